Source: an optimization exercise on an open RTL-to-GDS flow (aim: small area, a short achievable clock period and few clock cycles per item). Production flows keep margins and buffers that such runs may drop.
RTL that was checked went through simulation tests only; none was proved equivalent to the original.
Runs are listed by start time; runs that overlapped did not see each other's results, and the first one shown may already differ from the original design.
The series may have gaps, and a smaller design here may also do less where the tests do not look.
Function not checked in runs 2 to 9, 12 and 13: the RTL went through the layout flow alone.
Power figures rest on the tool's default switching activity, not on a simulated workload.

==> design.v <==
`timescale 1ns / 1ps
module mul_fp16
    (input  logic [15:0] a,
     input  logic [15:0] b,
     output logic [15:0] s
    );
    logic [21:0] m;
    logic [5:0]  esum;
    logic [4:0]  e0;
    logic        zero, ninf, pinf, keep;
    logic [9:0]  mo;
    always_comb begin
        m    = {1'b1, a[9:0]} * {1'b1, b[9:0]};
        esum = {1'b0, a[14:10]} + {1'b0, b[14:10]};
        e0   = esum[4:0] + 5'd17;               
        zero = (a == 16'h0000) || (b == 16'h0000);
        ninf = (a == 16'hFA00) || (b == 16'hFA00);
        pinf = (a == 16'h7A00) || (b == 16'h7A00);
        keep = m[21] || (e0 == 5'd0);
        mo   = keep ? m[20:11] : {m[19:11], 1'b0};
        if (zero)
            s = 16'h0000;
        else if (ninf)
            s = 16'hFA00;
        else if (pinf)
            s = 16'h7A00;
        else if (esum <= 6'd14)
            s = 16'h0000;
        else
            s = {a[15] ^ b[15], e0 + {4'd0, m[21]}, mo};
    end
endmodule
`timescale 1ns / 1ps
module add_s1
    (input  logic [15:0] a,
     input  logic [15:0] b,
     output logic [15:0] l,
     output logic [10:0] ms,
     output logic        sub
    );
    logic        agt;
    logic [15:0] t;
    logic [4:0]  shr;
    always_comb begin
        agt = a[14:0] > b[14:0];
        t   = agt ? b : a;
        shr = (agt ? a[14:10] : b[14:10]) - t[14:10];
        sub = a[15] ^ b[15];
        ms  = {1'b1, t[9:0]} >> shr;
        l   = agt ? a : b;
        if (a == 16'h0000) begin
            l  = b;
            ms = 11'd0;
        end else if (b == 16'h0000) begin
            l  = a;
            ms = 11'd0;
        end else if (a == 16'hFA00 || b == 16'hFA00) begin
            l  = 16'hFA00;
            ms = 11'd0;
        end else if (a == 16'h7A00 || b == 16'h7A00) begin
            l  = 16'h7A00;
            ms = 11'd0;
        end else if (a[14:0] == b[14:0] && sub) begin
            l  = 16'h0000;
            ms = 11'd0;
        end
    end
endmodule
module add_s2
    (input  logic [15:0] l,
     input  logic [10:0] ms,
     input  logic        sub,
     output logic [15:0] s
    );
    logic [11:0] mf;
    logic [4:0]  lz, sh;
    logic [10:0] mn;
    always_comb begin
        mf = sub ? {1'b0, 1'b1, l[9:0]} - {1'b0, ms}
                 : {1'b0, 1'b1, l[9:0]} + {1'b0, ms};
        lz = 5'd11;
        for (int p = 0; p <= 10; p++)
            if (mf[p]) lz = 5'(10 - p);
        sh = (lz < l[14:10]) ? lz : l[14:10];
        mn = mf[10:0] << sh;
        if (mf[11])
            s = {l[15], l[14:10] + 5'd1, mf[10:1]};
        else
            s = {l[15], l[14:10] - sh, mn[9:0]};
    end
endmodule
`timescale 1ns / 1ps
module dnn_relu_fp16
     (input     logic   clk,
      input     logic   rst,
      input     logic   start,
      input     logic   reset,
      output    logic   done,
      output    logic   unsigned    [16:0]    mem_addr,
      input     logic   signed      [15:0]    mem_data,
      output    logic               [159:0]   out);
    localparam logic [16:0] BASE_W1 = 17'd401;
    localparam logic [16:0] BASE_W2 = 17'd10426;
    localparam logic [15:0] ONE     = 16'h3C00;
    localparam logic [2:0] S_IDLE = 3'd0,
                           S_L1   = 3'd1,
                           S_PRE  = 3'd2,
                           S_L2   = 3'd3,
                           S_FIN  = 3'd4,
                           S_DONE = 3'd5;
    logic [2:0]  st;
    logic [16:0] ma;
    logic [4:0]  nj;
    logic [8:0]  n;        
    logic [16:0] fb;       
    logic [16:0] sb;       
    logic [4:0]  wleft;    
    logic        qv;       
    logic [4:0]  clrc;     
    logic [3:0]  cnt;      
    logic [4:0]  li;       
    logic        lk;       
    logic [2:0]  lp;       
    logic r_act, r_w1, r_l2, r_pre, r_l2f, r_last, r_fin, r_first;
    logic m_act, m_v, m_l2, m_pre, m_l2f, m_last, m_fin;
    logic s1_l2, s1_pre, s1_l2f, s1_last, s1_fin;
    logic s2_l2, s2_pre, s2_last, s2_fin;
    logic y_pre, y_last, y_fin;
    logic [15:0] D, A, Q, P, Y, H;
    logic [15:0] R [0:23];
    logic [15:0] O [0:9];
    logic [15:0] X_l;
    logic [10:0] X_ms;
    logic        X_sub;
    logic [4:0]  njn;
    logic        cap, busy, clr, rot;
    logic [15:0] prod, acc, s1_l, s2_s;
    logic [10:0] s1_ms;
    logic        s1_sub;
    assign njn  = (nj >= 5'd12) ? nj - 5'd12 : nj + 5'd13;
    assign cap  = (st == S_L1) && m_act && (D[14:0] != 15'd0);
    assign busy = r_w1 && (wleft != 5'd0);
    assign clr  = (clrc != 5'd0);
    assign rot  = s1_l2f || y_last || y_pre;
    mul_fp16 U_MUL (.a(A), .b(D), .s(prod));
    always_comb begin
        if (s1_l2)
            acc = s1_pre ? 16'h0000 : (s1_l2f ? O[0] : Y);
        else
            acc = clr ? 16'h0000 : R[0];
    end
    add_s1 U_ADD1 (.a(acc), .b(P), .l(s1_l), .ms(s1_ms), .sub(s1_sub));
    add_s2 U_ADD2 (.l(X_l), .ms(X_ms), .sub(X_sub), .s(s2_s));
    logic [2:0]  st_n;
    logic [16:0] ma_n, sb_n;
    logic [8:0]  n_n;
    logic [4:0]  wleft_n, li_n;
    logic [3:0]  cnt_n;
    logic        lk_n;
    logic [2:0]  lp_n;
    logic nr_act, nr_w1, nr_l2, nr_pre, nr_l2f, nr_last, nr_fin, nr_first;
    always_comb begin
        st_n = st; ma_n = ma; sb_n = sb; n_n = n; wleft_n = wleft;
        cnt_n = cnt; li_n = li; lk_n = lk; lp_n = lp;
        nr_act = 1'b0; nr_w1 = 1'b0; nr_l2 = 1'b0; nr_pre = 1'b0;
        nr_l2f = 1'b0; nr_last = 1'b0; nr_fin = 1'b0; nr_first = 1'b0;
        case (st)
            S_IDLE: begin
                ma_n = 17'd0;
                nr_act = 1'b1;
                if (start) begin
                    st_n = S_L1;
                    ma_n = 17'd1;
                    n_n  = 9'd2;
                end
            end
            S_L1: begin
                if (busy) begin
                    nr_w1 = 1'b1;
                    wleft_n = wleft - 5'd1;
                    ma_n = sb + {12'd0, njn};
                end else if (qv || cap) begin
                    nr_w1 = 1'b1;
                    nr_first = 1'b1;
                    wleft_n = 5'd24;
                    sb_n = cap ? fb : sb + 17'd25;
                    ma_n = sb_n + {12'd0, njn};
                end else if (n != 9'd401) begin
                    nr_act = 1'b1;
                    ma_n = {8'd0, n};
                    n_n = n + 9'd1;
                end else if (!r_act) begin
                    st_n = S_PRE;
                    cnt_n = 4'd0;
                    ma_n = BASE_W2;
                    nr_l2 = 1'b1;
                    nr_pre = 1'b1;
                end
            end
            S_PRE: begin
                if (cnt != 4'd11)
                    cnt_n = cnt + 4'd1;
                if (cnt < 4'd9) begin
                    ma_n = ma + 17'd1;
                    nr_l2 = 1'b1;
                    nr_pre = 1'b1;
                end else if (cnt == 4'd11 && njn == 5'd0) begin
                    st_n = S_L2;
                    ma_n = BASE_W2 + 17'd10;
                    li_n = 5'd1; lk_n = 1'b0; lp_n = 3'd0;
                    nr_l2 = 1'b1;
                    nr_l2f = 1'b1;
                end
            end
            S_L2: begin
                if (!lk) begin
                    lk_n = 1'b1;
                    ma_n = ma + 17'd1;
                    nr_l2 = 1'b1;
                    nr_l2f = (li == 5'd1);
                    nr_last = (li == 5'd25);
                    nr_fin = (li == 5'd25) && (lp == 3'd4);
                end else if (li != 5'd25) begin
                    li_n = li + 5'd1;
                    lk_n = 1'b0;
                    ma_n = ma + 17'd9;
                    nr_l2 = 1'b1;
                    nr_last = (li == 5'd24);
                end else if (lp != 3'd4) begin
                    lp_n = lp + 3'd1;
                    li_n = 5'd1;
                    lk_n = 1'b0;
                    ma_n = ma - 17'd239;
                    nr_l2 = 1'b1;
                    nr_l2f = 1'b1;
                end else begin
                    st_n = S_FIN;
                end
            end
            S_FIN: begin
                if (y_fin)
                    st_n = S_DONE;
            end
            S_DONE: begin
                ma_n = 17'd0;
                nr_act = 1'b1;
                if (reset)
                    st_n = S_IDLE;
            end
            default: st_n = S_IDLE;
        endcase
    end
    always_ff @(posedge clk or posedge rst) begin
        if (rst) begin
            st <= S_IDLE; ma <= 17'd0; nj <= 5'd0; n <= 9'd0;
            fb <= 17'd0; sb <= 17'd0; wleft <= 5'd0; qv <= 1'b0;
            clrc <= 5'd0; cnt <= 4'd0; li <= 5'd0; lk <= 1'b0; lp <= 3'd0;
            done <= 1'b0;
            r_act <= 1'b0; r_w1 <= 1'b0; r_l2 <= 1'b0; r_pre <= 1'b0;
            r_l2f <= 1'b0; r_last <= 1'b0; r_fin <= 1'b0; r_first <= 1'b0;
            m_act <= 1'b0; m_v <= 1'b0; m_l2 <= 1'b0; m_pre <= 1'b0;
            m_l2f <= 1'b0; m_last <= 1'b0; m_fin <= 1'b0;
            s1_l2 <= 1'b0; s1_pre <= 1'b0; s1_l2f <= 1'b0; s1_last <= 1'b0; s1_fin <= 1'b0;
            s2_l2 <= 1'b0; s2_pre <= 1'b0; s2_last <= 1'b0; s2_fin <= 1'b0;
            y_pre <= 1'b0; y_last <= 1'b0; y_fin <= 1'b0;
        end else begin
            st <= st_n; ma <= ma_n; nj <= njn; n <= n_n; sb <= sb_n;
            wleft <= wleft_n; cnt <= cnt_n; li <= li_n; lk <= lk_n; lp <= lp_n;
            if (st == S_IDLE && start)
                fb <= BASE_W1;
            else if (m_act)
                fb <= fb + 17'd25;
            if (st == S_IDLE)
                qv <= 1'b0;
            else
                qv <= cap || (qv && !r_first);
            if (st == S_IDLE && start)
                clrc <= 5'd25;
            else if (clrc != 5'd0)
                clrc <= clrc - 5'd1;
            if (y_fin)
                done <= 1'b1;
            else if (reset)
                done <= 1'b0;
            r_act <= nr_act; r_w1 <= nr_w1; r_l2 <= nr_l2; r_pre <= nr_pre;
            r_l2f <= nr_l2f; r_last <= nr_last; r_fin <= nr_fin; r_first <= nr_first;
            m_act <= r_act || (st == S_IDLE && start); m_v <= r_w1 || r_l2; m_l2 <= r_l2; m_pre <= r_pre;
            m_l2f <= r_l2f; m_last <= r_last; m_fin <= r_fin;
            s1_l2 <= m_l2; s1_pre <= m_pre; s1_l2f <= m_l2f; s1_last <= m_last; s1_fin <= m_fin;
            s2_l2 <= s1_l2; s2_pre <= s1_pre; s2_last <= s1_last; s2_fin <= s1_fin;
            y_pre <= s2_pre; y_last <= s2_last; y_fin <= s2_fin;
        end
    end
    always_ff @(posedge clk) begin
        D <= mem_data;
        P <= m_v ? prod : 16'h0000;
        X_l <= s1_l;
        X_ms <= s1_ms;
        X_sub <= s1_sub;
        Y <= s2_s;
        H <= R[0];
        for (int k = 0; k < 23; k++)
            R[k] <= R[k+1];
        R[23] <= s2_l2 ? H : s2_s;
        if (cap)
            Q <= D;
        if (r_first)
            A <= Q;
        else if (r_pre)
            A <= ONE;
        else if (r_l2 && !lk)
            A <= R[2][15] ? 16'h0000 : R[2];
        if (rot) begin
            for (int k = 0; k < 9; k++)
                O[k] <= O[k+1];
            O[9] <= (y_pre || !Y[15]) ? Y : 16'h0000;
        end
    end
    always_comb begin
        for (int k = 0; k < 10; k++)
            out[16*k +: 16] = O[k];
    end
    assign mem_addr = ma;
endmodule
==> run.sh <==
#!/bin/bash
# synth_recipe.tcl (not shown) runs the flow's synth.tcl, then flattens the netlist and writes it again
# the make line also repeats each setting of config.mk as NAME=value (left out here)
make -C /OpenROAD-flow-scripts/flow DESIGN_CONFIG=/design/flow/config.mk WORK_HOME=/design/flow/orfs CLKGATE_MAP_FILE= SYNTH_SCRIPT=/design/flow/synth_recipe.tcl finish
==> config.mk <==
export PLATFORM = sky130hd
export DESIGN_NAME = dnn_relu_fp16
export DESIGN_NICKNAME = dnn_relu_fp16
export VERILOG_FILES = /design/flow/design.v
export SDC_FILE = /design/flow/constraint.sdc
export NUM_CORES = 8
export LEC_CHECK = 0
export CAP_MARGIN = 20
export CORE_MARGIN = 2
export CORE_UTILIZATION = 40
export SLEW_MARGIN = 20
==> constraint.sdc <==
create_clock -name core_clock -period 30.0 [get_ports {clk}]
set_input_delay 6.0000 -clock core_clock [delete_from_list [all_inputs] [get_ports {clk}]]
set_output_delay 6.0000 -clock core_clock [all_outputs]
set_load 0.01 [all_outputs]
==> results of run 1 <==
## flip-flops by register name (all words and copies together), names as in the netlist, 17 cells and up
| name | flops |
|---|---|
| R | 384 |
| ma | 17 |
| sb | 17 |
| O | 160 |
| fb | 17 |
## cell usage after synthesis, types with 20 or more instances
library cell / count
nor3_1: 55
nand2_1: 205
mux2i_1: 56
nor2_1: 168
nand3_1: 47
ha_1: 137
a21oi_1: 123
a21o_1: 30
o21ai_0: 108
inv_1: 186
xor2_1: 54
fa_1: 84
and2_1: 66
edfxtp_1: 192
a22o_1: 27
nand2b_1: 22
nor4_1: 20
nand4_1: 24
dfrtp_1: 120
dfxtp_1: 476
mux2_2: 21
xnor2_1: 79
clkbuf_1: 67
## through the flow
stage          util (%)  cells
6_report           47.8   4013
3_3_place_gp       44.2   3865
3_5_place_dp       44.2   3865
4_1_cts            47.8   4012
5_1_grt            47.8   4013
2_1_floorplan         -   2684
## final timing paths
kind | to | slack, ns | depth (start not counted)
min | R[16][1]$_DFF_P_ | 0.32 | 0
max reg2reg | R[23][14]$_DFF_P_ | 22.75 | 26
max in group asynchronous | sb[2]$_DFFE_PP0P_ | 22.80 | 3
max | mem_addr[12] | 22.22 | 1
min reg2reg | R[16][1]$_DFF_P_ | 0.32 | 0
min in group asynchronous | ma[12]$_DFFE_PP0P_ | 5.86 | 2
## per-layer routing
metal | share of wire [%] | GRT usage, % | vias up | wire length (µm)
li1 | - | - | 9803 | -
met4 | 3.1 | 6.49 | 0 | 2310
met1 | 43 | 23.4 | 10300 | 32300
met5 | 0 | 0 | - | 0
met2 | 50 | 32.0 | 487 | 37200
met3 | 3.8 | 2.85 | 132 | 2860
## cells by family (layout without fill, tap and decap cells)
| family | after synthesis | after routing |
|---|---|---|
| multiplexers | 85 | 85 |
| adder cells (fa/ha/maj) | 221 | 221 |
| AO/OA/AOI/OAI | 476 | 476 |
| AND/OR/NAND/NOR | 710 | 710 |
| buffers and inverters | 270 | 549 |
| XOR/XNOR | 134 | 134 |
| flip-flops | 788 | 788 |
## worst register-to-register path, cell delays in order (launching register included)
cell	delay, ns
dfxtp_1	0.34
nor2_1	0.15
nor4b_1	0.64
a21oi_1	0.17
xnor2_1	0.16
ha_1	0.40
nand2_1	0.11
a2bb2oi_1	0.15
a311oi_1	0.41
o21a_1	0.26
a31oi_2	0.22
or3_1	0.46
a21oi_1	0.34
ha_1	0.22
a21oi_1	0.08
or2_2	0.34
and2_1	0.21
o31ai_1	0.11
o21a_4	0.24
mux2i_1	0.80
xor2_1	0.21
nor2_1	0.06
ha_1	0.34
a21oi_1	0.17
xor2_1	0.18
xnor2_1	0.12
mux2_2	0.27
## layout make-up
type                    count  area share (%)
repair buffers            214            5.65
multi-input cells        1626            32.6
clock inverters            40            1.61
well taps                1050            3.50
clock buffers             107            5.99
inverters                 188            1.89
flip-flops and latches    788            48.7
==> run summary, run 1 <==
FILL cells 6922; MaxCap Viol Count 0; Synth Warn # 6; top post-synthesis cells by area dfxtp_1, edfxtp_1, dfrtp_1; WP data required 24.00 ns; # Post-CTS Setup Buffers 0; fin nets 3139; Setup WS pre-CTS 21.81 ns; Die Span Y 285 µm; critical path peak fanout 8; drt via density 5.15; first-pass GRT wire length 119000 µm; post-cts resize count 0; H-tree levels 3; Hold Path Origin R[17][1]$_DFF_P_; fin crit share 25.9%; CP Launch Type register; HPWL after DPL 54400 µm; prevailing post-synth register cell dfxtp_1; cell taking the most area after synthesis dfxtp_1; Longest Clk Path Bufs 3; multiplexer area fraction after synthesis 3.10%; Slew @ Worst Pin 1.12 ns; GP Congestion 0.898; outcome timing/DRC/antenna clean; Reg area 18300 µm²; kind of critical path reg2out; critical path cell sequence clkdlybuf4s50_1; worst hold slack 0.317 ns; Tot GR Track Use 18.4%; crit path DAT 1.78 ns; input/output buffers 197; final hold vios 0; Core Footprint 78500 µm²; WL/cell 18.6 µm; delay-heaviest family, CP buffers and inverters; Adder-Cell Fraction of Synth Area 10.8%; CTS buffer count 80; crit path buf inv count 1; Ports 198; commonest non-fill, non-tap cell in the layout dfxtp_1; CTS tree done; Max Slew Vio Count 0; post-synthesis compound-gate area fraction 10.0%; worst relative slew slack 24.0%; Post-Synth XOR/XNOR Area 3.76%; clock-pin slew on the worst setup and hold paths 0.06 ns; dpl cell area 34700 µm²; Die Area 81200 µm²; final critical-path required period 7.78 ns; Min-Delay Path Class reg2reg; via count 20700; Post-Syn Instances 2684; reg-to-reg startpoint X_ms[3]$_SDFF_PP0_; mapped cell area 31600 µm²; EDFF count, synth 192; Largest stage delay, worst path 0.61 ns; Synth top area share 30.2%; Worst Skew 0.0332 ns; drt first-iter violations 1223; sequential-to-total area share from yosys stat 58.0%; Post-synth ARST share 15.2%; vias in the first global route 21200; drt first pass iters 5; final number of setup-violating endpoints 0; FF+latch count, synth 788; pin count of the biggest net entering global routing 83; initial core utilization 40.2%; Antenna Violating Nets Remaining 0; Crit-path slowest cell clkdlybuf4s50_1; antenna violations before repair 2; GR Overflow Total 0; Root Driver clkbuf_16; layout cells sized above 1 7.26%; FMAX 128 MHz; syn_area_per_cell 11.8 µm²; ANT cells 0; Crit. End Element output pin; synth-to-layout area growth 19.0%; unrepaired setup endpoints after global routing false; TNS Setup 0 ns; TritonCTS Sinks 788; Chip Width 285 µm; worst-skew pair later-pin latency 0.64 ns; finished layout cell area 37500 µm²; DRT Wirelength 74700 µm; largest family of logic cells by synthesized area simple AND/OR/NAND/NOR gates; hold buffers post-CTS 0; commonest non-fill, non-tap cells in the layout dfxtp_1, nand2_1, clkdlybuf4s50_1; DRC viols 0; Critical Path Start ma[12]$_DFFE_PP0P_; # rows 103; area of the multi-input gates 12300 µm²; worst setup margin 22.22 ns; post-synth cell types 101; simple-gate share of the synthesized area 11.1%
Testbench counts, summed over its fixed seeds: cycles 143,457, items 48.
Power of run 1 is not shown: the default activity estimate is doubtful for this run.
==> run 2: changes to the inputs <==
==> design.v (replaced) <==
`timescale 1ns / 1ps
module mul_fp16
    (input  logic [15:0] a,
     input  logic [12:0] a3,
     input  logic [15:0] b,
     output logic [15:0] s
    );
    logic [10:0] ma;
    logic [12:0] pp [0:4];
    logic [21:0] m, r0, r1, r2, r3, r4, r5, s1, c1, s2, c2, s3, c3, s4, c4;
    logic [5:0]  esum;
    logic [4:0]  e0, e1;
    logic        keep;
    logic [9:0]  mo;
    always_comb begin
        ma = {1'b1, a[9:0]};
        for (int j = 0; j < 5; j++) begin
            case (b[2*j +: 2])
                2'd0: pp[j] = 13'd0;
                2'd1: pp[j] = {2'b00, ma};
                2'd2: pp[j] = {1'b0, ma, 1'b0};
                default: pp[j] = a3;
            endcase
        end
        r0 = {9'd0, pp[0]};
        r1 = {7'd0, pp[1], 2'd0};
        r2 = {5'd0, pp[2], 4'd0};
        r3 = {3'd0, pp[3], 6'd0};
        r4 = {1'b0, pp[4], 8'd0};
        r5 = {1'b0, ma, 10'd0};
        s1 = r0 ^ r1 ^ r2;
        c1 = ((r0 & r1) | (r0 & r2) | (r1 & r2)) << 1;
        s2 = r3 ^ r4 ^ r5;
        c2 = ((r3 & r4) | (r3 & r5) | (r4 & r5)) << 1;
        s3 = s1 ^ c1 ^ s2;
        c3 = ((s1 & c1) | (s1 & s2) | (c1 & s2)) << 1;
        s4 = s3 ^ c3 ^ c2;
        c4 = ((s3 & c3) | (s3 & c2) | (c3 & c2)) << 1;
        m = s4 + c4;
        esum = {1'b0, a[14:10]} + {1'b0, b[14:10]};
        e0   = esum[4:0] + 5'd17;               
        e1   = e0 + 5'd1;
        keep = m[21] || (e0 == 5'd0);
        mo   = keep ? m[20:11] : {m[19:11], 1'b0};
        if ((a == 16'h0000) || (b == 16'h0000))
            s = 16'h0000;
        else if ((a == 16'hFA00) || (b == 16'hFA00))
            s = 16'hFA00;
        else if ((a == 16'h7A00) || (b == 16'h7A00))
            s = 16'h7A00;
        else if (esum <= 6'd14)
            s = 16'h0000;
        else
            s = {a[15] ^ b[15], m[21] ? e1 : e0, mo};
    end
endmodule
`timescale 1ns / 1ps
module add_s1
    (input  logic [15:0] a,
     input  logic [15:0] b,
     output logic [15:0] l,
     output logic [10:0] ms,
     output logic        sub
    );
    logic        agt;
    logic [15:0] t;
    logic [4:0]  shr;
    always_comb begin
        agt = a[14:0] > b[14:0];
        t   = agt ? b : a;
        shr = (agt ? a[14:10] : b[14:10]) - t[14:10];
        sub = a[15] ^ b[15];
        ms  = {1'b1, t[9:0]} >> shr;
        l   = agt ? a : b;
        if (a == 16'h0000) begin
            l  = b;
            ms = 11'd0;
        end else if (b == 16'h0000) begin
            l  = a;
            ms = 11'd0;
        end else if (a == 16'hFA00 || b == 16'hFA00) begin
            l  = 16'hFA00;
            ms = 11'd0;
        end else if (a == 16'h7A00 || b == 16'h7A00) begin
            l  = 16'h7A00;
            ms = 11'd0;
        end else if (a[14:0] == b[14:0] && sub) begin
            l  = 16'h0000;
            ms = 11'd0;
        end
    end
endmodule
module add_s2
    (input  logic [15:0] l,
     input  logic [10:0] ms,
     input  logic        sub,
     output logic [15:0] s
    );
    logic [11:0] mf;
    logic [10:0] mk, z, mn;
    logic [4:0]  sh;
    always_comb begin
        mf = sub ? {1'b0, 1'b1, l[9:0]} - {1'b0, ms}
                 : {1'b0, 1'b1, l[9:0]} + {1'b0, ms};
        mk = 11'd0;
        for (int p = 0; p <= 10; p++)
            if (l[14:10] == 5'(10 - p)) mk[p] = 1'b1;
        z  = mf[10:0] | mk;
        sh = 5'd11;
        for (int p = 0; p <= 10; p++)
            if (z[p]) sh = 5'(10 - p);
        mn = mf[10:0] << sh;
        if (mf[11])
            s = {l[15], l[14:10] + 5'd1, mf[10:1]};
        else
            s = {l[15], l[14:10] - sh, mn[9:0]};
    end
endmodule
`timescale 1ns / 1ps
module dnn_relu_fp16
     (input     logic   clk,
      input     logic   rst,
      input     logic   start,
      input     logic   reset,
      output    logic   done,
      output    logic   unsigned    [16:0]    mem_addr,
      input     logic   signed      [15:0]    mem_data,
      output    logic               [159:0]   out);
    localparam logic [13:0] BASE_W1 = 14'd401;
    localparam logic [13:0] BASE_W2 = 14'd10426;
    localparam logic [15:0] ONE     = 16'h3C00;
    localparam logic [12:0] ONE3    = 13'd3072;     
    localparam logic [2:0] S_IDLE = 3'd0,
                           S_L1   = 3'd1,
                           S_PRE  = 3'd2,
                           S_L2   = 3'd3,
                           S_FIN  = 3'd4,
                           S_DONE = 3'd5;
    logic [2:0]  st;
    logic [4:0]  nj;
    logic        start_q;
    logic [13:0] ma;       
    logic [13:0] la;       
    logic [8:0]  n;        
    logic [13:0] fb;       
    logic [13:0] sb;       
    logic [4:0]  wleft;    
    logic        qv;       
    logic [4:0]  clrc;     
    logic [3:0]  cnt;      
    logic [4:0]  li;       
    logic        lk;       
    logic [2:0]  lp;       
    logic        sel_r, sel_y, sel_o;    
    logic        rot;      
    logic r_act, r_w1, r_l2, r_pre, r_l2f, r_last, r_fin, r_first;
    logic m_act, m_v, m_l2, m_pre, m_l2f, m_last, m_fin;
    logic s1_l2, s1_pre, s1_l2f, s1_last, s1_fin;
    logic s2_l2, s2_pre, s2_last, s2_fin;
    logic y_pre, y_last, y_fin;
    logic [15:0] D, A, Q, P, Y, H;
    logic [12:0] A3;
    logic [15:0] R [0:23];
    logic [15:0] O [0:9];
    logic [15:0] X_l;
    logic [10:0] X_ms;
    logic        X_sub;
    logic [4:0]  njn;
    logic        cap, busy;
    logic [15:0] prod, acc, s1_l, s2_s, h2;
    logic [10:0] s1_ms;
    logic        s1_sub;
    assign njn  = (nj >= 5'd12) ? nj - 5'd12 : nj + 5'd13;
    assign cap  = (st == S_L1) && m_act && (D[14:0] != 15'd0);
    assign busy = r_w1 && (wleft != 5'd0);
    assign h2   = R[2][15] ? 16'h0000 : R[2];
    mul_fp16 U_MUL (.a(A), .a3(A3), .b(D), .s(prod));
    assign acc = ({16{sel_r}} & R[0]) | ({16{sel_y}} & Y) | ({16{sel_o}} & O[0]);
    add_s1 U_ADD1 (.a(acc), .b(P), .l(s1_l), .ms(s1_ms), .sub(s1_sub));
    add_s2 U_ADD2 (.l(X_l), .ms(X_ms), .sub(X_sub), .s(s2_s));
    logic [2:0]  st_n;
    logic [13:0] ma_n, la_n, sb_n;
    logic [8:0]  n_n;
    logic [4:0]  wleft_n, li_n;
    logic [3:0]  cnt_n;
    logic        lk_n;
    logic [2:0]  lp_n;
    logic nr_act, nr_w1, nr_l2, nr_pre, nr_l2f, nr_last, nr_fin, nr_first;
    always_comb begin
        st_n = st; ma_n = 14'd0; la_n = la; sb_n = sb; n_n = n; wleft_n = wleft;
        cnt_n = cnt; li_n = li; lk_n = lk; lp_n = lp;
        nr_act = 1'b0; nr_w1 = 1'b0; nr_l2 = 1'b0; nr_pre = 1'b0;
        nr_l2f = 1'b0; nr_last = 1'b0; nr_fin = 1'b0; nr_first = 1'b0;
        case (st)
            S_IDLE: begin
                nr_act = 1'b1;
                if (start_q) begin
                    st_n = S_L1;
                    ma_n = 14'd1;
                    n_n  = 9'd2;
                end
            end
            S_L1: begin
                if (busy) begin
                    nr_w1 = 1'b1;
                    wleft_n = wleft - 5'd1;
                    ma_n = sb + {9'd0, njn};
                end else if (qv || cap) begin
                    nr_w1 = 1'b1;
                    nr_first = 1'b1;
                    wleft_n = 5'd24;
                    sb_n = cap ? fb : sb + 14'd25;
                    ma_n = sb_n + {9'd0, njn};
                end else if (n != 9'd401) begin
                    nr_act = 1'b1;
                    ma_n = {5'd0, n};
                    n_n = n + 9'd1;
                end else if (!r_act) begin
                    st_n = S_PRE;
                    cnt_n = 4'd0;
                    la_n = BASE_W2;
                    ma_n = la_n;
                    nr_l2 = 1'b1;
                    nr_pre = 1'b1;
                end
            end
            S_PRE: begin
                if (cnt != 4'd11)
                    cnt_n = cnt + 4'd1;
                if (cnt < 4'd9) begin
                    la_n = la + 14'd1;
                    ma_n = la_n;
                    nr_l2 = 1'b1;
                    nr_pre = 1'b1;
                end else if (cnt == 4'd11 && njn == 5'd0) begin
                    st_n = S_L2;
                    la_n = BASE_W2 + 14'd10;
                    ma_n = la_n;
                    li_n = 5'd1; lk_n = 1'b0; lp_n = 3'd0;
                    nr_l2 = 1'b1;
                    nr_l2f = 1'b1;
                end
            end
            S_L2: begin
                if (!lk) begin
                    lk_n = 1'b1;
                    la_n = la + 14'd1;
                    ma_n = la_n;
                    nr_l2 = 1'b1;
                    nr_l2f = (li == 5'd1);
                    nr_last = (li == 5'd25);
                    nr_fin = (li == 5'd25) && (lp == 3'd4);
                end else if (li != 5'd25) begin
                    li_n = li + 5'd1;
                    lk_n = 1'b0;
                    la_n = la + 14'd9;
                    ma_n = la_n;
                    nr_l2 = 1'b1;
                    nr_last = (li == 5'd24);
                end else if (lp != 3'd4) begin
                    lp_n = lp + 3'd1;
                    li_n = 5'd1;
                    lk_n = 1'b0;
                    la_n = la - 14'd239;
                    ma_n = la_n;
                    nr_l2 = 1'b1;
                    nr_l2f = 1'b1;
                end else begin
                    st_n = S_FIN;
                end
            end
            S_FIN: begin
                if (y_fin)
                    st_n = S_DONE;
            end
            S_DONE: begin
                nr_act = 1'b1;
                if (reset)
                    st_n = S_IDLE;
            end
            default: st_n = S_IDLE;
        endcase
    end
    always_ff @(posedge clk or posedge rst) begin
        if (rst) begin
            st <= S_IDLE; nj <= 5'd0; done <= 1'b0;
            r_act <= 1'b0; r_w1 <= 1'b0; r_l2 <= 1'b0; r_pre <= 1'b0;
            r_l2f <= 1'b0; r_last <= 1'b0; r_fin <= 1'b0; r_first <= 1'b0;
            m_act <= 1'b0; m_v <= 1'b0; m_l2 <= 1'b0; m_pre <= 1'b0;
            m_l2f <= 1'b0; m_last <= 1'b0; m_fin <= 1'b0;
            s1_l2 <= 1'b0; s1_pre <= 1'b0; s1_l2f <= 1'b0; s1_last <= 1'b0; s1_fin <= 1'b0;
            s2_l2 <= 1'b0; s2_pre <= 1'b0; s2_last <= 1'b0; s2_fin <= 1'b0;
            y_pre <= 1'b0; y_last <= 1'b0; y_fin <= 1'b0;
        end else begin
            st <= st_n; nj <= njn;
            if (st == S_FIN && y_fin)
                done <= 1'b1;
            else if (reset)
                done <= 1'b0;
            r_act <= nr_act; r_w1 <= nr_w1; r_l2 <= nr_l2; r_pre <= nr_pre;
            r_l2f <= nr_l2f; r_last <= nr_last; r_fin <= nr_fin; r_first <= nr_first;
            m_act <= r_act; m_v <= r_w1 || r_l2; m_l2 <= r_l2; m_pre <= r_pre;
            m_l2f <= r_l2f; m_last <= r_last; m_fin <= r_fin;
            s1_l2 <= m_l2; s1_pre <= m_pre; s1_l2f <= m_l2f; s1_last <= m_last; s1_fin <= m_fin;
            s2_l2 <= s1_l2; s2_pre <= s1_pre; s2_last <= s1_last; s2_fin <= s1_fin;
            y_pre <= s2_pre; y_last <= s2_last; y_fin <= s2_fin;
        end
    end
    always_ff @(posedge clk) begin
        start_q <= start;
        ma <= ma_n; la <= la_n; n <= n_n; sb <= sb_n;
        wleft <= wleft_n; cnt <= cnt_n; li <= li_n; lk <= lk_n; lp <= lp_n;
        if (st == S_IDLE && start_q)
            fb <= BASE_W1;
        else if (m_act)
            fb <= fb + 14'd25;
        if (st == S_IDLE)
            qv <= 1'b0;
        else
            qv <= cap || (qv && !r_first);
        if (st == S_IDLE && start_q)
            clrc <= 5'd24;
        else if (clrc != 5'd0)
            clrc <= clrc - 5'd1;
        sel_r <= !m_l2 && !(st == S_IDLE && start_q) && (clrc == 5'd0);
        sel_y <= m_l2 && !m_pre && !m_l2f;
        sel_o <= m_l2 && m_l2f;
        rot   <= m_l2f || s2_last || s2_pre;
    end
    always_ff @(posedge clk) begin
        D <= mem_data;
        P <= m_v ? prod : 16'h0000;
        X_l <= s1_l;
        X_ms <= s1_ms;
        X_sub <= s1_sub;
        Y <= s2_s;
        H <= R[0];
        for (int k = 0; k < 23; k++)
            R[k] <= R[k+1];
        R[23] <= s2_l2 ? H : s2_s;
        if (cap)
            Q <= D;
        if (r_first) begin
            A  <= Q;
            A3 <= {2'b01, Q[9:0]} + {1'b1, Q[9:0], 1'b0};
        end else if (r_pre) begin
            A  <= ONE;
            A3 <= ONE3;
        end else if (r_l2 && !lk) begin
            A  <= h2;
            A3 <= {2'b01, h2[9:0]} + {1'b1, h2[9:0], 1'b0};
        end
        if (rot) begin
            for (int k = 0; k < 9; k++)
                O[k] <= O[k+1];
            O[9] <= (y_pre || !Y[15]) ? Y : 16'h0000;
        end
    end
    always_comb begin
        for (int k = 0; k < 10; k++)
            out[16*k +: 16] = O[k];
    end
    assign mem_addr = {3'd0, ma};
endmodule
==> run 2 against run 1 <==
  * Synthesized cell count is 2.5% lower
  * Routed wire length fell by 0.19%
  * Utilization rose by 0.22 points
  * Worst hold slack better by 0.00055 ns
  * Clock-buffer cell count increased by 7
  * Fmax increased by 1.1%
  * Critical path depth did not move
  * Cell area decreased by 0.85%
  * Die area fell by 0.74%
  * Via count down 1.3%
==> run summary, run 2 <==
fin crit share 25.7% (-0.28 points); FF+latch count, synth 808 (+2.5%); WL/cell 19.0 µm (+2.0%); Synth top cells by count dfxtp_1, edfxtp_1, nand2_1, inv_1, nor2_1; Synth Warn # 7 (+1); final critical-path required period 7.70 ns (-0.0829 ns); Post-Syn Instances 2618 (-2.5%); pin count of the biggest net entering global routing 67 (-19%); synth-to-layout area growth 18.9% (about the same); most numerous cell in the Yosys netlist dfxtp_1; post-synth cell types 96 (-5.0%); Top reg by flops R; HPWL after DPL 53000 µm (-2.6%); crit path DAT 1.70 ns (-0.08 ns); final number of setup-violating endpoints 0 (unchanged); FMAX 130 MHz (+1.1%); Die Span Y 284 µm (-0.37%); DRC viols 0 (unchanged); top post-synthesis cells by area dfxtp_1, edfxtp_1, ha_1; drt first-iter violations 1691 (+38%); finished layout cell area 37200 µm² (-0.85%); worst hold slack 0.317 ns (+0.000546 ns); Crit. End Element output pin; vias in the first global route 20400 (-3.9%); Longest Clk Path Bufs 3 (unchanged); cell taking the most area after synthesis dfxtp_1; worst-skew pair later-pin latency 0.62 ns (-0.02 ns); prevailing post-synth register cell dfxtp_1; Root Driver clkbuf_16; Core Footprint 77500 µm² (-1.3%); CTS buffer count 81 (+1.3%); Largest register FFs 384 (unchanged); Worst Skew 0.0183 ns (-0.0149 ns); Synth top area share 32.9% (+2.7 points); Min-Delay Path Class reg2reg; # rows 102 (-0.97%); Crit-path slowest cell clkdlybuf4s50_1; H-tree levels 3 (unchanged); clock-pin slew on the worst setup and hold paths 0.07 ns (about the same); drt via density 5.20 (+0.85%); first-pass GRT wire length 116000 µm (-2.5%); Post-synth ARST share 4.21% (-11 points); Largest stage delay, worst path 0.61 ns (about the same); TNS Setup 0 ns (unchanged); hold buffers post-CTS 0 (unchanged); post-cts resize count 0 (unchanged); Antenna Violating Nets Remaining 0 (unchanged); CTS tree done; final hold vios 0 (unchanged); GP Congestion 0.908 (+1.1%); commonest non-fill, non-tap cell in the layout dfxtp_1; input/output buffers 194 (-1.5%); GR Overflow Total 0 (unchanged); layout cells sized above 1 8.59% (+1.3 points); critical path peak fanout 2 (-6); initial core utilization 40.4% (+0.22 points); kind of critical path reg2out; # Post-CTS Setup Buffers 0 (unchanged); Chip Width 284 µm (-0.37%); MaxCap Viol Count 0 (unchanged); worst relative slew slack 29.8% (+5.8 points); drt first pass iters 5 (unchanged); syn_area_per_cell 12.0 µm² (+1.7%); crit path buf inv count 1 (unchanged); outcome timing/DRC/antenna clean; via count 20400 (-1.3%); dpl cell area 34300 µm² (-0.98%); critical path cell sequence clkdlybuf4s50_1; delay-heaviest family, CP buffers and inverters; unrepaired setup endpoints after global routing false; antenna violations before repair 0 (-2); ANT cells 0 (unchanged); Slew @ Worst Pin 1.05 ns (-0.0751 ns); WP data required 24.00 ns (about the same); CP Launch Type register; fin nets 3004 (-4.3%); TritonCTS Sinks 808 (+2.5%); Die Area 80600 µm² (-0.74%); mapped cell area 31300 µm² (-0.75%); EDFF count, synth 259 (+35%); commonest non-fill, non-tap cells in the layout dfxtp_1, edfxtp_1, clkdlybuf4s50_1; Ports 198 (unchanged); Tot GR Track Use 18.1% (-0.37 points); DRT Wirelength 74600 µm (-0.19%); sequential-to-total area share from yosys stat 60.5% (+2.5 points); Max Slew Vio Count 0 (unchanged); biggest regs R: 384 flops, O: 160 flops
-- run 2: cell count changes in the layout (fill, tap and decap cells not counted), sizes merged, moves of 19 or more --
cell / change
and2: -26
a22o: +27
inv: -22
dfxtp: +39
mux2: +20
edfxtp: +67
fa: -40
a22oi: +23
and3: +19
nand2: -37
dfrtp: -86
-- run 2: logic make-up after synthesis --
group | Yosys count | synth area share (%)
AOI/OAI and AO/OA | 516 | 11.2
xor gates and xnor gates | 141 | 3.94
adders and majority gates | 164 | 7.61
buffers and inverters | 261 | 3.32
DFF | 808 | 60.5
muxes | 91 | 3.47
other | 1 | 0.0120
and+or+nand+nor | 636 | 9.98
-- run 2: final cells by class --
type,count,area [µm²]
Tap cell,1040,1300
Inverter,162,608
Clock inverter,35,425
Clock buffer,114,2470
Fill cell,6998,40200
Sequential cell,808,18900
Multi-Input combinational cell,1551,11400
Timing Repair Buffer,216,2110
-- run 2: worst paths after layout --
| path | startpoint | endpoint | slack, ns | cells after the start |
|---|---|---|---|---|
| worst max-delay path | O[8][13]$_DFFE_PP_ | out[141] | 22.30 | 1 |
| worst max register to register | D[4]$_DFF_P_ | P[9]$_SDFF_PP0_ | 23.64 | 19 |
| worst min register to register | R[3][12]$_DFF_P_ | R[2][12]$_DFF_P_ | 0.32 | 0 |
| worst min-delay path | R[3][12]$_DFF_P_ | R[2][12]$_DFF_P_ | 0.32 | 0 |
| max in group asynchronous | rst | nj[1]$_DFF_PP0_ | 23.84 | 3 |
| min in group asynchronous | rst | s1_fin$_DFF_PP0_ | 5.81 | 3 |
-- run 2: metrics by stage --
| stage | setup WS (ns) | cells | util (%) |
|---|---|---|---|
| after floorplan | 22.94 | 2620 | - |
| after global placement | 22.27 | 3777 | 44.3 |
| after detailed placement | 22.33 | 3777 | 44.3 |
| after CTS | 22.27 | 3926 | 48.0 |
| after global routing | 22.26 | 3926 | 48.1 |
| final | 22.30 | 3926 | 48.1 |
-- run 2: layer usage --
metal | track usage [%] | up-vias | wire (µm) | part of all wire, %
met5 | 0 | - | 0 | 0
met4 | 5.77 | 0 | 2110 | 2.8
met3 | 3.18 | 139 | 3700 | 5.0
met2 | 28.3 | 587 | 34000 | 46
met1 | 25.4 | 10000 | 34700 | 47
li1 | - | 9669 | - | -
Power of run 2 is not shown: the default activity estimate is doubtful for this run.
==> run 3: changes to the inputs <==
--- a/config.mk
+++ b/config.mk
@@ -7,5 +7,6 @@
 export LEC_CHECK = 0
 export CAP_MARGIN = 20
 export CORE_MARGIN = 2
-export CORE_UTILIZATION = 40
+export CORE_UTILIZATION = 60
+export CTS_BUF_LIST = sky130_fd_sc_hd__clkbuf_4 sky130_fd_sc_hd__clkbuf_8
 export SLEW_MARGIN = 20
==> run 3 against run 2 <==
  * Sequential share of layout area rose by 0.83 points
  * Clock skew is 0.025 ns higher
  * Critical path depth unchanged
==> run summary, run 3 <==
Synth top cells by count dfxtp_1, edfxtp_1, nand2_1, inv_1, nor2_1; FMAX 129 MHz (-0.41%); Synth top area share 32.9% (unchanged); Ports 198 (unchanged); drt first pass iters 6 (+1); post-synth cell types 96 (unchanged); DRC viols 0 (unchanged); cell taking the most area after synthesis dfxtp_1; Largest register FFs 384 (unchanged); worst relative slew slack 27.3% (-2.4 points); vias in the first global route 20800 (+2.2%); FF+latch count, synth 808 (unchanged); TritonCTS Sinks 808 (unchanged); Largest stage delay, worst path 0.61 ns (about the same); initial core utilization 60.8% (+20 points); hold buffers post-CTS 0 (unchanged); fin nets 3039 (+1.2%); drt via density 5.74 (+10%); Crit. End Element output pin; Synth Warn # 7 (unchanged); sequential-to-total area share from yosys stat 60.5% (unchanged); crit path DAT 1.73 ns (+0.03 ns); EDFF count, synth 259 (unchanged); commonest non-fill, non-tap cells in the layout dfxtp_1, edfxtp_1, clkdlybuf4s50_1; GR Overflow Total 0 (unchanged); Post-synth ARST share 4.21% (unchanged); Core Footprint 51500 µm² (-34%); Min-Delay Path Class reg2reg; syn_area_per_cell 12.0 µm² (unchanged); Die Area 54000 µm² (-33%); delay-heaviest family, CP buffers and inverters; kind of critical path reg2out; Root Driver clkbuf_8; biggest regs R: 384 flops, O: 160 flops; Chip Width 232 µm (-18%); via count 20900 (+2.4%); Longest Clk Path Bufs 3 (unchanged); prevailing post-synth register cell dfxtp_1; clock-pin slew on the worst setup and hold paths 0.06 ns (about the same); CP Launch Type register; H-tree levels 3 (unchanged); DRT Wirelength 73300 µm (-1.6%); layout cells sized above 1 11.2% (+2.6 points); post-cts resize count 0 (unchanged); CTS tree done; TNS Setup 0 ns (unchanged); drt first-iter violations 1561 (-7.7%); # Post-CTS Setup Buffers 0 (unchanged); critical path peak fanout 2 (unchanged); worst-skew pair later-pin latency 0.73 ns (+0.11 ns); CTS buffer count 120 (+48%); Tot GR Track Use 27.2% (+9.2 points); Worst Skew 0.0435 ns (+0.0252 ns); Antenna Violating Nets Remaining 0 (unchanged); antenna violations before repair 0 (unchanged); WL/cell 20.1 µm (+6.0%); first-pass GRT wire length 115000 µm (-0.24%); Post-Syn Instances 2618 (unchanged); HPWL after DPL 50900 µm (-4.0%); FILL cells 3609 (-48%); top post-synthesis cells by area dfxtp_1, edfxtp_1, ha_1; final number of setup-violating endpoints 0 (unchanged); Crit-path slowest cell clkdlybuf4s50_1; input/output buffers 194 (unchanged); most numerous cell in the Yosys netlist dfxtp_1; commonest non-fill, non-tap cell in the layout dfxtp_1; outcome timing/DRC/antenna clean; unrepaired setup endpoints after global routing false; Slew @ Worst Pin 1.08 ns (+0.0331 ns); Die Span Y 232 µm (-18%); mapped cell area 31300 µm² (unchanged); crit path buf inv count 1 (unchanged); final hold vios 0 (unchanged); WP data required 24.00 ns (about the same); Max Slew Vio Count 0 (unchanged); GP Congestion 0.955 (+5.1%); fin crit share 25.8% (+0.11 points); pin count of the biggest net entering global routing 86 (+28%); critical path cell sequence clkdlybuf4s50_1; MaxCap Viol Count 0 (unchanged); final critical-path required period 7.73 ns (+0.0319 ns); # rows 83 (-19%); Top reg by flops R; worst hold slack 0.301 ns (-0.0162 ns); synth-to-layout area growth 17.0%
## run 3: cell counts after synthesis
No cell type changed its count.
## run 3: final cells by class
type | count | area, µm² | share of cell area [%]
sequential | 808 | 18900 | 51.7
multi-input combinational | 1551 | 11400 | 31.1
clock buffer | 177 | 2200 | 6.02
timing repair buffer | 212 | 2080 | 5.67
tap | 680 | 851 | 2.32
inverter | 162 | 608 | 1.66
clock inverter | 51 | 571 | 1.56
antenna | 1 | 2.50 | 0.00683
## run 3: final timing paths
| check | slack [ns] | cells after the start | end | startpoint |
|---|---|---|---|---|
| min in group asynchronous | 5.69 | 3 | r_act$_DFF_PP0_ | rst |
| setup reg to reg | 23.68 | 19 | P[9]$_SDFF_PP0_ | D[6]$_DFF_P_ |
| max in group asynchronous | 23.94 | 3 | m_v$_DFF_PP0_ | rst |
| setup / recovery | 22.27 | 1 | out[13] | O[0][13]$_DFFE_PP_ |
| hold / removal | 0.30 | 0 | R[12][3]$_DFF_P_ | R[13][3]$_DFF_P_ |
| hold reg to reg | 0.30 | 0 | R[12][3]$_DFF_P_ | R[13][3]$_DFF_P_ |
## run 3: cell families (layout without fill, tap and decap cells)
| group | count (synthesis) | count (layout) | share of synthesized area (%) |
|---|---|---|---|
| fa+ha+maj | 164 | 164 | 7.61 |
| simple gates | 636 | 636 | 9.98 |
| mux | 91 | 91 | 3.47 |
| compound gates | 516 | 516 | 11.2 |
| other cells | 1 | 4 | 0.0120 |
| flops | 808 | 808 | 60.5 |
| xor+xnor | 141 | 141 | 3.94 |
| buf+inv | 261 | 602 | 3.32 |
## run 3: metal layers
layer  wire length (µm)  global-route usage (%)  vias up
met5                  0                       0        -
met4               1490                    7.23        0
met3               4950                    5.71      115
met2              33800                    42.9      756
met1              33100                    38.5    10300
li1                   -                       -     9784
## run 3: through the flow
| stage | instances | setup WS [ns] | utilization, % | instance area (µm²) |
|---|---|---|---|---|
| CTS | 3641 | 22.19 | 71.1 | 36600 |
| finish | 3642 | 22.27 | 71.1 | 36600 |
| global route | 3641 | 22.19 | 71.1 | 36600 |
| floorplan | 2620 | 22.94 | - | 31300 |
| detailed placement | 3413 | 22.37 | 65.7 | 33800 |
| global placement | 3413 | 22.32 | 65.7 | 33800 |
Power of run 3 is not shown: the default activity estimate is doubtful for this run.
==> run 4: changes to the inputs <==
--- a/design.v
+++ b/design.v
@@ -147,9 +147,7 @@
     logic [4:0]  wleft;    
     logic        qv;       
     logic [4:0]  clrc;     
-    logic [3:0]  cnt;      
-    logic [4:0]  li;       
-    logic        lk;       
+    logic [5:0]  c2;       
     logic [2:0]  lp;       
     logic        sel_r, sel_y, sel_o;    
     logic        rot;      
@@ -167,13 +165,14 @@
     logic        X_sub;
     logic [4:0]  njn;
     logic        cap, busy;
-    logic [15:0] prod, acc, s1_l, s2_s, h2;
+    logic [15:0] prod, acc, s1_l, s2_s, h2, asrc;
     logic [10:0] s1_ms;
     logic        s1_sub;
     assign njn  = (nj >= 5'd12) ? nj - 5'd12 : nj + 5'd13;
     assign cap  = (st == S_L1) && m_act && (D[14:0] != 15'd0);
     assign busy = r_w1 && (wleft != 5'd0);
     assign h2   = R[2][15] ? 16'h0000 : R[2];
+    assign asrc = r_first ? Q : h2;
     mul_fp16 U_MUL (.a(A), .a3(A3), .b(D), .s(prod));
     assign acc = ({16{sel_r}} & R[0]) | ({16{sel_y}} & Y) | ({16{sel_o}} & O[0]);
     add_s1 U_ADD1 (.a(acc), .b(P), .l(s1_l), .ms(s1_ms), .sub(s1_sub));
@@ -181,14 +180,13 @@
     logic [2:0]  st_n;
     logic [13:0] ma_n, la_n, sb_n;
     logic [8:0]  n_n;
-    logic [4:0]  wleft_n, li_n;
-    logic [3:0]  cnt_n;
-    logic        lk_n;
+    logic [4:0]  wleft_n;
+    logic [5:0]  c2_n;
     logic [2:0]  lp_n;
     logic nr_act, nr_w1, nr_l2, nr_pre, nr_l2f, nr_last, nr_fin, nr_first;
     always_comb begin
-        st_n = st; ma_n = 14'd0; la_n = la; sb_n = sb; n_n = n; wleft_n = wleft;
-        cnt_n = cnt; li_n = li; lk_n = lk; lp_n = lp;
+        st_n = st; ma_n = 14'd0; la_n = la + 14'd1; sb_n = sb; n_n = n;
+        wleft_n = wleft - 5'd1; c2_n = c2 + 6'd1; lp_n = lp;
         nr_act = 1'b0; nr_w1 = 1'b0; nr_l2 = 1'b0; nr_pre = 1'b0;
         nr_l2f = 1'b0; nr_last = 1'b0; nr_fin = 1'b0; nr_first = 1'b0;
         case (st)
@@ -203,7 +201,6 @@
             S_L1: begin
                 if (busy) begin
                     nr_w1 = 1'b1;
-                    wleft_n = wleft - 5'd1;
                     ma_n = sb + {9'd0, njn};
                 end else if (qv || cap) begin
                     nr_w1 = 1'b1;
@@ -217,7 +214,6 @@
                     n_n = n + 9'd1;
                 end else if (!r_act) begin
                     st_n = S_PRE;
-                    cnt_n = 4'd0;
                     la_n = BASE_W2;
                     ma_n = la_n;
                     nr_l2 = 1'b1;
@@ -225,42 +221,31 @@
                 end
             end
             S_PRE: begin
-                if (cnt != 4'd11)
-                    cnt_n = cnt + 4'd1;
-                if (cnt < 4'd9) begin
-                    la_n = la + 14'd1;
+                if (la < BASE_W2 + 14'd9) begin
                     ma_n = la_n;
                     nr_l2 = 1'b1;
                     nr_pre = 1'b1;
-                end else if (cnt == 4'd11 && njn == 5'd0) begin
+                end else if (la >= BASE_W2 + 14'd11 && njn == 5'd0) begin
                     st_n = S_L2;
                     la_n = BASE_W2 + 14'd10;
                     ma_n = la_n;
-                    li_n = 5'd1; lk_n = 1'b0; lp_n = 3'd0;
+                    c2_n = 6'd0;
+                    lp_n = 3'd0;
                     nr_l2 = 1'b1;
                     nr_l2f = 1'b1;
                 end
             end
             S_L2: begin
-                if (!lk) begin
-                    lk_n = 1'b1;
-                    la_n = la + 14'd1;
+                if (c2 != 6'd49) begin
+                    la_n = la + (c2[0] ? 14'd9 : 14'd1);
                     ma_n = la_n;
                     nr_l2 = 1'b1;
-                    nr_l2f = (li == 5'd1);
-                    nr_last = (li == 5'd25);
-                    nr_fin = (li == 5'd25) && (lp == 3'd4);
-                end else if (li != 5'd25) begin
-                    li_n = li + 5'd1;
-                    lk_n = 1'b0;
-                    la_n = la + 14'd9;
-                    ma_n = la_n;
-                    nr_l2 = 1'b1;
-                    nr_last = (li == 5'd24);
+                    nr_l2f = (c2_n < 6'd2);
+                    nr_last = (c2_n >= 6'd48);
+                    nr_fin = (c2_n == 6'd49) && (lp == 3'd4);
                 end else if (lp != 3'd4) begin
                     lp_n = lp + 3'd1;
-                    li_n = 5'd1;
-                    lk_n = 1'b0;
+                    c2_n = 6'd0;
                     la_n = la - 14'd239;
                     ma_n = la_n;
                     nr_l2 = 1'b1;
@@ -309,7 +294,7 @@
     always_ff @(posedge clk) begin
         start_q <= start;
         ma <= ma_n; la <= la_n; n <= n_n; sb <= sb_n;
-        wleft <= wleft_n; cnt <= cnt_n; li <= li_n; lk <= lk_n; lp <= lp_n;
+        wleft <= wleft_n; c2 <= c2_n; lp <= lp_n;
         if (st == S_IDLE && start_q)
             fb <= BASE_W1;
         else if (m_act)
@@ -340,15 +325,12 @@
         R[23] <= s2_l2 ? H : s2_s;
         if (cap)
             Q <= D;
-        if (r_first) begin
-            A  <= Q;
-            A3 <= {2'b01, Q[9:0]} + {1'b1, Q[9:0], 1'b0};
+        if (r_first || (r_l2 && !r_pre && !c2[0])) begin
+            A  <= asrc;
+            A3 <= {2'b01, asrc[9:0]} + {1'b1, asrc[9:0], 1'b0};
         end else if (r_pre) begin
             A  <= ONE;
             A3 <= ONE3;
-        end else if (r_l2 && !lk) begin
-            A  <= h2;
-            A3 <= {2'b01, h2[9:0]} + {1'b1, h2[9:0], 1'b0};
         end
         if (rot) begin
             for (int k = 0; k < 9; k++)
--- a/config.mk
+++ b/config.mk
@@ -7,6 +7,8 @@
 export LEC_CHECK = 0
 export CAP_MARGIN = 20
 export CORE_MARGIN = 2
-export CORE_UTILIZATION = 60
-export CTS_BUF_LIST = sky130_fd_sc_hd__clkbuf_4 sky130_fd_sc_hd__clkbuf_8
+export CORE_UTILIZATION = 40
+export CTS_BUF_LIST = sky130_fd_sc_hd__clkbuf_16
+export CTS_CLUSTER_DIAMETER = 80
+export CTS_CLUSTER_SIZE = 30
 export SLEW_MARGIN = 20
==> run 4 against run 3 <==
  * Still clean on timing, DRC and antenna
  * Clock-buffer cell count shrank 134
  * Via count down 5.7%
  * Fmax is 2.2% lower
  * Die area up 45%
  * Sequential share of layout area rose by 1.4 points
  * Synthesized cell count shrank 0.84%
  * Worst hold slack better by 0.025 ns
  * Largest cell class unchanged
  * Highest routed layer unchanged
==> run summary, run 4 <==
outcome timing/DRC/antenna clean; Root Driver clkbuf_16; WP data required 24.00 ns (about the same); worst hold slack 0.326 ns (+0.0252 ns); FF-to-FF End P[6]$_SDFF_PP0_; worst relative slew slack 31.2% (+3.9 points); unrepaired setup endpoints after global routing false; most numerous cell in the Yosys netlist dfxtp_1; # rows 101 (+22%); CP Capture Point out[51]; Reg area 18600 µm² (-2.0%); drt via density 5.24 (-8.8%); kind of critical path reg2out; EDFF count, synth 230 (-11%); Largest stage delay, worst path 0.63 ns (+0.02 ns); FF+latch count, synth 804 (-0.50%); final critical-path required period 7.91 ns (+0.175 ns); Core Footprint 75700 µm² (+47%); Crit. End Element output pin; WL/cell 19.5 µm (-2.9%); Min-Delay Path Class reg2reg; CTS buffer count 42 (-65%); input/output buffers 194 (unchanged); clock-pin slew on the worst setup and hold paths 0.11 ns (+0.05 ns); fin nets 2928 (-3.7%); HPWL after DPL 54600 µm (+7.4%); syn_area_per_cell 11.8 µm² (-1.7%); # Post-CTS Setup Buffers 0 (unchanged); FILL cells 6875 (+90%); commonest non-fill, non-tap cell in the layout dfxtp_1; crit path buf inv count 1 (unchanged); Post-synth ARST share 4.23% (+0.021 points); fin crit share 26.4% (+0.58 points); biggest regs R: 384 flops, O: 160 flops; final hold vios 0 (unchanged); critical path peak fanout 2 (unchanged); worst-skew pair later-pin latency 0.64 ns (-0.09 ns); Chip Width 280 µm (+21%); crit path DAT 1.91 ns (+0.18 ns); Post-Syn Instances 2596 (-0.84%); Synth top cells by count dfxtp_1, edfxtp_1, nor2_1, nand2_1, inv_1; reg-to-reg startpoint D[2]$_DFF_P_; pin count of the biggest net entering global routing 82 (-4.7%); initial core utilization 40.3% (-20 points); Worst Hold Depth 0 (unchanged); drt first pass iters 5 (-1); commonest non-fill, non-tap cells in the layout dfxtp_1, edfxtp_1, clkdlybuf4s50_1; hold buffers post-CTS 0 (unchanged); Synth Warn # 7 (unchanged); Antenna Violating Nets Remaining 0 (unchanged); H-tree levels 2 (-1); GR Overflow Total 0 (unchanged); GP Congestion 0.933 (-2.3%); R2R depth 18 (-1); R2R Setup Slk 23.19 ns (-0.49 ns); CTS tree done; via count 19700 (-5.7%); vias in the first global route 19100 (-8.0%); synth-to-layout area growth 14.6%; stages on the worst setup path 1 (unchanged); Largest register FFs 384 (unchanged); Worst Skew 0.0585 ns (+0.0150 ns); Hold Path Origin R[1][8]$_DFF_P_; MaxCap Viol Count 0 (unchanged); first-pass GRT wire length 113000 µm (-2.4%); Max Slew Vio Count 0 (unchanged); Die Area 78500 µm² (+45%); antenna violations before repair 7 (+7); top post-synthesis cells by area dfxtp_1, edfxtp_1, ha_1; Tot GR Track Use 18.4% (-8.9 points); DRC viols 0 (unchanged); post-cts resize count 0 (unchanged); Critical Path Start O[3][3]$_DFFE_PP_; CP Launch Type register; delay-heaviest family, CP flip-flops; layout cells sized above 1 6.14% (-5.0 points); Slew @ Worst Pin 1.03 ns (-0.0507 ns); Synth top area share 35.4% (+2.5 points); TNS Setup 0 ns (unchanged); TritonCTS Sinks 804 (-0.50%); Top reg by flops R; FMAX 126 MHz (-2.2%); prevailing post-synth register cell dfxtp_1; drt first-iter violations 1591 (+1.9%); Crit-path slowest cell edfxtp_1; Longest Clk Path Bufs 3 (unchanged); final number of setup-violating endpoints 0 (unchanged); post-synth cell types 96 (unchanged); Ports 198 (unchanged); DRT Wirelength 73600 µm (+0.39%); mapped cell area 30500 µm² (-2.6%); critical path cell sequence clkdlybuf4s50_1; Die Span Y 280 µm (+21%); cell taking the most area after synthesis dfxtp_1; area of the multi-input gates 11000 µm² (-3.3%); sequential-to-total area share from yosys stat 60.8% (+0.38 points)
[run 4: kinds of logic after synthesis]
group	Yosys count	share of synthesized area, %
compound gates	503	11.1
xor+xnor	142	4.08
fa+ha+maj	154	7.37
buf+inv	248	3.19
flops	804	60.8
mux	80	2.87
other cells	1	0.0123
simple gates	664	10.5
[run 4: worst min-delay path by stage]
stage | endpoint | slack, ns
finish | R[0][8]$_DFF_P_ | 0.33
global route | R[5][4]$_DFF_P_ | 0.32
CTS | R[0][8]$_DFF_P_ | 0.32
detailed placement | R[10][9]$_DFF_P_ | 0.31
global placement | R[8][10]$_DFF_P_ | 0.31
floorplan | R[0][0]$_DFF_P_ | 0.31
[run 4: cell type report]
type | instances | area share [%]
Antenna cell | 4 | 0.0286
Inverter | 153 | 1.64
Timing Repair Buffer | 207 | 5.87
Sequential cell | 804 | 53.1
Clock inverter | 32 | 1.33
Multi-Input combinational cell | 1546 | 31.5
Clock buffer | 43 | 3.08
Tap cell | 978 | 3.50
[run 4: through the flow]
step,utilization (%),cells,setup WS [ns],area [µm²]
after floorplan,-,2598,23.25,30500
after global placement,44.1,3687,22.58,33400
after detailed placement,44.1,3687,22.60,33400
after CTS,46.2,3762,22.06,34900
after global routing,46.2,3763,22.04,35000
final,46.2,3767,22.09,35000
[run 4: layer usage]
metal / up-vias / global-route usage [%] / share of wire (%)
met5: - / 0 / 0
met4: 0 / 4.61 / 2.3
met3: 91 / 2.36 / 4.7
met2: 464 / 30.1 / 47
met1: 9752 / 25.8 / 46
li1: 9418 / - / -
Power of run 4 is not shown: the default activity estimate is doubtful for this run.
==> run 5: changes to the inputs <==
--- a/config.mk
+++ b/config.mk
@@ -8,7 +8,7 @@
 export CAP_MARGIN = 20
 export CORE_MARGIN = 2
 export CORE_UTILIZATION = 40
-export CTS_BUF_LIST = sky130_fd_sc_hd__clkbuf_16
-export CTS_CLUSTER_DIAMETER = 80
-export CTS_CLUSTER_SIZE = 30
+export CTS_BUF_LIST = sky130_fd_sc_hd__clkbuf_8
+export CTS_CLUSTER_DIAMETER = 50
+export CTS_CLUSTER_SIZE = 20
 export SLEW_MARGIN = 20
==> run 5 against run 4 <==
  * Synthesized cell count did not move
  * Worst hold slack got worse by 0.018 ns
  * Utilization is 0.78 points higher
  * Register-to-register slack worse by 0.06 ns
  * Sequential cell count unchanged
  * Fmax decreased by 0.91%
  * Area after synthesis unchanged
  * Non-clock buffer count unchanged
  * Critical path depth unchanged
  * Via count rose by 2.0%
  * Die area stayed put
  * Clock skew shrank 0.00098 ns
  * Highest routed layer is now met5
==> run summary, run 5 <==
outcome timing/DRC/antenna clean; Tot GR Track Use 18.6% (+0.28 points); CTS buffer count 87 (+110%); vias in the first global route 19700 (+2.8%); Die Area 78500 µm² (unchanged); WL/cell 19.3 µm (-1.3%); Longest Clk Path Bufs 3 (unchanged); Min-Delay Path Class reg2reg; Post-Syn Instances 2596 (unchanged); hold buffers post-CTS 0 (unchanged); crit path DAT 1.98 ns (+0.07 ns); worst relative slew slack 32.2% (+0.99 points); worst-skew pair later-pin latency 0.73 ns (+0.09 ns); fin nets 2973 (+1.5%); mapped cell area 30500 µm² (unchanged); Core Footprint 75700 µm² (unchanged); pin count of the biggest net entering global routing 82 (unchanged); final hold vios 0 (unchanged); final number of setup-violating endpoints 0 (unchanged); TritonCTS Sinks 804 (unchanged); post-synth cell types 96 (unchanged); FILL cells 6826 (-0.71%); Post-synth ARST share 4.23% (unchanged); simple-gate share of the synthesized area 10.5% (unchanged); drt first pass iters 8 (+3); post-cts resize count 0 (unchanged); delay-heaviest family, CP flip-flops; Synth Warn # 7 (unchanged); antenna violations before repair 9 (+2); largest family of logic cells by synthesized area compound AO/OA/AOI/OAI gates; Worst Skew 0.0575 ns (-0.000983 ns); input/output buffers 194 (unchanged); cell taking the most area after synthesis dfxtp_1; syn_area_per_cell 11.8 µm² (unchanged); via count 20100 (+2.0%); # Post-CTS Setup Buffers 0 (unchanged); MaxCap Viol Count 0 (unchanged); layout cells sized above 1 9.09% (+3.0 points); first-pass GRT wire length 114000 µm (+1.3%); Post-Synth XOR/XNOR Area 4.08% (unchanged); GR Overflow Total 0 (unchanged); Synth top cells by count dfxtp_1, edfxtp_1, nor2_1, nand2_1, inv_1; Die Span Y 280 µm (unchanged); post-synthesis compound-gate area fraction 11.1% (unchanged); most numerous cell in the Yosys netlist dfxtp_1; Largest register FFs 384 (unchanged); unrepaired setup endpoints after global routing false; commonest non-fill, non-tap cell in the layout dfxtp_1; Crit. End Element output pin; H-tree levels 3 (+1); Synth top area share 35.4% (unchanged); critical path cell sequence clkdlybuf4s50_1; final critical-path required period 7.98 ns (+0.0726 ns); top post-synthesis cells by area dfxtp_1, edfxtp_1, ha_1; Chip Width 280 µm (unchanged); Largest stage delay, worst path 0.64 ns (about the same); Root Driver clkbuf_8; clock-pin slew on the worst setup and hold paths 0.10 ns (about the same); biggest regs R: 384 flops, O: 160 flops; synth-to-layout area growth 16.5%; WP data required 24.00 ns (about the same); Crit-path slowest cell edfxtp_1; # rows 101 (unchanged); TNS Setup 0 ns (unchanged); Slew @ Worst Pin 1.02 ns (-0.0148 ns); CTS tree done; DRC viols 0 (unchanged); sequential-to-total area share from yosys stat 60.8% (unchanged); FF+latch count, synth 804 (unchanged); prevailing post-synth register cell dfxtp_1; DRT Wirelength 74400 µm (+1.0%); multiplexer area fraction after synthesis 2.87% (unchanged); drt via density 5.22 (-0.40%); drt first-iter violations 1619 (+1.8%); Max Slew Vio Count 0 (unchanged); Adder-Cell Fraction of Synth Area 7.37% (unchanged); initial core utilization 40.3% (unchanged); fin crit share 26.6% (+0.24 points); Ports 198 (unchanged); kind of critical path reg2out; crit path buf inv count 1 (unchanged); EDFF count, synth 230 (unchanged); GP Congestion 0.933 (unchanged); commonest non-fill, non-tap cells in the layout dfxtp_1, edfxtp_1, clkdlybuf4s50_1; Top reg by flops R; HPWL after DPL 54600 µm (unchanged); critical path peak fanout 2 (unchanged); FMAX 125 MHz (-0.91%); CP Launch Type register; Antenna Violating Nets Remaining 0 (unchanged)
## run 5: area by class of cell
cell class,instances,area [µm²],share of cell area (%)
Inverter,153,574,1.62
Antenna cell,8,20.0,0.0563
Sequential cell,804,18600,52.2
Clock inverter,74,922,2.59
Multi-Input combinational cell,1546,11000,30.9
Timing Repair Buffer,207,2050,5.77
Clock buffer,87,1200,3.37
Tap cell,978,1220,3.44
## run 5: metrics by stage
stage                     utilization, %  instance area, µm²  hold slack [ns]  setup slack (ns)  instances
after floorplan                        -               30500            0.310             23.25       2598
after global placement              44.1               33400            0.310             22.58       3687
after detailed placement            44.1               33400            0.312             22.60       3687
after CTS                           46.9               35500            0.307             21.97       3848
after global routing                47.0               35500            0.306             21.96       3851
final                               47.0               35600            0.308             22.02       3857
## run 5: final timing paths
| kind | endpoint | depth (start not counted) | start | slack (ns) |
|---|---|---|---|---|
| max | out[51] | 1 | O[3][3]$_DFFE_PP_ | 22.02 |
| min | R[2][15]$_DFF_P_ | 0 | R[3][15]$_DFF_P_ | 0.31 |
| max reg2reg | P[6]$_SDFF_PP0_ | 18 | D[2]$_DFF_P_ | 23.13 |
| min reg2reg | R[2][15]$_DFF_P_ | 0 | R[3][15]$_DFF_P_ | 0.31 |
| max in group asynchronous | nj[0]$_DFF_PP0_ | 3 | rst | 23.95 |
| min in group asynchronous | done$_DFFE_PP0P_ | 3 | rst | 5.65 |
## run 5: routing by layer
metal  up-vias  share of wire, %  global-route usage (%)
met2       551                47                    30.2
met1      9866                46                    25.7
li1       9563                 -                       -
met4         2               2.6                    5.99
met5         -             0.017                       0
met3       134               4.8                    2.86
## run 5: cells by family (layout without fill, tap and decap cells)
group | after synthesis | in the layout
muxes | 80 | 80
xor gates and xnor gates | 142 | 142
other | 1 | 11
DFF | 804 | 804
AOI/OAI and AO/OA | 503 | 503
and+or+nand+nor | 664 | 664
buffers and inverters | 248 | 521
adders and majority gates | 154 | 154
Power of run 5 is not shown: the default activity estimate is doubtful for this run.
==> run 6: changes to the inputs <==
==> flow/run.sh (new file) <==
#!/bin/bash
# Layout flow: the standard flow (standard.sh), with the port buffers
# made of sky130_fd_sc_hd__buf_2 cells and timing repair aimed at a setup
# slack of 22.5 ns. Each tool's output goes to a log file of its own here.
set -euo pipefail
bash standard.sh synth > log_synth.txt 2>&1
bash standard.sh SETUP_SLACK_MARGIN=22.5 "BUFFER_PORTS_ARGS=-buffer_cell sky130_fd_sc_hd__buf_2" finish > log_layout.txt 2>&1
==> standard.sh (new file) <==
#!/bin/bash
# synth_recipe.tcl (not shown) runs the flow's synth.tcl, then flattens the netlist and writes it again
# the make line also repeats each setting of config.mk as NAME=value (left out here)
make -C /OpenROAD-flow-scripts/flow DESIGN_CONFIG=/design/flow/config.mk WORK_HOME=/design/flow/orfs CLKGATE_MAP_FILE= SYNTH_SCRIPT=/design/flow/synth_recipe.tcl "${@:-finish}"
--- a/config.mk
+++ b/config.mk
@@ -8,7 +8,7 @@
 export CAP_MARGIN = 20
 export CORE_MARGIN = 2
 export CORE_UTILIZATION = 40
-export CTS_BUF_LIST = sky130_fd_sc_hd__clkbuf_8
-export CTS_CLUSTER_DIAMETER = 50
-export CTS_CLUSTER_SIZE = 20
+export CTS_BUF_LIST = sky130_fd_sc_hd__clkbuf_16
+export CTS_CLUSTER_DIAMETER = 80
+export CTS_CLUSTER_SIZE = 30
 export SLEW_MARGIN = 20
removed: run.sh
==> run 6 against run 5 <==
  * Clock skew fell by 0.017 ns
  * Critical path depth unchanged
  * Fmax is 8.2% higher
  * Setup slack gained 0.61 ns
  * Final cell count shrank 2.4%
  * Still clean
  * Worst hold slack improved by 0.0059 ns
  * Die area unchanged
  * Cell area fell by 4.6%
  * Global-route usage decreased by 0.51 points
  * Sequential share of layout area is 2.5 points higher
==> run summary, run 6 <==
Largest stage delay, worst path 0.53 ns (-0.11 ns); Slew @ Worst Pin 1.08 ns (+0.0619 ns); area of the multi-input gates 11000 µm² (unchanged); Longest Clk Path Bufs 3 (unchanged); kind of critical path reg2out; Core Footprint 75700 µm² (unchanged); vias in the first global route 19100 (-2.7%); crit path buf inv count 1 (unchanged); Synth top area share 35.4% (unchanged); GR Overflow Total 0 (unchanged); Tot GR Track Use 18.1% (-0.51 points); FILL cells 6957 (+1.9%); WL/cell 19.3 µm (+0.17%); clock-pin slew on the worst setup and hold paths 0.11 ns (about the same); Crit-path slowest cell edfxtp_1; Crit. End Element output pin; FF-to-FF End P[6]$_SDFF_PP0_; post-cts resize count 0 (unchanged); delay-heaviest family, CP flip-flops; Critical Path Start O[2][0]$_DFFE_PP_; TritonCTS Sinks 804 (unchanged); met1 usage 25.3% (-0.37 points); Synth top cells by count dfxtp_1, edfxtp_1, nor2_1, nand2_1, inv_1; final critical-path required period 7.37 ns (-0.606 ns); fin nets 2928 (-1.5%); Max Slew Vio Count 0 (unchanged); prevailing post-synth register cell dfxtp_1; met2 Use GR 29.2% (-0.98 points); CTS buffer count 42 (-52%); reg-to-reg startpoint D[2]$_DFF_P_; Reg area 18600 µm² (unchanged); drt first pass iters 5 (-3); most numerous cell in the Yosys netlist dfxtp_1; MaxCap Viol Count 0 (unchanged); Post-Syn Instances 2596 (unchanged); outcome timing/DRC/antenna clean; post-synth cell types 96 (unchanged); drt first-iter violations 1498 (-7.5%); Chip Width 280 µm (unchanged); biggest regs R: 384 flops, O: 160 flops; Post-synth ARST share 4.23% (unchanged); crit path DAT 1.37 ns (-0.61 ns); worst hold slack 0.314 ns (+0.00589 ns); DRC viols 0 (unchanged); Min-Delay Path Class reg2reg; worst-skew pair later-pin latency 0.64 ns (-0.09 ns); commonest non-fill, non-tap cells in the layout dfxtp_1, edfxtp_1, buf_2; GP Congestion 0.892 (-4.3%); DRT Wirelength 72700 µm (-2.2%); mapped cell area 30500 µm² (unchanged); layout cells sized above 1 13.0% (+3.9 points); worst relative slew slack 28.0% (-4.1 points); hold buffers post-CTS 0 (unchanged); Die Span Y 280 µm (unchanged); first-pass GRT wire length 111000 µm (-2.6%); sequential-to-total area share from yosys stat 60.8% (unchanged); M3 GR Usage 2.66% (-0.20 points); synth-to-layout area growth 11.2%; CTS tree done; fin crit share 24.6% (-2.0 points); Root Driver clkbuf_16; cell taking the most area after synthesis dfxtp_1; via count 19800 (-1.7%); Top reg by flops R; Antenna Violating Nets Remaining 0 (unchanged); commonest non-fill, non-tap cell in the layout dfxtp_1; Synth Warn # 7 (unchanged); antenna violations before repair 9 (unchanged); # Post-CTS Setup Buffers 1 (+1); CP Capture Point out[32]; HPWL after DPL 54100 µm (-1.1%); CP Launch Type register; H-tree levels 2 (-1); initial core utilization 40.3% (unchanged); drt via density 5.25 (+0.72%); critical path cell sequence buf_2; pin count of the biggest net entering global routing 84 (+2.4%); R2R Setup Slk 23.25 ns (+0.12 ns); Die Area 78500 µm² (unchanged); final design utilization 44.8% (-2.2 points); # rows 101 (unchanged); stages on the worst setup path 1 (unchanged); FF+latch count, synth 804 (unchanged); critical path peak fanout 2 (unchanged); input/output buffers 194 (unchanged); final number of setup-violating endpoints 0 (unchanged); Ports 198 (unchanged); TNS Setup 0 ns (unchanged); syn_area_per_cell 11.8 µm² (unchanged); final hold vios 0 (unchanged); EDFF count, synth 230 (unchanged); Largest register FFs 384 (unchanged); Worst Skew 0.0406 ns (-0.0169 ns); WP data required 24.00 ns (about the same); unrepaired setup endpoints after global routing false; FMAX 136 MHz (+8.2%); gr busiest metal met2; top post-synthesis cells by area dfxtp_1, edfxtp_1, ha_1; R2R depth 18 (unchanged)
run 6: cells by family (layout without fill, tap and decap cells):
kind of cell | count (synthesis) | count (layout) | share of synthesized area [%]
buffers and inverters | 248 | 435 | 3.19
muxes | 80 | 80 | 2.87
xor gates and xnor gates | 142 | 142 | 4.08
and+or+nand+nor | 664 | 664 | 10.5
AOI/OAI and AO/OA | 503 | 503 | 11.1
other | 1 | 4 | 0.0123
DFF | 804 | 804 | 60.8
adders and majority gates | 154 | 154 | 7.37
run 6: how the worst min path moves through the flow:
stage	startpoint	to	depth (start not counted)
after detailed placement	R[15][3]$_DFF_P_	R[14][3]$_DFF_P_	0
after floorplan	R[1][0]$_DFF_P_	R[0][0]$_DFF_P_	0
after CTS	R[5][3]$_DFF_P_	R[4][3]$_DFF_P_	0
final	R[5][3]$_DFF_P_	R[4][3]$_DFF_P_	0
after global routing	R[5][3]$_DFF_P_	R[4][3]$_DFF_P_	0
after global placement	R[7][11]$_DFF_P_	R[6][11]$_DFF_P_	0
run 6: worst reg2reg max path, cell delays in order (launching register included):
cell and delay, ns:
dfxtp_1 0.84, nor2b_1 0.66, a22oi_1 0.25, fa_1 0.55, inv_1 0.06, fa_1 0.53, inv_1 0.05, fa_1 0.53
inv_1 0.04, ha_1 0.31, and3_1 0.19, o211ai_1 0.11, o21ai_1 0.37, a211oi_1 0.22, or4_1 0.58, nand3_1 0.20
o31a_1 0.65, a21oi_1 0.08, a2111oi_0 0.42
run 6: per-layer routing:
| metal | wire [µm] | share of wire, % |
|---|---|---|
| met2 | 33800 | 46 |
| met5 | 0 | 0 |
| met1 | 33000 | 45 |
| met3 | 4100 | 5.6 |
| met4 | 1880 | 2.6 |
run 6: metrics by stage:
stage | area (µm²) | worst slack [ns] | instances
6_report | 33900 | 22.63 | 3764
5_1_grt | 33900 | 22.56 | 3763
4_1_cts | 33900 | 22.55 | 3763
3_5_place_dp | 32400 | 23.02 | 3687
3_3_place_gp | 32400 | 22.97 | 3687
2_1_floorplan | 30500 | 23.25 | 2598
run 6: layout make-up:
| class | instances | share of cell area [%] |
|---|---|---|
| Antenna cell | 1 | 0.00738 |
| Clock buffer | 43 | 3.17 |
| Clock inverter | 32 | 1.22 |
| Inverter | 153 | 1.69 |
| Multi-Input combinational cell | 1546 | 32.4 |
| Sequential cell | 804 | 54.7 |
| Tap cell | 978 | 3.61 |
| Timing Repair Buffer | 207 | 3.15 |
Power of run 6 is not shown: the default activity estimate is doubtful for this run.
==> run 7: changes to the inputs <==
==> flow/run.sh (replaced) <==
#!/bin/bash
# Layout flow: the standard flow (standard.sh), with the port buffers
# made of sky130_fd_sc_hd__buf_2 cells and timing repair aimed at a setup
# slack of 23.0 ns. Each tool's output goes to a log file of its own here.
set -euo pipefail
bash standard.sh synth > log_synth.txt 2>&1
bash standard.sh SETUP_SLACK_MARGIN=23.0 "BUFFER_PORTS_ARGS=-buffer_cell sky130_fd_sc_hd__buf_2" finish > log_layout.txt 2>&1
==> run 7 against run 6 <==
  * Still clean on timing, DRC and antenna
  * First-iteration DRC count shrank 1.3%
  * Non-clock buffer count increased by 106
  * Area after synthesis did not move
  * Clock skew increased by 0.0031 ns
  * Synthesized cell count unchanged
  * Final cell count is 2.9% higher
  * Fmax hardly changed
  * Routed wire length increased by 0.97%
  * Die area unchanged
  * Worst hold slack is essentially flat
  * Cell area grew 2.8%
  * Critical path type unchanged
==> run summary, run 7 <==
syn_area_per_cell 11.8 µm² (unchanged); dpl cell area 32400 µm² (unchanged); drt via density 5.20 (-1.1%); Max Slew Vio Count 0 (unchanged); finished layout cell area 34900 µm² (+2.8%); TNS Setup 0 ns (unchanged); critical path peak fanout 2 (unchanged); fin nets 3034 (+3.6%); commonest non-fill, non-tap cells in the layout dfxtp_1, edfxtp_1, nor2_1; initial core utilization 40.3% (unchanged); # rows 101 (unchanged); DRC viols 0 (unchanged); clock-pin slew on the worst setup and hold paths 0.11 ns (about the same); Die Area 78500 µm² (unchanged); Reg area 18600 µm² (about the same); CP Launch Type register; Largest stage delay, worst path 0.53 ns (about the same); final number of setup-violating endpoints 0 (unchanged); prevailing post-synth register cell dfxtp_1; GP Congestion 0.892 (unchanged); Post-Place Cells 3687 (unchanged); worst relative slew slack 27.7% (-0.38 points); crit path DAT 1.37 ns (about the same); Longest Clk Path Bufs 3 (unchanged); final hold vios 0 (unchanged); vias in the first global route 19400 (+1.3%); kind of critical path reg2out; outcome timing/DRC/antenna clean; FILL cells 6887 (-1.0%); drt first pass iters 5 (unchanged); via count 20100 (+1.7%); GR Overflow Total 0 (unchanged); layout cells sized above 1 16.4% (+3.4 points); critical path cell sequence buf_2; Ports 198 (unchanged); Crit. End Element output pin; antenna violations before repair 9 (unchanged); Worst Skew 0.0437 ns (+0.00313 ns); Synth top cells by count dfxtp_1, edfxtp_1, nor2_1, nand2_1, inv_1; HPWL after DPL 54100 µm (unchanged); drt first-iter violations 1478 (-1.3%); Tot GR Track Use 18.2% (+0.085 points); Root Driver clkbuf_16; H-tree levels 2 (unchanged); biggest regs R: 384 flops, O: 160 flops; number of non-filler instances in the completed layout 3872 (+2.9%); Synth top area share 35.4% (unchanged); mapped cell area 30500 µm² (unchanged); post-synth cell types 96 (unchanged); sequential-to-total area share from yosys stat 60.8% (unchanged); DRT Wirelength 73400 µm (+0.97%); synth-to-layout area growth 14.3%; Die Span Y 280 µm (unchanged); WP data required 24.00 ns (about the same); FF+latch count, synth 804 (unchanged); Top reg by flops R; Post-synth ARST share 4.23% (unchanged); input/output buffers 194 (unchanged); unrepaired setup endpoints after global routing true; MaxCap Viol Count 0 (unchanged); Synth Warn # 7 (unchanged); CTS buffer count 42 (unchanged); CTS tree done; fin crit share 24.6% (about the same); area of the multi-input gates 11000 µm² (about the same); commonest non-fill, non-tap cell in the layout dfxtp_1; Chip Width 280 µm (unchanged); worst-skew pair later-pin latency 0.64 ns (about the same); Min-Delay Path Class reg2reg; crit path buf inv count 1 (unchanged); delay-heaviest family, CP flip-flops; Slew @ Worst Pin 1.08 ns (+0.00563 ns); Largest register FFs 384 (unchanged); Post-Syn Instances 2596 (unchanged); WL/cell 19.0 µm (-1.8%); most numerous cell in the Yosys netlist dfxtp_1; first-pass GRT wire length 112000 µm (+0.57%); Crit-path slowest cell edfxtp_1; TritonCTS Sinks 804 (unchanged); EDFF count, synth 230 (unchanged); FMAX 136 MHz (about the same); Core Footprint 75700 µm² (unchanged); cell taking the most area after synthesis dfxtp_1; pin count of the biggest net entering global routing 84 (unchanged); final critical-path required period 7.37 ns (-0.00270 ns); top post-synthesis cells by area dfxtp_1, edfxtp_1, ha_1; Antenna Violating Nets Remaining 0 (unchanged)
==> run 7: timing repair <==
action | in CTS | in global routing
buffers inserted | 65 | 42
resized for setup | 17 | 18
endpoints found under the setup margin | 175 | 179
pin swaps | 0 | 0
hold buffers | 0 | 0
==> run 7: worst paths after layout <==
| check | startpoint | end | slack [ns] | cells after the start |
|---|---|---|---|---|
| max reg2reg | D[2]$_DFF_P_ | P[6]$_SDFF_PP0_ | 23.50 | 18 |
| min | R[5][3]$_DFF_P_ | R[4][3]$_DFF_P_ | 0.31 | 0 |
| min reg2reg | R[5][3]$_DFF_P_ | R[4][3]$_DFF_P_ | 0.31 | 0 |
| max in group asynchronous | rst | nj[3]$_DFF_PP0_ | 24.18 | 3 |
| max | O[2][2]$_DFFE_PP_ | out[34] | 22.63 | 1 |
| min in group asynchronous | rst | m_fin$_DFF_PP0_ | 5.46 | 3 |
==> run 7: stage by stage <==
step / util (%) / worst slack (ns) / hold WS [ns]
global route: 46.1 / 22.58 / 0.305
detailed placement: 42.8 / 23.02 / 0.312
CTS: 45.5 / 22.55 / 0.310
floorplan: - / 23.25 / 0.310
finish: 46.1 / 22.63 / 0.313
global placement: 42.8 / 22.97 / 0.310
==> run 7: final cells by class <==
class	instances	area share (%)
Sequential cell	804	53.3
Multi-Input combinational cell	1546	31.5
Timing Repair Buffer	313	5.72
Tap cell	978	3.51
Clock buffer	43	3.09
Inverter	153	1.65
Clock inverter	32	1.18
Antenna cell	3	0.0215
==> run 7: kinds of logic after synthesis <==
kind of cell             after synthesis  synth area share [%]
flip-flops                           804                  60.8
AND/OR/NAND/NOR                      664                  10.5
adder cells (fa/ha/maj)              154                  7.37
AO/OA/AOI/OAI                        503                  11.1
other                                  1                0.0123
XOR/XNOR                             142                  4.08
buffers and inverters                248                  3.19
multiplexers                          80                  2.87
==> run 7: routing by layer <==
| metal | vias to the layer above | routed length [µm] | global-route usage, % |
|---|---|---|---|
| met5 | - | 0 | 0 |
| met4 | 0 | 1940 | 5.62 |
| met3 | 108 | 4000 | 2.67 |
| met2 | 523 | 34100 | 29.4 |
| met1 | 9862 | 33400 | 25.3 |
| li1 | 9624 | - | - |
Power of run 7 is not shown: the default activity estimate is doubtful for this run.
==> run 8: changes to the inputs <==
==> flow/run.sh (replaced) <==
#!/bin/bash
# Layout flow: the standard flow (standard.sh), with the port buffers
# made of sky130_fd_sc_hd__buf_2 cells and timing repair aimed at a setup
# slack of 22.5 ns. Each tool's output goes to a log file of its own here.
set -euo pipefail
bash standard.sh synth > log_synth.txt 2>&1
bash standard.sh SETUP_SLACK_MARGIN=22.5 "BUFFER_PORTS_ARGS=-buffer_cell sky130_fd_sc_hd__buf_2" finish > log_layout.txt 2>&1
--- a/config.mk
+++ b/config.mk
@@ -7,7 +7,7 @@
 export LEC_CHECK = 0
 export CAP_MARGIN = 20
 export CORE_MARGIN = 2
-export CORE_UTILIZATION = 40
+export CORE_UTILIZATION = 70
 export CTS_BUF_LIST = sky130_fd_sc_hd__clkbuf_16
 export CTS_CLUSTER_DIAMETER = 80
 export CTS_CLUSTER_SIZE = 30
==> run 8 against run 7 <==
  * Global-route usage increased by 13 points
  * Setup slack improved by 0.056 ns
  * Register-to-register slack got worse by 0.53 ns
  * Worst hold slack improved by 0.00057 ns
  * Fmax increased by 0.77%
  * Still clean
  * Utilization increased by 31 points
  * Cell area decreased by 4.9%
  * Highest routed layer unchanged
==> run summary, run 8 <==
CTS buffer count 36 (-14%); final number of setup-violating endpoints 0 (unchanged); Core Footprint 43100 µm² (-43%); final design utilization 77.0% (+31 points); Tot GR Track Use 31.6% (+13 points); Worst Skew 0.0244 ns (-0.0194 ns); initial core utilization 70.8% (+31 points); Synth top area share 35.4% (unchanged); biggest regs R: 384 flops, O: 160 flops; WL/cell 21.3 µm (+12%); final critical-path required period 7.32 ns (-0.0564 ns); worst setup margin 22.68 ns (+0.0564 ns); critical path cell sequence buf_2; worst-skew pair later-pin latency 0.60 ns (-0.04 ns); FMAX 137 MHz (+0.77%); most numerous cell in the Yosys netlist dfxtp_1; EDFF count, synth 230 (unchanged); WP data required 24.00 ns (about the same); hold buffers post-CTS 0 (unchanged); input/output buffers 194 (unchanged); crit path DAT 1.32 ns (-0.05 ns); mapped cell area 30500 µm² (unchanged); post-synthesis compound-gate area fraction 11.1% (unchanged); top post-synthesis cells by area dfxtp_1, edfxtp_1, ha_1; Longest Clk Path Bufs 3 (unchanged); fin crit share 24.4% (-0.19 points); TritonCTS Sinks 804 (unchanged); unrepaired setup endpoints after global routing false; Root Driver clkbuf_16; Die Area 45300 µm² (-42%); Largest stage delay, worst path 0.52 ns (about the same); FF+latch count, synth 804 (unchanged); commonest non-fill, non-tap cell in the layout dfxtp_1; DRT Wirelength 71700 µm (-2.3%); Post-Place Cells 3298 (-11%); post-cts resize count 0 (-17); antenna violations before repair 3 (-6); kind of critical path reg2out; DRC viols 0 (unchanged); Adder-Cell Fraction of Synth Area 7.37% (unchanged); CTS tree done; clock-pin slew on the worst setup and hold paths 0.11 ns (about the same); Max Slew Vio Count 0 (unchanged); worst relative slew slack 29.4% (+1.7 points); Setup WS pre-CTS 23.04 ns (+0.0206 ns); final hold vios 0 (unchanged); Largest register FFs 384 (unchanged); HPWL after DPL 50300 µm (-6.9%); drt via density 6.03 (+16%); Die Span Y 213 µm (-24%); # Post-CTS Setup Buffers 0 (-100%); Chip Width 213 µm (-24%); critical path peak fanout 2 (unchanged); # rows 76 (-25%); multiplexer area fraction after synthesis 2.87% (unchanged); layout cells sized above 1 12.6% (-3.8 points); crit path buf inv count 1 (unchanged); simple-gate share of the synthesized area 10.5% (unchanged); GP Congestion 0.939 (+5.2%); pin count of the biggest net entering global routing 88 (+4.8%); Top reg by flops R; outcome timing/DRC/antenna clean; Crit-path slowest cell edfxtp_1; commonest non-fill, non-tap cells in the layout dfxtp_1, edfxtp_1, buf_2; delay-heaviest family, CP flip-flops; cell taking the most area after synthesis dfxtp_1; CP Launch Type register; via count 20300 (+0.95%); Crit. End Element output pin; number of non-filler instances in the completed layout 3367 (-13%); vias in the first global route 19600 (+1.4%); Synth Warn # 7 (unchanged); TNS Setup 0 ns (unchanged); Antenna Violating Nets Remaining 0 (unchanged); Post-Synth XOR/XNOR Area 4.08% (unchanged); Post-Syn Instances 2596 (unchanged); Post-synth ARST share 4.23% (unchanged); drt first pass iters 8 (+3); syn_area_per_cell 11.8 µm² (unchanged); post-synth cell types 96 (unchanged); Min-Delay Path Class reg2reg; prevailing post-synth register cell dfxtp_1; Synth top cells by count dfxtp_1, edfxtp_1, nor2_1, nand2_1, inv_1; Slew @ Worst Pin 1.06 ns (-0.0253 ns); fin nets 2925 (-3.6%); first-pass GRT wire length 110000 µm (-1.7%); drt first-iter violations 2025 (+37%); H-tree levels 2 (unchanged); sequential-to-total area share from yosys stat 60.8% (unchanged); Ports 198 (unchanged); largest family of logic cells by synthesized area compound AO/OA/AOI/OAI gates; synth-to-layout area growth 8.66%; MaxCap Viol Count 0 (unchanged); GR Overflow Total 0 (unchanged)
-- run 8: per-stage QoR --
stage	cell area (µm²)	hold WS, ns
after floorplan	30500	0.310
after global placement	32000	0.310
after detailed placement	32000	0.312
after CTS	33100	0.315
after global routing	33100	0.316
final	33200	0.314
-- run 8: kinds of logic after synthesis --
kind of cell,after synthesis
buffers and inverters,248
other,1
flip-flops,804
multiplexers,80
XOR/XNOR,142
AND/OR/NAND/NOR,664
adder cells (fa/ha/maj),154
AO/OA/AOI/OAI,503
-- run 8: path summary, 6_finish.rpt --
check,start,end,slack [ns],cells past startpoint
worst max-delay path,O[9][12]$_SDFFCE_PN0P_,out[156],22.68,1
worst min register to register,R[16][5]$_DFF_P_,R[15][5]$_DFF_P_,0.31,0
min in group asynchronous,rst,r_w1$_DFF_PP0_,5.52,3
worst max register to register,D[4]$_DFF_P_,P[6]$_SDFF_PP0_,22.97,19
worst min-delay path,R[16][5]$_DFF_P_,R[15][5]$_DFF_P_,0.31,0
max in group asynchronous,rst,st[0]$_DFFE_PP0P_,24.13,3
-- run 8: area by class of cell --
cell class	instances	area, µm²
antenna	3	7.51
clock buffer	36	901
clock inverter	30	275
fill	2736	9920
inverter	153	574
multi-input combinational	1546	11000
sequential	804	18600
tap	585	732
timing repair buffer	210	1090
-- run 8: layer usage --
layer	GRT usage, %	part of all wire, %	vias to the layer above
met1	43.2	42	9909
met3	4.74	7.3	123
met5	0	0	-
met4	9.84	2.7	0
met2	52.6	48	873
li1	-	-	9404
Power of run 8 is not shown: the default activity estimate is doubtful for this run.
==> run 9: changes to the inputs <==
--- a/config.mk
+++ b/config.mk
@@ -7,7 +7,7 @@
 export LEC_CHECK = 0
 export CAP_MARGIN = 20
 export CORE_MARGIN = 2
-export CORE_UTILIZATION = 70
+export CORE_UTILIZATION = 55
 export CTS_BUF_LIST = sky130_fd_sc_hd__clkbuf_16
 export CTS_CLUSTER_DIAMETER = 80
 export CTS_CLUSTER_SIZE = 30
==> run 9 against run 8 <==
  * Synthesized cell count did not move
  * Critical path depth did not move
  * Sequential share of layout area fell by 0.73 points
  * First-iteration DRC count fell by 34%
  * Clock skew rose by 0.021 ns
  * Cell area rose by 1.3%
  * Global-route usage fell by 7.7 points
  * Die area rose by 27%
  * Routed wire length fell by 3.8%
  * Non-clock buffer count did not move
  * Clock-buffer cell count rose by 4
  * Highest routed layer unchanged
==> run summary, run 9 <==
outcome timing/DRC/antenna clean; CTS buffer count 40 (+11%); Tot GR Track Use 24.0% (-7.7 points); ANT cells 0 (-3); Largest register FFs 384 (unchanged); drt via density 5.58 (-7.6%); DRT Wirelength 69000 µm (-3.8%); final critical-path required period 7.25 ns (-0.0631 ns); hold buffers post-CTS 0 (unchanged); Min-Delay Path Class reg2reg; initial core utilization 55.5% (-15 points); WL/cell 19.5 µm (-8.3%); CP Launch Type register; TritonCTS Sinks 804 (unchanged); FF-to-FF End P[5]$_SDFF_PP0_; Worst Hold Depth 0 (unchanged); prevailing post-synth register cell dfxtp_1; synth-to-layout area growth 10.1%; worst hold slack 0.314 ns (+0.000442 ns); critical path cell sequence buf_2; simple-gate share of the synthesized area 10.5% (unchanged); multiplexer area fraction after synthesis 2.87% (unchanged); first-pass GRT wire length 107000 µm (-2.6%); cell taking the most area after synthesis dfxtp_1; # Post-CTS Setup Buffers 0 (unchanged); GP Congestion 0.936 (-0.30%); CTS tree done; R2R depth 18 (-1); Hold Path Origin R[11][8]$_DFF_P_; final number of setup-violating endpoints 0 (unchanged); H-tree levels 2 (unchanged); input/output buffers 194 (unchanged); TNS Setup 0 ns (unchanged); Synth top area share 35.4% (unchanged); clock-pin slew on the worst setup and hold paths 0.11 ns (about the same); GR Overflow Total 0 (unchanged); largest family of logic cells by synthesized area compound AO/OA/AOI/OAI gates; DRC viols 0 (unchanged); Synth Warn # 7 (unchanged); critical path peak fanout 2 (unchanged); MaxCap Viol Count 0 (unchanged); post-synth cell types 96 (unchanged); vias in the first global route 18900 (-3.8%); Top reg by flops R; R2R Setup Slk 23.33 ns (+0.36 ns); Chip Width 240 µm (+13%); layout cells sized above 1 13.0% (+0.33 points); commonest non-fill, non-tap cell in the layout dfxtp_1; Post-Synth XOR/XNOR Area 4.08% (unchanged); Root Driver clkbuf_16; FF+latch count, synth 804 (unchanged); # rows 86 (+13%); crit path buf inv count 1 (unchanged); fin nets 2929 (+0.14%); HPWL after DPL 50400 µm (+0.25%); worst relative slew slack 26.7% (-2.7 points); final hold vios 0 (unchanged); Die Span Y 240 µm (+13%); fin crit share 24.2% (-0.21 points); post-synthesis compound-gate area fraction 11.1% (unchanged); biggest regs R: 384 flops, O: 160 flops; FILL cells 4469 (+63%); Die Area 57400 µm² (+27%); Worst Hold End R[10][8]$_DFF_P_; EDFF count, synth 230 (unchanged); Antenna Violating Nets Remaining 0 (unchanged); post-cts resize count 0 (unchanged); drt first-iter violations 1329 (-34%); Worst Skew 0.0457 ns (+0.0213 ns); kind of critical path reg2out; FMAX 138 MHz (+0.87%); drt first pass iters 8 (unchanged); Ports 198 (unchanged); delay-heaviest family, CP flip-flops; Post-synth ARST share 4.23% (unchanged); Largest stage delay, worst path 0.46 ns (-0.06 ns); Longest Clk Path Bufs 3 (unchanged); Synth top cells by count dfxtp_1, edfxtp_1, nor2_1, nand2_1, inv_1; most numerous cell in the Yosys netlist dfxtp_1; Slew @ Worst Pin 1.10 ns (+0.0405 ns); worst-skew pair later-pin latency 0.61 ns (about the same); Crit. End Element output pin; sequential-to-total area share from yosys stat 60.8% (unchanged); Max Slew Vio Count 0 (unchanged); top post-synthesis cells by area dfxtp_1, edfxtp_1, ha_1; syn_area_per_cell 11.8 µm² (unchanged); pin count of the biggest net entering global routing 84 (-4.5%); reg-to-reg startpoint D[0]$_DFF_P_; WP data required 24.00 ns (about the same); Crit-path slowest cell edfxtp_1; antenna violations before repair 1 (-2); Adder-Cell Fraction of Synth Area 7.37% (unchanged); Post-Syn Instances 2596 (unchanged); via count 19700 (-3.0%); Core Footprint 55000 µm² (+28%); mapped cell area 30500 µm² (unchanged); crit path DAT 1.25 ns (-0.07 ns); unrepaired setup endpoints after global routing false; commonest non-fill, non-tap cells in the layout dfxtp_1, edfxtp_1, buf_2
==> run 9: metal layers <==
metal	routed length [µm]	GRT usage, %	part of all wire, %
met5	0	0	0
met4	1560	6.27	2.3
met1	32600	35.4	47
met2	31200	37.5	45
met3	3680	2.93	5.3
==> run 9: layout make-up <==
type | count | area [µm²] | share of cell area [%]
Multi-Input combinational cell | 1546 | 11000 | 32.7
Clock buffer | 40 | 1000 | 2.98
Inverter | 153 | 574 | 1.71
Clock inverter | 33 | 418 | 1.24
Sequential cell | 804 | 18600 | 55.3
Timing Repair Buffer | 210 | 1090 | 3.25
Tap cell | 748 | 936 | 2.79
==> run 9: logic make-up after synthesis <==
| kind of cell | Yosys count |
|---|---|
| simple gates | 664 |
| xor+xnor | 142 |
| mux | 80 |
| compound gates | 503 |
| buf+inv | 248 |
| flops | 804 |
| other cells | 1 |
| fa+ha+maj | 154 |
==> run 9: metrics by stage <==
stage / setup WS [ns] / util (%) / std cells / area (µm²)
5_1_grt: 22.70 / 61.1 / 3534 / 33600
3_5_place_dp: 23.04 / 58.5 / 3461 / 32200
4_1_cts: 22.71 / 61.1 / 3534 / 33600
3_3_place_gp: 23.07 / 58.5 / 3461 / 32200
2_1_floorplan: 23.25 / - / 2598 / 30500
6_report: 22.75 / 61.1 / 3534 / 33600
==> run 9: worst max-delay path by stage <==
stage	cells after the start	to	slack, ns	from
finish	1	out[144]	22.75	O[9][0]$_SDFFCE_PN0P_
global placement	6	st[0]$_DFFE_PP0P_	23.07	reset
CTS	1	out[0]	22.71	O[0][0]$_DFFE_PP_
detailed placement	6	st[0]$_DFFE_PP0P_	23.04	reset
floorplan	1	done$_DFFE_PP0P_	23.25	rst
global route	1	out[144]	22.70	O[9][0]$_SDFFCE_PN0P_
Power of run 9 is not shown: the default activity estimate is doubtful for this run.
==> run 10: changes to the inputs <==
--- a/design.v
+++ b/design.v
@@ -140,15 +140,12 @@
     logic [4:0]  nj;
     logic        start_q;
     logic [13:0] ma;       
-    logic [13:0] la;       
     logic [8:0]  n;        
     logic [13:0] fb;       
     logic [13:0] sb;       
-    logic [4:0]  wleft;    
+    logic [5:0]  cc;       
     logic        qv;       
     logic [4:0]  clrc;     
-    logic [5:0]  c2;       
-    logic [2:0]  lp;       
     logic        sel_r, sel_y, sel_o;    
     logic        rot;      
     logic r_act, r_w1, r_l2, r_pre, r_l2f, r_last, r_fin, r_first;
@@ -170,7 +167,7 @@
     logic        s1_sub;
     assign njn  = (nj >= 5'd12) ? nj - 5'd12 : nj + 5'd13;
     assign cap  = (st == S_L1) && m_act && (D[14:0] != 15'd0);
-    assign busy = r_w1 && (wleft != 5'd0);
+    assign busy = r_w1 && (cc != 6'd0);
     assign h2   = R[2][15] ? 16'h0000 : R[2];
     assign asrc = r_first ? Q : h2;
     mul_fp16 U_MUL (.a(A), .a3(A3), .b(D), .s(prod));
@@ -178,15 +175,13 @@
     add_s1 U_ADD1 (.a(acc), .b(P), .l(s1_l), .ms(s1_ms), .sub(s1_sub));
     add_s2 U_ADD2 (.l(X_l), .ms(X_ms), .sub(X_sub), .s(s2_s));
     logic [2:0]  st_n;
-    logic [13:0] ma_n, la_n, sb_n;
+    logic [13:0] ma_n, sb_n;
     logic [8:0]  n_n;
-    logic [4:0]  wleft_n;
-    logic [5:0]  c2_n;
-    logic [2:0]  lp_n;
+    logic [5:0]  cc_n;
     logic nr_act, nr_w1, nr_l2, nr_pre, nr_l2f, nr_last, nr_fin, nr_first;
     always_comb begin
-        st_n = st; ma_n = 14'd0; la_n = la + 14'd1; sb_n = sb; n_n = n;
-        wleft_n = wleft - 5'd1; c2_n = c2 + 6'd1; lp_n = lp;
+        st_n = st; ma_n = 14'd0; n_n = n; cc_n = cc - 6'd1;
+        sb_n = (st == S_PRE || st == S_L2) ? sb + 14'd1 : sb;
         nr_act = 1'b0; nr_w1 = 1'b0; nr_l2 = 1'b0; nr_pre = 1'b0;
         nr_l2f = 1'b0; nr_last = 1'b0; nr_fin = 1'b0; nr_first = 1'b0;
         case (st)
@@ -205,7 +200,7 @@
                 end else if (qv || cap) begin
                     nr_w1 = 1'b1;
                     nr_first = 1'b1;
-                    wleft_n = 5'd24;
+                    cc_n = 6'd24;
                     sb_n = cap ? fb : sb + 14'd25;
                     ma_n = sb_n + {9'd0, njn};
                 end else if (n != 9'd401) begin
@@ -214,40 +209,40 @@
                     n_n = n + 9'd1;
                 end else if (!r_act) begin
                     st_n = S_PRE;
-                    la_n = BASE_W2;
-                    ma_n = la_n;
+                    sb_n = BASE_W2;
+                    ma_n = sb_n;
                     nr_l2 = 1'b1;
                     nr_pre = 1'b1;
                 end
             end
             S_PRE: begin
-                if (la < BASE_W2 + 14'd9) begin
-                    ma_n = la_n;
+                if (sb < BASE_W2 + 14'd9) begin
+                    ma_n = sb_n;
                     nr_l2 = 1'b1;
                     nr_pre = 1'b1;
-                end else if (la >= BASE_W2 + 14'd11 && njn == 5'd0) begin
+                end else if (sb >= BASE_W2 + 14'd11 && njn == 5'd0) begin
                     st_n = S_L2;
-                    la_n = BASE_W2 + 14'd10;
-                    ma_n = la_n;
-                    c2_n = 6'd0;
-                    lp_n = 3'd0;
+                    sb_n = BASE_W2 + 14'd10;
+                    ma_n = sb_n;
+                    cc_n = 6'd49;
+                    n_n = 9'd0;
                     nr_l2 = 1'b1;
                     nr_l2f = 1'b1;
                 end
             end
             S_L2: begin
-                if (c2 != 6'd49) begin
-                    la_n = la + (c2[0] ? 14'd9 : 14'd1);
-                    ma_n = la_n;
+                if (cc != 6'd0) begin
+                    sb_n = sb + (cc[0] ? 14'd1 : 14'd9);
+                    ma_n = sb_n;
                     nr_l2 = 1'b1;
-                    nr_l2f = (c2_n < 6'd2);
-                    nr_last = (c2_n >= 6'd48);
-                    nr_fin = (c2_n == 6'd49) && (lp == 3'd4);
-                end else if (lp != 3'd4) begin
-                    lp_n = lp + 3'd1;
-                    c2_n = 6'd0;
-                    la_n = la - 14'd239;
-                    ma_n = la_n;
+                    nr_l2f = (cc_n >= 6'd48);
+                    nr_last = (cc_n <= 6'd1);
+                    nr_fin = (cc_n == 6'd0) && (n[2:0] == 3'd4);
+                end else if (n[2:0] != 3'd4) begin
+                    n_n = n + 9'd1;
+                    cc_n = 6'd49;
+                    sb_n = sb - 14'd239;
+                    ma_n = sb_n;
                     nr_l2 = 1'b1;
                     nr_l2f = 1'b1;
                 end else begin
@@ -293,8 +288,7 @@
     end
     always_ff @(posedge clk) begin
         start_q <= start;
-        ma <= ma_n; la <= la_n; n <= n_n; sb <= sb_n;
-        wleft <= wleft_n; c2 <= c2_n; lp <= lp_n;
+        ma <= ma_n; n <= n_n; sb <= sb_n; cc <= cc_n;
         if (st == S_IDLE && start_q)
             fb <= BASE_W1;
         else if (m_act)
@@ -325,7 +319,7 @@
         R[23] <= s2_l2 ? H : s2_s;
         if (cap)
             Q <= D;
-        if (r_first || (r_l2 && !r_pre && !c2[0])) begin
+        if (r_first || (r_l2 && !r_pre && cc[0])) begin
             A  <= asrc;
             A3 <= {2'b01, asrc[9:0]} + {1'b1, asrc[9:0], 1'b0};
         end else if (r_pre) begin
==> run 10 against run 9 <==
  * Still clean
  * Cell area is 1.5% lower
  * Setup slack got worse by 0.010 ns
  * Critical path depth unchanged
  * Worst hold slack about the same
  * Synthesized cell count down 0.46%
  * Critical endpoint is now out[3]
  * Highest routed layer unchanged
==> run summary, run 10 <==
outcome timing/DRC/antenna clean; Synth top area share 35.6% (+0.13 points); Longest Clk Path Bufs 3 (unchanged); unrepaired setup endpoints after global routing false; Clk pwr share 28.1%; hold buffers post-CTS 0 (unchanged); Min-Delay Path Class reg2reg; Sw Share 27.6%; final hold vios 0 (unchanged); Antenna Violating Nets Remaining 0 (unchanged); critical path cell sequence buf_2; sequential-to-total area share from yosys stat 59.6% (-1.2 points); Worst Skew 0.0562 ns (+0.0105 ns); Largest stage delay, worst path 0.46 ns (about the same); Setup WS pre-CTS 22.93 ns (-0.117 ns); Die Span Y 238 µm (-0.63%); Die Area 56700 µm² (-1.3%); input/output buffers 194 (unchanged); Post-Syn Instances 2584 (-0.46%); net switching power 0.612 mW; prevailing post-synth register cell dfxtp_1; first-pass GRT wire length 110000 µm (+2.4%); vias in the first global route 19100 (+0.85%); MaxCap Viol Count 0 (unchanged); cell taking the most area after synthesis dfxtp_1; pin count of the biggest net entering global routing 78 (-7.1%); Crit-path slowest cell edfxtp_1; critical path peak fanout 2 (unchanged); Top reg by flops R; worst-skew pair later-pin latency 0.63 ns (+0.02 ns); # Post-CTS Setup Buffers 0 (unchanged); mapped cell area 30100 µm² (-1.3%); Worst Hold Depth 0 (unchanged); initial core utilization 55.8% (+0.26 points); power share of the combinational group 13.5%; DRC viols 0 (unchanged); # rows 85 (-1.2%); Tot GR Track Use 24.8% (+0.89 points); Synth top cells by count dfxtp_1, edfxtp_1, nor2_1, nand2_1, inv_1; reg-to-reg startpoint D[2]$_DFF_P_; Synth Warn # 7 (unchanged); Worst Hold End R[2][3]$_DFF_P_; clock-pin slew on the worst setup and hold paths 0.11 ns (about the same); worst hold slack 0.314 ns (-0.000492 ns); R2R Setup Slk 23.57 ns (+0.24 ns); post-cts resize count 0 (unchanged); drt first-iter violations 1591 (+20%); syn_area_per_cell 11.7 µm² (-0.83%); FMAX 138 MHz (-0.14%); TritonCTS Sinks 782 (-2.7%); fin crit share 24.2% (+0.034 points); H-tree levels 2 (unchanged); WP data required 24.00 ns (about the same); post-synth cell types 97 (+1.0%); drt first pass iters 5 (-3); leakage 14.2 nW; FF-to-FF End P[3]$_SDFF_PP0_; Crit. End Element output pin; crit path DAT 1.26 ns (about the same); delay-heaviest family, CP flip-flops; GP Congestion 0.910 (-2.8%); HPWL after DPL 51400 µm (+1.9%); Root Driver clkbuf_16; CTS tree done; GR Overflow Total 0 (unchanged); synth-to-layout area growth 9.86%; WL/cell 20.6 µm (+5.4%); fin nets 2913 (-0.55%); Post-synth ARST share 4.35% (+0.12 points); R2R depth 17 (-1); most numerous cell in the Yosys netlist dfxtp_1; commonest non-fill, non-tap cell in the layout dfxtp_1; Chip Width 238 µm (-0.63%); drt via density 5.71 (+2.4%); internal power 1.60 mW; CTS buffer count 38 (-5.0%); TNS Setup 0 ns (unchanged); Ports 198 (unchanged); Hold Path Origin R[3][3]$_DFF_P_; crit path buf inv count 1 (unchanged); Core Footprint 54000 µm² (-1.7%); FF+latch count, synth 782 (-2.7%); EDFF count, synth 213 (-7.4%); Peak VDD IR 0.0716 mV; kind of critical path reg2out; final critical-path required period 7.26 ns (+0.0103 ns); CP Launch Type register; commonest non-fill, non-tap cells in the layout dfxtp_1, edfxtp_1, buf_2; Flop pwr share 58.4%; Max Slew Vio Count 0 (unchanged); Slew @ Worst Pin 1.05 ns (-0.0515 ns); Largest register FFs 384 (unchanged); worst relative slew slack 29.9% (+3.2 points); Power Dens Cells 66.8 nW/µm²; via count 19800 (+0.44%); DRT Wirelength 71300 µm (+3.4%); top post-synthesis cells by area dfxtp_1, edfxtp_1, ha_1; final number of setup-violating endpoints 0 (unchanged); stages on the worst setup path 1 (unchanged); antenna violations before repair 0 (-1); biggest regs R: 384 flops, O: 160 flops; worst setup margin 22.74 ns (-0.0103 ns); layout cells sized above 1 13.0% (about the same)
run 10: cell families after synthesis:
family                     count (synthesis)  synth area share, %
DFF                                      782                 59.6
and+or+nand+nor                          640                 10.4
AOI/OAI and AO/OA                        535                 12.2
buffers and inverters                    259                 3.36
adders and majority gates                151                 7.34
xor gates and xnor gates                 130                 3.84
muxes                                     86                 3.19
other                                      1               0.0124
run 10: power by group through the flow:
stage / combinational, mW / clock [mW] / sequential [mW]
final: 0.300 / 0.621 / 1.29
after global routing: 0.322 / 0.676 / 1.31
after CTS: 0.301 / 0.640 / 1.29
after detailed placement: 0.299 / 0 / 1.32
after global placement: 0.302 / 0 / 1.31
after floorplan: 0.117 / 0 / 1.34
run 10: cell type report:
cell class / instances / area, µm²
Tap cell: 696 / 871
Timing Repair Buffer: 224 / 1200
Inverter: 151 / 567
Clock buffer: 38 / 951
Fill cell: 4441 / 20900
Multi-Input combinational cell: 1545 / 11200
Clock inverter: 29 / 379
Antenna cell: 1 / 2.50
Sequential cell: 782 / 18000
run 10: worst max path at each step:
stage                                    to  slack [ns]              start
after global placement    st[0]$_DFFE_PP0P_       22.98              reset
after CTS                            out[3]       22.70  O[0][3]$_DFFE_PP_
final                                out[3]       22.74  O[0][3]$_DFFE_PP_
after floorplan           st[0]$_DFFE_PP0P_       23.17              reset
after global routing                 out[3]       22.68  O[0][3]$_DFFE_PP_
after detailed placement  st[0]$_DFFE_PP0P_       22.93              reset
run 10: metal layers:
layer	up-vias	wire length (µm)	global-route usage (%)
li1	9415	-	-
met1	9639	33000	35.7
met3	134	3760	3.11
met2	604	32300	39.3
met4	0	2290	8.20
met5	-	0	0
run 10: per-stage QoR:
stage                     area [µm²]  total power [mW]  utilization [%]  instances
after floorplan                30100              1.46                -       2586
after global placement         31800              1.61             58.8       3398
after detailed placement       31800              1.61             58.8       3398
after CTS                      33100              2.23             61.2       3465
after global routing           33100              2.31             61.2       3465
final                          33100              2.21             61.3       3466
Testbench counts for the RTL of run 10, summed over its fixed seeds: cycles 143,457, items 48.
==> run 11: changes to the inputs <==
--- a/config.mk
+++ b/config.mk
@@ -9,6 +9,6 @@
 export CORE_MARGIN = 2
 export CORE_UTILIZATION = 55
 export CTS_BUF_LIST = sky130_fd_sc_hd__clkbuf_16
-export CTS_CLUSTER_DIAMETER = 80
-export CTS_CLUSTER_SIZE = 30
+export CTS_CLUSTER_DIAMETER = 60
+export CTS_CLUSTER_SIZE = 38
 export SLEW_MARGIN = 20
==> run 11 against run 10 <==
  * Still clean
  * Global-route usage is 0.097 points higher
  * Sequential power hardly changed
  * Final cell count up 0.40%
  * Clock-buffer cell count is 7 higher
  * Clock power grew 22%
  * Sequential cell count unchanged
  * Total power is 6.3% higher
  * Routed wire length grew 0.18%
  * Fmax is 0.44% lower
  * Critical endpoint unchanged
==> run summary, run 11 <==
outcome timing/DRC/antenna clean; Post-Place Cells 3398 (unchanged); EDFF count, synth 213 (unchanged); FMAX 137 MHz (-0.44%); input/output buffers 194 (unchanged); critical path cell sequence buf_2; MaxCap Viol Count 0 (unchanged); WL/cell 20.5 µm (-0.22%); final critical-path required period 7.30 ns (+0.0322 ns); worst-skew pair later-pin latency 0.66 ns (+0.03 ns); commonest non-fill, non-tap cells in the layout dfxtp_1, edfxtp_1, buf_2; worst setup margin 22.70 ns (-0.0322 ns); internal power 1.68 mW (+4.8%); Crit. End Element output pin; Crit-path slowest cell edfxtp_1; fin crit share 24.3% (+0.11 points); kind of critical path reg2out; TNS Setup 0 ns (unchanged); mapped cell area 30100 µm² (unchanged); syn_area_per_cell 11.7 µm² (unchanged); CTS buffer count 44 (+16%); top post-synthesis cells by area dfxtp_1, edfxtp_1, ha_1; Root Driver clkbuf_16; final hold vios 0 (unchanged); drt via density 5.72 (+0.20%); via count 19900 (+0.61%); cell taking the most area after synthesis dfxtp_1; post-cts resize count 0 (unchanged); drt first-iter violations 1437 (-9.7%); Longest Clk Path Bufs 3 (unchanged); FF+latch count, synth 782 (unchanged); first-pass GRT wire length 110000 µm (+0.24%); TritonCTS Sinks 782 (unchanged); post-synth cell types 97 (unchanged); worst relative slew slack 27.1% (-2.8 points); H-tree levels 2 (unchanged); R2R depth 17 (unchanged); power share of the combinational group 12.8% (-0.7 points); sequential-to-total area share from yosys stat 59.6% (unchanged); pin count of the biggest net entering global routing 78 (unchanged); Die Area 56700 µm² (unchanged); final number of setup-violating endpoints 0 (unchanged); drt first pass iters 6 (+1); Worst Hold Depth 0 (unchanged); FILL cells 4374 (-1.5%); antenna violations before repair 0 (unchanged); Min-Delay Path Class reg2reg; Flop pwr share 55.0% (-3.4 points); Antenna Violating Nets Remaining 0 (unchanged); critical path peak fanout 2 (unchanged); clock-pin slew on the worst setup and hold paths 0.11 ns (about the same); Ports 198 (unchanged); WP data required 24.00 ns (about the same); Core Footprint 54000 µm² (unchanged); Slew @ Worst Pin 1.09 ns (+0.0412 ns); hold buffers post-CTS 0 (unchanged); stages on the worst setup path 1 (unchanged); CTS tree done; Synth top area share 35.6% (unchanged); GP Congestion 0.910 (unchanged); DRC viols 0 (unchanged); ANT cells 0 (-1); layout cells sized above 1 13.7% (+0.76 points); commonest non-fill, non-tap cell in the layout dfxtp_1; most numerous cell in the Yosys netlist dfxtp_1; prevailing post-synth register cell dfxtp_1; Post-synth ARST share 4.35% (unchanged); Top reg by flops R; Worst Skew 0.0523 ns (-0.00384 ns); Tot GR Track Use 24.9% (+0.097 points); Sw Share 28.7% (+1.0 points); fin nets 2919 (+0.21%); Largest register FFs 384 (unchanged); initial core utilization 55.8% (unchanged); Die Span Y 238 µm (unchanged); Synth top cells by count dfxtp_1, edfxtp_1, nor2_1, nand2_1, inv_1; number of non-filler instances in the completed layout 3480 (+0.40%); # Post-CTS Setup Buffers 0 (unchanged); Synth Warn # 7 (unchanged); Setup WS pre-CTS 22.93 ns (unchanged); synth-to-layout area growth 11.6%; GR Overflow Total 0 (unchanged); Chip Width 238 µm (unchanged); # rows 85 (unchanged); vias in the first global route 19100 (+0.47%); delay-heaviest family, CP flip-flops; leakage 14.4 nW (+1.4%); unrepaired setup endpoints after global routing false; Max Slew Vio Count 0 (unchanged); Power Dens Cells 69.9 nW/µm² (+4.6%); Post-Syn Instances 2584 (unchanged); crit path buf inv count 1 (unchanged); DRT Wirelength 71400 µm (+0.18%); Pwr Total 2.35 mW (+6.3%); HPWL after DPL 51400 µm (unchanged); CP Launch Type register; crit path DAT 1.30 ns (+0.04 ns); Peak VDD IR 0.0754 mV (+5.3%); biggest regs R: 384 flops, O: 160 flops; Largest stage delay, worst path 0.46 ns (about the same); Clk pwr share 32.3% (+4.2 points); net switching power 0.674 mW (+10%); worst hold slack 0.302 ns (-0.0124 ns)
==> run 11: per-layer routing <==
layer	track usage (%)	up-vias	wire length, µm
met2	39.6	602	32800
met1	35.7	9765	32900
met4	7.78	0	2010
met5	0	-	0
li1	-	9430	-
met3	3.34	115	3730
==> run 11: kinds of logic (layout without fill, tap and decap cells) <==
group	Yosys count	in the layout	share of synthesized area, %
other	1	3	0.0124
adders and majority gates	151	151	7.34
and+or+nand+nor	640	640	10.4
buffers and inverters	259	457	3.36
DFF	782	782	59.6
muxes	86	86	3.19
xor gates and xnor gates	130	130	3.84
AOI/OAI and AO/OA	535	535	12.2
==> run 11: final timing paths <==
path | slack, ns | end | startpoint
max reg2reg | 23.59 | P[3]$_SDFF_PP0_ | D[2]$_DFF_P_
min | 0.30 | R[18][9]$_DFF_P_ | R[19][9]$_DFF_P_
max | 22.70 | out[3] | O[0][3]$_DFFE_PP_
min reg2reg | 0.30 | R[18][9]$_DFF_P_ | R[19][9]$_DFF_P_
max in group asynchronous | 24.25 | m_v$_DFF_PP0_ | rst
min in group asynchronous | 5.42 | s1_last$_DFF_PP0_ | rst
==> run 11: area by class of cell <==
cell class | instances | area [µm²] | area share, %
Clock buffer | 45 | 1130 | 3.35
Tap cell | 696 | 871 | 2.59
Timing Repair Buffer | 224 | 1200 | 3.56
Clock inverter | 37 | 744 | 2.21
Sequential cell | 782 | 18000 | 53.4
Inverter | 151 | 567 | 1.69
Multi-Input combinational cell | 1545 | 11200 | 33.2
==> run 11: power groups by stage <==
stage          sequential, mW  combinational, mW  clock (mW)
2_1_floorplan            1.34              0.117           0
3_3_place_gp             1.31              0.302           0
3_5_place_dp             1.32              0.299           0
4_1_cts                  1.29              0.301       0.780
5_1_grt                  1.31              0.323       0.818
6_report                 1.29              0.300       0.759
==> run 11: metrics by stage <==
step	instance area (µm²)	util (%)
after floorplan	30100	-
after CTS	33600	62.2
after global placement	31800	58.8
after detailed placement	31800	58.8
final	33600	62.2
after global routing	33600	62.2
==> run 12: changes to the inputs <==
--- a/design.v
+++ b/design.v
@@ -142,17 +142,16 @@
     logic [13:0] ma;       
     logic [8:0]  n;        
     logic [13:0] fb;       
-    logic [13:0] sb;       
     logic [5:0]  cc;       
     logic        qv;       
     logic [4:0]  clrc;     
     logic        sel_r, sel_y, sel_o;    
     logic        rot;      
-    logic r_act, r_w1, r_l2, r_pre, r_l2f, r_last, r_fin, r_first;
-    logic m_act, m_v, m_l2, m_pre, m_l2f, m_last, m_fin;
-    logic s1_l2, s1_pre, s1_l2f, s1_last, s1_fin;
-    logic s2_l2, s2_pre, s2_last, s2_fin;
-    logic y_pre, y_last, y_fin;
+    logic r_act, r_w1, r_l2, r_pre, r_l2f, r_last, r_first;
+    logic m_act, m_v, m_l2, m_pre, m_l2f, m_last;
+    logic s1_l2, s1_pre, s1_last;
+    logic s2_l2, s2_pre, s2_last;
+    logic y_pre, y_last;
     logic [15:0] D, A, Q, P, Y, H;
     logic [12:0] A3;
     logic [15:0] R [0:23];
@@ -175,15 +174,16 @@
     add_s1 U_ADD1 (.a(acc), .b(P), .l(s1_l), .ms(s1_ms), .sub(s1_sub));
     add_s2 U_ADD2 (.l(X_l), .ms(X_ms), .sub(X_sub), .s(s2_s));
     logic [2:0]  st_n;
-    logic [13:0] ma_n, sb_n;
+    logic [13:0] ma_n;
+    logic [13:0] step;
     logic [8:0]  n_n;
     logic [5:0]  cc_n;
-    logic nr_act, nr_w1, nr_l2, nr_pre, nr_l2f, nr_last, nr_fin, nr_first;
+    logic nr_act, nr_w1, nr_l2, nr_pre, nr_l2f, nr_last, nr_first;
+    assign step = (nj >= 5'd12) ? -14'd12 : 14'd13;
     always_comb begin
         st_n = st; ma_n = 14'd0; n_n = n; cc_n = cc - 6'd1;
-        sb_n = (st == S_PRE || st == S_L2) ? sb + 14'd1 : sb;
         nr_act = 1'b0; nr_w1 = 1'b0; nr_l2 = 1'b0; nr_pre = 1'b0;
-        nr_l2f = 1'b0; nr_last = 1'b0; nr_fin = 1'b0; nr_first = 1'b0;
+        nr_l2f = 1'b0; nr_last = 1'b0; nr_first = 1'b0;
         case (st)
             S_IDLE: begin
                 nr_act = 1'b1;
@@ -196,34 +196,37 @@
             S_L1: begin
                 if (busy) begin
                     nr_w1 = 1'b1;
-                    ma_n = sb + {9'd0, njn};
-                end else if (qv || cap) begin
+                    ma_n = ma + step;
+                end else if (cap) begin
                     nr_w1 = 1'b1;
                     nr_first = 1'b1;
                     cc_n = 6'd24;
-                    sb_n = cap ? fb : sb + 14'd25;
-                    ma_n = sb_n + {9'd0, njn};
+                    ma_n = fb + {9'd0, njn};
+                end else if (qv) begin
+                    nr_w1 = 1'b1;
+                    nr_first = 1'b1;
+                    cc_n = 6'd24;
+                    ma_n = ma + step + 14'd25;
                 end else if (n != 9'd401) begin
                     nr_act = 1'b1;
                     ma_n = {5'd0, n};
                     n_n = n + 9'd1;
                 end else if (!r_act) begin
                     st_n = S_PRE;
-                    sb_n = BASE_W2;
-                    ma_n = sb_n;
+                    cc_n = 6'd11;
+                    ma_n = BASE_W2;
                     nr_l2 = 1'b1;
                     nr_pre = 1'b1;
                 end
             end
             S_PRE: begin
-                if (sb < BASE_W2 + 14'd9) begin
-                    ma_n = sb_n;
+                if (cc > 6'd2 && !cc[5]) begin
+                    ma_n = ma + 14'd1;
                     nr_l2 = 1'b1;
                     nr_pre = 1'b1;
-                end else if (sb >= BASE_W2 + 14'd11 && njn == 5'd0) begin
+                end else if ((cc == 6'd0 || cc[5]) && njn == 5'd0) begin
                     st_n = S_L2;
-                    sb_n = BASE_W2 + 14'd10;
-                    ma_n = sb_n;
+                    ma_n = BASE_W2 + 14'd10;
                     cc_n = 6'd49;
                     n_n = 9'd0;
                     nr_l2 = 1'b1;
@@ -232,17 +235,14 @@
             end
             S_L2: begin
                 if (cc != 6'd0) begin
-                    sb_n = sb + (cc[0] ? 14'd1 : 14'd9);
-                    ma_n = sb_n;
+                    ma_n = ma + (cc[0] ? 14'd1 : 14'd9);
                     nr_l2 = 1'b1;
                     nr_l2f = (cc_n >= 6'd48);
                     nr_last = (cc_n <= 6'd1);
-                    nr_fin = (cc_n == 6'd0) && (n[2:0] == 3'd4);
                 end else if (n[2:0] != 3'd4) begin
                     n_n = n + 9'd1;
                     cc_n = 6'd49;
-                    sb_n = sb - 14'd239;
-                    ma_n = sb_n;
+                    ma_n = ma - 14'd239;
                     nr_l2 = 1'b1;
                     nr_l2f = 1'b1;
                 end else begin
@@ -250,7 +250,7 @@
                 end
             end
             S_FIN: begin
-                if (y_fin)
+                if (y_last && !s2_last)
                     st_n = S_DONE;
             end
             S_DONE: begin
@@ -265,30 +265,30 @@
         if (rst) begin
             st <= S_IDLE; nj <= 5'd0; done <= 1'b0;
             r_act <= 1'b0; r_w1 <= 1'b0; r_l2 <= 1'b0; r_pre <= 1'b0;
-            r_l2f <= 1'b0; r_last <= 1'b0; r_fin <= 1'b0; r_first <= 1'b0;
+            r_l2f <= 1'b0; r_last <= 1'b0; r_first <= 1'b0;
             m_act <= 1'b0; m_v <= 1'b0; m_l2 <= 1'b0; m_pre <= 1'b0;
-            m_l2f <= 1'b0; m_last <= 1'b0; m_fin <= 1'b0;
-            s1_l2 <= 1'b0; s1_pre <= 1'b0; s1_l2f <= 1'b0; s1_last <= 1'b0; s1_fin <= 1'b0;
-            s2_l2 <= 1'b0; s2_pre <= 1'b0; s2_last <= 1'b0; s2_fin <= 1'b0;
-            y_pre <= 1'b0; y_last <= 1'b0; y_fin <= 1'b0;
+            m_l2f <= 1'b0; m_last <= 1'b0;
+            s1_l2 <= 1'b0; s1_pre <= 1'b0; s1_last <= 1'b0;
+            s2_l2 <= 1'b0; s2_pre <= 1'b0; s2_last <= 1'b0;
+            y_pre <= 1'b0; y_last <= 1'b0;
         end else begin
             st <= st_n; nj <= njn;
-            if (st == S_FIN && y_fin)
+            if (st == S_FIN && y_last && !s2_last)
                 done <= 1'b1;
             else if (reset)
                 done <= 1'b0;
             r_act <= nr_act; r_w1 <= nr_w1; r_l2 <= nr_l2; r_pre <= nr_pre;
-            r_l2f <= nr_l2f; r_last <= nr_last; r_fin <= nr_fin; r_first <= nr_first;
+            r_l2f <= nr_l2f; r_last <= nr_last; r_first <= nr_first;
             m_act <= r_act; m_v <= r_w1 || r_l2; m_l2 <= r_l2; m_pre <= r_pre;
-            m_l2f <= r_l2f; m_last <= r_last; m_fin <= r_fin;
-            s1_l2 <= m_l2; s1_pre <= m_pre; s1_l2f <= m_l2f; s1_last <= m_last; s1_fin <= m_fin;
-            s2_l2 <= s1_l2; s2_pre <= s1_pre; s2_last <= s1_last; s2_fin <= s1_fin;
-            y_pre <= s2_pre; y_last <= s2_last; y_fin <= s2_fin;
+            m_l2f <= r_l2f; m_last <= r_last;
+            s1_l2 <= m_l2; s1_pre <= m_pre; s1_last <= m_last;
+            s2_l2 <= s1_l2; s2_pre <= s1_pre; s2_last <= s1_last;
+            y_pre <= s2_pre; y_last <= s2_last;
         end
     end
     always_ff @(posedge clk) begin
         start_q <= start;
-        ma <= ma_n; n <= n_n; sb <= sb_n; cc <= cc_n;
+        ma <= ma_n; n <= n_n; cc <= cc_n;
         if (st == S_IDLE && start_q)
             fb <= BASE_W1;
         else if (m_act)
--- a/config.mk
+++ b/config.mk
@@ -9,6 +9,6 @@
 export CORE_MARGIN = 2
 export CORE_UTILIZATION = 55
 export CTS_BUF_LIST = sky130_fd_sc_hd__clkbuf_16
-export CTS_CLUSTER_DIAMETER = 60
-export CTS_CLUSTER_SIZE = 38
+export CTS_CLUSTER_DIAMETER = 80
+export CTS_CLUSTER_SIZE = 30
 export SLEW_MARGIN = 20
==> run 12 against run 11 <==
  * Clock-buffer cell count down 8
  * Non-clock buffer count decreased by 5
  * Clock skew fell by 0.0045 ns
  * Utilization shrank 0.93 points
  * Via count decreased by 2.7%
  * Final cell count shrank 2.4%
  * Critical endpoint is now mem_addr[7]
  * Largest cell class unchanged
==> run summary, run 12 <==
outcome timing/DRC/antenna clean; Die Span Y 235 µm (-1.3%); synth-to-layout area growth 9.99%; FF+latch count, synth 764 (-2.3%); Tot GR Track Use 24.0% (-0.95 points); Peak VDD IR 0.0518 mV (-31%); Hold Path Origin R[4][2]$_DFF_P_; R2R depth 19 (+2); ANT cells 0 (unchanged); commonest non-fill, non-tap cell in the layout dfxtp_1; Crit-path slowest cell dfxtp_1; Clk pwr share 32.9% (+0.6 points); # Post-CTS Setup Buffers 0 (unchanged); reg-to-reg startpoint D[2]$_DFF_P_; GP Congestion 0.897 (-1.5%); Worst Hold End R[3][2]$_DFF_P_; layout cells sized above 1 13.2% (-0.47 points); initial core utilization 55.8% (about the same); Root Driver clkbuf_16; fin nets 2859 (-2.1%); hold buffers post-CTS 0 (unchanged); MaxCap Viol Count 0 (unchanged); crit path buf inv count 1 (unchanged); Critical Path Start ma[7]$_SDFF_PP0_; CP Launch Type register; worst relative slew slack 18.2% (-8.8 points); DRC viols 0 (unchanged); Core Footprint 52700 µm² (-2.5%); antenna violations before repair 3 (+3); EDFF count, synth 213 (unchanged); Post-synth ARST share 3.93% (-0.42 points); Top reg by flops R; Sw Share 23.6% (-5.1 points); via count 19400 (-2.7%); drt first-iter violations 1603 (+12%); kind of critical path reg2out; Antenna Violating Nets Remaining 0 (unchanged); top post-synthesis cells by area dfxtp_1, edfxtp_1, ha_1; clock-pin slew on the worst setup and hold paths 0.11 ns (about the same); Ports 198 (unchanged); drt via density 5.70 (-0.39%); HPWL after DPL 50400 µm (-1.9%); net switching power 0.426 mW (-37%); internal power 1.38 mW (-18%); unrepaired setup endpoints after global routing false; H-tree levels 2 (unchanged); Slew @ Worst Pin 1.23 ns (+0.137 ns); Synth top cells by count dfxtp_1, edfxtp_1, nor2_1, nand2_1, inv_1; FF-to-FF End P[4]$_SDFF_PP0_; WP data required 24.00 ns (about the same); Synth Warn # 7 (unchanged); Die Area 55200 µm² (-2.5%); Pwr Total 1.80 mW (-23%); Longest Clk Path Bufs 3 (unchanged); Synth top area share 35.5% (about the same); TNS Setup 0 ns (unchanged); WL/cell 20.1 µm (-2.3%); Max Slew Vio Count 0 (unchanged); stages on the worst setup path 1 (unchanged); fin crit share 24.8% (+0.50 points); power share of the combinational group 8.3% (-4.5 points); syn_area_per_cell 11.7 µm² (+0.45%); number of non-filler instances in the completed layout 3398 (-2.4%); Largest stage delay, worst path 0.63 ns (+0.17 ns); CTS tree done; Post-Place Cells 3332 (-1.9%); cell taking the most area after synthesis dfxtp_1; vias in the first global route 18500 (-3.6%); FMAX 134 MHz (-2.0%); R2R Setup Slk 23.27 ns (-0.32 ns); pin count of the biggest net entering global routing 80 (+2.6%); TritonCTS Sinks 764 (-2.3%); DRT Wirelength 68200 µm (-4.6%); delay-heaviest family, CP flip-flops; Min-Delay Path Class reg2reg; critical path cell sequence buf_2; first-pass GRT wire length 105000 µm (-4.7%); final number of setup-violating endpoints 0 (unchanged); Power Dens Cells 55.8 nW/µm² (-20%); Largest register FFs 384 (unchanged); leakage 13.8 nW (-4.5%); prevailing post-synth register cell dfxtp_1; biggest regs R: 384 flops, O: 160 flops; mapped cell area 29400 µm² (-2.5%); Post-Syn Instances 2507 (-3.0%); final critical-path required period 7.44 ns (+0.149 ns); Worst Hold Depth 0 (unchanged); FILL cells 4314 (-1.4%); final hold vios 0 (unchanged); GR Overflow Total 0 (unchanged); CTS buffer count 36 (-18%); worst-skew pair later-pin latency 0.62 ns (-0.04 ns); Reg area 17600 µm² (-2.1%); critical path peak fanout 8 (+6); commonest non-fill, non-tap cells in the layout dfxtp_1, edfxtp_1, buf_2; input/output buffers 194 (unchanged); Chip Width 235 µm (-1.3%); Flop pwr share 58.7% (+3.7 points); area of the multi-input gates 10800 µm² (-2.8%); Worst Skew 0.0479 ns (-0.00449 ns); sequential-to-total area share from yosys stat 59.9% (+0.26 points); Crit. End Element output pin; most numerous cell in the Yosys netlist dfxtp_1; crit path DAT 1.44 ns (+0.14 ns); post-synth cell types 98 (+1.0%); # rows 84 (-1.2%); drt first pass iters 8 (+2)
-- run 12: power groups by stage --
stage / clock network, mW / logic, mW / registers [mW]
floorplan: 0 / 0.123 / 1.08
global placement: 0 / 0.147 / 1.08
detailed placement: 0 / 0.151 / 1.08
CTS: 0.612 / 0.152 / 1.06
global route: 0.645 / 0.173 / 1.06
finish: 0.594 / 0.150 / 1.06
-- run 12: metrics by stage --
step | instance area [µm²] | setup WS (ns) | hold slack (ns) | util, %
floorplan | 29400 | 22.75 | 0.310 | -
global placement | 31000 | 22.50 | 0.309 | 59.0
detailed placement | 31000 | 22.46 | 0.312 | 59.0
CTS | 32300 | 22.54 | 0.312 | 61.3
global route | 32300 | 22.51 | 0.317 | 61.3
finish | 32300 | 22.56 | 0.303 | 61.3
-- run 12: final cells by class --
cell class,count,share of cell area [%]
Clock buffer,37,2.87
Clock inverter,28,0.965
Timing Repair Buffer,219,3.58
Inverter,161,1.87
Sequential cell,764,54.5
Tap cell,688,2.67
Multi-Input combinational cell,1501,33.6
-- run 12: logic make-up (layout without fill, tap and decap cells) --
| group | after synthesis | in the layout | share of synthesized area (%) |
|---|---|---|---|
| AO/OA/AOI/OAI | 503 | 503 | 11.7 |
| XOR/XNOR | 121 | 121 | 3.61 |
| adder cells (fa/ha/maj) | 156 | 156 | 7.72 |
| buffers and inverters | 244 | 445 | 3.24 |
| flip-flops | 764 | 764 | 59.9 |
| multiplexers | 75 | 75 | 2.91 |
| other | 1 | 3 | 0.0128 |
| AND/OR/NAND/NOR | 643 | 643 | 10.9 |
-- run 12: worst max path at each step --
| stage | slack (ns) | end |
|---|---|---|
| final | 22.56 | mem_addr[7] |
| after global routing | 22.51 | mem_addr[2] |
| after CTS | 22.54 | mem_addr[5] |
| after detailed placement | 22.46 | st[1]$_DFFE_PP0P_ |
| after global placement | 22.50 | st[1]$_DFFE_PP0P_ |
| after floorplan | 22.75 | st[1]$_DFFE_PP0P_ |
-- run 12: timing repair --
| action | in CTS | in global routing |
|---|---|---|
| gates cloned | 0 | 0 |
| pin swaps | 0 | 0 |
| endpoints found under the hold margin | 0 | 0 |
| endpoints found under the setup margin | 1 | 1 |
| gates resized for setup | 1 | 1 |
-- run 12: routing by layer --
metal	up-vias	share of wire, %	global-route usage, %
met5	-	0	0
met1	9502	47	34.7
met2	529	46	37.4
met3	89	4.9	3.31
li1	9247	-	-
met4	0	2.8	7.88
==> run 13: changes to the inputs <==
==> flow/run.sh (replaced) <==
#!/bin/bash
# Layout flow: the standard flow (standard.sh), with the port buffers
# made of sky130_fd_sc_hd__buf_2 cells and timing repair aimed at a setup
# slack of 22.5 ns. Each tool's output goes to a log file of its own here.
set -euo pipefail
bash standard.sh synth > log_synth.txt 2>&1
bash standard.sh SETUP_SLACK_MARGIN=22.75 "BUFFER_PORTS_ARGS=-buffer_cell sky130_fd_sc_hd__buf_2" finish > log_layout.txt 2>&1
==> run 13 against run 12 <==
  * Still clean
  * Critical path depth unchanged
  * Final cell count up 0.65%
  * Sequential share of layout area down 0.25 points
  * Sequential power about the same
  * Clock-buffer cell count unchanged
  * Global-route usage up 0.064 points
  * Clock skew down 0.0012 ns
  * Setup slack better by 0.21 ns
  * Area after synthesis unchanged
  * Worst hold slack worse by 0.0012 ns
  * Clock power about the same
  * Total power down 0.12%
  * Critical path type unchanged
  * Critical endpoint is now out[147]
  * Highest routed layer unchanged
==> run summary, run 13 <==
outcome timing/DRC/antenna clean; layout cells sized above 1 14.4% (+1.1 points); antenna violations before repair 4 (+1); DRC viols 0 (unchanged); final hold vios 0 (unchanged); Synth top area share 35.5% (unchanged); Largest stage delay, worst path 0.47 ns (-0.16 ns); CTS buffer count 36 (unchanged); FF+latch count, synth 764 (unchanged); ANT cells 0 (unchanged); # rows 84 (unchanged); GR Overflow Total 0 (unchanged); Largest register FFs 384 (unchanged); WP data required 24.00 ns (about the same); final critical-path required period 7.24 ns (-0.208 ns); synth-to-layout area growth 10.7%; Post-Place Cells 3332 (unchanged); commonest non-fill, non-tap cells in the layout dfxtp_1, edfxtp_1, buf_2; HPWL after DPL 50400 µm (unchanged); Crit. End Element output pin; mapped cell area 29400 µm² (unchanged); Synth Warn # 7 (unchanged); drt first-iter violations 1539 (-4.0%); Top reg by flops R; most numerous cell in the Yosys netlist dfxtp_1; Crit-path slowest cell edfxtp_1; dpl cell area 31000 µm² (unchanged); biggest regs R: 384 flops, O: 160 flops; GP Congestion 0.897 (unchanged); DRT Wirelength 68200 µm (about the same); Chip Width 235 µm (unchanged); via count 19500 (+0.57%); TritonCTS Sinks 764 (unchanged); worst setup margin 22.76 ns (+0.208 ns); worst-skew pair later-pin latency 0.61 ns (about the same); cell taking the most area after synthesis dfxtp_1; top post-synthesis cells by area dfxtp_1, edfxtp_1, ha_1; commonest non-fill, non-tap cell in the layout dfxtp_1; first-pass GRT wire length 105000 µm (+0.30%); crit path DAT 1.24 ns (-0.20 ns); delay-heaviest family, CP flip-flops; WL/cell 19.9 µm (-0.64%); Ports 198 (unchanged); Longest Clk Path Bufs 3 (unchanged); Root Driver clkbuf_16; critical path cell sequence buf_2; final number of setup-violating endpoints 0 (unchanged); TNS Setup 0 ns (unchanged); Synth top cells by count dfxtp_1, edfxtp_1, nor2_1, nand2_1, inv_1; input/output buffers 194 (unchanged); H-tree levels 2 (unchanged); Die Span Y 235 µm (unchanged); fin crit share 24.1% (-0.69 points); leakage 13.9 nW (+0.94%); kind of critical path reg2out; clock-pin slew on the worst setup and hold paths 0.11 ns (about the same); Die Area 55200 µm² (unchanged); Setup WS pre-CTS 22.46 ns (unchanged); Tot GR Track Use 24.1% (+0.064 points); FILL cells 4297 (-0.39%); CTS tree done; Core Footprint 52700 µm² (unchanged); initial core utilization 55.8% (unchanged); post-synth cell types 98 (unchanged); pin count of the biggest net entering global routing 80 (unchanged); Slew @ Worst Pin 1.11 ns (-0.119 ns); worst relative slew slack 26.2% (+8.0 points); MaxCap Viol Count 0 (unchanged); Max Slew Vio Count 0 (unchanged); worst hold slack 0.302 ns (-0.00119 ns); Antenna Violating Nets Remaining 0 (unchanged); FMAX 138 MHz (+2.9%); Worst Skew 0.0467 ns (-0.00120 ns); finished layout cell area 32500 µm² (+0.66%); EDFF count, synth 213 (unchanged); Power Dens Cells 55.4 nW/µm² (-0.77%); fin nets 2881 (+0.77%); drt via density 5.70 (about the same); Peak VDD IR 0.0517 mV (about the same); Post-Syn Instances 2507 (unchanged); critical path peak fanout 2 (-6); prevailing post-synth register cell dfxtp_1; sequential-to-total area share from yosys stat 59.9% (unchanged); vias in the first global route 18500 (+0.46%); hold buffers post-CTS 0 (unchanged); Post-synth ARST share 3.93% (unchanged); Min-Delay Path Class reg2reg; drt first pass iters 6 (-2); number of non-filler instances in the completed layout 3420 (+0.65%); CP Launch Type register; crit path buf inv count 1 (unchanged); syn_area_per_cell 11.7 µm² (unchanged); unrepaired setup endpoints after global routing true
run 13: cell counts after synthesis:
No cell type changed its count.
run 13: power breakdown:
group | internal, mW | switching [mW] | leakage, nW
Sequential | 1.05 | 0.00352 | 6.84
Combinational | 0.0659 | 0.0840 | 6.45
Clock | 0.256 | 0.337 | 0.640
Total | 1.38 | 0.424 | 13.9
run 13: worst reg2reg max path, cell delays in order, from the launching register on:
cell,delay [ns]
dfxtp_1,0.91
nor2b_1,0.65
a22o_1,0.29
fa_1,0.42
inv_1,0.09
fa_1,0.42
fa_1,0.54
inv_1,0.05
ha_1,0.28
a21o_1,0.18
a221o_1,0.33
a31oi_1,0.52
a311oi_1,0.36
o21a_1,0.29
o211ai_1,0.42
o31ai_2,0.13
buf_4,0.22
a21boi_0,0.15
a211o_1,0.27
a21oi_1,0.14
run 13: cell families (layout without fill, tap and decap cells):
kind of cell | after synthesis | count (layout) | share of synthesized area (%)
AOI/OAI and AO/OA | 503 | 503 | 11.7
adders and majority gates | 156 | 156 | 7.72
muxes | 75 | 75 | 2.91
buffers and inverters | 244 | 467 | 3.24
xor gates and xnor gates | 121 | 121 | 3.61
and+or+nand+nor | 643 | 643 | 10.9
other | 1 | 3 | 0.0128
DFF | 764 | 764 | 59.9
run 13: final cells by class:
class                           instances  area (µm²)  share of cell area, %
Sequential cell                       764       17600                   54.2
Tap cell                              688         861                   2.65
Inverter                              161         604                   1.86
Timing Repair Buffer                  241        1330                   4.10
Multi-Input combinational cell       1501       10800                   33.4
Clock inverter                         28         312                  0.959
Clock buffer                           37         926                   2.85
run 13: path summary, 6_finish.rpt:
kind                       slack (ns)  cells after the start             startpoint               end
min                              0.30                      0        R[4][2]$_DFF_P_   R[3][2]$_DFF_P_
max                             22.76                      1  O[9][3]$_SDFFCE_PN0P_          out[147]
min in group asynchronous        5.46                      3                    rst  y_last$_DFF_PP0_
max in group asynchronous       24.20                      3                    rst   nj[2]$_DFF_PP0_
max reg2reg                     23.27                     19           D[2]$_DFF_P_   P[4]$_SDFF_PP0_
min reg2reg                      0.30                      0        R[4][2]$_DFF_P_   R[3][2]$_DFF_P_
run 13: routing by layer:
layer / track usage, % / wire length, µm / part of all wire, %
met1: 34.7 / 31700 / 46
met2: 37.6 / 31100 / 46
met3: 3.31 / 3500 / 5.1
met4: 7.83 / 1890 / 2.8
met5: 0 / 0 / 0
run 13: stage by stage:
stage | power [mW] | util (%)
final | 1.80 | 61.7
after global routing | 1.88 | 61.7
after CTS | 1.82 | 61.6
after global placement | 1.23 | 59.0
after floorplan | 1.20 | -
after detailed placement | 1.23 | 59.0
run 13: timing repair:
| item | CTS | global route |
|---|---|---|
| setup buffers | 18 | 4 |
| cloned | 0 | 0 |
| setup endpoints to repair | 36 | 12 |
| gates resized for setup | 24 | 2 |
==> run 14: changes to the inputs <==
--- a/design.v
+++ b/design.v
@@ -1,6 +1,7 @@
 `timescale 1ns / 1ps
 module mul_fp16
-    (input  logic [15:0] a,
+    (input  logic        v,
+     input  logic [15:0] a,
      input  logic [12:0] a3,
      input  logic [15:0] b,
      output logic [15:0] s
@@ -42,7 +43,7 @@
         e1   = e0 + 5'd1;
         keep = m[21] || (e0 == 5'd0);
         mo   = keep ? m[20:11] : {m[19:11], 1'b0};
-        if ((a == 16'h0000) || (b == 16'h0000))
+        if (!v || (a == 16'h0000) || (b == 16'h0000))
             s = 16'h0000;
         else if ((a == 16'hFA00) || (b == 16'hFA00))
             s = 16'hFA00;
@@ -169,7 +170,7 @@
     assign busy = r_w1 && (cc != 6'd0);
     assign h2   = R[2][15] ? 16'h0000 : R[2];
     assign asrc = r_first ? Q : h2;
-    mul_fp16 U_MUL (.a(A), .a3(A3), .b(D), .s(prod));
+    mul_fp16 U_MUL (.v(m_v), .a(A), .a3(A3), .b(D), .s(prod));
     assign acc = ({16{sel_r}} & R[0]) | ({16{sel_y}} & Y) | ({16{sel_o}} & O[0]);
     add_s1 U_ADD1 (.a(acc), .b(P), .l(s1_l), .ms(s1_ms), .sub(s1_sub));
     add_s2 U_ADD2 (.l(X_l), .ms(X_ms), .sub(X_sub), .s(s2_s));
@@ -264,29 +265,24 @@
     always_ff @(posedge clk or posedge rst) begin
         if (rst) begin
             st <= S_IDLE; nj <= 5'd0; done <= 1'b0;
-            r_act <= 1'b0; r_w1 <= 1'b0; r_l2 <= 1'b0; r_pre <= 1'b0;
-            r_l2f <= 1'b0; r_last <= 1'b0; r_first <= 1'b0;
-            m_act <= 1'b0; m_v <= 1'b0; m_l2 <= 1'b0; m_pre <= 1'b0;
-            m_l2f <= 1'b0; m_last <= 1'b0;
-            s1_l2 <= 1'b0; s1_pre <= 1'b0; s1_last <= 1'b0;
-            s2_l2 <= 1'b0; s2_pre <= 1'b0; s2_last <= 1'b0;
-            y_pre <= 1'b0; y_last <= 1'b0;
         end else begin
             st <= st_n; nj <= njn;
             if (st == S_FIN && y_last && !s2_last)
                 done <= 1'b1;
             else if (reset)
                 done <= 1'b0;
-            r_act <= nr_act; r_w1 <= nr_w1; r_l2 <= nr_l2; r_pre <= nr_pre;
-            r_l2f <= nr_l2f; r_last <= nr_last; r_first <= nr_first;
-            m_act <= r_act; m_v <= r_w1 || r_l2; m_l2 <= r_l2; m_pre <= r_pre;
-            m_l2f <= r_l2f; m_last <= r_last;
-            s1_l2 <= m_l2; s1_pre <= m_pre; s1_last <= m_last;
-            s2_l2 <= s1_l2; s2_pre <= s1_pre; s2_last <= s1_last;
-            y_pre <= s2_pre; y_last <= s2_last;
         end
     end
     always_ff @(posedge clk) begin
+        r_act <= nr_act; r_w1 <= nr_w1; r_l2 <= nr_l2; r_pre <= nr_pre;
+        r_l2f <= nr_l2f; r_last <= nr_last; r_first <= nr_first;
+        m_act <= r_act; m_v <= r_w1 || r_l2; m_l2 <= r_l2; m_pre <= r_pre;
+        m_l2f <= r_l2f; m_last <= r_last;
+        s1_l2 <= m_l2; s1_pre <= m_pre; s1_last <= m_last;
+        s2_l2 <= s1_l2; s2_pre <= s1_pre; s2_last <= s1_last;
+        y_pre <= s2_pre; y_last <= s2_last;
+    end
+    always_ff @(posedge clk) begin
         start_q <= start;
         ma <= ma_n; n <= n_n; cc <= cc_n;
         if (st == S_IDLE && start_q)
@@ -308,7 +304,7 @@
     end
     always_ff @(posedge clk) begin
         D <= mem_data;
-        P <= m_v ? prod : 16'h0000;
+        P <= prod;
         X_l <= s1_l;
         X_ms <= s1_ms;
         X_sub <= s1_sub;
==> run 14 against run 13 <==
  * Still clean
  * Non-clock buffer count fell by 17
  * Clock-buffer cell count is 1 higher
  * Sequential cell count unchanged
  * Critical path depth unchanged
  * Setup slack got worse by 0.033 ns
  * Sequential share of layout area up 0.13 points
  * First-iteration DRC count fell by 9.9%
  * Register-to-register slack worse by 0.07 ns
  * Final cell count down 1.1%
  * Routed wire length is 0.76% higher
==> run summary, run 14 <==
commonest non-fill, non-tap cell in the layout dfxtp_1; cell taking the most area after synthesis dfxtp_1; CP Launch Type register; fin crit share 24.2% (+0.11 points); post-synthesis compound-gate area fraction 11.7% (+0.026 points); vias in the first global route 18800 (+1.2%); worst-skew pair later-pin latency 0.61 ns (about the same); FF+latch count, synth 764 (unchanged); Adder-Cell Fraction of Synth Area 7.81% (+0.086 points); DRT Wirelength 68700 µm (+0.76%); worst relative slew slack 25.4% (-0.81 points); Core Footprint 52600 µm² (-0.20%); kind of critical path reg2out; MaxCap Viol Count 0 (unchanged); first-pass GRT wire length 106000 µm (+0.58%); DRC viols 0 (unchanged); delay-heaviest family, CP flip-flops; crit path buf inv count 1 (unchanged); Post-synth ARST share 1.18% (-2.7 points); Antenna Violating Nets Remaining 0 (unchanged); unrepaired setup endpoints after global routing true; Root Driver clkbuf_16; final design utilization 61.3% (-0.38 points); Slew @ Worst Pin 1.12 ns (+0.00979 ns); layout cells sized above 1 13.7% (-0.66 points); crit path DAT 1.27 ns (+0.03 ns); top post-synthesis cells by area dfxtp_1, edfxtp_1, ha_1; WL/cell 20.3 µm (+1.8%); Ports 198 (unchanged); post-synth cell types 97 (-1.0%); drt first-iter violations 1387 (-9.9%); Synth top cells by count dfxtp_1, edfxtp_1, nand2_1, nor2_1, inv_1; antenna violations before repair 1 (-3); Crit. End Element output pin; Post-Synth XOR/XNOR Area 3.90% (+0.29 points); Die Area 54900 µm² (-0.54%); synth-to-layout area growth 10.4%; FMAX 138 MHz (-0.46%); R2R Setup Slk 23.20 ns (-0.07 ns); Top reg by flops R; critical path peak fanout 2 (unchanged); commonest non-fill, non-tap cells in the layout dfxtp_1, edfxtp_1, buf_2; Die Span Y 234 µm (-0.27%); FF-to-FF End P[5]$_SDFF_PP0_; Synth top area share 37.2% (+1.6 points); clock-pin slew on the worst setup and hold paths 0.11 ns (about the same); syn_area_per_cell 11.7 µm² (-0.27%); reg-to-reg startpoint D[2]$_DFF_P_; Longest Clk Path Bufs 3 (unchanged); drt first pass iters 7 (+1); CTS tree done; WP data required 24.00 ns (about the same); critical path cell sequence buf_2; most numerous cell in the Yosys netlist dfxtp_1; Largest stage delay, worst path 0.48 ns (about the same); initial core utilization 55.6% (-0.20 points); drt via density 5.64 (-1.0%); largest family of logic cells by synthesized area compound AO/OA/AOI/OAI gates; GR Overflow Total 0 (unchanged); Min-Delay Path Class reg2reg; fin nets 2850 (-1.1%); # rows 84 (unchanged); Worst Hold Depth 0 (unchanged); sequential-to-total area share from yosys stat 59.8% (about the same); Worst Skew 0.0190 ns (-0.0276 ns); Worst Hold End R[21][1]$_DFF_P_; pin count of the biggest net entering global routing 83 (+3.8%); hold buffers post-CTS 0 (unchanged); final number of setup-violating endpoints 0 (unchanged); final hold vios 0 (unchanged); mapped cell area 29200 µm² (-0.55%); Post-Syn Instances 2500 (-0.28%); input/output buffers 194 (unchanged); H-tree levels 2 (unchanged); Crit-path slowest cell edfxtp_1; GP Congestion 0.927 (+3.4%); Chip Width 234 µm (-0.27%); Tot GR Track Use 25.1% (+1.0 points); via count 19100 (-2.0%); TritonCTS Sinks 764 (unchanged); HPWL after DPL 50300 µm (-0.20%); outcome timing/DRC/antenna clean; biggest regs R: 384 flops, O: 160 flops; TNS Setup 0 ns (unchanged); Synth Warn # 7 (unchanged); EDFF count, synth 213 (unchanged); R2R depth 17 (-2); ANT cells 0 (unchanged); prevailing post-synth register cell dfxtp_1; multiplexer area fraction after synthesis 3.10% (+0.19 points); final critical-path required period 7.27 ns (+0.0333 ns); Hold Path Origin R[22][1]$_DFF_P_; Max Slew Vio Count 0 (unchanged); Largest register FFs 384 (unchanged); CTS buffer count 37 (+2.8%); simple-gate share of the synthesized area 10.3% (-0.61 points)
==> run 14: per-layer routing <==
| layer | track usage [%] | share of wire (%) | wire length (µm) | vias up |
|---|---|---|---|---|
| met5 | 0 | 0 | 0 | - |
| met4 | 9.12 | 3.4 | 2320 | 0 |
| met3 | 5.56 | 6.7 | 4580 | 111 |
| met2 | 38.7 | 44 | 30200 | 609 |
| met1 | 34.8 | 46 | 31500 | 9203 |
| li1 | - | - | - | 9156 |
==> run 14: worst max-delay path by stage <==
stage	depth (start not counted)	slack, ns	startpoint	endpoint
3_5_place_dp	7	22.77	reset	st[0]$_DFFE_PP0P_
6_report	1	22.73	O[2][7]$_DFFE_PP_	out[39]
2_1_floorplan	6	23.01	reset	st[0]$_DFFE_PP0P_
4_1_cts	1	22.69	O[2][7]$_DFFE_PP_	out[39]
3_3_place_gp	7	22.76	reset	st[0]$_DFFE_PP0P_
5_1_grt	1	22.70	O[9][7]$_SDFFCE_PN0P_	out[151]
==> run 14: logic make-up after synthesis <==
| family | count (synthesis) |
|---|---|
| buffers and inverters | 246 |
| other | 1 |
| AND/OR/NAND/NOR | 624 |
| XOR/XNOR | 129 |
| multiplexers | 80 |
| AO/OA/AOI/OAI | 499 |
| flip-flops | 764 |
| adder cells (fa/ha/maj) | 157 |
==> run 14: cell type report <==
class	instances	area (µm²)
Fill cell	4320	20300
Sequential cell	764	17500
Multi-Input combinational cell	1492	10800
Timing Repair Buffer	224	1250
Clock buffer	38	951
Tap cell	688	861
Inverter	154	578
Clock inverter	24	310
==> run 14: through the flow <==
step	cells	hold slack [ns]	area (µm²)	setup slack, ns
after floorplan	2502	0.310	29200	23.01
after global placement	3305	0.309	30800	22.76
after detailed placement	3305	0.312	30800	22.77
after CTS	3384	0.324	32200	22.69
after global routing	3384	0.326	32200	22.70
final	3384	0.325	32200	22.73
==> run 14: repair_timing <==
action / in CTS / in global routing
gates resized for setup: 25 / 12
endpoints found under the setup margin: 48 / 27
setup buffers: 17 / 0
pin swaps: 0 / 0
Testbench counts for the RTL of run 14, summed over its fixed seeds: cycles 143,457, items 48.
Power of run 14 is not shown: default switching activity piles up to over one toggle a cycle in this logic, so the estimate is an artifact.
==> run 15: changes to the inputs <==
--- a/config.mk
+++ b/config.mk
@@ -7,7 +7,7 @@
 export LEC_CHECK = 0
 export CAP_MARGIN = 20
 export CORE_MARGIN = 2
-export CORE_UTILIZATION = 55
+export CORE_UTILIZATION = 62
 export CTS_BUF_LIST = sky130_fd_sc_hd__clkbuf_16
 export CTS_CLUSTER_DIAMETER = 80
 export CTS_CLUSTER_SIZE = 30
==> run 15 against run 14 <==
  * Routed wire length decreased by 3.3%
  * Highest routed layer unchanged
  * Area after synthesis unchanged
  * Still clean
  * Largest cell class unchanged
  * Register-to-register slack improved by 0.24 ns
  * Cell area decreased by 0.76%
  * Setup slack improved by 0.018 ns
  * Fmax increased by 0.25%
  * Sequential cell count unchanged
  * Critical path type unchanged
  * Worst hold slack got worse by 0.0029 ns
  * Final cell count decreased by 2.7%
  * Die area decreased by 11%
==> run summary, run 15 <==
Die Span Y 221 µm (-5.7%); TritonCTS Sinks 764 (unchanged); commonest non-fill, non-tap cells in the layout dfxtp_1, edfxtp_1, buf_2; # rows 79 (-6.0%); Post-Syn Instances 2500 (unchanged); synth-to-layout area growth 9.58%; Ports 198 (unchanged); worst-skew pair later-pin latency 0.59 ns (-0.02 ns); critical path cell sequence buf_6; CTS tree done; HPWL after DPL 48500 µm (-3.4%); WL met2 29800 µm (-1.3%); post-synth cell types 97 (unchanged); syn_area_per_cell 11.7 µm² (unchanged); Critical Path Start O[0][13]$_DFFE_PP_; prevailing post-synth register cell dfxtp_1; pin count of the biggest net entering global routing 90 (+8.4%); Min-Delay Path Class reg2reg; cell taking the most area after synthesis dfxtp_1; Synth top cells by count dfxtp_1, edfxtp_1, nand2_1, nor2_1, inv_1; drt via density 5.82 (+3.3%); commonest non-fill, non-tap cell in the layout dfxtp_1; crit path buf inv count 1 (unchanged); Synth Warn # 7 (unchanged); R2R Setup Slk 23.44 ns (+0.24 ns); Top reg by flops R; FF+latch count, synth 764 (unchanged); FMAX 138 MHz (+0.25%); stages on the worst setup path 1 (unchanged); sequential-to-total area share from yosys stat 59.8% (unchanged); initial core utilization 62.7% (+7.2 points); drt first-iter violations 1553 (+12%); antenna violations before repair 3 (+2); Tot GR Track Use 27.2% (+2.2 points); Crit. End Element output pin; unrepaired setup endpoints after global routing true; Largest register FFs 384 (unchanged); top post-synthesis cells by area dfxtp_1, edfxtp_1, ha_1; first-pass GRT wire length 105000 µm (-0.36%); GP Congestion 0.914 (-1.4%); EDFF count, synth 213 (unchanged); reg-to-reg startpoint D[4]$_DFF_P_; Root Driver clkbuf_16; dpl cell area 30600 µm² (-0.33%); DR top layer met4; Max Slew Vio Count 0 (unchanged); Longest Clk Path Bufs 3 (unchanged); input/output buffers 194 (unchanged); mapped cell area 29200 µm² (unchanged); CP Launch Type register; FILL cells 3413 (-21%); fin nets 2841 (-0.32%); vias in the first global route 18800 (+0.30%); layout cells sized above 1 13.4% (-0.33 points); DRT Wirelength 66400 µm (-3.3%); ANT cells 0 (unchanged); fin crit share 24.2% (-0.061 points); delay-heaviest family, CP flip-flops; Hold Path Origin R[6][13]$_DFF_P_; Chip Width 221 µm (-5.7%); Slew @ Worst Pin 1.06 ns (-0.0536 ns); via count 19200 (+0.55%); MaxCap Viol Count 0 (unchanged); drt first pass iters 7 (unchanged); Post-synth ARST share 1.18% (unchanged); final hold vios 0 (unchanged); WL/cell 20.2 µm (-0.69%); hold buffers post-CTS 0 (unchanged); most numerous cell in the Yosys netlist dfxtp_1; finished layout cell area 32000 µm² (-0.76%); Core Footprint 46600 µm² (-11%); Crit-path slowest cell edfxtp_1; Worst Skew 0.0362 ns (+0.0172 ns); Die Area 48800 µm² (-11%); R2R depth 19 (+2); critical path peak fanout 2 (unchanged); H-tree levels 2 (unchanged); Largest stage delay, worst path 0.49 ns (about the same); clock-pin slew on the worst setup and hold paths 0.11 ns (about the same); Antenna Violating Nets Remaining 0 (unchanged); worst relative slew slack 29.1% (+3.7 points); met3 wire length 4550 µm (-0.59%); Synth top area share 37.2% (unchanged); TNS Setup 0 ns (unchanged); DRC viols 0 (unchanged); met1 wire length 29500 µm (-6.4%); GR Overflow Total 0 (unchanged); CTS buffer count 37 (unchanged); final number of setup-violating endpoints 0 (unchanged); Worst Hold Depth 0 (unchanged); WP data required 24.00 ns (about the same); kind of critical path reg2out; final critical-path required period 7.25 ns (-0.0183 ns); crit path DAT 1.25 ns (-0.02 ns); outcome timing/DRC/antenna clean; biggest regs R: 384 flops, O: 160 flops
==> run 15: cell counts after synthesis <==
No cell type changed its count.
==> run 15: path summary, 6_finish.rpt <==
kind,to
max in group asynchronous,nj[1]$_DFF_PP0_
setup / recovery,out[13]
min in group asynchronous,done$_DFFE_PP0P_
hold reg to reg,R[5][13]$_DFF_P_
setup reg to reg,P[5]$_SDFF_PP0_
hold / removal,R[5][13]$_DFF_P_
==> run 15: kinds of logic after synthesis <==
kind of cell,after synthesis,synth area share (%)
DFF,764,59.8
AOI/OAI and AO/OA,499,11.7
buffers and inverters,246,3.30
xor gates and xnor gates,129,3.90
other,1,0.0128
muxes,80,3.10
and+or+nand+nor,624,10.3
adders and majority gates,157,7.81
==> run 15: cell type report <==
class	instances	area (µm²)	share of cell area, %
Sequential cell	764	17500	54.7
Multi-Input combinational cell	1492	10800	33.7
Timing Repair Buffer	215	1150	3.60
Clock buffer	38	951	2.97
Tap cell	607	759	2.37
Inverter	154	578	1.81
Clock inverter	24	273	0.853
==> run 15: routing by layer <==
metal	vias up	GRT usage, %
li1	9131	-
met1	9314	37.9
met2	610	42.9
met3	129	4.94
met4	0	10.2
met5	-	0
==> run 15: worst register-to-register path, cell delays in order (launching register included) <==
cell	delay, ns
dfxtp_1	0.86
inv_1	0.14
nor2_1	0.58
a22o_1	0.27
fa_1	0.45
inv_1	0.12
fa_1	0.42
fa_1	0.55
inv_1	0.04
ha_1	0.25
o21ai_0	0.13
a211o_1	0.32
o32ai_1	0.70
o211ai_1	0.28
o21a_1	0.27
xor2_1	0.19
nor2_1	0.30
buf_4	0.26
o21ai_0	0.10
a211oi_1	0.24
==> run 15: metrics by stage <==
step	util (%)	cells	setup slack [ns]	hold WS, ns
floorplan	-	2502	23.01	0.310
global placement	65.8	3224	22.77	0.310
detailed placement	65.8	3224	22.81	0.312
CTS	68.5	3288	22.72	0.326
global route	68.7	3294	22.72	0.332
finish	68.7	3294	22.75	0.322
==> run 15: timing repair <==
action                     4_1_cts  5_1_grt
buffers inserted                 2        4
setup endpoints to repair       14       16
pin swaps                        0        0
resized for setup               13       12
Power of run 15 is left out for the same reason.
==> run 16: changes to the inputs <==
==> flow/run.sh (replaced) <==
#!/bin/bash
# Layout flow: the standard flow (standard.sh), with the port buffers
# made of sky130_fd_sc_hd__buf_2 cells, timing repair aimed at a setup
# slack of 22.75 ns, and clock tree synthesis without dummy loads.
# Each tool's output goes to a log file of its own here.
set -euo pipefail
bash standard.sh synth > log_synth.txt 2>&1
bash standard.sh SETUP_SLACK_MARGIN=22.75 \
  "BUFFER_PORTS_ARGS=-buffer_cell sky130_fd_sc_hd__buf_2" \
  "CTS_ARGS=-sink_clustering_enable -repair_clock_nets -sink_clustering_size 30 -sink_clustering_max_diameter 80 -buf_list sky130_fd_sc_hd__clkbuf_16 -dont_use_dummy_load" \
  finish > log_layout.txt 2>&1
==> run 16 against run 15 <==
  * Register-to-register slack improved by 0.02 ns
  * First-iteration DRC count increased by 3.2%
  * Clock skew up 0.042 ns
  * Critical endpoint unchanged
==> run summary, run 16 <==
Post-Syn Instances 2500 (unchanged); most numerous cell in the Yosys netlist dfxtp_1; syn_area_per_cell 11.7 µm² (unchanged); pin count of the biggest net entering global routing 90 (unchanged); Reg area 17500 µm² (about the same); drt via density 5.83 (+0.17%); Largest register FFs 384 (unchanged); delay-heaviest family, CP flip-flops; layout cells sized above 1 12.9% (-0.51 points); antenna violations before repair 3 (unchanged); H-tree levels 2 (unchanged); DRC viols 0 (unchanged); worst hold slack 0.301 ns (-0.0204 ns); Hold Path Origin R[22][14]$_DFF_P_; FF-to-FF End P[5]$_SDFF_PP0_; Antenna Violating Nets Remaining 0 (unchanged); Min-Delay Path Class reg2reg; DRT Wirelength 66300 µm (about the same); critical path peak fanout 2 (unchanged); commonest non-fill, non-tap cells in the layout dfxtp_1, edfxtp_1, buf_2; Top reg by flops R; Die Area 48800 µm² (unchanged); reg-to-reg startpoint D[4]$_DFF_P_; Post-synth ARST share 1.18% (unchanged); TNS Setup 0 ns (unchanged); ANT cells 0 (unchanged); crit path buf inv count 1 (unchanged); met1 wire length 29600 µm (+0.18%); input/output buffers 194 (unchanged); Largest stage delay, worst path 0.49 ns (about the same); initial core utilization 62.7% (unchanged); first-pass GRT wire length 105000 µm (-0.20%); CTS buffer count 37 (unchanged); FMAX 138 MHz (-0.11%); Longest Clk Path Bufs 3 (unchanged); HPWL after DPL 48500 µm (unchanged); Worst Skew 0.0784 ns (+0.0422 ns); Ports 198 (unchanged); Synth top area share 37.2% (unchanged); FILL cells 3454 (+1.2%); vias in the first global route 18800 (-0.037%); biggest regs R: 384 flops, O: 160 flops; Die Span Y 221 µm (unchanged); TritonCTS Sinks 764 (unchanged); WL met2 29700 µm (-0.58%); Root Driver clkbuf_16; area of the multi-input gates 10800 µm² (unchanged); top post-synthesis cells by area dfxtp_1, edfxtp_1, ha_1; crit path DAT 1.26 ns (about the same); Crit-path slowest cell edfxtp_1; GR Overflow Total 0 (unchanged); Crit. End Element output pin; Synth Warn # 7 (unchanged); clock-pin slew on the worst setup and hold paths 0.10 ns (about the same); drt first-iter violations 1603 (+3.2%); sequential-to-total area share from yosys stat 59.8% (unchanged); drt first pass iters 6 (-1); Slew @ Worst Pin 1.03 ns (-0.0326 ns); DR top layer met4; FF+latch count, synth 764 (unchanged); outcome timing/DRC/antenna clean; Tot GR Track Use 27.2% (-0.045 points); Worst Hold End R[21][14]$_DFF_P_; EDFF count, synth 213 (unchanged); GP Congestion 0.914 (unchanged); Chip Width 221 µm (unchanged); met3 wire length 4610 µm (+1.2%); worst-skew pair later-pin latency 0.59 ns (about the same); WL/cell 20.3 µm (+0.67%); Core Footprint 46600 µm² (unchanged); Worst Hold Depth 0 (unchanged); fin nets 2841 (unchanged); cell taking the most area after synthesis dfxtp_1; Synth top cells by count dfxtp_1, edfxtp_1, nand2_1, nor2_1, inv_1; final hold vios 0 (unchanged); CTS tree done; via count 19100 (-0.59%); final number of setup-violating endpoints 0 (unchanged); post-synth cell types 97 (unchanged); MaxCap Viol Count 0 (unchanged); # rows 79 (unchanged); final critical-path required period 7.26 ns (+0.00760 ns); prevailing post-synth register cell dfxtp_1; Max Slew Vio Count 0 (unchanged); CP Launch Type register; R2R depth 19 (unchanged); worst relative slew slack 31.3% (+2.2 points); synth-to-layout area growth 8.51%; commonest non-fill, non-tap cell in the layout dfxtp_1; mapped cell area 29200 µm² (unchanged); R2R Setup Slk 23.46 ns (+0.02 ns); unrepaired setup endpoints after global routing true; critical path cell sequence buf_6; WP data required 24.00 ns (about the same); fin crit share 24.2% (+0.025 points); kind of critical path reg2out
-- run 16: cell counts after synthesis --
No cell type changed its count.
-- run 16: worst max path at each step --
stage	to	cells past startpoint	from
after floorplan	st[0]$_DFFE_PP0P_	6	reset
after global placement	st[0]$_DFFE_PP0P_	7	reset
after detailed placement	st[0]$_DFFE_PP0P_	7	reset
after CTS	out[13]	1	O[0][13]$_DFFE_PP_
after global routing	out[13]	1	O[0][13]$_DFFE_PP_
final	out[13]	1	O[0][13]$_DFFE_PP_
-- run 16: kinds of logic (layout without fill, tap and decap cells) --
kind of cell / count (synthesis) / after routing / synth area share (%)
multiplexers: 80 / 80 / 3.10
other: 1 / 3 / 0.0128
XOR/XNOR: 129 / 129 / 3.90
buffers and inverters: 246 / 406 / 3.30
flip-flops: 764 / 764 / 59.8
AO/OA/AOI/OAI: 499 / 499 / 11.7
AND/OR/NAND/NOR: 624 / 624 / 10.3
adder cells (fa/ha/maj): 157 / 157 / 7.81
-- run 16: metal layers --
layer	up-vias	track usage [%]
met5	-	0
met4	0	10.3
met3	128	4.97
met2	639	42.7
met1	9197	37.9
li1	9106	-
-- run 16: stage by stage --
stage / instance area (µm²) / std cells / setup WS, ns / utilization, %
2_1_floorplan: 29200 / 2502 / 23.01 / -
5_1_grt: 31700 / 3269 / 22.72 / 68.0
6_report: 31700 / 3269 / 22.74 / 68.0
3_5_place_dp: 30600 / 3224 / 22.81 / 65.8
3_3_place_gp: 30600 / 3224 / 22.77 / 65.8
4_1_cts: 31600 / 3263 / 22.74 / 67.9
-- run 16: area by class of cell --
class                   instances  share of cell area, %
clock buffers                  37                   2.92
repair buffers                215                   3.63
inverters                     154                   1.82
well taps                     607                   2.40
multi-input cells            1492                   34.0
flip-flops and latches        764                   55.2
-- run 16: worst reg2reg max path: stages (launching register included) --
cell	delay [ns]
dfxtp_1	0.86
inv_1	0.14
nor2_1	0.56
a22o_1	0.26
fa_1	0.45
inv_1	0.12
fa_1	0.42
fa_1	0.55
inv_1	0.04
ha_1	0.25
o21ai_0	0.13
a211o_1	0.32
o32ai_1	0.71
o211ai_1	0.28
o21a_1	0.27
xor2_1	0.20
nor2_1	0.31
buf_4	0.26
o21ai_0	0.10
a211oi_1	0.24
-- run 16: what timing repair did --
item,in CTS,in global routing
setup endpoints to repair,14,12
buffers inserted,2,4
hold buffers,0,0
resized for setup,12,7
Power of run 16 is left out for the same reason.
==> run 17: changes to the inputs <==
--- a/flow/run.sh
+++ b/flow/run.sh
@@ -7,5 +7,5 @@
 bash standard.sh synth > log_synth.txt 2>&1
 bash standard.sh SETUP_SLACK_MARGIN=22.75 \
   "BUFFER_PORTS_ARGS=-buffer_cell sky130_fd_sc_hd__buf_2" \
-  "CTS_ARGS=-sink_clustering_enable -repair_clock_nets -sink_clustering_size 30 -sink_clustering_max_diameter 80 -buf_list sky130_fd_sc_hd__clkbuf_16 -dont_use_dummy_load" \
+  "CTS_ARGS=-sink_clustering_enable -repair_clock_nets -sink_clustering_size 36 -sink_clustering_max_diameter 80 -buf_list sky130_fd_sc_hd__clkbuf_16 -dont_use_dummy_load" \
   finish > log_layout.txt 2>&1
==> run 17 against run 16 <==
  * Fmax hardly changed
  * Global-route usage decreased by 0.12 points
  * Clock skew fell by 0.0044 ns
  * Non-clock buffer count rose by 3
  * Utilization fell by 0.12 points
  * Final cell count unchanged
  * Synthesized cell count is the same
  * Setup slack got worse by 0.0013 ns
  * Worst hold slack got worse by 0.017 ns
  * Via count about the same
  * Highest routed layer unchanged
==> run summary, run 17 <==
final number of setup-violating endpoints 0 (unchanged); CTS tree done; critical path peak fanout 2 (unchanged); clock-pin slew on the worst setup and hold paths 0.12 ns (+0.02 ns); commonest non-fill, non-tap cells in the layout dfxtp_1, edfxtp_1, buf_2; CP Launch Type register; worst-skew pair later-pin latency 0.60 ns (about the same); EDFF count, synth 213 (unchanged); TritonCTS Sinks 764 (unchanged); # rows 79 (unchanged); final critical-path required period 7.26 ns (+0.00130 ns); area of the multi-input gates 10800 µm² (unchanged); Crit. End Element output pin; ANT cells 0 (unchanged); GR Overflow Total 0 (unchanged); delay-heaviest family, CP flip-flops; Top reg by flops R; GP Congestion 0.914 (unchanged); fin crit share 24.2% (about the same); syn_area_per_cell 11.7 µm² (unchanged); DRC viols 0 (unchanged); FF+latch count, synth 764 (unchanged); post-synth cell types 97 (unchanged); drt via density 5.83 (about the same); TNS Setup 0 ns (unchanged); commonest non-fill, non-tap cell in the layout dfxtp_1; H-tree levels 2 (unchanged); Synth Warn # 7 (unchanged); crit path buf inv count 1 (unchanged); CTS buffer count 34 (-8.1%); Largest register FFs 384 (unchanged); initial core utilization 62.7% (unchanged); crit path DAT 1.26 ns (about the same); Synth top cells by count dfxtp_1, edfxtp_1, nand2_1, nor2_1, inv_1; Root Driver clkbuf_16; unrepaired setup endpoints after global routing true; pin count of the biggest net entering global routing 90 (unchanged); gr busiest metal met2; biggest regs R: 384 flops, O: 160 flops; worst hold slack 0.284 ns (-0.0170 ns); met2 Use GR 42.4% (-0.26 points); final design utilization 67.9% (-0.12 points); antenna violations before repair 2 (-1); fin nets 2841 (unchanged); drt first-iter violations 1589 (-0.87%); prevailing post-synth register cell dfxtp_1; Slew @ Worst Pin 1.04 ns (+0.00698 ns); sequential-to-total area share from yosys stat 59.8% (unchanged); top post-synthesis cells by area dfxtp_1, edfxtp_1, ha_1; Synth top area share 37.2% (unchanged); Tot GR Track Use 27.1% (-0.12 points); mapped cell area 29200 µm² (unchanged); Antenna Violating Nets Remaining 0 (unchanged); Longest Clk Path Bufs 3 (unchanged); Reg area 17500 µm² (about the same); worst relative slew slack 30.8% (-0.47 points); Chip Width 221 µm (unchanged); first-pass GRT wire length 105000 µm (-0.38%); FMAX 138 MHz (about the same); Max Slew Vio Count 0 (unchanged); Core Footprint 46600 µm² (unchanged); outcome timing/DRC/antenna clean; drt first pass iters 6 (unchanged); met1 usage 37.7% (-0.21 points); Largest stage delay, worst path 0.49 ns (about the same); final hold vios 0 (unchanged); DRT Wirelength 66000 µm (-0.45%); Ports 198 (unchanged); Post-Syn Instances 2500 (unchanged); WL/cell 20.2 µm (-0.45%); FILL cells 3474 (+0.58%); MaxCap Viol Count 0 (unchanged); critical path cell sequence buf_6; WP data required 24.00 ns (about the same); via count 19100 (+0.021%); synth-to-layout area growth 8.32%; input/output buffers 194 (unchanged); HPWL after DPL 48500 µm (unchanged); Die Area 48800 µm² (unchanged); cell taking the most area after synthesis dfxtp_1; vias in the first global route 18700 (-0.60%); most numerous cell in the Yosys netlist dfxtp_1; Min-Delay Path Class reg2reg; layout cells sized above 1 12.8% (-0.038 points); kind of critical path reg2out; M3 GR Usage 5.17% (+0.20 points); Crit-path slowest cell edfxtp_1; Die Span Y 221 µm (unchanged); Post-synth ARST share 1.18% (unchanged); Worst Skew 0.0741 ns (-0.00438 ns)
-- run 17: cell counts after synthesis --
Identical to the previous run, type by type.
-- run 17: kinds of logic after synthesis --
group                      after synthesis  share of synthesized area (%)
AOI/OAI and AO/OA                      499                           11.7
xor gates and xnor gates               129                           3.90
other                                    1                         0.0128
muxes                                   80                           3.10
DFF                                    764                           59.8
buffers and inverters                  246                           3.30
and+or+nand+nor                        624                           10.3
adders and majority gates              157                           7.81
-- run 17: metrics by stage --
| stage | cell area, µm² | std cells | setup slack, ns |
|---|---|---|---|
| floorplan | 29200 | 2502 | 23.01 |
| global route | 31600 | 3269 | 22.71 |
| detailed placement | 30600 | 3224 | 22.81 |
| global placement | 30600 | 3224 | 22.77 |
| finish | 31600 | 3269 | 22.74 |
| CTS | 31500 | 3259 | 22.73 |
-- run 17: path summary, 6_finish.rpt --
kind | startpoint | to | slack (ns) | cells past startpoint
max | O[0][13]$_DFFE_PP_ | out[13] | 22.74 | 1
min | R[22][14]$_DFF_P_ | R[21][14]$_DFF_P_ | 0.28 | 0
max reg2reg | D[4]$_DFF_P_ | P[5]$_SDFF_PP0_ | 23.42 | 19
min reg2reg | R[22][14]$_DFF_P_ | R[21][14]$_DFF_P_ | 0.28 | 0
max in group asynchronous | rst | nj[1]$_DFF_PP0_ | 24.37 | 2
min in group asynchronous | rst | done$_DFFE_PP0P_ | 5.38 | 2
-- run 17: routing by layer --
metal | up-vias | share of wire (%)
li1 | 9106 | -
met1 | 9191 | 45
met2 | 639 | 45
met3 | 138 | 7.0
met4 | 0 | 3.8
met5 | - | 0
-- run 17: what timing repair did --
item                                    in CTS  in global routing
gates resized for setup                     14                  3
buffers inserted                             1                  8
hold buffers                                 0                  0
endpoints found under the setup margin      14                 15
endpoints found under the hold margin        0                  0
-- run 17: layout make-up --
type,count,share of cell area (%)
Sequential cell,764,55.3
Inverter,154,1.83
Tap cell,607,2.40
Clock buffer,34,2.69
Multi-Input combinational cell,1492,34.1
Timing Repair Buffer,218,3.71
-- run 17: worst register-to-register path, cell delays in order (launching register included) --
cell and delay [ns]:
dfxtp_1 0.86, inv_1 0.14, nor2_1 0.56, a22o_1 0.26, fa_1 0.45, inv_1 0.12
fa_1 0.42, fa_1 0.55, inv_1 0.04, ha_1 0.25, o21ai_0 0.13, a211o_1 0.32
o32ai_1 0.74, o211ai_1 0.28, o21a_1 0.27, xor2_1 0.20, nor2_1 0.31, buf_4 0.26
o21ai_0 0.10, a211oi_1 0.25
Power of run 17 is left out for the same reason.
==> run 18: changes to the inputs <==
--- a/flow/run.sh
+++ b/flow/run.sh
@@ -7,5 +7,5 @@
 bash standard.sh synth > log_synth.txt 2>&1
 bash standard.sh SETUP_SLACK_MARGIN=22.75 \
   "BUFFER_PORTS_ARGS=-buffer_cell sky130_fd_sc_hd__buf_2" \
-  "CTS_ARGS=-sink_clustering_enable -repair_clock_nets -sink_clustering_size 36 -sink_clustering_max_diameter 80 -buf_list sky130_fd_sc_hd__clkbuf_16 -dont_use_dummy_load" \
+  "CTS_ARGS=-sink_clustering_enable -repair_clock_nets -sink_clustering_size 20 -sink_clustering_max_diameter 50 -buf_list sky130_fd_sc_hd__clkbuf_8 -dont_use_dummy_load" \
   finish > log_layout.txt 2>&1
==> run 18 against run 17 <==
  * Still clean on timing, DRC and antenna
  * Non-clock buffer count up 104
  * Utilization up 2.0 points
  * Cell area up 3.0%
  * Global-route usage grew 0.59 points
  * Routed wire length grew 4.6%
  * Final cell count is 3.8% higher
  * Sequential share of layout area shrank 1.5 points
  * Area after synthesis unchanged
  * Register-to-register slack better by 0.03 ns
  * Worst hold slack worse by 0.016 ns
  * Fmax down 1.4%
  * Clock skew grew 0.0076 ns
  * Largest cell class unchanged
==> run summary, run 18 <==
Min-Delay Path Class reg2reg; Max Slew Vio Count 0 (unchanged); Tot GR Track Use 27.7% (+0.59 points); GP Congestion 0.914 (unchanged); DRC viols 0 (unchanged); Post-Syn Instances 2500 (unchanged); Slew @ Worst Pin 1.05 ns (+0.00903 ns); most numerous cell in the Yosys netlist dfxtp_1; hold buffers post-CTS 0 (unchanged); outcome timing/DRC/antenna clean; post-synth cell types 97 (unchanged); worst relative slew slack 30.2% (-0.60 points); DR top layer met4; Root Driver clkbuf_8; top post-synthesis cells by area dfxtp_1, edfxtp_1, ha_1; HPWL after DPL 48500 µm (unchanged); input/output buffers 194 (unchanged); WP data required 24.00 ns (about the same); CTS buffer count 55 (+62%); drt first pass iters 6 (unchanged); Critical Path Start O[0][13]$_DFFE_PP_; MaxCap Viol Count 0 (unchanged); delay-heaviest family, CP flip-flops; WL/cell 20.3 µm (+0.71%); reg-to-reg startpoint D[4]$_DFF_P_; mapped cell area 29200 µm² (unchanged); critical path peak fanout 2 (unchanged); WL met2 31600 µm (+7.2%); DRT Wirelength 69100 µm (+4.6%); Largest stage delay, worst path 0.49 ns (about the same); via count 19600 (+3.0%); Largest register FFs 384 (unchanged); Setup WS pre-CTS 22.81 ns (unchanged); commonest non-fill, non-tap cells in the layout dfxtp_1, edfxtp_1, nand2_1; crit path buf inv count 1 (unchanged); fin nets 2966 (+4.4%); ANT cells 0 (unchanged); Crit-path slowest cell edfxtp_1; cell taking the most area after synthesis dfxtp_1; # rows 79 (unchanged); met1 wire length 30400 µm (+3.3%); prevailing post-synth register cell dfxtp_1; syn_area_per_cell 11.7 µm² (unchanged); met3 wire length 4630 µm (-0.13%); vias in the first global route 19300 (+3.1%); Die Span Y 221 µm (unchanged); Longest Clk Path Bufs 3 (unchanged); pin count of the biggest net entering global routing 90 (unchanged); worst-skew pair later-pin latency 0.70 ns (+0.10 ns); EDFF count, synth 213 (unchanged); Top reg by flops R; synth-to-layout area growth 11.6%; critical path cell sequence buf_6; crit path DAT 1.36 ns (+0.10 ns); sequential-to-total area share from yosys stat 59.8% (unchanged); first-pass GRT wire length 107000 µm (+2.4%); worst setup margin 22.64 ns (-0.105 ns); TritonCTS Sinks 764 (unchanged); TNS Setup 0 ns (unchanged); clock-pin slew on the worst setup and hold paths 0.11 ns (about the same); fin crit share 24.5% (+0.35 points); Chip Width 221 µm (unchanged); Die Area 48800 µm² (unchanged); CTS tree done; antenna violations before repair 1 (-1); biggest regs R: 384 flops, O: 160 flops; final critical-path required period 7.36 ns (+0.105 ns); Synth top cells by count dfxtp_1, edfxtp_1, nand2_1, nor2_1, inv_1; Post-synth ARST share 1.18% (unchanged); unrepaired setup endpoints after global routing true; H-tree levels 2 (unchanged); final hold vios 0 (unchanged); FF+latch count, synth 764 (unchanged); CP Launch Type register; final number of setup-violating endpoints 0 (unchanged); Synth top area share 37.2% (unchanged); Hold Path Origin R[22][14]$_DFF_P_; Antenna Violating Nets Remaining 0 (unchanged); Core Footprint 46600 µm² (unchanged); drt via density 5.79 (-0.79%); kind of critical path reg2out; Worst Skew 0.0816 ns (+0.00758 ns); initial core utilization 62.7% (unchanged); Synth Warn # 7 (unchanged); Ports 198 (unchanged); Crit. End Element output pin; drt first-iter violations 1664 (+4.7%); commonest non-fill, non-tap cell in the layout dfxtp_1; layout cells sized above 1 16.9% (+4.1 points); FMAX 136 MHz (-1.4%); GR Overflow Total 0 (unchanged)
[run 18: final timing paths]
kind,slack (ns),cells after the start,end
max,22.64,1,out[13]
min,0.27,0,R[21][14]$_DFF_P_
max in group asynchronous,24.47,2,nj[0]$_DFF_PP0_
min reg2reg,0.27,0,R[21][14]$_DFF_P_
max reg2reg,23.45,19,P[5]$_SDFF_PP0_
min in group asynchronous,5.28,2,st[0]$_DFFE_PP0P_
[run 18: cell families (layout without fill, tap and decap cells)]
kind of cell             count (synthesis)  after routing  synth area share (%)
flip-flops                             764            764                  59.8
AND/OR/NAND/NOR                        624            624                  10.3
AO/OA/AOI/OAI                          499            499                  11.7
buffers and inverters                  246            531                  3.30
adder cells (fa/ha/maj)                157            157                  7.81
XOR/XNOR                               129            129                  3.90
multiplexers                            80             80                  3.10
other                                    1              3                0.0128
[run 18: layer usage]
| layer | vias to the layer above | track usage [%] |
|---|---|---|
| li1 | 9348 | - |
| met2 | 601 | 43.6 |
| met5 | - | 0 |
| met3 | 154 | 5.96 |
| met4 | 0 | 9.87 |
| met1 | 9544 | 38.0 |
[run 18: cell type report]
cell class / instances / area [µm²]
Sequential cell: 764 / 17500
Fill cell: 3362 / 14000
Multi-Input combinational cell: 1492 / 10800
Timing Repair Buffer: 322 / 2180
Tap cell: 607 / 759
Clock buffer: 55 / 757
Inverter: 154 / 578
[run 18: worst register-to-register path, stage by stage, from the launching register on]
cell      delay [ns]
dfxtp_1         0.86
inv_1           0.14
nor2_1          0.57
a22o_1          0.26
fa_1            0.45
inv_1           0.12
fa_1            0.42
fa_1            0.55
inv_1           0.04
ha_1            0.25
o21ai_0         0.13
a211o_1         0.32
o32ai_1         0.71
o211ai_1        0.28
o21a_1          0.27
xor2_1          0.20
nor2_1          0.31
buf_4           0.26
o21ai_0         0.10
a211oi_1        0.24
[run 18: what timing repair did]
action | CTS | global route
setup buffers | 68 | 45
resized for setup | 43 | 41
setup endpoints to repair | 174 | 162
[run 18: metrics by stage]
stage	std cells	hold slack (ns)	cell area, µm²	utilization, %
after floorplan	2502	0.310	29200	-
after global routing	3394	0.259	32600	70.0
after CTS	3347	0.267	32000	68.8
final	3394	0.269	32600	70.0
after detailed placement	3224	0.312	30600	65.8
after global placement	3224	0.310	30600	65.8
Power of run 18 is left out for the same reason.
==> run 19: changes to the inputs <==
--- a/design.v
+++ b/design.v
@@ -153,7 +153,7 @@
     logic s1_l2, s1_pre, s1_last;
     logic s2_l2, s2_pre, s2_last;
     logic y_pre, y_last;
-    logic [15:0] D, A, Q, P, Y, H;
+    logic [15:0] D, A, Q, P, Y;
     logic [12:0] A3;
     logic [15:0] R [0:23];
     logic [15:0] O [0:9];
@@ -309,11 +309,12 @@
         X_ms <= s1_ms;
         X_sub <= s1_sub;
         Y <= s2_s;
-        H <= R[0];
         for (int k = 0; k < 23; k++)
             R[k] <= R[k+1];
-        R[23] <= s2_l2 ? H : s2_s;
-        if (cap)
+        R[23] <= s2_l2 ? Q : s2_s;
+        if (s1_l2)
+            Q <= R[0];
+        else if (cap)
             Q <= D;
         if (r_first || (r_l2 && !r_pre && cc[0])) begin
             A  <= asrc;
--- a/flow/run.sh
+++ b/flow/run.sh
@@ -7,5 +7,5 @@
 bash standard.sh synth > log_synth.txt 2>&1
 bash standard.sh SETUP_SLACK_MARGIN=22.75 \
   "BUFFER_PORTS_ARGS=-buffer_cell sky130_fd_sc_hd__buf_2" \
-  "CTS_ARGS=-sink_clustering_enable -repair_clock_nets -sink_clustering_size 20 -sink_clustering_max_diameter 50 -buf_list sky130_fd_sc_hd__clkbuf_8 -dont_use_dummy_load" \
+  "CTS_ARGS=-sink_clustering_enable -repair_clock_nets -sink_clustering_size 30 -sink_clustering_max_diameter 80 -buf_list sky130_fd_sc_hd__clkbuf_16 -dont_use_dummy_load" \
   finish > log_layout.txt 2>&1
==> run 19 against run 18 <==
  * Still clean on timing, DRC and antenna
  * Clock skew is 0.0032 ns lower
  * Synthesized cell count down 0.56%
  * Worst hold slack improved by 0.045 ns
  * Non-clock buffer count fell by 92
  * Final cell count down 3.9%
  * Die area fell by 0.69%
  * First-iteration DRC count fell by 2.6%
  * Routed wire length down 4.1%
  * Sequential share of layout area is 0.66 points higher
  * Highest routed layer unchanged
==> run summary, run 19 <==
commonest non-fill, non-tap cells in the layout dfxtp_1, edfxtp_1, buf_2; Synth top cells by count dfxtp_1, edfxtp_1, nor2_1, nand2_1, inv_1; TritonCTS Sinks 748 (-2.1%); via count 19100 (-2.8%); cell taking the most area after synthesis dfxtp_1; most numerous cell in the Yosys netlist dfxtp_1; worst-skew pair later-pin latency 0.60 ns (-0.10 ns); Slew @ Worst Pin 1.16 ns (+0.116 ns); Chip Width 220 µm (-0.35%); post-synthesis compound-gate area fraction 12.3% (+0.56 points); Antenna Violating Nets Remaining 0 (unchanged); Synth Warn # 7 (unchanged); Die Area 48500 µm² (-0.69%); multiplexer area fraction after synthesis 3.32% (+0.22 points); Post-synth ARST share 1.20% (+0.025 points); drt first-iter violations 1620 (-2.6%); critical path peak fanout 2 (unchanged); syn_area_per_cell 11.7 µm² (-0.14%); Post-Syn Instances 2486 (-0.56%); Max Slew Vio Count 0 (unchanged); fin crit share 24.3% (-0.26 points); layout cells sized above 1 14.4% (-2.5 points); final hold vios 0 (unchanged); DRT Wirelength 66200 µm (-4.1%); outcome timing/DRC/antenna clean; prevailing post-synth register cell dfxtp_1; vias in the first global route 18400 (-4.6%); Critical Path Start O[0][10]$_DFFE_PP_; Tot GR Track Use 27.0% (-0.64 points); largest family of logic cells by synthesized area compound AO/OA/AOI/OAI gates; Synth top area share 36.3% (-0.84 points); WL/cell 20.3 µm (-0.18%); final critical-path required period 7.29 ns (-0.0789 ns); MaxCap Viol Count 0 (unchanged); CP Launch Type register; H-tree levels 2 (unchanged); FILL cells 3473 (+3.3%); # rows 79 (unchanged); biggest regs R: 384 flops, O: 160 flops; worst setup margin 22.71 ns (+0.0789 ns); unrepaired setup endpoints after global routing true; input/output buffers 194 (unchanged); Adder-Cell Fraction of Synth Area 7.86% (+0.055 points); top post-synthesis cells by area dfxtp_1, edfxtp_1, ha_1; sequential-to-total area share from yosys stat 59.2% (-0.68 points); DRC viols 0 (unchanged); synth-to-layout area growth 8.77%; crit path buf inv count 1 (unchanged); Worst Skew 0.0784 ns (-0.00323 ns); HPWL after DPL 48500 µm (-0.10%); simple-gate share of the synthesized area 10.2% (-0.10 points); GR Overflow Total 0 (unchanged); initial core utilization 62.5% (-0.18 points); Longest Clk Path Bufs 3 (unchanged); Root Driver clkbuf_16; delay-heaviest family, CP flip-flops; commonest non-fill, non-tap cell in the layout dfxtp_1; Crit. End Element output pin; Largest register FFs 384 (unchanged); FF+latch count, synth 748 (-2.1%); ANT cells 0 (unchanged); final number of setup-violating endpoints 0 (unchanged); Post-Synth XOR/XNOR Area 3.80% (-0.093 points); Hold Path Origin R[1][6]$_DFF_P_; Setup WS pre-CTS 22.90 ns (+0.0928 ns); drt first pass iters 7 (+1); CTS tree done; Ports 198 (unchanged); Crit-path slowest cell edfxtp_1; Die Span Y 220 µm (-0.35%); crit path DAT 1.29 ns (-0.07 ns); worst relative slew slack 22.5% (-7.8 points); kind of critical path reg2out; post-synth cell types 96 (-1.0%); GP Congestion 0.903 (-1.2%); WP data required 24.00 ns (about the same); drt via density 5.86 (+1.2%); EDFF count, synth 213 (unchanged); first-pass GRT wire length 102000 µm (-5.2%); antenna violations before repair 1 (unchanged); number of non-filler instances in the completed layout 3262 (-3.9%); Largest stage delay, worst path 0.50 ns (about the same); TNS Setup 0 ns (unchanged); FMAX 137 MHz (+1.1%); pin count of the biggest net entering global routing 89 (-1.1%); final design utilization 68.0% (-1.9 points); Post-Place Cells 3202 (-0.68%); fin nets 2834 (-4.5%); Core Footprint 46400 µm² (-0.42%); Top reg by flops R; mapped cell area 29000 µm² (-0.70%); CTS buffer count 36 (-35%); reg-to-reg startpoint D[2]$_DFF_P_; critical path cell sequence buf_6; Min-Delay Path Class reg2reg; clock-pin slew on the worst setup and hold paths 0.11 ns (about the same)
==> run 19: cell count changes after synthesis, moves of 10 or more <==
cell     before  now
o21a_1        7   17
nand2_1     172  146
mux2_2       43   61
nor2_1      160  172
mux2i_1      33   22
dfxtp_1     542  526
==> run 19: kinds of logic after synthesis <==
group	after synthesis
flops	748
simple gates	611
compound gates	515
buf+inv	245
fa+ha+maj	157
xor+xnor	122
mux	87
other cells	1
==> run 19: path summary, 6_finish.rpt <==
| check | end | slack, ns | cells after the start |
|---|---|---|---|
| worst max-delay path | out[10] | 22.71 | 1 |
| worst min-delay path | R[0][6]$_DFF_P_ | 0.31 | 0 |
| worst max register to register | P[1]$_SDFF_PP0_ | 23.32 | 17 |
| worst min register to register | R[0][6]$_DFF_P_ | 0.31 | 0 |
| max in group asynchronous | nj[4]$_DFF_PP0_ | 24.33 | 2 |
| min in group asynchronous | nj[2]$_DFF_PP0_ | 5.40 | 2 |
==> run 19: area by class of cell <==
type / instances / area [µm²] / area share, %
Sequential cell: 748 / 17200 / 54.5
Clock buffer: 36 / 901 / 2.86
Inverter: 146 / 548 / 1.74
Timing Repair Buffer: 230 / 1270 / 4.02
Tap cell: 607 / 759 / 2.41
Multi-Input combinational cell: 1495 / 10900 / 34.5
==> run 19: routing by layer <==
metal / wire length (µm) / global-route usage [%]
met5: 0 / 0
met3: 3960 / 4.07
met4: 2040 / 9.22
met1: 29900 / 38.1
met2: 30400 / 43.0
==> run 19: stage by stage <==
step | cell area [µm²] | hold slack (ns)
after global routing | 31500 | 0.318
after floorplan | 29000 | 0.310
final | 31500 | 0.314
after detailed placement | 30400 | 0.312
after global placement | 30400 | 0.310
after CTS | 31400 | 0.313
==> run 19: timing repair <==
| item | in CTS | in global routing |
|---|---|---|
| setup endpoints to repair | 27 | 26 |
| hold buffers | 0 | 0 |
| setup buffers | 13 | 11 |
| resized for setup | 17 | 3 |
Testbench counts for the RTL of run 19, summed over its fixed seeds: cycles 143,457, items 48.
Power of run 19 is left out for the same reason.
==> run 20: changes to the inputs <==
--- a/config.mk
+++ b/config.mk
@@ -7,8 +7,5 @@
 export LEC_CHECK = 0
 export CAP_MARGIN = 20
 export CORE_MARGIN = 2
-export CORE_UTILIZATION = 62
-export CTS_BUF_LIST = sky130_fd_sc_hd__clkbuf_16
-export CTS_CLUSTER_DIAMETER = 80
-export CTS_CLUSTER_SIZE = 30
+export CORE_UTILIZATION = 70
 export SLEW_MARGIN = 20
==> run 20 against run 19 <==
  * Still clean
  * Routed wire length increased by 2.3%
  * Sequential cell count unchanged
  * First-iteration DRC count is 17% higher
  * Critical path type unchanged
  * Largest cell class unchanged
==> run summary, run 20 <==
Post-Synth XOR/XNOR Area 3.80% (unchanged); vias in the first global route 19200 (+4.4%); drt via density 6.10 (+4.2%); Longest Clk Path Bufs 3 (unchanged); DRT Wirelength 67800 µm (+2.3%); H-tree levels 2 (unchanged); kind of critical path reg2out; pin count of the biggest net entering global routing 98 (+10%); CP Launch Type register; Post-synth ARST share 1.20% (unchanged); mapped cell area 29000 µm² (unchanged); Largest stage delay, worst path 0.49 ns (about the same); commonest non-fill, non-tap cell in the layout dfxtp_1; Chip Width 208 µm (-5.8%); final number of setup-violating endpoints 0 (unchanged); Die Area 43100 µm² (-11%); EDFF count, synth 213 (unchanged); GR Overflow Total 0 (unchanged); Crit-path slowest cell edfxtp_1; top post-synthesis cells by area dfxtp_1, edfxtp_1, ha_1; worst relative slew slack 18.2% (-4.3 points); Post-Place Cells 3126 (-2.4%); fin crit share 24.2% (-0.088 points); WL/cell 21.4 µm (+5.4%); FILL cells 2689 (-23%); Root Driver clkbuf_16; sequential-to-total area share from yosys stat 59.2% (unchanged); Synth top cells by count dfxtp_1, edfxtp_1, nor2_1, nand2_1, inv_1; clock-pin slew on the worst setup and hold paths 0.10 ns (about the same); CTS tree done; MaxCap Viol Count 0 (unchanged); Synth Warn # 7 (unchanged); Die Span Y 208 µm (-5.8%); Largest register FFs 384 (unchanged); cell taking the most area after synthesis dfxtp_1; simple-gate share of the synthesized area 10.2% (unchanged); Ports 198 (unchanged); layout cells sized above 1 13.6% (-0.80 points); # rows 74 (-6.3%); crit path buf inv count 1 (unchanged); Min-Delay Path Class reg2reg; Synth top area share 36.3% (unchanged); Adder-Cell Fraction of Synth Area 7.86% (unchanged); Crit. End Element output pin; Core Footprint 40800 µm² (-12%); most numerous cell in the Yosys netlist dfxtp_1; outcome timing/DRC/antenna clean; critical path peak fanout 2 (unchanged); multiplexer area fraction after synthesis 3.32% (unchanged); critical path cell sequence buf_2; final critical-path required period 7.26 ns (-0.0264 ns); TNS Setup 0 ns (unchanged); HPWL after DPL 49000 µm (+1.1%); synth-to-layout area growth 7.75%; finished layout cell area 31200 µm² (-0.94%); initial core utilization 71.0% (+8.5 points); via count 19300 (+1.2%); biggest regs R: 384 flops, O: 160 flops; worst-skew pair later-pin latency 0.59 ns (about the same); final hold vios 0 (unchanged); antenna violations before repair 1 (unchanged); fin nets 2813 (-0.74%); dpl cell area 30300 µm² (-0.33%); syn_area_per_cell 11.7 µm² (unchanged); FF+latch count, synth 748 (unchanged); CTS buffer count 35 (-2.8%); crit path DAT 1.26 ns (-0.03 ns); unrepaired setup endpoints after global routing true; Worst Skew 0.0669 ns (-0.0115 ns); GP Congestion 0.931 (+3.1%); prevailing post-synth register cell dfxtp_1; Post-Syn Instances 2486 (unchanged); Max Slew Vio Count 0 (unchanged); TritonCTS Sinks 748 (unchanged); drt first pass iters 7 (unchanged); FMAX 138 MHz (+0.36%); first-pass GRT wire length 106000 µm (+4.7%); Slew @ Worst Pin 1.23 ns (+0.0640 ns); Top reg by flops R; Tot GR Track Use 31.3% (+4.3 points); drt first-iter violations 1892 (+17%); largest family of logic cells by synthesized area compound AO/OA/AOI/OAI gates; delay-heaviest family, CP flip-flops; DRC viols 0 (unchanged); post-synthesis compound-gate area fraction 12.3% (unchanged); WP data required 24.00 ns (about the same); number of non-filler instances in the completed layout 3167 (-2.9%); commonest non-fill, non-tap cells in the layout dfxtp_1, edfxtp_1, buf_2; post-synth cell types 96 (unchanged); Antenna Violating Nets Remaining 0 (unchanged); input/output buffers 194 (unchanged); hold buffers post-CTS 0 (unchanged)
-- run 20: cell counts after synthesis --
No cell type changed its count.
-- run 20: area by class of cell --
cell class	count	area (µm²)	share of cell area [%]
inverter	146	548	1.75
multi-input combinational	1495	10900	34.8
antenna	1	2.50	0.00801
clock buffer	35	876	2.80
sequential	748	17200	55.0
tap	532	666	2.13
timing repair buffer	210	1090	3.51
-- run 20: path summary, 6_finish.rpt --
path,start,end,slack [ns],cells after the start
worst min register to register,R[19][13]$_DFF_P_,R[18][13]$_DFF_P_,0.30,0
worst min-delay path,R[19][13]$_DFF_P_,R[18][13]$_DFF_P_,0.30,0
worst max-delay path,O[0][7]$_DFFE_PP_,out[7],22.74,1
max in group asynchronous,rst,nj[2]$_DFF_PP0_,24.32,2
min in group asynchronous,rst,nj[4]$_DFF_PP0_,5.38,2
worst max register to register,D[2]$_DFF_P_,P[1]$_SDFF_PP0_,23.26,17
-- run 20: per-layer routing --
| metal | track usage [%] | vias up | wire length [µm] |
|---|---|---|---|
| met2 | 51.7 | 807 | 32100 |
| met4 | 11.8 | 0 | 2400 |
| li1 | - | 9041 | - |
| met3 | 4.90 | 154 | 4970 |
| met1 | 42.0 | 9332 | 28300 |
| met5 | 0 | - | 0 |
-- run 20: cell families (layout without fill, tap and decap cells) --
family,after synthesis,in the layout
other cells,1,4
simple gates,611,611
mux,87,87
xor+xnor,122,122
compound gates,515,515
buf+inv,245,391
fa+ha+maj,157,157
flops,748,748
-- run 20: repair_timing --
action                     in CTS  in global routing
gates cloned                    0                  0
buffers inserted                4                  1
setup endpoints to repair      12                  4
gates resized for setup         8                  2
-- run 20: worst reg2reg max path, cell delays in order, from the launching register on --
cell	delay (ns)
dfxtp_1	0.93
nor2b_1	0.71
a22oi_1	0.24
fa_1	0.54
fa_1	0.54
inv_1	0.04
ha_1	0.28
ha_1	0.28
nand4_1	0.09
o41ai_1	0.49
a21oi_1	0.26
o31ai_4	0.40
a41oi_1	0.26
o221ai_2	0.26
xor2_2	0.27
o31a_1	0.48
nor3_1	0.11
a2111oi_1	0.41
-- run 20: stage by stage --
step                setup slack (ns)  hold WS (ns)  utilization (%)
floorplan                      23.14         0.310                -
global placement               22.89         0.310             74.2
detailed placement             22.89         0.312             74.2
CTS                            22.70         0.298             76.5
global route                   22.69         0.304             76.5
finish                         22.74         0.297             76.5
Power of run 20 is left out for the same reason.
==> run 21: changes to the inputs <==
--- a/design.v
+++ b/design.v
@@ -181,6 +181,18 @@
     logic [5:0]  cc_n;
     logic nr_act, nr_w1, nr_l2, nr_pre, nr_l2f, nr_last, nr_first;
     assign step = (nj >= 5'd12) ? -14'd12 : 14'd13;
+    logic [13:0] kc, ma_inc;
+    always_comb begin
+        if (st == S_L1)
+            kc = busy ? step : step + 14'd25;
+        else if (st == S_PRE)
+            kc = 14'd1;
+        else if (cc == 6'd0)
+            kc = -14'd239;
+        else
+            kc = cc[0] ? 14'd1 : 14'd9;
+    end
+    assign ma_inc = ma + kc;
     always_comb begin
         st_n = st; ma_n = 14'd0; n_n = n; cc_n = cc - 6'd1;
         nr_act = 1'b0; nr_w1 = 1'b0; nr_l2 = 1'b0; nr_pre = 1'b0;
@@ -197,7 +209,7 @@
             S_L1: begin
                 if (busy) begin
                     nr_w1 = 1'b1;
-                    ma_n = ma + step;
+                    ma_n = ma_inc;
                 end else if (cap) begin
                     nr_w1 = 1'b1;
                     nr_first = 1'b1;
@@ -207,7 +219,7 @@
                     nr_w1 = 1'b1;
                     nr_first = 1'b1;
                     cc_n = 6'd24;
-                    ma_n = ma + step + 14'd25;
+                    ma_n = ma_inc;
                 end else if (n != 9'd401) begin
                     nr_act = 1'b1;
                     ma_n = {5'd0, n};
@@ -222,7 +234,7 @@
             end
             S_PRE: begin
                 if (cc > 6'd2 && !cc[5]) begin
-                    ma_n = ma + 14'd1;
+                    ma_n = ma_inc;
                     nr_l2 = 1'b1;
                     nr_pre = 1'b1;
                 end else if ((cc == 6'd0 || cc[5]) && njn == 5'd0) begin
@@ -236,14 +248,14 @@
             end
             S_L2: begin
                 if (cc != 6'd0) begin
-                    ma_n = ma + (cc[0] ? 14'd1 : 14'd9);
+                    ma_n = ma_inc;
                     nr_l2 = 1'b1;
                     nr_l2f = (cc_n >= 6'd48);
                     nr_last = (cc_n <= 6'd1);
                 end else if (n[2:0] != 3'd4) begin
                     n_n = n + 9'd1;
                     cc_n = 6'd49;
-                    ma_n = ma - 14'd239;
+                    ma_n = ma_inc;
                     nr_l2 = 1'b1;
                     nr_l2f = 1'b1;
                 end else begin
==> run 21 against run 20 <==
  * Routed wire length is 3.2% lower
  * Cell area down 2.8%
  * Utilization grew 0.25 points
  * Critical endpoint is now out[13]
  * Still clean
  * Via count down 5.7%
  * Worst hold slack worse by 0.027 ns
==> run summary, run 21 <==
DRC viols 0 (unchanged); clock-pin slew on the worst setup and hold paths 0.10 ns (about the same); met1 wire length 27800 µm (-1.9%); R2R depth 18 (+1); Crit. End Element output pin; Slew @ Worst Pin 1.15 ns (-0.0818 ns); R2R Setup Slk 23.41 ns (+0.15 ns); Core Footprint 39500 µm² (-3.1%); crit path buf inv count 1 (unchanged); TritonCTS Sinks 748 (unchanged); CP Capture Point out[13]; WL/cell 21.7 µm (+1.4%); Min-Delay Path Class reg2reg; input/output buffers 194 (unchanged); top post-synthesis cells by area dfxtp_1, edfxtp_1, ha_1; final hold vios 0 (unchanged); FF+latch count, synth 748 (unchanged); Die Area 41600 µm² (-3.4%); CTS buffer count 35 (unchanged); antenna violations before repair 2 (+1); mapped cell area 28000 µm² (-3.5%); drt via density 6.03 (-1.3%); synth-to-layout area growth 8.49%; Largest stage delay, worst path 0.50 ns (about the same); unrepaired setup endpoints after global routing true; DRT Wirelength 65600 µm (-3.2%); syn_area_per_cell 12.0 µm² (+3.2%); Critical Path Start O[0][13]$_DFFE_PP_; # rows 73 (-1.4%); biggest regs R: 384 flops, O: 160 flops; critical path cell sequence buf_2; Synth top cells by count dfxtp_1, edfxtp_1, nand2_1, inv_1, nor2_1; initial core utilization 70.7% (-0.26 points); Synth Warn # 7 (unchanged); GP Congestion 0.938 (+0.70%); fin nets 2679 (-4.8%); drt first pass iters 8 (+1); Longest Clk Path Bufs 3 (unchanged); WP data required 24.00 ns (about the same); Worst Skew 0.0692 ns (+0.00231 ns); Largest register FFs 384 (unchanged); Antenna Violating Nets Remaining 0 (unchanged); reg-to-reg startpoint D[4]$_DFF_P_; hold buffers post-CTS 0 (unchanged); Tot GR Track Use 31.9% (+0.59 points); fin crit share 24.2% (about the same); Max Slew Vio Count 0 (unchanged); drt first-iter violations 1634 (-14%); DR top layer met5; critical path peak fanout 2 (unchanged); Top reg by flops R; prevailing post-synth register cell dfxtp_1; via count 18200 (-5.7%); kind of critical path reg2out; met3 wire length 4600 µm (-7.5%); Ports 198 (unchanged); final number of setup-violating endpoints 0 (unchanged); Chip Width 204 µm (-1.7%); post-synth cell types 88 (-8.3%); H-tree levels 2 (unchanged); most numerous cell in the Yosys netlist dfxtp_1; HPWL after DPL 46700 µm (-4.8%); commonest non-fill, non-tap cells in the layout dfxtp_1, edfxtp_1, buf_2; commonest non-fill, non-tap cell in the layout dfxtp_1; Die Span Y 204 µm (-1.7%); Root Driver clkbuf_16; WL met2 31100 µm (-3.3%); FF-to-FF End P[9]$_SDFF_PP0_; outcome timing/DRC/antenna clean; ANT cells 0 (-1); delay-heaviest family, CP flip-flops; Post-synth ARST share 1.20% (unchanged); first-pass GRT wire length 102000 µm (-4.1%); cell taking the most area after synthesis dfxtp_1; CTS tree done; Crit-path slowest cell edfxtp_1; Post-Syn Instances 2324 (-6.5%); pin count of the biggest net entering global routing 93 (-5.1%); stages on the worst setup path 1 (unchanged); final critical-path required period 7.27 ns (+0.00580 ns); Synth top area share 37.6% (+1.3 points); FMAX 138 MHz (about the same); vias in the first global route 18100 (-5.7%); MaxCap Viol Count 0 (unchanged); GR Overflow Total 0 (unchanged); worst-skew pair later-pin latency 0.59 ns (about the same); CP Launch Type register; layout cells sized above 1 13.9% (+0.30 points); EDFF count, synth 213 (unchanged); sequential-to-total area share from yosys stat 61.3% (+2.1 points); worst relative slew slack 22.9% (+4.7 points); TNS Setup 0 ns (unchanged); crit path DAT 1.27 ns (about the same)
==> run 21: cell types whose count changed after synthesis, moves of 5 or more <==
cell      before  now
o21ai_0      108   74
nor2_1       172  141
clkbuf_1      79   61
nand3_1       48   34
xnor2_1       71   61
a21oi_1      108   99
xor2_1        48   39
nand2_1      146  154
nor3_1        51   43
o21a_1        17    9
a22o_1        48   41
and3_1        20   15
o21ai_1       14    9
o31ai_1        5   10
==> run 21: kinds of logic (layout without fill, tap and decap cells) <==
logic type,count (synthesis),count (layout),synth area share [%]
DFF,748,748,61.3
and+or+nand+nor,555,555,9.70
AOI/OAI and AO/OA,442,442,10.8
buffers and inverters,229,402,3.20
adders and majority gates,158,158,8.22
xor gates and xnor gates,102,102,3.25
muxes,89,89,3.47
other,1,3,0.0134
==> run 21: how the worst min path moves through the flow <==
stage | depth (start not counted) | to | startpoint | slack (ns)
after floorplan | 0 | R[0][0]$_DFF_P_ | R[1][0]$_DFF_P_ | 0.31
after global placement | 0 | R[10][15]$_DFF_P_ | R[11][15]$_DFF_P_ | 0.31
after detailed placement | 0 | R[13][7]$_DFF_P_ | R[14][7]$_DFF_P_ | 0.31
after CTS | 0 | R[0][14]$_DFF_P_ | R[1][14]$_DFF_P_ | 0.27
after global routing | 0 | R[0][14]$_DFF_P_ | R[1][14]$_DFF_P_ | 0.27
final | 0 | R[0][14]$_DFF_P_ | R[1][14]$_DFF_P_ | 0.27
==> run 21: repair_timing <==
item | CTS | global route
resized for setup | 1 | 0
endpoints found under the setup margin | 12 | 4
setup buffers | 8 | 1
==> run 21: through the flow <==
| step | hold WS [ns] | setup slack [ns] | utilization (%) | instance area [µm²] | instances |
|---|---|---|---|---|---|
| global route | 0.267 | 22.71 | 76.7 | 30400 | 3024 |
| detailed placement | 0.312 | 22.73 | 74.3 | 29400 | 2980 |
| global placement | 0.310 | 22.77 | 74.3 | 29400 | 2980 |
| finish | 0.270 | 22.74 | 76.7 | 30400 | 3024 |
| floorplan | 0.310 | 23.03 | - | 28000 | 2326 |
| CTS | 0.268 | 22.72 | 76.7 | 30300 | 3023 |
==> run 21: layer usage <==
metal / vias to the layer above / global-route usage (%)
met4: 2 / 11.5
li1: 8482 / -
met3: 137 / 4.38
met2: 798 / 52.2
met5: - / 0
met1: 8808 / 43.8
==> run 21: layout make-up <==
type / instances / area (µm²)
clock buffer: 35 / 876
sequential: 748 / 17200
tap: 525 / 657
multi-input combinational: 1349 / 9940
fill: 2484 / 9200
inverter: 149 / 559
timing repair buffer: 218 / 1160
Testbench counts for the RTL of run 21, summed over its fixed seeds: cycles 143,457, items 48.
Power of run 21 is not shown: the default activity estimate is doubtful for this run.
==> run 22: changes to the inputs <==
--- a/design.v
+++ b/design.v
@@ -130,6 +130,7 @@
     localparam logic [13:0] BASE_W1 = 14'd401;
     localparam logic [13:0] BASE_W2 = 14'd10426;
     localparam logic [15:0] ONE     = 16'h3C00;
+    localparam logic [4:0]  NJ0     = 5'd6;
     localparam logic [12:0] ONE3    = 13'd3072;     
     localparam logic [2:0] S_IDLE = 3'd0,
                            S_L1   = 3'd1,
@@ -278,7 +279,8 @@
         if (rst) begin
             st <= S_IDLE; nj <= 5'd0; done <= 1'b0;
         end else begin
-            st <= st_n; nj <= njn;
+            st <= st_n;
+            nj <= (st == S_IDLE && start_q) ? NJ0 : njn;
             if (st == S_FIN && y_last && !s2_last)
                 done <= 1'b1;
             else if (reset)
--- a/config.mk
+++ b/config.mk
@@ -7,5 +7,5 @@
 export LEC_CHECK = 0
 export CAP_MARGIN = 20
 export CORE_MARGIN = 2
-export CORE_UTILIZATION = 70
+export CORE_UTILIZATION = 66
 export SLEW_MARGIN = 20
==> run 22 against run 21 <==
  * Worst hold slack better by 0.031 ns
  * Area after synthesis barely moved
  * First-iteration DRC count is 11% lower
  * Synthesized cell count unchanged
  * Register-to-register slack got worse by 0.10 ns
  * Clock skew up 0.018 ns
  * Sequential share of layout area down 0.13 points
  * Clock-buffer cell count up 1
  * Non-clock buffer count shrank 1
  * Cell area increased by 0.23%
  * Setup slack got worse by 0.030 ns
  * Final cell count grew 0.60%
  * Critical endpoint is now out[77]
==> run summary, run 22 <==
first-pass GRT wire length 96200 µm (-5.7%); final critical-path required period 7.30 ns (+0.0304 ns); syn_area_per_cell 12.0 µm² (about the same); cell taking the most area after synthesis dfxtp_1; final number of setup-violating endpoints 0 (unchanged); CTS buffer count 36 (+2.9%); Largest register FFs 384 (unchanged); Largest stage delay, worst path 0.51 ns (about the same); WP data required 24.00 ns (about the same); largest family of logic cells by synthesized area compound AO/OA/AOI/OAI gates; TritonCTS Sinks 748 (unchanged); Root Driver clkbuf_16; DRC viols 0 (unchanged); Post-Syn Instances 2324 (unchanged); Antenna Violating Nets Remaining 0 (unchanged); simple-gate share of the synthesized area 9.14% (-0.55 points); pin count of the biggest net entering global routing 61 (-34%); biggest regs R: 384 flops, O: 160 flops; post-synthesis compound-gate area fraction 10.7% (-0.15 points); Synth Warn # 7 (unchanged); critical path cell sequence buf_6; hold buffers post-CTS 0 (unchanged); input/output buffers 194 (unchanged); Worst Hold Depth 0 (unchanged); FF+latch count, synth 748 (unchanged); delay-heaviest family, CP flip-flops; stages on the worst setup path 1 (unchanged); critical path peak fanout 2 (unchanged); Crit-path slowest cell edfxtp_1; drt first pass iters 5 (-3); CP Launch Type register; CTS tree done; crit path DAT 1.30 ns (+0.03 ns); final hold vios 0 (unchanged); clock-pin slew on the worst setup and hold paths 0.11 ns (about the same); commonest non-fill, non-tap cells in the layout dfxtp_1, edfxtp_1, buf_2; initial core utilization 66.8% (-3.9 points); Worst Skew 0.0868 ns (+0.0175 ns); MaxCap Viol Count 0 (unchanged); Min-Delay Path Class reg2reg; FMAX 137 MHz (-0.42%); Slew @ Worst Pin 1.04 ns (-0.103 ns); Synth top area share 37.6% (about the same); worst-skew pair later-pin latency 0.60 ns (about the same); Max Slew Vio Count 0 (unchanged); Synth top cells by count dfxtp_1, edfxtp_1, inv_1, nor2_1, nand2_1; Chip Width 210 µm (+2.9%); EDFF count, synth 213 (unchanged); Post-synth ARST share 1.20% (unchanged); commonest non-fill, non-tap cell in the layout dfxtp_1; post-synth cell types 86 (-2.3%); unrepaired setup endpoints after global routing true; WL/cell 20.4 µm (-6.0%); via count 17800 (-2.3%); HPWL after DPL 44800 µm (-3.9%); drt via density 5.85 (-2.9%); Ports 198 (unchanged); mapped cell area 28000 µm² (about the same); R2R depth 19 (+1); Adder-Cell Fraction of Synth Area 8.22% (about the same); kind of critical path reg2out; Post-Synth XOR/XNOR Area 3.28% (+0.032 points); H-tree levels 2 (unchanged); Crit. End Element output pin; worst relative slew slack 30.5% (+7.6 points); top post-synthesis cells by area dfxtp_1, edfxtp_1, ha_1; # rows 75 (+2.7%); most numerous cell in the Yosys netlist dfxtp_1; layout cells sized above 1 13.8% (-0.097 points); Die Span Y 210 µm (+2.9%); Top reg by flops R; prevailing post-synth register cell dfxtp_1; crit path buf inv count 1 (unchanged); TNS Setup 0 ns (unchanged); outcome timing/DRC/antenna clean; DRT Wirelength 62000 µm (-5.5%); fin nets 2682 (+0.11%); Die Area 44000 µm² (+5.9%); multiplexer area fraction after synthesis 4.07% (+0.60 points); vias in the first global route 17200 (-4.8%); Core Footprint 41900 µm² (+5.8%); drt first-iter violations 1455 (-11%); GR Overflow Total 0 (unchanged); Longest Clk Path Bufs 3 (unchanged); synth-to-layout area growth 8.76%; Tot GR Track Use 28.1% (-3.8 points); antenna violations before repair 2 (unchanged); sequential-to-total area share from yosys stat 61.3% (about the same); fin crit share 24.3% (+0.10 points); GP Congestion 0.916 (-2.4%)
==> run 22: path summary, 6_finish.rpt <==
kind                                    end          startpoint  slack, ns
max                                 out[77]  O[4][13]$_DFFE_PP_      22.70
min                         R[0][9]$_DFF_P_     R[1][9]$_DFF_P_       0.30
max reg2reg                 P[2]$_SDFF_PP0_        D[4]$_DFF_P_      23.31
min reg2reg                 R[0][9]$_DFF_P_     R[1][9]$_DFF_P_       0.30
max in group asynchronous  done$_DFFE_PP0P_                 rst      24.31
min in group asynchronous   nj[0]$_DFF_PP0_                 rst       5.38
==> run 22: cell type report <==
type                       count  area, µm²
sequential                   748      17200
fill                        2888      11400
multi-input combinational   1343       9930
timing repair buffer         217       1170
clock buffer                  36        901
tap                          539        674
inverter                     158        593
antenna                        1       2.50
==> run 22: routing by layer <==
metal	global-route usage, %	share of wire (%)	up-vias
met5	0	0	-
met4	7.24	2.3	0
met3	4.44	6.1	84
met2	46.1	47	599
met1	39.4	44	8674
li1	-	-	8451
==> run 22: logic make-up (layout without fill, tap and decap cells) <==
logic type | after synthesis | after routing
buf+inv | 235 | 411
xor+xnor | 103 | 103
flops | 748 | 748
mux | 100 | 100
other cells | 1 | 4
simple gates | 534 | 534
fa+ha+maj | 158 | 158
compound gates | 445 | 445
==> run 22: metrics by stage <==
stage / area (µm²) / setup WS [ns] / hold WS [ns] / instances / util (%)
2_1_floorplan: 28000 / 23.00 / 0.310 / 2326 / -
3_3_place_gp: 29400 / 22.76 / 0.310 / 2995 / 70.3
3_5_place_dp: 29400 / 22.74 / 0.312 / 2995 / 70.3
4_1_cts: 30400 / 22.68 / 0.304 / 3036 / 72.5
5_1_grt: 30400 / 22.67 / 0.308 / 3042 / 72.7
6_report: 30400 / 22.70 / 0.301 / 3042 / 72.7
==> run 22: timing repair <==
item	CTS	global route
pin swaps	0	0
setup endpoints to repair	7	10
resized for setup	1	3
setup buffers	5	5
Testbench counts for the RTL of run 22, summed over its fixed seeds: cycles 143,185, items 48.
Power of run 22 is not shown: default switching activity piles up to over one toggle a cycle in this logic, so the estimate is an artifact.
==> run 23: changes to the inputs <==
--- a/config.mk
+++ b/config.mk
@@ -7,5 +7,5 @@
 export LEC_CHECK = 0
 export CAP_MARGIN = 20
 export CORE_MARGIN = 2
-export CORE_UTILIZATION = 66
+export CORE_UTILIZATION = 70
 export SLEW_MARGIN = 20
==> run 23 against run 22 <==
  * Fmax is 0.66% higher
  * Synthesized cell count stayed put
  * Still clean on timing, DRC and antenna
  * Critical path depth stayed put
  * Final cell count is 0.79% lower
  * Cell area is 0.32% lower
  * Largest cell class unchanged
  * Non-clock buffer count is 10 lower
  * Sequential cell count stayed put
==> run summary, run 23 <==
outcome timing/DRC/antenna clean; first-pass GRT wire length 97900 µm (+1.8%); Ports 198 (unchanged); CP Launch Type register; reg-to-reg startpoint D[2]$_DFF_P_; commonest non-fill, non-tap cell in the layout dfxtp_1; TNS Setup 0 ns (unchanged); Crit-path slowest cell edfxtp_1; commonest non-fill, non-tap cells in the layout dfxtp_1, edfxtp_1, buf_2; Slew @ Worst Pin 1.07 ns (+0.0308 ns); Die Area 41600 µm² (-5.6%); kind of critical path reg2out; CTS buffer count 36 (unchanged); Critical Path Start O[0][10]$_DFFE_PP_; syn_area_per_cell 12.0 µm² (unchanged); Chip Width 204 µm (-2.8%); mapped cell area 28000 µm² (unchanged); Synth Warn # 7 (unchanged); R2R depth 17 (-2); Antenna Violating Nets Remaining 0 (unchanged); antenna violations before repair 1 (-1); Synth top area share 37.6% (unchanged); finished layout cell area 30300 µm² (-0.32%); fin nets 2672 (-0.37%); Crit. End Element output pin; R2R Setup Slk 23.15 ns (-0.16 ns); Hold Path Origin R[23][9]$_DFF_P_; Top reg by flops R; critical path cell sequence buf_6; sequential-to-total area share from yosys stat 61.3% (unchanged); final number of setup-violating endpoints 0 (unchanged); GP Congestion 0.952 (+4.0%); prevailing post-synth register cell dfxtp_1; drt first pass iters 7 (+2); CTS tree done; Min-Delay Path Class reg2reg; DRC viols 0 (unchanged); Root Driver clkbuf_16; MaxCap Viol Count 0 (unchanged); FMAX 138 MHz (+0.66%); biggest regs R: 384 flops, O: 160 flops; FF+latch count, synth 748 (unchanged); worst relative slew slack 28.5% (-2.1 points); Worst Hold Depth 0 (unchanged); hold buffers post-CTS 0 (unchanged); crit path buf inv count 1 (unchanged); Max Slew Vio Count 0 (unchanged); worst-skew pair later-pin latency 0.59 ns (about the same); final hold vios 0 (unchanged); TritonCTS Sinks 748 (unchanged); Post-synth ARST share 1.20% (unchanged); drt first-iter violations 1521 (+4.5%); crit path DAT 1.25 ns (-0.05 ns); final critical-path required period 7.25 ns (-0.0477 ns); Die Span Y 204 µm (-2.8%); via count 17900 (+0.79%); FF-to-FF End P[2]$_SDFF_PP0_; EDFF count, synth 213 (unchanged); delay-heaviest family, CP flip-flops; Longest Clk Path Bufs 3 (unchanged); FILL cells 2535 (-12%); Reg area 17200 µm² (unchanged); Largest stage delay, worst path 0.48 ns (-0.03 ns); area of the multi-input gates 9930 µm² (about the same); WP data required 24.00 ns (about the same); H-tree levels 2 (unchanged); Synth top cells by count dfxtp_1, edfxtp_1, inv_1, nor2_1, nand2_1; synth-to-layout area growth 8.41%; pin count of the biggest net entering global routing 91 (+49%); Largest register FFs 384 (unchanged); vias in the first global route 17700 (+2.7%); unrepaired setup endpoints after global routing true; dpl cell area 29400 µm² (-0.14%); GR Overflow Total 0 (unchanged); fin crit share 24.2% (-0.16 points); Worst Skew 0.0814 ns (-0.00534 ns); Post-Syn Instances 2324 (unchanged); WL/cell 20.9 µm (+2.5%); HPWL after DPL 45600 µm (+1.7%); critical path peak fanout 2 (unchanged); layout cells sized above 1 13.6% (-0.23 points); cell taking the most area after synthesis dfxtp_1; input/output buffers 194 (unchanged); clock-pin slew on the worst setup and hold paths 0.10 ns (about the same); most numerous cell in the Yosys netlist dfxtp_1; # rows 73 (-2.7%); Tot GR Track Use 30.4% (+2.3 points); post-synth cell types 86 (unchanged); top post-synthesis cells by area dfxtp_1, edfxtp_1, ha_1; initial core utilization 70.7% (+3.9 points); DRT Wirelength 63100 µm (+1.7%); Worst Hold End R[22][9]$_DFF_P_; drt via density 5.95 (+1.6%); Core Footprint 39500 µm² (-5.5%)
## run 23: cell types whose count changed in the layout (fill, tap and decap cells not counted), sizes merged
cell	before	now
buf	217	207
## run 23: layout make-up
| cell class | count | share of cell area, % |
|---|---|---|
| clock buffer | 36 | 2.97 |
| timing repair buffer | 207 | 3.57 |
| multi-input combinational | 1343 | 32.8 |
| antenna | 1 | 0.00825 |
| tap | 525 | 2.17 |
| inverter | 158 | 1.96 |
| sequential | 748 | 56.6 |
## run 23: how the worst max path moves through the flow
| stage | to | cells after the start |
|---|---|---|
| 6_report | out[10] | 1 |
| 5_1_grt | out[10] | 1 |
| 4_1_cts | out[10] | 1 |
| 3_5_place_dp | st[0]$_DFFE_PP0P_ | 8 |
| 3_3_place_gp | st[0]$_DFFE_PP0P_ | 8 |
| 2_1_floorplan | st[0]$_DFFE_PP0P_ | 7 |
## run 23: metrics by stage
step	hold WS (ns)	instances	setup WS (ns)	util [%]
after floorplan	0.310	2326	23.00	-
after CTS	0.283	3015	22.73	76.6
after global routing	0.282	3018	22.73	76.7
after global placement	0.310	2977	22.82	74.2
after detailed placement	0.312	2978	22.68	74.2
final	0.285	3018	22.75	76.7
## run 23: cells by family (layout without fill, tap and decap cells)
family	after synthesis	after routing	share of synthesized area (%)
flops	748	748	61.3
xor+xnor	103	103	3.28
simple gates	534	534	9.14
other cells	1	4	0.0134
buf+inv	235	401	3.26
compound gates	445	445	10.7
mux	100	100	4.07
fa+ha+maj	158	158	8.22
## run 23: what timing repair did
item | 4_1_cts | 5_1_grt
buffers inserted | 1 | 2
setup endpoints to repair | 2 | 6
resized for setup | 2 | 5
## run 23: per-layer routing
metal	global-route usage (%)	up-vias	part of all wire, %
met5	0	-	0
met4	10.5	0	3.5
met3	3.81	132	5.2
met2	51.0	671	49
met1	41.3	8714	42
li1	-	8432	-
Power of run 23 is left out for the same reason.
==> run 24: changes to the inputs <==
--- a/config.mk
+++ b/config.mk
@@ -8,4 +8,5 @@
 export CAP_MARGIN = 20
 export CORE_MARGIN = 2
 export CORE_UTILIZATION = 70
+export GPL_TIMING_DRIVEN = 1
 export SLEW_MARGIN = 20
==> run 24 against run 23 <==
  * Clock skew unchanged
  * Register-to-register slack hardly changed
  * Sequential share of layout area unchanged
  * First-iteration DRC count stayed put
  * Global-route usage unchanged
  * Via count did not move
  * Fmax unchanged
  * Setup slack is the same
  * Utilization unchanged
  * Highest routed layer unchanged
==> run summary, run 24 <==
Synth top cells by count dfxtp_1, edfxtp_1, inv_1, nor2_1, nand2_1; Die Span Y 204 µm (unchanged); Crit-path slowest cell edfxtp_1; Tot GR Track Use 30.4% (unchanged); DRT Wirelength 63100 µm (unchanged); Min-Delay Path Class reg2reg; # rows 73 (unchanged); Critical Path Start O[0][10]$_DFFE_PP_; commonest non-fill, non-tap cells in the layout dfxtp_1, edfxtp_1, buf_2; Longest Clk Path Bufs 3 (unchanged); GP Congestion 0.952 (unchanged); crit path DAT 1.25 ns (about the same); initial core utilization 70.7% (unchanged); worst relative slew slack 28.5% (unchanged); WL/cell 20.9 µm (unchanged); critical path cell sequence buf_6; vias in the first global route 17700 (unchanged); EDFF count, synth 213 (unchanged); drt via density 5.95 (unchanged); reg-to-reg startpoint D[2]$_DFF_P_; MaxCap Viol Count 0 (unchanged); final number of setup-violating endpoints 0 (unchanged); Largest register FFs 384 (unchanged); Synth Warn # 7 (unchanged); post-synthesis compound-gate area fraction 10.7% (unchanged); CTS buffer count 36 (unchanged); Slew @ Worst Pin 1.07 ns (unchanged); H-tree levels 2 (unchanged); kind of critical path reg2out; via count 17900 (unchanged); final hold vios 0 (unchanged); first-pass GRT wire length 97900 µm (unchanged); Core Footprint 39500 µm² (unchanged); pin count of the biggest net entering global routing 91 (unchanged); sequential-to-total area share from yosys stat 61.3% (unchanged); Die Area 41600 µm² (unchanged); multiplexer area fraction after synthesis 4.07% (unchanged); Max Slew Vio Count 0 (unchanged); clock-pin slew on the worst setup and hold paths 0.10 ns (about the same); commonest non-fill, non-tap cell in the layout dfxtp_1; Post-synth ARST share 1.20% (unchanged); WP data required 24.00 ns (about the same); Worst Skew 0.0814 ns (unchanged); largest family of logic cells by synthesized area compound AO/OA/AOI/OAI gates; fin nets 2672 (unchanged); CP Launch Type register; post-synth cell types 86 (unchanged); most numerous cell in the Yosys netlist dfxtp_1; Hold Path Origin R[23][9]$_DFF_P_; CTS tree done; FF+latch count, synth 748 (unchanged); critical path peak fanout 2 (unchanged); drt first pass iters 7 (unchanged); Ports 198 (unchanged); FMAX 138 MHz (unchanged); prevailing post-synth register cell dfxtp_1; synth-to-layout area growth 8.41% (unchanged); syn_area_per_cell 12.0 µm² (unchanged); Post-Synth XOR/XNOR Area 3.28% (unchanged); final critical-path required period 7.25 ns (unchanged); Synth top area share 37.6% (unchanged); Top reg by flops R; HPWL after DPL 45600 µm (unchanged); worst-skew pair later-pin latency 0.59 ns (about the same); top post-synthesis cells by area dfxtp_1, edfxtp_1, ha_1; Chip Width 204 µm (unchanged); Root Driver clkbuf_16; Crit. End Element output pin; Antenna Violating Nets Remaining 0 (unchanged); DRC viols 0 (unchanged); crit path buf inv count 1 (unchanged); TNS Setup 0 ns (unchanged); Adder-Cell Fraction of Synth Area 8.22% (unchanged); layout cells sized above 1 13.6% (unchanged); delay-heaviest family, CP flip-flops; biggest regs R: 384 flops, O: 160 flops; Post-Syn Instances 2324 (unchanged); fin crit share 24.2% (unchanged); TritonCTS Sinks 748 (unchanged); input/output buffers 194 (unchanged); Largest stage delay, worst path 0.48 ns (about the same); GR Overflow Total 0 (unchanged); drt first-iter violations 1521 (unchanged); simple-gate share of the synthesized area 9.14% (unchanged); cell taking the most area after synthesis dfxtp_1; R2R Setup Slk 23.15 ns (about the same); unrepaired setup endpoints after global routing true; outcome timing/DRC/antenna clean; mapped cell area 28000 µm² (unchanged); antenna violations before repair 1 (unchanged)
run 24: cell counts after synthesis:
No cell type changed its count.
run 24: layer usage:
metal | share of wire [%] | global-route usage (%)
met1 | 42 | 41.3
met2 | 49 | 51.0
met3 | 5.2 | 3.81
met4 | 3.5 | 10.5
met5 | 0 | 0
run 24: final cells by class:
| type | count | area (µm²) |
|---|---|---|
| timing repair buffer | 207 | 1080 |
| fill | 2535 | 9230 |
| sequential | 748 | 17200 |
| clock buffer | 36 | 901 |
| tap | 525 | 657 |
| multi-input combinational | 1343 | 9930 |
| antenna | 1 | 2.50 |
| inverter | 158 | 593 |
run 24: final timing paths:
check,end,depth (start not counted)
setup reg to reg,P[2]$_SDFF_PP0_,17
max in group asynchronous,nj[4]$_DFF_PP0_,2
min in group asynchronous,st[1]$_DFFE_PP0P_,2
hold / removal,R[22][9]$_DFF_P_,0
hold reg to reg,R[22][9]$_DFF_P_,0
setup / recovery,out[10],1
run 24: cell families (layout without fill, tap and decap cells):
kind of cell,after synthesis,count (layout)
DFF,748,748
and+or+nand+nor,534,534
AOI/OAI and AO/OA,445,445
other,1,4
buffers and inverters,235,401
xor gates and xnor gates,103,103
muxes,100,100
adders and majority gates,158,158
run 24: through the flow:
step                      area, µm²  utilization, %  instances  setup WS, ns  hold WS, ns
after global routing          30300            76.7       3018         22.73        0.282
after floorplan               28000               -       2326         23.00        0.310
after CTS                     30300            76.6       3015         22.73        0.283
final                         30300            76.7       3018         22.75        0.285
after detailed placement      29400            74.2       2978         22.68        0.312
after global placement        29400            74.2       2977         22.82        0.310
run 24: timing repair:
item,CTS,global route
hold buffers,0,0
hold endpoints to repair,0,0
setup endpoints to repair,2,6
setup buffers,1,2
resized for setup,2,5
Power of run 24 is left out for the same reason.
==> run 25: changes to the inputs <==
--- a/flow/run.sh
+++ b/flow/run.sh
@@ -7,5 +7,5 @@
 bash standard.sh synth > log_synth.txt 2>&1
 bash standard.sh SETUP_SLACK_MARGIN=22.75 \
   "BUFFER_PORTS_ARGS=-buffer_cell sky130_fd_sc_hd__buf_2" \
-  "CTS_ARGS=-sink_clustering_enable -repair_clock_nets -sink_clustering_size 30 -sink_clustering_max_diameter 80 -buf_list sky130_fd_sc_hd__clkbuf_16 -dont_use_dummy_load" \
+  "CTS_ARGS=-sink_clustering_enable -repair_clock_nets -sink_clustering_size 30 -sink_clustering_max_diameter 80 -buf_list sky130_fd_sc_hd__clkbuf_16 -dont_use_dummy_load -sink_clustering_levels 1" \
   finish > log_layout.txt 2>&1
--- a/config.mk
+++ b/config.mk
@@ -8,5 +8,4 @@
 export CAP_MARGIN = 20
 export CORE_MARGIN = 2
 export CORE_UTILIZATION = 70
-export GPL_TIMING_DRIVEN = 1
 export SLEW_MARGIN = 20
==> run 25 against run 24 <==
  * Setup slack did not move
  * Synthesized cell count is the same
  * Sequential cell count unchanged
  * Final cell count stayed put
  * Critical path depth stayed put
  * Highest routed layer unchanged
  * Utilization unchanged
  * Non-clock buffer count did not move
  * Fmax stayed put
  * Cell area is the same
  * Clock-buffer cell count unchanged
==> run summary, run 25 <==
Worst Hold Depth 0 (unchanged); mapped cell area 28000 µm² (unchanged); worst-skew pair later-pin latency 0.59 ns (about the same); CTS tree done; Synth Warn # 7 (unchanged); FF-to-FF End P[2]$_SDFF_PP0_; FF+latch count, synth 748 (unchanged); sequential-to-total area share from yosys stat 61.3% (unchanged); initial core utilization 70.7% (unchanged); Root Driver clkbuf_16; R2R Setup Slk 23.15 ns (about the same); Antenna Violating Nets Remaining 0 (unchanged); crit path DAT 1.25 ns (about the same); final hold vios 0 (unchanged); Chip Width 204 µm (unchanged); Ports 198 (unchanged); Crit. End Element output pin; Worst Hold End R[22][9]$_DFF_P_; post-synth cell types 86 (unchanged); DRT Wirelength 63100 µm (unchanged); Max Slew Vio Count 0 (unchanged); via count 17900 (unchanged); Core Footprint 39500 µm² (unchanged); Largest stage delay, worst path 0.48 ns (about the same); Post-synth ARST share 1.20% (unchanged); drt first pass iters 7 (unchanged); antenna violations before repair 1 (unchanged); GR Overflow Total 0 (unchanged); CP Launch Type register; FILL cells 2535 (unchanged); Worst Skew 0.0814 ns (unchanged); Slew @ Worst Pin 1.07 ns (unchanged); Post-Syn Instances 2324 (unchanged); biggest regs R: 384 flops, O: 160 flops; delay-heaviest family, CP flip-flops; synth-to-layout area growth 8.41% (unchanged); reg-to-reg startpoint D[2]$_DFF_P_; crit path buf inv count 1 (unchanged); worst relative slew slack 28.5% (unchanged); pin count of the biggest net entering global routing 91 (unchanged); Top reg by flops R; commonest non-fill, non-tap cell in the layout dfxtp_1; DRC viols 0 (unchanged); Synth top cells by count dfxtp_1, edfxtp_1, inv_1, nor2_1, nand2_1; first-pass GRT wire length 97900 µm (unchanged); final critical-path required period 7.25 ns (unchanged); HPWL after DPL 45600 µm (unchanged); clock-pin slew on the worst setup and hold paths 0.10 ns (about the same); TritonCTS Sinks 748 (unchanged); H-tree levels 2 (unchanged); prevailing post-synth register cell dfxtp_1; drt first-iter violations 1521 (unchanged); TNS Setup 0 ns (unchanged); FMAX 138 MHz (unchanged); syn_area_per_cell 12.0 µm² (unchanged); CTS buffer count 36 (unchanged); most numerous cell in the Yosys netlist dfxtp_1; Hold Path Origin R[23][9]$_DFF_P_; MaxCap Viol Count 0 (unchanged); fin crit share 24.2% (unchanged); unrepaired setup endpoints after global routing true; final number of setup-violating endpoints 0 (unchanged); fin nets 2672 (unchanged); EDFF count, synth 213 (unchanged); GP Congestion 0.952 (unchanged); critical path peak fanout 2 (unchanged); Synth top area share 37.6% (unchanged); Min-Delay Path Class reg2reg; Die Area 41600 µm² (unchanged); outcome timing/DRC/antenna clean; top post-synthesis cells by area dfxtp_1, edfxtp_1, ha_1; R2R depth 17 (unchanged); # rows 73 (unchanged); Largest register FFs 384 (unchanged); commonest non-fill, non-tap cells in the layout dfxtp_1, edfxtp_1, buf_2; Die Span Y 204 µm (unchanged); Longest Clk Path Bufs 3 (unchanged); drt via density 5.95 (unchanged); input/output buffers 194 (unchanged); Crit-path slowest cell edfxtp_1; WL/cell 20.9 µm (unchanged); layout cells sized above 1 13.6% (unchanged); critical path cell sequence buf_6; Tot GR Track Use 30.4% (unchanged); WP data required 24.00 ns (about the same); hold buffers post-CTS 0 (unchanged); kind of critical path reg2out; cell taking the most area after synthesis dfxtp_1; vias in the first global route 17700 (unchanged)
==> run 25: logic make-up (layout without fill, tap and decap cells) <==
kind of cell             Yosys count  after routing  share of synthesized area, %
AO/OA/AOI/OAI                    445            445                          10.7
XOR/XNOR                         103            103                          3.28
adder cells (fa/ha/maj)          158            158                          8.22
buffers and inverters            235            401                          3.26
flip-flops                       748            748                          61.3
multiplexers                     100            100                          4.07
other                              1              4                        0.0134
AND/OR/NAND/NOR                  534            534                          9.14
==> run 25: cell type report <==
cell class,instances,area (µm²),share of cell area (%)
antenna,1,2.50,0.00825
clock buffer,36,901,2.97
inverter,158,593,1.96
multi-input combinational,1343,9930,32.8
sequential,748,17200,56.6
tap,525,657,2.17
timing repair buffer,207,1080,3.57
==> run 25: worst max path at each step <==
stage          slack (ns)          startpoint  cells past startpoint           endpoint
2_1_floorplan       23.00               reset                      7  st[0]$_DFFE_PP0P_
3_3_place_gp        22.82               reset                      8  st[0]$_DFFE_PP0P_
3_5_place_dp        22.68               reset                      8  st[0]$_DFFE_PP0P_
4_1_cts             22.73  O[0][10]$_DFFE_PP_                      1            out[10]
5_1_grt             22.73  O[0][10]$_DFFE_PP_                      1            out[10]
6_report            22.75  O[0][10]$_DFFE_PP_                      1            out[10]
==> run 25: per-layer routing <==
layer / GRT usage, % / vias to the layer above / wire [µm]
met5: 0 / - / 0
met4: 10.5 / 0 / 2200
met3: 3.81 / 132 / 3310
met2: 51.0 / 671 / 30800
met1: 41.3 / 8714 / 26800
li1: - / 8432 / -
==> run 25: metrics by stage <==
step	util (%)	worst slack, ns	hold WS [ns]	cell area [µm²]	cells
final	76.7	22.75	0.285	30300	3018
after global routing	76.7	22.73	0.282	30300	3018
after CTS	76.6	22.73	0.283	30300	3015
after detailed placement	74.2	22.68	0.312	29400	2978
after global placement	74.2	22.82	0.310	29400	2977
after floorplan	-	23.00	0.310	28000	2326
==> run 25: what timing repair did <==
| item | 4_1_cts | 5_1_grt |
|---|---|---|
| gates resized for setup | 2 | 5 |
| endpoints found under the setup margin | 2 | 6 |
| buffers inserted | 1 | 2 |
| pin swaps | 0 | 0 |
Power of run 25 is left out for the same reason.
==> run 26: changes to the inputs <==
--- a/flow/run.sh
+++ b/flow/run.sh
@@ -7,5 +7,5 @@
 bash standard.sh synth > log_synth.txt 2>&1
 bash standard.sh SETUP_SLACK_MARGIN=22.75 \
   "BUFFER_PORTS_ARGS=-buffer_cell sky130_fd_sc_hd__buf_2" \
-  "CTS_ARGS=-sink_clustering_enable -repair_clock_nets -sink_clustering_size 30 -sink_clustering_max_diameter 80 -buf_list sky130_fd_sc_hd__clkbuf_16 -dont_use_dummy_load -sink_clustering_levels 1" \
+  "CTS_ARGS=-sink_clustering_enable -repair_clock_nets -sink_clustering_size 30 -sink_clustering_max_diameter 80 -buf_list sky130_fd_sc_hd__clkbuf_16 -dont_use_dummy_load -distance_between_buffers 300" \
   finish > log_layout.txt 2>&1
==> run 26 against run 25 <==
  * First-iteration DRC count is the same
  * Synthesized cell count unchanged
  * Critical path type unchanged
  * Sequential share of layout area did not move
  * Utilization did not move
  * Sequential cell count unchanged
  * Critical endpoint unchanged
  * Final cell count did not move
  * Still clean on timing, DRC and antenna
  * Routed wire length stayed put
==> run summary, run 26 <==
initial core utilization 70.7% (unchanged); fin crit share 24.2% (unchanged); synth-to-layout area growth 8.41% (unchanged); Chip Width 204 µm (unchanged); TNS Setup 0 ns (unchanged); Setup WS pre-CTS 22.68 ns (unchanged); fin nets 2672 (unchanged); Root Driver clkbuf_16; final critical-path required period 7.25 ns (unchanged); Largest register FFs 384 (unchanged); Synth top area share 37.6% (unchanged); Synth top cells by count dfxtp_1, edfxtp_1, inv_1, nor2_1, nand2_1; post-synth cell types 86 (unchanged); biggest regs R: 384 flops, O: 160 flops; layout cells sized above 1 13.6% (unchanged); Min-Delay Path Class reg2reg; GR Overflow Total 0 (unchanged); commonest non-fill, non-tap cell in the layout dfxtp_1; prevailing post-synth register cell dfxtp_1; Slew @ Worst Pin 1.07 ns (unchanged); commonest non-fill, non-tap cells in the layout dfxtp_1, edfxtp_1, buf_2; input/output buffers 194 (unchanged); reg-to-reg startpoint D[2]$_DFF_P_; Core Footprint 39500 µm² (unchanged); # rows 73 (unchanged); Antenna Violating Nets Remaining 0 (unchanged); Tot GR Track Use 30.4% (unchanged); Post-Syn Instances 2324 (unchanged); Post-synth ARST share 1.20% (unchanged); worst relative slew slack 28.5% (unchanged); FF+latch count, synth 748 (unchanged); Hold Path Origin R[23][9]$_DFF_P_; worst setup margin 22.75 ns (unchanged); critical path peak fanout 2 (unchanged); Crit-path slowest cell edfxtp_1; H-tree levels 2 (unchanged); delay-heaviest family, CP flip-flops; GP Congestion 0.952 (unchanged); Longest Clk Path Bufs 3 (unchanged); mapped cell area 28000 µm² (unchanged); critical path cell sequence buf_6; DRT Wirelength 63100 µm (unchanged); drt first-iter violations 1521 (unchanged); outcome timing/DRC/antenna clean; via count 17900 (unchanged); kind of critical path reg2out; FILL cells 2535 (unchanged); worst-skew pair later-pin latency 0.59 ns (about the same); drt via density 5.95 (unchanged); DRC viols 0 (unchanged); Reg area 17200 µm² (unchanged); drt first pass iters 7 (unchanged); Ports 198 (unchanged); most numerous cell in the Yosys netlist dfxtp_1; Die Span Y 204 µm (unchanged); unrepaired setup endpoints after global routing true; pin count of the biggest net entering global routing 91 (unchanged); crit path DAT 1.25 ns (about the same); final hold vios 0 (unchanged); Critical Path Start O[0][10]$_DFFE_PP_; Top reg by flops R; sequential-to-total area share from yosys stat 61.3% (unchanged); crit path buf inv count 1 (unchanged); Largest stage delay, worst path 0.48 ns (about the same); Max Slew Vio Count 0 (unchanged); Synth Warn # 7 (unchanged); CTS buffer count 36 (unchanged); EDFF count, synth 213 (unchanged); clock-pin slew on the worst setup and hold paths 0.10 ns (about the same); WL/cell 20.9 µm (unchanged); CP Launch Type register; FMAX 138 MHz (unchanged); WP data required 24.00 ns (about the same); TritonCTS Sinks 748 (unchanged); antenna violations before repair 1 (unchanged); cell taking the most area after synthesis dfxtp_1; vias in the first global route 17700 (unchanged); area of the multi-input gates 9930 µm² (unchanged); syn_area_per_cell 12.0 µm² (unchanged); HPWL after DPL 45600 µm (unchanged); first-pass GRT wire length 97900 µm (unchanged); CTS tree done; Die Area 41600 µm² (unchanged); MaxCap Viol Count 0 (unchanged); top post-synthesis cells by area dfxtp_1, edfxtp_1, ha_1; worst hold slack 0.285 ns (unchanged); Crit. End Element output pin; Worst Skew 0.0814 ns (unchanged); final number of setup-violating endpoints 0 (unchanged)
-- run 26: cell counts after synthesis --
No cell type changed its count.
-- run 26: final cells by class --
class                           count  share of cell area, %
Tap cell                          525                   2.17
Clock buffer                       36                   2.97
Sequential cell                   748                   56.6
Multi-Input combinational cell   1343                   32.8
Inverter                          158                   1.96
Antenna cell                        1                0.00825
Timing Repair Buffer              207                   3.57
-- run 26: what timing repair did --
action | in CTS | in global routing
setup buffers | 1 | 2
gates resized for setup | 2 | 5
setup endpoints to repair | 2 | 6
hold buffers | 0 | 0
-- run 26: final timing paths --
kind | endpoint | slack (ns) | depth (start not counted)
min in group asynchronous | st[1]$_DFFE_PP0P_ | 5.36 | 2
min | R[22][9]$_DFF_P_ | 0.28 | 0
max | out[10] | 22.75 | 1
max in group asynchronous | nj[4]$_DFF_PP0_ | 24.36 | 2
max reg2reg | P[2]$_SDFF_PP0_ | 23.15 | 17
min reg2reg | R[22][9]$_DFF_P_ | 0.28 | 0
-- run 26: cells by family (layout without fill, tap and decap cells) --
group / count (synthesis) / in the layout / synth area share, %
multiplexers: 100 / 100 / 4.07
adder cells (fa/ha/maj): 158 / 158 / 8.22
AND/OR/NAND/NOR: 534 / 534 / 9.14
XOR/XNOR: 103 / 103 / 3.28
other: 1 / 4 / 0.0134
buffers and inverters: 235 / 401 / 3.26
AO/OA/AOI/OAI: 445 / 445 / 10.7
flip-flops: 748 / 748 / 61.3
-- run 26: per-stage QoR --
stage                     util (%)  cells  instance area [µm²]
after global routing          76.7   3018                30300
final                         76.7   3018                30300
after CTS                     76.6   3015                30300
after global placement        74.2   2977                29400
after floorplan                  -   2326                28000
after detailed placement      74.2   2978                29400
-- run 26: metal layers --
layer	share of wire (%)	GRT usage [%]	vias to the layer above	wire length (µm)
met5	0	0	-	0
met4	3.5	10.5	0	2200
met3	5.2	3.81	132	3310
met2	49	51.0	671	30800
met1	42	41.3	8714	26800
li1	-	-	8432	-
Power of run 26 is left out for the same reason.
==> run 27: changes to the inputs <==
==> flow/run.sh (replaced) <==
#!/bin/bash
# Layout flow: the standard flow (standard.sh), with the port buffers
# made of sky130_fd_sc_hd__buf_2 cells, timing repair aimed at a setup
# slack of 22.6 ns, and clock tree synthesis without dummy loads.
# Each tool's output goes to a log file of its own here.
set -euo pipefail
bash standard.sh synth > log_synth.txt 2>&1
bash standard.sh SETUP_SLACK_MARGIN=22.6 \
  "BUFFER_PORTS_ARGS=-buffer_cell sky130_fd_sc_hd__buf_2" \
  "CTS_ARGS=-sink_clustering_enable -repair_clock_nets -sink_clustering_size 30 -sink_clustering_max_diameter 80 -buf_list sky130_fd_sc_hd__clkbuf_16 -dont_use_dummy_load" \
  finish > log_layout.txt 2>&1
==> run 27 against run 26 <==
  * Via count grew 0.15%
  * Final cell count barely moved
  * First-iteration DRC count rose by 4.3%
  * Clock skew about the same
  * Clock-buffer cell count stayed put
  * Synthesized cell count is the same
  * Sequential share of layout area increased by 0.080 points
  * Register-to-register slack worse by 0.17 ns
==> run summary, run 27 <==
pin count of the biggest net entering global routing 91 (unchanged); layout cells sized above 1 13.4% (-0.22 points); met1 wire length 26600 µm (-0.63%); hold buffers post-CTS 0 (unchanged); Slew @ Worst Pin 1.05 ns (-0.0232 ns); Core Footprint 39500 µm² (unchanged); TNS Setup 0 ns (unchanged); Post-Place Cells 2978 (unchanged); initial core utilization 70.7% (unchanged); Post-Syn Instances 2324 (unchanged); Die Area 41600 µm² (unchanged); met3 wire length 3600 µm (+8.7%); H-tree levels 2 (unchanged); DRT Wirelength 63100 µm (about the same); Root Driver clkbuf_16; prevailing post-synth register cell dfxtp_1; drt first-iter violations 1586 (+4.3%); Top reg by flops R; first-pass GRT wire length 97900 µm (unchanged); Chip Width 204 µm (unchanged); # Post-CTS Setup Buffers 0 (-1); WL met2 30700 µm (-0.21%); CTS buffer count 36 (unchanged); # rows 73 (unchanged); Ports 198 (unchanged); Antenna Violating Nets Remaining 0 (unchanged); FF+latch count, synth 748 (unchanged); post-cts resize count 0 (-2); delay-heaviest family, CP flip-flops; critical path peak fanout 2 (unchanged); GR Overflow Total 0 (unchanged); via count 18000 (+0.15%); top post-synthesis cells by area dfxtp_1, edfxtp_1, ha_1; final number of setup-violating endpoints 0 (unchanged); GP Congestion 0.952 (unchanged); Largest stage delay, worst path 0.48 ns (about the same); kind of critical path reg2out; crit path DAT 1.27 ns (+0.02 ns); final critical-path required period 7.27 ns (+0.0186 ns); mapped cell area 28000 µm² (unchanged); sequential-to-total area share from yosys stat 61.3% (unchanged); final hold vios 0 (unchanged); cell taking the most area after synthesis dfxtp_1; antenna violations before repair 1 (unchanged); synth-to-layout area growth 8.26%; MaxCap Viol Count 0 (unchanged); commonest non-fill, non-tap cells in the layout dfxtp_1, edfxtp_1, buf_2; CP Launch Type register; DRC viols 0 (unchanged); drt via density 5.96 (+0.25%); biggest regs R: 384 flops, O: 160 flops; Worst Skew 0.0816 ns (+0.000204 ns); most numerous cell in the Yosys netlist dfxtp_1; fin nets 2669 (-0.11%); Largest register FFs 384 (unchanged); critical path cell sequence buf_2; EDFF count, synth 213 (unchanged); worst-skew pair later-pin latency 0.58 ns (about the same); FMAX 138 MHz (-0.26%); WP data required 24.00 ns (about the same); Max Slew Vio Count 0 (unchanged); Crit. End Element output pin; input/output buffers 194 (unchanged); outcome timing/DRC/antenna clean; CTS tree done; Min-Delay Path Class reg2reg; Synth top cells by count dfxtp_1, edfxtp_1, inv_1, nor2_1, nand2_1; commonest non-fill, non-tap cell in the layout dfxtp_1; Die Span Y 204 µm (unchanged); Tot GR Track Use 30.4% (unchanged); TritonCTS Sinks 748 (unchanged); Post-synth ARST share 1.20% (unchanged); syn_area_per_cell 12.0 µm² (unchanged); worst hold slack 0.286 ns (+0.00147 ns); Synth top area share 37.6% (unchanged); vias in the first global route 17700 (-0.085%); WL/cell 20.9 µm (about the same); Longest Clk Path Bufs 3 (unchanged); number of non-filler instances in the completed layout 3015 (-0.099%); worst relative slew slack 30.0% (+1.5 points); clock-pin slew on the worst setup and hold paths 0.10 ns (about the same); fin crit share 24.2% (+0.062 points); unrepaired setup endpoints after global routing false; drt first pass iters 5 (-2); DR top layer met4; Synth Warn # 7 (unchanged); Crit-path slowest cell edfxtp_1; HPWL after DPL 45600 µm (unchanged); post-synth cell types 86 (unchanged); crit path buf inv count 1 (unchanged)
## run 27: final cells by class
type	count	area, µm²
multi-input combinational	1343	9930
fill	2540	9270
sequential	748	17200
antenna	1	2.50
inverter	158	593
tap	525	657
timing repair buffer	204	1050
clock buffer	36	901
## run 27: path summary, 6_finish.rpt
kind	start	to	slack (ns)	cells past startpoint
worst max-delay path	O[0][10]$_DFFE_PP_	out[10]	22.73	1
worst min-delay path	R[23][9]$_DFF_P_	R[22][9]$_DFF_P_	0.29	0
worst max register to register	D[4]$_DFF_P_	P[2]$_SDFF_PP0_	22.98	18
worst min register to register	R[23][9]$_DFF_P_	R[22][9]$_DFF_P_	0.29	0
max in group asynchronous	rst	nj[4]$_DFF_PP0_	24.36	2
min in group asynchronous	rst	st[1]$_DFFE_PP0P_	5.37	2
## run 27: cell families (layout without fill, tap and decap cells)
kind of cell	Yosys count	count (layout)	share of synthesized area [%]
mux	100	100	4.07
compound gates	445	445	10.7
buf+inv	235	398	3.26
other cells	1	4	0.0134
simple gates	534	534	9.14
fa+ha+maj	158	158	8.22
flops	748	748	61.3
xor+xnor	103	103	3.28
## run 27: worst register-to-register path, cell delays in order, from the launching register on
cell       delay [ns]
dfxtp_1          0.81
inv_1            0.24
nor2_1           0.65
a22oi_1          0.21
fa_1             0.53
fa_1             0.53
fa_1             0.54
inv_1            0.04
ha_1             0.29
a211o_1          0.26
a21oi_1          0.34
o211ai_1         0.17
nand2_1          0.15
o21ai_2          0.10
o31ai_1          0.27
xor2_1           0.52
nor2_1           0.34
o211a_1          0.29
a2111oi_0        0.56
## run 27: routing by layer
| metal | global-route usage (%) | vias to the layer above |
|---|---|---|
| met5 | 0 | - |
| li1 | - | 8424 |
| met2 | 51.0 | 707 |
| met4 | 10.3 | 0 |
| met3 | 3.79 | 130 |
| met1 | 41.4 | 8715 |
## run 27: metrics by stage
stage | util [%] | area (µm²) | setup slack (ns)
floorplan | - | 28000 | 23.00
global placement | 74.2 | 29400 | 22.82
detailed placement | 74.2 | 29400 | 22.68
CTS | 76.5 | 30300 | 22.73
global route | 76.6 | 30300 | 22.60
finish | 76.6 | 30300 | 22.73
Power of run 27 is left out for the same reason.
==> run 28: changes to the inputs <==
==> flow/run.sh (replaced) <==
#!/bin/bash
# Layout flow: the standard flow (standard.sh), with the port buffers
# made of sky130_fd_sc_hd__buf_2 cells, timing repair aimed at a setup
# slack of 22.85 ns, and clock tree synthesis without dummy loads.
# Each tool's output goes to a log file of its own here.
set -euo pipefail
bash standard.sh synth > log_synth.txt 2>&1
bash standard.sh SETUP_SLACK_MARGIN=22.85 \
  "BUFFER_PORTS_ARGS=-buffer_cell sky130_fd_sc_hd__buf_2" \
  "CTS_ARGS=-sink_clustering_enable -repair_clock_nets -sink_clustering_size 30 -sink_clustering_max_diameter 80 -buf_list sky130_fd_sc_hd__clkbuf_16 -dont_use_dummy_load" \
  finish > log_layout.txt 2>&1
==> run 28 against run 27 <==
  * Still clean
  * Die area stayed put
  * Synthesized cell count stayed put
  * Utilization is 2.2 points higher
  * Via count is 3.4% higher
  * Global-route usage is 0.42 points higher
  * Final cell count is 3.3% higher
  * Setup slack worse by 0.047 ns
  * Fmax is 0.64% lower
  * Highest routed layer unchanged
==> run summary, run 28 <==
outcome timing/DRC/antenna clean; mapped cell area 28000 µm² (unchanged); worst setup margin 22.69 ns (-0.0470 ns); post-synth cell types 86 (unchanged); Synth Warn # 7 (unchanged); via count 18600 (+3.4%); CP Launch Type register; Crit. End Element output pin; commonest non-fill, non-tap cells in the layout dfxtp_1, edfxtp_1, buf_2; antenna violations before repair 0 (-1); Top reg by flops R; Antenna Violating Nets Remaining 0 (unchanged); Post-Syn Instances 2324 (unchanged); Die Span Y 204 µm (unchanged); MaxCap Viol Count 0 (unchanged); TritonCTS Sinks 748 (unchanged); FMAX 137 MHz (-0.64%); GR Overflow Total 0 (unchanged); crit path buf inv count 1 (unchanged); Worst Skew 0.0846 ns (+0.00294 ns); Max Slew Vio Count 0 (unchanged); Chip Width 204 µm (unchanged); most numerous cell in the Yosys netlist dfxtp_1; HPWL after DPL 45600 µm (unchanged); crit path DAT 1.31 ns (+0.04 ns); sequential-to-total area share from yosys stat 61.3% (unchanged); GP Congestion 0.952 (unchanged); cell taking the most area after synthesis dfxtp_1; unrepaired setup endpoints after global routing true; top post-synthesis cells by area dfxtp_1, edfxtp_1, ha_1; Setup WS pre-CTS 22.68 ns (unchanged); clock-pin slew on the worst setup and hold paths 0.12 ns (+0.02 ns); Root Driver clkbuf_16; Die Area 41600 µm² (unchanged); # rows 73 (unchanged); drt first pass iters 6 (+1); layout cells sized above 1 16.8% (+3.4 points); Post-synth ARST share 1.20% (unchanged); Longest Clk Path Bufs 3 (unchanged); pin count of the biggest net entering global routing 91 (unchanged); prevailing post-synth register cell dfxtp_1; final number of setup-violating endpoints 0 (unchanged); worst-skew pair later-pin latency 0.59 ns (about the same); critical path peak fanout 2 (unchanged); Critical Path Start O[3][11]$_DFFE_PP_; commonest non-fill, non-tap cell in the layout dfxtp_1; final hold vios 0 (unchanged); drt first-iter violations 1709 (+7.8%); WP data required 24.00 ns (about the same); number of non-filler instances in the completed layout 3113 (+3.3%); critical path cell sequence buf_2; hold buffers post-CTS 0 (unchanged); CTS buffer count 36 (unchanged); worst relative slew slack 27.1% (-3.0 points); Min-Delay Path Class reg2reg; biggest regs R: 384 flops, O: 160 flops; synth-to-layout area growth 11.3%; DRC viols 0 (unchanged); Slew @ Worst Pin 1.09 ns (+0.0444 ns); EDFF count, synth 213 (unchanged); delay-heaviest family, CP flip-flops; vias in the first global route 18000 (+1.7%); Synth top cells by count dfxtp_1, edfxtp_1, inv_1, nor2_1, nand2_1; Synth top area share 37.6% (unchanged); Ports 198 (unchanged); syn_area_per_cell 12.0 µm² (unchanged); Post-Place Cells 2978 (unchanged); first-pass GRT wire length 99000 µm (+1.2%); initial core utilization 70.7% (unchanged); input/output buffers 194 (unchanged); WL/cell 21.7 µm (+3.8%); DRT Wirelength 67600 µm (+7.1%); reg-to-reg startpoint D[2]$_DFF_P_; drt via density 5.97 (+0.11%); Largest stage delay, worst path 0.52 ns (+0.04 ns); Core Footprint 39500 µm² (unchanged); FF+latch count, synth 748 (unchanged); CTS tree done; Tot GR Track Use 30.8% (+0.42 points); kind of critical path reg2out; Crit-path slowest cell edfxtp_1; fin crit share 24.4% (+0.16 points); TNS Setup 0 ns (unchanged); worst hold slack 0.285 ns (-0.00177 ns); Hold Path Origin R[23][9]$_DFF_P_; final critical-path required period 7.31 ns (+0.0470 ns); H-tree levels 2 (unchanged); Largest register FFs 384 (unchanged); fin nets 2767 (+3.7%)
run 28: cell counts after synthesis:
Identical to the previous run, type by type.
run 28: cell families after synthesis:
kind of cell / synth area share, %
AOI/OAI and AO/OA: 10.7
xor gates and xnor gates: 3.28
adders and majority gates: 8.22
buffers and inverters: 3.26
DFF: 61.3
muxes: 4.07
other: 0.0134
and+or+nand+nor: 9.14
run 28: final cells by class:
cell class | instances | area, µm²
sequential | 748 | 17200
multi-input combinational | 1343 | 9930
fill | 2387 | 8420
timing repair buffer | 302 | 1890
clock buffer | 36 | 901
tap | 525 | 657
inverter | 158 | 593
antenna | 1 | 2.50
run 28: worst paths after layout:
| check | slack, ns | endpoint | cells after the start |
|---|---|---|---|
| worst max-delay path | 22.69 | out[59] | 1 |
| worst min register to register | 0.28 | R[22][9]$_DFF_P_ | 0 |
| worst max register to register | 23.12 | P[2]$_SDFF_PP0_ | 17 |
| min in group asynchronous | 5.37 | st[1]$_DFFE_PP0P_ | 2 |
| max in group asynchronous | 24.36 | nj[0]$_DFF_PP0_ | 2 |
| worst min-delay path | 0.28 | R[22][9]$_DFF_P_ | 0 |
run 28: metrics by stage:
step | util (%) | instance area [µm²]
6_report | 78.7 | 31100
4_1_cts | 77.6 | 30700
5_1_grt | 78.7 | 31100
2_1_floorplan | - | 28000
3_3_place_gp | 74.2 | 29400
3_5_place_dp | 74.2 | 29400
run 28: what timing repair did:
| item | CTS | global route |
|---|---|---|
| endpoints found under the setup margin | 130 | 160 |
| buffers inserted | 54 | 44 |
| gates cloned | 0 | 0 |
| gates resized for setup | 11 | 19 |
| endpoints found under the hold margin | 0 | 0 |
run 28: per-layer routing:
metal	wire length [µm]	track usage, %	part of all wire, %
met1	27200	41.1	40
met2	33400	52.0	49
met3	4310	4.51	6.4
met4	2660	10.7	3.9
met5	0	0	0
Power of run 28 is left out for the same reason.
==> run 29: changes to the inputs <==
--- a/design.v
+++ b/design.v
@@ -146,7 +146,7 @@
     logic [13:0] fb;       
     logic [5:0]  cc;       
     logic        qv;       
-    logic [4:0]  clrc;     
+    logic        clr;      
     logic        sel_r, sel_y, sel_o;    
     logic        rot;      
     logic r_act, r_w1, r_l2, r_pre, r_l2f, r_last, r_first;
@@ -307,11 +307,8 @@
             qv <= 1'b0;
         else
             qv <= cap || (qv && !r_first);
-        if (st == S_IDLE && start_q)
-            clrc <= 5'd24;
-        else if (clrc != 5'd0)
-            clrc <= clrc - 5'd1;
-        sel_r <= !m_l2 && !(st == S_IDLE && start_q) && (clrc == 5'd0);
+        clr   <= (st == S_IDLE && start_q) || (clr && njn != NJ0);
+        sel_r <= !m_l2 && !((st == S_IDLE && start_q) || (clr && njn != NJ0));
         sel_y <= m_l2 && !m_pre && !m_l2f;
         sel_o <= m_l2 && m_l2f;
         rot   <= m_l2f || s2_last || s2_pre;
==> flow/run.sh (replaced) <==
#!/bin/bash
# Layout flow: the standard flow (standard.sh), with the port buffers
# made of sky130_fd_sc_hd__buf_2 cells, timing repair aimed at a setup
# slack of 22.75 ns, and clock tree synthesis without dummy loads.
# Each tool's output goes to a log file of its own here.
set -euo pipefail
bash standard.sh synth > log_synth.txt 2>&1
bash standard.sh SETUP_SLACK_MARGIN=22.75 \
  "BUFFER_PORTS_ARGS=-buffer_cell sky130_fd_sc_hd__buf_2" \
  "CTS_ARGS=-sink_clustering_enable -repair_clock_nets -sink_clustering_size 30 -sink_clustering_max_diameter 80 -buf_list sky130_fd_sc_hd__clkbuf_16 -dont_use_dummy_load" \
  finish > log_layout.txt 2>&1
==> run 29 against run 28 <==
  * Clock-buffer cell count is 1 lower
  * Critical path depth stayed put
  * Non-clock buffer count is 97 lower
  * Cell area is 2.9% lower
  * Worst hold slack better by 0.0046 ns
  * Sequential cell count is 4 lower
  * Register-to-register slack better by 0.16 ns
  * Sequential share of layout area is 1.4 points higher
==> run summary, run 29 <==
worst relative slew slack 30.7% (+3.6 points); synth-to-layout area growth 8.12%; Tot GR Track Use 31.2% (+0.37 points); critical path peak fanout 2 (unchanged); drt first-iter violations 1864 (+9.1%); MaxCap Viol Count 0 (unchanged); input/output buffers 194 (unchanged); Ports 198 (unchanged); prevailing post-synth register cell dfxtp_1; Chip Width 204 µm (about the same); FF-to-FF End P[6]$_SDFF_PP0_; biggest regs R: 384 flops, O: 160 flops; delay-heaviest family, CP flip-flops; Root Driver clkbuf_16; R2R Setup Slk 23.28 ns (+0.16 ns); FF+latch count, synth 744 (-0.53%); outcome timing/DRC/antenna clean; CTS buffer count 35 (-2.8%); kind of critical path reg2out; CP Launch Type register; Longest Clk Path Bufs 3 (unchanged); drt first pass iters 7 (+1); final hold vios 0 (unchanged); vias in the first global route 17500 (-2.7%); Synth top cells by count dfxtp_1, edfxtp_1, inv_1, nor2_1, nand2_1; initial core utilization 70.7% (about the same); top post-synthesis cells by area dfxtp_1, edfxtp_1, ha_1; Min-Delay Path Class reg2reg; reg-to-reg startpoint D[6]$_DFF_P_; GR Overflow Total 0 (unchanged); Largest register FFs 384 (unchanged); FILL cells 2503 (+4.9%); pin count of the biggest net entering global routing 90 (-1.1%); fin nets 2680 (-3.1%); final critical-path required period 7.22 ns (-0.0948 ns); Worst Hold End R[16][9]$_DFF_P_; R2R depth 18 (+1); HPWL after DPL 48200 µm (+5.7%); sequential-to-total area share from yosys stat 61.1% (-0.25 points); cell taking the most area after synthesis dfxtp_1; worst-skew pair later-pin latency 0.60 ns (about the same); Crit-path slowest cell edfxtp_1; Crit. End Element output pin; Worst Hold Depth 0 (unchanged); first-pass GRT wire length 99300 µm (+0.27%); Synth top area share 37.4% (-0.26 points); TritonCTS Sinks 744 (-0.53%); commonest non-fill, non-tap cells in the layout dfxtp_1, edfxtp_1, buf_2; drt via density 6.08 (+1.8%); TNS Setup 0 ns (unchanged); critical path cell sequence buf_2; Synth Warn # 7 (unchanged); final number of setup-violating endpoints 0 (unchanged); post-synth cell types 89 (+3.5%); most numerous cell in the Yosys netlist dfxtp_1; layout cells sized above 1 13.6% (-3.3 points); WL/cell 21.8 µm (+0.21%); crit path buf inv count 1 (unchanged); GP Congestion 0.947 (-0.58%); syn_area_per_cell 11.9 µm² (-0.75%); Post-synth ARST share 1.21% (+0.0065 points); Top reg by flops R; CTS tree done; Hold Path Origin R[17][9]$_DFF_P_; via count 18400 (-1.0%); crit path DAT 1.22 ns (-0.09 ns); EDFF count, synth 213 (unchanged); Slew @ Worst Pin 1.04 ns (-0.0583 ns); Die Area 41500 µm² (about the same); WP data required 24.00 ns (about the same); Post-Syn Instances 2340 (+0.69%); FMAX 139 MHz (+1.3%); Antenna Violating Nets Remaining 0 (unchanged); worst hold slack 0.289 ns (+0.00456 ns); Post-Place Cells 2989 (+0.37%); Die Span Y 204 µm (about the same); antenna violations before repair 2 (+2); Largest stage delay, worst path 0.46 ns (-0.06 ns); # rows 73 (unchanged); DRT Wirelength 65800 µm (-2.6%); DRC viols 0 (unchanged); Core Footprint 39500 µm² (unchanged); H-tree levels 2 (unchanged); Max Slew Vio Count 0 (unchanged); commonest non-fill, non-tap cell in the layout dfxtp_1; fin crit share 24.1% (-0.32 points); clock-pin slew on the worst setup and hold paths 0.10 ns (-0.02 ns); Worst Skew 0.0889 ns (+0.00438 ns); mapped cell area 28000 µm² (about the same); number of non-filler instances in the completed layout 3027 (-2.8%); unrepaired setup endpoints after global routing false
run 29: per-stage QoR:
step           setup WS (ns)  cell area (µm²)  utilization, %
2_1_floorplan          22.81            28000               -
3_3_place_gp           22.56            29300            74.1
3_5_place_dp           22.45            29300            74.1
4_1_cts                22.75            30200            76.4
5_1_grt                22.76            30200            76.4
6_report               22.78            30200            76.4
run 29: logic make-up (layout without fill, tap and decap cells):
| family | after synthesis | in the layout | share of synthesized area [%] |
|---|---|---|---|
| buffers and inverters | 252 | 411 | 3.54 |
| XOR/XNOR | 94 | 94 | 2.95 |
| AO/OA/AOI/OAI | 447 | 447 | 10.8 |
| adder cells (fa/ha/maj) | 157 | 157 | 8.18 |
| multiplexers | 97 | 97 | 3.93 |
| other | 1 | 4 | 0.0134 |
| AND/OR/NAND/NOR | 548 | 548 | 9.51 |
| flip-flops | 744 | 744 | 61.1 |
run 29: repair_timing:
item,4_1_cts,5_1_grt
setup buffers,2,0
setup endpoints to repair,2,1
gates resized for setup,0,2
hold buffers,0,0
pin swaps,0,0
gates cloned,0,0
run 29: worst max-delay path by stage:
stage | slack, ns | from | cells after the start | endpoint
finish | 22.78 | O[0][12]$_DFFE_PP_ | 1 | out[12]
global route | 22.76 | O[8][12]$_DFFE_PP_ | 1 | out[140]
CTS | 22.75 | O[0][12]$_DFFE_PP_ | 1 | out[12]
detailed placement | 22.45 | reset | 8 | r_pre$_SDFF_PN0_
global placement | 22.56 | reset | 8 | r_pre$_SDFF_PN0_
floorplan | 22.81 | reset | 7 | r_pre$_SDFF_PN0_
run 29: cell type report:
type / count / area, µm² / share of cell area [%]
diodes: 1 / 2.50 / 0.00828
inverters: 171 / 642 / 2.12
repair buffers: 205 / 1060 / 3.50
multi-input cells: 1346 / 9910 / 32.8
well taps: 525 / 657 / 2.17
flip-flops and latches: 744 / 17100 / 56.5
clock buffers: 35 / 876 / 2.90
run 29: per-layer routing:
layer  vias up  wire, µm  global-route usage (%)  part of all wire, %
li1       8482         -                       -                    -
met1      8903     26400                    41.0                   40
met2       850     32500                    52.9                   49
met3       157      4510                    4.13                  6.8
met4         2      2470                    12.3                  3.8
met5         -        13                       0                0.020
Testbench counts for the RTL of run 29, summed over its fixed seeds: cycles 143,185, items 48.
Power of run 29 is left out for the same reason.

==> separate check: timing with driven ports <==
In the flow no input, the clock included, has a driving cell. The finished layouts below were timed again as built, in two steps. Step 1 sets driving cells, clkbuf_16 on the clock port and buf_2 on the other inputs (assumed; they add their load-dependent delay and slew). Step 2 moves the port delays by t, midway between the first and last clock arrival at a register: inputs arrive t later, outputs are due t later. That takes back most of the time a late clock gives input paths. Slacks: ideal / step 1 / step 2; pairs: ideal / step 1.
run | shift t [ns] | setup slack, ns | clock arrival spread, ns | cell pins on the clock port's net
run 1 | 0.689 | 22.215 / 22.152 / 21.825 | 0.036 / 0.035 | 1
run 2 | 0.671 | 22.298 / 22.238 / 22.287 | 0.019 / 0.019 | 1
run 3 | 0.760 | 22.267 / 22.209 / 22.365 | 0.049 / 0.049 | 1
run 4 | 0.681 | 22.092 / 22.027 / 22.603 | 0.065 / 0.065 | 1
run 5 | 0.762 | 22.019 / 21.956 / 22.613 | 0.069 / 0.069 | 1
run 6 | 0.682 | 22.625 / 22.561 / 22.982 | 0.048 / 0.047 | 1
run 7 | 0.682 | 22.628 / 22.564 / 22.978 | 0.050 / 0.050 | 1
run 8 | 0.652 | 22.684 / 22.620 / 22.973 | 0.032 / 0.032 | 1
run 9 | 0.652 | 22.747 / 22.687 / 23.041 | 0.046 / 0.046 | 1
run 10 | 0.667 | 22.737 / 22.677 / 22.955 | 0.057 / 0.056 | 1
run 11 | 0.691 | 22.705 / 22.646 / 22.936 | 0.055 / 0.055 | 1
run 12 | 0.656 | 22.556 / 22.492 / 22.431 | 0.049 / 0.048 | 1
run 13 | 0.653 | 22.764 / 22.701 / 22.412 | 0.047 / 0.047 | 1
run 14 | 0.667 | 22.731 / 22.667 / 22.735 | 0.023 / 0.022 | 1
run 15 | 0.634 | 22.749 / 22.692 / 22.812 | 0.039 / 0.040 | 1
run 16 | 0.617 | 22.742 / 22.682 / 22.793 | 0.085 / 0.085 | 1
run 17 | 0.619 | 22.740 / 22.683 / 22.790 | 0.076 / 0.077 | 1
run 18 | 0.719 | 22.635 / 22.580 / 22.798 | 0.095 / 0.095 | 1
run 19 | 0.621 | 22.714 / 22.654 / 22.860 | 0.085 / 0.085 | 1
run 20 | 0.609 | 22.741 / 22.681 / 22.843 | 0.073 / 0.073 | 1
run 21 | 0.607 | 22.735 / 22.677 / 22.714 | 0.074 / 0.073 | 1
run 22 | 0.617 | 22.705 / 22.648 / 22.715 | 0.093 / 0.093 | 1
run 23 | 0.609 | 22.752 / 22.693 / 22.658 | 0.090 / 0.090 | 1
run 24 | 0.609 | 22.752 / 22.693 / 22.658 | 0.090 / 0.090 | 1
run 25 | 0.609 | 22.752 / 22.693 / 22.658 | 0.090 / 0.090 | 1
run 26 | 0.609 | 22.752 / 22.693 / 22.658 | 0.090 / 0.090 | 1
run 27 | 0.607 | 22.734 / 22.672 / 22.613 | 0.085 / 0.085 | 1
run 28 | 0.611 | 22.687 / 22.626 / 22.627 | 0.092 / 0.092 | 1
run 29 | 0.612 | 22.781 / 22.725 / 22.388 | 0.092 / 0.092 | 1
After both steps every run listed still meets setup and hold. The setup slack of run 29, which loses most, moves by -0.056 ns with the drivers and by -0.393 ns with both steps.
